Background: an optimization exercise with open tools, aiming at small area. Do not read the settings as production practice. In this exercise RTL edits were held to simulation tests only and were not proved equivalent to the original. Order is by start time. A run may have started before the one above it ended, and the first run may already hold edits. The series may have gaps, and a smaller design here may also do less where the tests do not look. Power and IR drop assume default switching activity.

**config.mk**
```make
export PLATFORM = sky130hd
export DESIGN_NAME = exec_unit
export DESIGN_NICKNAME = exec_unit
export VERILOG_FILES = /design/flow/design.v
export SDC_FILE = /design/flow/constraint.sdc
export NUM_CORES = 4
export LEC_CHECK = 0
export CAP_MARGIN = 20
export CORE_MARGIN = 2
export CORE_UTILIZATION = 40
export PLACE_DENSITY = 0.6
export SLEW_MARGIN = 20
```
**constraint.sdc**
```tcl
create_clock -name core_clock -period 8.0 [get_ports {clock_i}]
set_input_delay 1.6000 -clock core_clock [delete_from_list [all_inputs] [get_ports {clock_i}]]
set_output_delay 1.6000 -clock core_clock [all_outputs]
set_load 0.01 [all_outputs]
```
**design.v**
```verilog
`timescale 1ns / 1ps
`timescale 1ns / 1ps
 `timescale 1ns / 1ps
package cpu_core_pkg;
localparam int RSIZE  = 32 ;   
localparam int ISIZE  = 32 ;   
localparam [6:0] OP_LUI     = 7'b011_0111 ;   
localparam [6:0] OP_AUIPC   = 7'b001_0111 ;   
localparam [6:0] OP_JAL     = 7'b110_1111 ;   
localparam [6:0] OP_JALR    = 7'b110_0111 ;   
localparam [6:0] OP_BRANCH  = 7'b110_0011 ;   
localparam [6:0] OP_LOAD    = 7'b000_0011 ;   
localparam [6:0] OP_STORE   = 7'b010_0011 ;   
localparam [6:0] OP_ALU     = 7'b011_0011 ;   
localparam [6:0] OP_ALUI    = 7'b001_0011 ;   
localparam [2:0] F3_ADDX  = 3'b000 ;
localparam [2:0] F3_SUB   = 3'b000 ;
localparam [2:0] F3_SLTX  = 3'b010 ;
localparam [2:0] F3_SLTUX = 3'b011 ;
localparam [2:0] F3_XORX  = 3'b100 ;
localparam [2:0] F3_ORX   = 3'b110 ;
localparam [2:0] F3_ANDX  = 3'b111 ;
localparam [2:0] F3_SLLX  = 3'b001 ;
localparam [2:0] F3_SRXX  = 3'b101 ;
localparam [2:0] F3_JALR = 3'b000 ;
localparam [2:0] F3_BEQ  = 3'b000 ;
localparam [2:0] F3_BNE  = 3'b001 ;
localparam [2:0] F3_BLT  = 3'b100 ;
localparam [2:0] F3_BGE  = 3'b101 ;  
localparam [2:0] F3_BLTU = 3'b110 ;
localparam [2:0] F3_BGEU = 3'b111 ;
localparam [2:0] F3_LB   = 3'b000 ;
localparam [2:0] F3_LH   = 3'b001 ;
localparam [2:0] F3_LW   = 3'b010 ;
localparam [2:0] F3_LBU  = 3'b100 ;
localparam [2:0] F3_LHU  = 3'b101 ;
localparam [2:0] F3_SB   = 3'b000 ;
localparam [2:0] F3_SH   = 3'b001 ;
localparam [2:0] F3_SW   = 3'b010 ;
localparam [1:0] BYTE    = 2'b00 ;
localparam [1:0] HWORD   = 2'b01 ;
localparam [1:0] WORD    = 2'b10 ;
localparam [3:0] ALU_ADD  = 4'b0000 ;
localparam [3:0] ALU_SUB  = 4'b0001 ;
localparam [3:0] ALU_SLT  = 4'b0100 ;
localparam [3:0] ALU_SLTU = 4'b0110 ;
localparam [3:0] ALU_XOR  = 4'b1000 ;
localparam [3:0] ALU_OR   = 4'b1100 ;
localparam [3:0] ALU_AND  = 4'b1110 ;
localparam [3:0] ALU_SLL  = 4'b0010 ;
localparam [3:0] ALU_SRL  = 4'b1010 ;
localparam [3:0] ALU_SRA  = 4'b1011 ;
localparam [3:0] ALU_ILLG = 4'b1111 ;   
endpackage
`timescale 1ns / 1ps
 import cpu_core_pkg :: *;
 `timescale 1ns / 1ps
module alu(
    input   logic [3:0]             alu_opcode_i,
    input   logic [32-1:0]       rs0_data_i,
    input   logic [32-1:0]       rs1_data_i,
    input   logic                   du_bubble_i,
    input   logic                   stall_i,
    output  logic [32-1:0]       alu_result_o,
    output  logic                   alu_bubble_o,
    input   logic                   clock_i,
    input   logic                   nreset_i
    );
logic [32-1:0]       alu_result,      alu_result_reg;
logic                    alu_bubble,      alu_bubble_reg;
always_comb  begin
alu_bubble = du_bubble_i;
case (alu_opcode_i) 
ALU_ADD  : alu_result = rs0_data_i + rs1_data_i; 
ALU_SUB  : alu_result = rs0_data_i - rs1_data_i; 
ALU_SLT  : alu_result = {{32-1{1'b0}} ,(signed'(rs0_data_i) < signed'(rs1_data_i))} ;
ALU_SLTU : alu_result = {{32-1{1'b0}} ,(rs0_data_i < rs1_data_i)} ;
ALU_XOR  : alu_result =  rs0_data_i ^ rs1_data_i;
ALU_OR   : alu_result =  rs0_data_i | rs1_data_i;
ALU_AND  : alu_result =  rs0_data_i & rs1_data_i;
ALU_SLL  : alu_result =  rs0_data_i << (rs1_data_i[4:0]);
ALU_SRL  : alu_result =  rs0_data_i >> (rs1_data_i[4:0]);
ALU_SRA  : alu_result =  signed'(rs0_data_i) >>> (rs1_data_i[4:0]);
default: begin alu_result = 32'h0; alu_bubble = 1'b1;  end 
endcase
end  
assign alu_result_o =  alu_result_reg; 
assign alu_bubble_o =  alu_bubble_reg;    
always_ff @(posedge clock_i or negedge nreset_i)  begin
if        (!nreset_i)  begin   alu_result_reg <= 32'h0;      alu_bubble_reg <= 1'b1;          end
else if   (!stall_i)   begin   alu_result_reg <=   alu_result ;  alu_bubble_reg <= alu_bubble ;  end 
end  
endmodule
 import cpu_core_pkg :: *;
 `timescale 1ns / 1ps
module load_store_unit #(parameter PC_INIT = 32'h0000_0000)
    (
    input logic               clock_i,
    input logic               nreset_i,
    input logic [6:0]          opcode_i,
    input logic [2:0]        func3_i,
    input logic [32-1:0]  reg_file_rs0_i,
    input logic [32-1:0]  reg_file_rs1_i,
    input logic              is_S_type_i,
    input logic [11:0]       immI_i,
    input logic [11:0]       immS_i,
    output  logic                 bubble_o,
    input   logic                 bubble_i,
    input   logic                 stall_i,
    output logic [32-1:0]      mem_addr_o,
    output logic                  mem_cmd_o,
    output logic [32-1:0]      mem_data_o,
    output logic [1:0]            mem_size_o
    );
    localparam LOAD = 1'b0;
    localparam STORE = 1'b1;
logic                  bubble, bubble_rg;
logic [32-1:0]      mem_addr_rg;
logic                  mem_cmd_rg;
logic [32-1:0]      mem_data_rg; 
logic [1:0]            mem_size_rg;
logic [32-1:0]      immI, immS;
logic                  is_op_store, is_op_load;
logic [32-1:0]      load_addr, store_addr;
logic [32-1:0]      store_data;
always_ff @(posedge clock_i or negedge nreset_i) begin
    if (!nreset_i) begin
        bubble_rg <= 1'b1;
        mem_addr_rg <= '0;
        mem_cmd_rg <= LOAD;
        mem_data_rg <= '0;
        mem_size_rg <= BYTE;
    end else if(! stall_i )begin
        bubble_rg <= bubble;
        mem_addr_rg <= is_op_store ? store_addr: load_addr;
        mem_cmd_rg <= is_op_store ;
        mem_data_rg <= is_op_store ? store_data : '0 ;
        mem_size_rg <=  func3_i[1:0] ;
    end
end
 always_comb  begin
    case(func3_i[1:0])
    BYTE    : store_data = reg_file_rs1_i[7:0]   <<  (8 * store_addr[1:0]);  
    HWORD   : store_data = reg_file_rs1_i[15:0]  <<  (8 * store_addr[1:0]);
    WORD    : store_data = reg_file_rs1_i;
    default : store_data = reg_file_rs1_i;
    endcase
 end
assign immS = {{ (32-12){immS_i[11]  }}, immS_i };
assign immI = {{(32-12) {immI_i[11]  }}, immI_i };
assign is_op_store = is_S_type_i;
assign is_op_load   = (opcode_i == OP_LOAD);
assign bubble  = (is_op_load || is_op_store) ? bubble_i : 1'b1;
assign load_addr   = reg_file_rs0_i + immI;
assign store_addr  = reg_file_rs0_i + immS;
assign mem_addr_o = mem_addr_rg;
assign mem_cmd_o  = mem_cmd_rg;
assign mem_data_o = mem_data_rg;
assign mem_size_o = mem_size_rg;
assign bubble_o   = bubble_rg;
endmodule
     import cpu_core_pkg :: *;
     `timescale 1ns / 1ps
module exec_unit #(parameter  PC_INIT = 32'h0000_0000 )(
    input  logic              clock_i,
    input  logic              nreset_i,
    input  logic [32-1:0]  reg_file_rs0_i,
    input  logic [32-1:0]  reg_file_rs1_i,
    output logic              du_stall_o,
    input  logic              du_bubble_i,
    input  logic [32-1:0]  du_pc_i,
    input  logic [4:0]        du_rs0_i,
    input  logic [4:0]        du_rs1_i,
    input  logic [4:0]        du_rdt_i,
    input  logic [6:0]        du_opcode_i,
    input  logic [3:0]        du_alu_opcode_i,
    input  logic [2:0]        du_func3_i,
    input  logic              du_is_R_type_i,
    input  logic              du_is_I_type_i,
    input  logic              du_is_S_type_i,
    input  logic              du_is_B_type_i,
    input  logic              du_is_U_type_i,
    input  logic [11:0]       du_immI_i,
    input  logic [11:0]       du_immS_i,
    input  logic [19:0]       du_immU_i,
    input  logic              mem_stall_i,
    output logic [32-1:0]  xu_alu_result_o,
    output logic              xu_alu_bubble_o,
    output logic [4:0]        xu_rdt_addr_o,
    output logic              xu_is_mem_op_o,
    output logic              xu_bubble_o,
    output logic [32-1:0]  mem_addr_o,
    output logic              mem_cmd_o,
    output logic [32-1:0]  mem_data_o,
    output logic [1:0]        mem_size_o
);
logic                 lsu_bubble ;
logic [32-1:0]     lsu_mem_addr ;
logic                 lsu_mem_cmd ;
logic [32-1:0]     lsu_mem_data ;
logic [1:0]           lsu_mem_size ;
logic [3:0]             alu_opcode;
logic [32-1:0]       alu_rs0;
logic [32-1:0]       alu_rs1;
logic [32-1:0]       immI, immU;
logic [32-1:0]       alu_result;
logic                   alu_bubble;
logic                   is_LUI_op;
logic                   stall, xu_stall;
logic [4:0]                    xu_rdt_rg;
logic                          is_xu_MEM;
logic                          xu_bubble;
logic                          is_xu_instuct_load;
logic                          is_xu_instuct_valid;
logic                          is_src_eq_dst; 
logic                          is_du_rs0_eq_xu_rdt;
logic                          is_du_rs1_eq_xu_rdt;
logic                          is_xu_rdt_not_x0;
logic [3:0]                    is_du_instuct_risb;
logic                          is_pipe_inlock;
load_store_unit #(.PC_INIT(32'h0000_0000)) lsu_inst (
    .clock_i(clock_i),
    .nreset_i(nreset_i),
    .opcode_i(du_opcode_i),
    .func3_i(du_func3_i),
    .reg_file_rs0_i(reg_file_rs0_i),
    .reg_file_rs1_i(reg_file_rs1_i),
    .is_S_type_i(du_is_S_type_i),
    .immI_i(du_immI_i),
    .immS_i(du_immS_i),
    .bubble_i(du_bubble_i | is_pipe_inlock),
    .stall_i(stall),
    .bubble_o(lsu_bubble),
    .mem_addr_o(lsu_mem_addr),
    .mem_cmd_o(lsu_mem_cmd),
    .mem_data_o(lsu_mem_data),
    .mem_size_o(lsu_mem_size)
);
alu alu_inst (
    .alu_opcode_i(alu_opcode),
    .rs0_data_i(alu_rs0),
    .rs1_data_i(alu_rs1),
    .du_bubble_i(du_bubble_i | is_pipe_inlock),
    .stall_i(stall),
    .alu_result_o(alu_result),
    .alu_bubble_o(alu_bubble),
    .clock_i(clock_i),
    .nreset_i(nreset_i)
);
always_comb begin
    case({du_is_I_type_i, du_is_R_type_i, du_is_U_type_i})
        3'b010: begin
                alu_rs0 = reg_file_rs0_i;
                alu_rs1 = reg_file_rs1_i;
        end
        3'b100: begin
                alu_rs0 = reg_file_rs0_i;
                alu_rs1 = immI;
        end
        3'b001: begin
                alu_rs0 = is_LUI_op ? '0 : du_pc_i;  
                alu_rs1 = immU;
        end
        default : begin
                alu_rs0 = '0;
                alu_rs1 = '0;
        end
    endcase
end 
assign is_LUI_op = (du_opcode_i == OP_LUI) ;
assign alu_opcode = du_alu_opcode_i;
assign immU = {du_immU_i[19:0], {(32-20){1'b0}}};
assign immI = {{(32-12){du_immI_i[11]}}, du_immI_i};
always_ff @(posedge clock_i or negedge nreset_i) begin
    if (!nreset_i) begin
        xu_rdt_rg <= 5'b0;
    end else if (!stall) begin
        xu_rdt_rg <= du_rdt_i;
    end
end
assign is_xu_MEM = ~lsu_bubble;
assign xu_bubble = alu_bubble & lsu_bubble;
always_comb begin
case (is_du_instuct_risb)
    4'b0001: begin is_src_eq_dst =(is_du_rs0_eq_xu_rdt || is_du_rs1_eq_xu_rdt)&& is_xu_rdt_not_x0 ; end
    4'b0010: begin is_src_eq_dst =(is_du_rs0_eq_xu_rdt || is_du_rs1_eq_xu_rdt)&& is_xu_rdt_not_x0 ; end
    4'b0100: begin is_src_eq_dst =(is_du_rs0_eq_xu_rdt                     )&& is_xu_rdt_not_x0 ; end
    4'b1000: begin is_src_eq_dst =(is_du_rs0_eq_xu_rdt || is_du_rs1_eq_xu_rdt)&& is_xu_rdt_not_x0 ; end
    default: begin is_src_eq_dst = 1'b0; end
endcase
end  
assign is_du_instuct_risb = {du_is_R_type_i, du_is_I_type_i, du_is_S_type_i, du_is_B_type_i};
assign is_du_rs0_eq_xu_rdt = (du_rs0_i == xu_rdt_rg);
assign is_du_rs1_eq_xu_rdt = (du_rs1_i == xu_rdt_rg);
assign is_xu_rdt_not_x0 = (|xu_rdt_rg);   
assign is_xu_instuct_valid =  ~xu_bubble;
assign is_xu_instuct_load  =  ~lsu_mem_cmd;
assign is_pipe_inlock = is_xu_MEM && is_src_eq_dst && is_xu_instuct_valid && is_xu_instuct_load ;    
assign stall  = mem_stall_i;
assign xu_stall =  ( stall & ~du_bubble_i) | is_pipe_inlock;
assign du_stall_o = xu_stall;
assign mem_addr_o = lsu_mem_addr;
assign mem_cmd_o  = lsu_mem_cmd;
assign mem_data_o = lsu_mem_data;
assign mem_size_o = lsu_mem_size;
assign xu_alu_result_o = alu_result;
assign xu_alu_bubble_o = alu_bubble;
assign xu_rdt_addr_o   = xu_rdt_rg;
assign xu_is_mem_op_o  = is_xu_MEM;
assign xu_bubble_o = xu_bubble | mem_stall_i;
endmodule
```
**run.sh**
```bash
#!/bin/bash
# synth_recipe.tcl (not shown) runs the flow's synth.tcl, then flattens the netlist and writes it again
# the make line also repeats each setting of config.mk as NAME=value (left out here)
make -C /OpenROAD-flow-scripts/flow DESIGN_CONFIG=/design/flow/config.mk WORK_HOME=/design/flow/orfs CLKGATE_MAP_FILE= SYNTH_SCRIPT=/design/flow/synth_recipe.tcl finish
```
==> results of run 1 <==
## power breakdown
part	switching (mW)	internal (mW)
clock	0.311	0.230
sequential	0.0452	0.601
combinational	0.988	0.633
## cell type report
class                      count  share of cell area
tap                          592              0.0347
clock buffer                   9              0.0106
multi-input combinational   2046               0.651
antenna                        6            0.000704
clock inverter                 7             0.00452
timing repair buffer         342               0.153
inverter                     120              0.0211
sequential                   106               0.124
## synth_stat cells, drive strengths merged (42+ instances only)
master	instances	area share
o21ai	160	0.045
nand2	311	0.066
a211oi	67	0.029
a22o	43	0.023
nor2	205	0.044
nor3	42	0.012
inv	118	0.025
clkbuf	99	0.021
a21o	48	0.020
mux2i	72	0.041
ha	161	0.11
buf	66	0.020
xnor2	52	0.026
dfrtp	104	0.15
a21oi	277	0.080
## cells by family (layout without fill, tap and decap cells)
logic type | after synthesis | count (layout)
flip-flops | 106 | 106
AO/OA/AOI/OAI | 955 | 955
multiplexers | 109 | 109
other | 0 | 6
AND/OR/NAND/NOR | 731 | 731
adder cells (fa/ha/maj) | 165 | 165
buffers and inverters | 285 | 478
XOR/XNOR | 86 | 86
## path summary, 6_finish.rpt
check                                                        start                                      end  slack (ns)  depth (start not counted)
min in group asynchronous                                 nreset_i     lsu_inst.mem_addr_rg[27]$_DFFE_PN0N_        1.26                          1
max reg2reg                alu_inst.alu_result_reg[19]$_DFFE_PN0N_  alu_inst.alu_result_reg[19]$_DFFE_PN0N_        5.50                          4
max in group asynchronous                                 nreset_i     lsu_inst.mem_data_rg[10]$_DFFE_PN0N_        5.34                          2
max                                                 du_is_I_type_i  alu_inst.alu_result_reg[30]$_DFFE_PN0N_        0.92                         18
min reg2reg                   lsu_inst.mem_addr_rg[21]$_DFFE_PN0N_     lsu_inst.mem_addr_rg[21]$_DFFE_PN0N_        0.49                          1
min                           lsu_inst.mem_addr_rg[21]$_DFFE_PN0N_     lsu_inst.mem_addr_rg[21]$_DFFE_PN0N_        0.49                          1
## metal layers
layer | global-route usage | up-vias | part of all wire
met1 | 0.515 | 10300 | 0.40
met3 | 0.0952 | 268 | 0.096
met4 | 0.221 | 8 | 0.060
met2 | 0.635 | 1289 | 0.44
li1 | - | 9426 | -
met5 | 0 | - | 0.00055
## stage by stage
| step | cell area, sq um | util | worst slack [ns] |
|---|---|---|---|
| after detailed placement | 21000 | 0.478 | 0.798 |
| after global routing | 21300 | 0.485 | 0.738 |
| after floorplan | 17700 | - | 2.31 |
| final | 21300 | 0.486 | 0.919 |
| after CTS | 21300 | 0.485 | 1.23 |
| after global placement | 21000 | 0.478 | 0.934 |
==> run summary, run 1 <==
status - complete, no violations
clock tree buffer depth - 2
Worst Setup End Kind - register
placed insts - 3206
post-synthesis average cell area - 7.25 sq um
Least-Margin Pin Slew - 1.29 ns
Die W - 214 um
Final #Nets - 2968
CTS tree - done
Hold Buf Count CTS - 0
port bufs - 284
YS warnings - 3
worst path required time - 8.29 ns
CTS root buffer - clkbuf_16
Mapped Cells - 2437
CP max FO - 15
Setup crit start kind - primary input
total I/O pin count - 286
via count - 21300
fill count - 4558
unrepaired setup endpoints after global routing - false
highest clock rate - 0.141 GHz
layout cells sized above 1 - 0.0749
average wire per standard cell - 29.7 um
Worst EP arrival - 7.37 ns
most common cell after layout, fill and taps aside - nand2_1
Worst path most repeated cell - a21oi_1
Primary FF master, synth - dfrtp_1
core area - 43900 sq um
Peak VDD IR - 0.000115 V
Worst-path clk slew - 0.10 ns
mux share of post-synthesis cell area - 0.0716
vias in the first global route - 20500
multi-input logic area - 13900 sq um
Synth cell types - 99
Cell Rows - 77
Max-Cap Viols - 0
Residual DRC - 0
crit share post-route - 0.885
slowest stage delay, CP - 0.87 ns
fin crit period - 7.08 ns
largest family of logic cells by synthesized area - compound AO/OA/AOI/OAI gates
H-tree depth - 3
DP HPWL - 76000 um
postcts setup bufs - 0
first-pass GRT wire length - 139000 um
GR Overflow Total - 0
asr flop ratio synth - 1.00
Slew headroom - 0.119
Iter 0 DRT Violations - 2506
total negative slack - 0 ns
vias per inst - 6.61
Register Area - 2660 sq um
Synth Area in Compound Gates - 0.365
final WL - 95900 um
FF+latch count, synth - 106
area of the mapped netlist - 17700 sq um
Final Non-Filler Cells - 3228
Max stage delay cell, worst path - clkdlybuf4s50_1
Initial Util - 0.402
Synth Area in Adders - 0.119
worst-path cell chain - clkdlybuf4s50_1, xnor2_1, nor2_4, a22o_1, ha_1, inv_1, fa_1, nor2b_1, o311ai_0, a21oi_1, a21oi_1, buf_4, o21ai_1, a41oi_1, a2111oi_0, nor4_1, o22ai_1, a31oi_1
P&R area growth vs syn - 20.7%
Post-synth EDFFs - 0
delay-heaviest family, CP - compound AO/OA/AOI/OAI gates
GPL Wtd Cong - 1.11
most frequent cells in the layout - nand2_1, clkdlybuf4s50_1, a21oi_1
post-synthesis xor/xnor area fraction - 0.0426
Crit Path Class - in2reg
critical path buffer and inverter count - 3
Min Hold Slack - 0.488 ns
Synth Area in Simple Gates - 0.186
total global-route track usage - 0.405
Post-CTS Resized - 0
clock latency on the worst-skew pair - 0.43 ns
total CTS buffers - 9
die area - 45900 sq um
initial antenna violation count - 9
register area share after synthesis - 0.150
Worst Hold Class - reg2reg
TritonCTS Sinks - 106
Syn Nets - 2780
largest net degree at the start of global routing - 88
total leakage power - 8.96 nW
Hold Vio Cnt, Final - 0
total power draw - 2.81 mW
# setup viols final - 0
Slew Limit Fails - 0
Die Span Y - 214 um
P per Cell Area - 132 nW/um^2
Routed Antenna Nets - 0
drt pass-1 iters - 8
clk_skew - 0.0131 ns
==> run 2: changes to the inputs <==
==> design.v (replaced) <==
`timescale 1ns / 1ps
`timescale 1ns / 1ps
 `timescale 1ns / 1ps
package cpu_core_pkg;
localparam int RSIZE  = 32 ;   
localparam int ISIZE  = 32 ;   
localparam [6:0] OP_LUI     = 7'b011_0111 ;   
localparam [6:0] OP_AUIPC   = 7'b001_0111 ;   
localparam [6:0] OP_JAL     = 7'b110_1111 ;   
localparam [6:0] OP_JALR    = 7'b110_0111 ;   
localparam [6:0] OP_BRANCH  = 7'b110_0011 ;   
localparam [6:0] OP_LOAD    = 7'b000_0011 ;   
localparam [6:0] OP_STORE   = 7'b010_0011 ;   
localparam [6:0] OP_ALU     = 7'b011_0011 ;   
localparam [6:0] OP_ALUI    = 7'b001_0011 ;   
localparam [2:0] F3_ADDX  = 3'b000 ;
localparam [2:0] F3_SUB   = 3'b000 ;
localparam [2:0] F3_SLTX  = 3'b010 ;
localparam [2:0] F3_SLTUX = 3'b011 ;
localparam [2:0] F3_XORX  = 3'b100 ;
localparam [2:0] F3_ORX   = 3'b110 ;
localparam [2:0] F3_ANDX  = 3'b111 ;
localparam [2:0] F3_SLLX  = 3'b001 ;
localparam [2:0] F3_SRXX  = 3'b101 ;
localparam [2:0] F3_JALR = 3'b000 ;
localparam [2:0] F3_BEQ  = 3'b000 ;
localparam [2:0] F3_BNE  = 3'b001 ;
localparam [2:0] F3_BLT  = 3'b100 ;
localparam [2:0] F3_BGE  = 3'b101 ;  
localparam [2:0] F3_BLTU = 3'b110 ;
localparam [2:0] F3_BGEU = 3'b111 ;
localparam [2:0] F3_LB   = 3'b000 ;
localparam [2:0] F3_LH   = 3'b001 ;
localparam [2:0] F3_LW   = 3'b010 ;
localparam [2:0] F3_LBU  = 3'b100 ;
localparam [2:0] F3_LHU  = 3'b101 ;
localparam [2:0] F3_SB   = 3'b000 ;
localparam [2:0] F3_SH   = 3'b001 ;
localparam [2:0] F3_SW   = 3'b010 ;
localparam [1:0] BYTE    = 2'b00 ;
localparam [1:0] HWORD   = 2'b01 ;
localparam [1:0] WORD    = 2'b10 ;
localparam [3:0] ALU_ADD  = 4'b0000 ;
localparam [3:0] ALU_SUB  = 4'b0001 ;
localparam [3:0] ALU_SLT  = 4'b0100 ;
localparam [3:0] ALU_SLTU = 4'b0110 ;
localparam [3:0] ALU_XOR  = 4'b1000 ;
localparam [3:0] ALU_OR   = 4'b1100 ;
localparam [3:0] ALU_AND  = 4'b1110 ;
localparam [3:0] ALU_SLL  = 4'b0010 ;
localparam [3:0] ALU_SRL  = 4'b1010 ;
localparam [3:0] ALU_SRA  = 4'b1011 ;
localparam [3:0] ALU_ILLG = 4'b1111 ;   
endpackage
 `timescale 1ns / 1ps
module exec_unit #(parameter  PC_INIT = 32'h0000_0000 )(
    input  logic              clock_i,
    input  logic              nreset_i,
    input  logic [32-1:0]  reg_file_rs0_i,
    input  logic [32-1:0]  reg_file_rs1_i,
    output logic              du_stall_o,
    input  logic              du_bubble_i,
    input  logic [32-1:0]  du_pc_i,
    input  logic [4:0]        du_rs0_i,
    input  logic [4:0]        du_rs1_i,
    input  logic [4:0]        du_rdt_i,
    input  logic [6:0]        du_opcode_i,
    input  logic [3:0]        du_alu_opcode_i,
    input  logic [2:0]        du_func3_i,
    input  logic              du_is_R_type_i,
    input  logic              du_is_I_type_i,
    input  logic              du_is_S_type_i,
    input  logic              du_is_B_type_i,
    input  logic              du_is_U_type_i,
    input  logic [11:0]       du_immI_i,
    input  logic [11:0]       du_immS_i,
    input  logic [19:0]       du_immU_i,
    input  logic              mem_stall_i,
    output logic [32-1:0]  xu_alu_result_o,
    output logic              xu_alu_bubble_o,
    output logic [4:0]        xu_rdt_addr_o,
    output logic              xu_is_mem_op_o,
    output logic              xu_bubble_o,
    output logic [32-1:0]  mem_addr_o,
    output logic              mem_cmd_o,
    output logic [32-1:0]  mem_data_o,
    output logic [1:0]        mem_size_o
);
logic [31:0] alu_result_rg, mem_addr_rg, mem_data_rg;
logic        alu_bubble_rg, lsu_bubble_rg, mem_cmd_rg;
logic [1:0]  mem_size_rg;
logic [4:0]  rdt_rg;
logic rs0_hit, rs1_hit, src_eq, interlock, bub;
assign rs0_hit = (du_rs0_i == rdt_rg);
assign rs1_hit = (du_rs1_i == rdt_rg);
always_comb begin
    case ({du_is_R_type_i, du_is_I_type_i, du_is_S_type_i, du_is_B_type_i})
        4'b1000, 4'b0010, 4'b0001: src_eq = rs0_hit | rs1_hit;
        4'b0100:                   src_eq = rs0_hit;
        default:                   src_eq = 1'b0;
    endcase
end
assign interlock = ~lsu_bubble_rg & ~mem_cmd_rg & src_eq & (|rdt_rg);
assign bub       = du_bubble_i | interlock;
assign du_stall_o     = (mem_stall_i & ~du_bubble_i) | interlock;
assign xu_bubble_o    = (alu_bubble_rg & lsu_bubble_rg) | mem_stall_i;
assign xu_is_mem_op_o = ~lsu_bubble_rg;
logic [31:0] op1, op2;
always_comb begin
    case ({du_is_I_type_i, du_is_R_type_i, du_is_U_type_i})
        3'b010:  begin op1 = reg_file_rs0_i; op2 = reg_file_rs1_i; end
        3'b100:  begin op1 = reg_file_rs0_i; op2 = {{20{du_immI_i[11]}}, du_immI_i}; end
        3'b001:  begin op1 = (du_opcode_i == 7'h37) ? 32'h0 : du_pc_i; op2 = {du_immU_i, 12'h000}; end
        default: begin op1 = 32'h0; op2 = 32'h0; end
    endcase
end
logic [3:0]  aop;
logic        legal, inv, lt;
logic [31:0] op2x, sum, shin, shr, res;
logic [32:0] sum33;
assign aop   = du_alu_opcode_i;
assign legal = ~aop[0] | (~aop[2] & (aop[1] == aop[3]));
assign inv   = ~aop[3] & (aop[0] | aop[2]);
assign op2x  = op2 ^ {32{inv}};
assign sum33 = {1'b0, op1} + {1'b0, op2x} + {32'h0, inv};
assign sum   = sum33[31:0];
assign lt    = aop[1] ? ~sum33[32] : ((op1[31] ^ op2[31]) ? op1[31] : sum[31]);
always_comb begin
    for (int i = 0; i < 32; i++) shin[i] = aop[3] ? op1[i] : op1[31-i];
end
logic fill;
logic [31:0] s1, s2, s3, s4;
assign fill = aop[0] & op1[31];
assign s1  = op2[0] ? {fill, shin[31:1]} : shin;
assign s2  = op2[1] ? {{2{fill}}, s1[31:2]} : s1;
assign s3  = op2[2] ? {{4{fill}}, s2[31:4]} : s2;
assign s4  = op2[3] ? {{8{fill}}, s3[31:8]} : s3;
assign shr = op2[4] ? {{16{fill}}, s4[31:16]} : s4;
always_comb begin
    res = 32'h0;
    if (legal) begin
        case ({aop[3], aop[2], aop[1]})
            3'b000: res = sum;
            3'b010, 3'b011: res = {31'h0, lt};
            3'b001: for (int i = 0; i < 32; i++) res[i] = shr[31-i];
            3'b100: res = op1 ^ op2;
            3'b101: res = shr;
            3'b110: res = op1 | op2;
            3'b111: res = op1 & op2;
        endcase
    end
end
logic        store, load;
logic [11:0] imm;
logic [31:0] addr, sdata;
logic [1:0]  off;
assign store = du_is_S_type_i;
assign load  = (du_opcode_i == 7'h03);
assign imm   = store ? du_immS_i : du_immI_i;
assign addr  = reg_file_rs0_i + {{20{imm[11]}}, imm};
assign off   = addr[1:0];
always_comb begin
    case (du_func3_i[1:0])
        2'b00:   sdata = {24'h0, reg_file_rs1_i[7:0]}  << {off, 3'b000};
        2'b01:   sdata = {16'h0, reg_file_rs1_i[15:0]} << {off, 3'b000};
        default: sdata = reg_file_rs1_i;
    endcase
end
always_ff @(posedge clock_i or negedge nreset_i) begin
    if (!nreset_i) begin
        alu_result_rg <= 32'h0;
        alu_bubble_rg <= 1'b1;
        lsu_bubble_rg <= 1'b1;
        mem_addr_rg   <= 32'h0;
        mem_cmd_rg    <= 1'b0;
        mem_data_rg   <= 32'h0;
        mem_size_rg   <= 2'b00;
        rdt_rg        <= 5'h0;
    end else if (!mem_stall_i) begin
        alu_result_rg <= res;
        alu_bubble_rg <= ~legal | bub;
        lsu_bubble_rg <= (load | store) ? bub : 1'b1;
        mem_addr_rg   <= addr;
        mem_cmd_rg    <= store;
        mem_data_rg   <= store ? sdata : 32'h0;
        mem_size_rg   <= du_func3_i[1:0];
        rdt_rg        <= du_rdt_i;
    end
end
assign xu_alu_result_o = alu_result_rg;
assign xu_alu_bubble_o = alu_bubble_rg;
assign xu_rdt_addr_o   = rdt_rg;
assign mem_addr_o      = mem_addr_rg;
assign mem_cmd_o       = mem_cmd_rg;
assign mem_data_o      = mem_data_rg;
assign mem_size_o      = mem_size_rg;
endmodule
==> run summary, run 2 <==
top post-synthesis cells by area - dfrtp_1, ha_1, a21oi_1, nand2_1, o21ai_0
GR Overflow Total - 0
GPL Wtd Cong - 1.00
die area - 37500 sq um
area of the mapped netlist - 14400 sq um
clk_skew - 0.0211 ns
Setup crit start - du_is_U_type_i
via count - 16500
top cell type's share of synthesized area - 0.181
Routed Antenna Nets - 0
sw frac - 0.446
Setup crit start kind - primary input
Worst path most repeated cell - buf_4
final WL - 69600 um
critical path buffer and inverter count - 4
most frequent cells in the layout - clkdlybuf4s50_1, nand2_1, a21oi_1
Post-CTS Resized - 0
CTS tree - done
Max-Cap Viols - 0
sequential share of power - 0.253
DP Area - 17500 sq um
Synth Area in Simple Gates - 0.182
total leakage power - 7.52 nW
Die W - 194 um
initial antenna violation count - 5
worst path required time - 8.29 ns
DRT met1 WL - 28400 um
Detail Route met3 WL - 5940 um
Min Hold Slack - 0.490 ns
P&R area growth vs syn - 23.6%
# setup viols final - 0
TritonCTS Sinks - 106
total global-route track usage - 0.361
first-pass GRT wire length - 102000 um
Residual DRC - 0
Hold Vio Cnt, Final - 0
setup ws final - 1.40 ns
Synth Area in Adders - 0.112
largest net degree at the start of global routing - 71
port bufs - 284
Worst EP arrival - 6.89 ns
Post-synth EDFFs - 0
Least-Margin Pin Slew - 1.17 ns
drt pass-1 iters - 8
register area share after synthesis - 0.184
clock tree buffer depth - 2
Worst Setup End Kind - register
mux share of post-synthesis cell area - 0.0387
DP HPWL - 54200 um
layout cells sized above 1 - 0.0699
total I/O pin count - 286
Synth cell types - 96
vias in the first global route - 15900
Critical R2R Launch - rdt_rg[3]$_DFFE_PN0N_
Initial Util - 0.406
fin crit period - 6.60 ns
Final Util - 0.502
Syn Nets - 2253
Clk pwr share - 0.207
YS warnings - 1
RR Endpoint - lsu_bubble_rg$_DFFE_PN1N_
status - complete, no violations
total power draw - 2.57 mW
total CTS buffers - 9
worst-path cell chain - clkdlybuf4s50_1, nor2b_2, buf_4, o211a_1, buf_4, a22o_2, ha_1, a21oi_1, o21ai_0, a211oi_1, a2111oi_2, nor4b_2, o31ai_1, buf_4, a31oi_1, xor2_1, nand2_1, a32o_1
top cells by count, synth - nand2_1, a21oi_1, o21ai_0
vias per inst - 6.34
Die Span Y - 194 um
highest routed layer - met5
Worst Hold Class - reg2reg
fill count - 3499
Logic pwr share - 0.539
crit share post-route - 0.825
average wire per standard cell - 26.7 um
Cell Rows - 69
postcts setup bufs - 0
CP max FO - 36
H-tree depth - 3
Final #Nets - 2447
delay-heaviest family, CP - compound AO/OA/AOI/OAI gates
Slew headroom - 0.208
Synth Area in Compound Gates - 0.360
Max stage delay cell, worst path - clkdlybuf4s50_1
worst hold stages - 2
cell accounting for the most synthesized area - dfrtp_1
highest clock rate - 0.152 GHz
P per Cell Area - 145 nW/um^2
Slew Limit Fails - 0
Iter 0 DRT Violations - 1908
core area - 35500 sq um
P_int - 1.43 mW
Final Non-Filler Cells - 2610
Sw Pwr - 1.15 mW
Mapped Cells - 1947
Crit Path Class - in2reg
reg2reg path depth - 10
Peak VDD IR - 0.000122 V
largest family of logic cells by synthesized area - compound AO/OA/AOI/OAI gates
Primary FF master, synth - dfrtp_1
post-synthesis average cell area - 7.40 sq um
Reg2Reg Setup Slack - 6.12 ns
most common cell after layout, fill and taps aside - clkdlybuf4s50_1
Worst-path clk slew - 0.08 ns
Met2 Wirelength - 32200 um
asr flop ratio synth - 1.00
placed insts - 2591
slowest stage delay, CP - 0.84 ns
CTS root buffer - clkbuf_16
HP Start - mem_data_rg[23]$_DFFE_PN0N_
count leader, synth - nand2_1
unrepaired setup endpoints after global routing - false
total negative slack - 0 ns
final design area excluding fillers - 17800 sq um
FF+latch count, synth - 106
Hold Buf Count CTS - 0
post-synthesis xor/xnor area fraction - 0.0582
worst hold endpoint - mem_data_rg[23]$_DFFE_PN0N_
clock latency on the worst-skew pair - 0.41 ns
pre-CTS setup slack - 1.09 ns
[run 2: changes by cell type after synthesis, moves of 13 or more]
cell / before / now
a21oi_1: 273 / 196
nor2_1: 204 / 129
mux2i_1: 71 / 13
nand2_1: 309 / 256
o21ai_0: 145 / 184
a211oi_1: 64 / 29
ha_1: 161 / 126
inv_1: 97 / 68
clkbuf_1: 99 / 83
o21bai_1: 24 / 9
a22o_1: 31 / 17
a31oi_1: 36 / 23
nor2b_1: 23 / 10
[run 2: logic make-up after synthesis]
group,after synthesis
xor gates and xnor gates,94
DFF,106
buffers and inverters,222
and+or+nand+nor,578
muxes,43
AOI/OAI and AO/OA,776
adders and majority gates,128
[run 2: tightest hold or removal path: stages (launching register included)]
cell and delay, ns:
dfrtp_1 0.35, nand2_1 0.05, o21ai_0 0.06
[run 2: power groups by stage]
stage	combinational [mW]	sequential, mW	clock [mW]
2_1_floorplan	0.739	0.691	0
3_3_place_gp	1.35	0.661	0
3_5_place_dp	1.35	0.662	0
4_1_cts	1.36	0.653	0.541
5_1_grt	1.48	0.662	0.559
6_report	1.39	0.652	0.534
[run 2: layout make-up]
cell class,instances,area (sq um),share of cell area
multi-input combinational,1619,10800,0.609
inverter,89,334,0.0188
sequential,106,2660,0.149
tap,461,577,0.0324
clock inverter,7,92.6,0.00520
clock buffer,9,225,0.0127
antenna,3,7.51,0.000422
timing repair buffer,316,3070,0.172
[run 2: worst max path at each step]
| stage | to | slack, ns | cells after the start |
|---|---|---|---|
| after detailed placement | alu_result_rg[31]$_DFFE_PN0N_ | 1.09 | 18 |
| after global placement | alu_result_rg[31]$_DFFE_PN0N_ | 1.16 | 18 |
| after CTS | alu_result_rg[31]$_DFFE_PN0N_ | 1.49 | 18 |
| after global routing | alu_result_rg[31]$_DFFE_PN0N_ | 1.01 | 18 |
| final | alu_result_rg[31]$_DFFE_PN0N_ | 1.40 | 18 |
| after floorplan | alu_result_rg[31]$_DFFE_PN0N_ | 2.38 | 21 |
[run 2: layer usage]
layer / GRT usage / vias up
met5: 0 / -
met4: 0.151 / 4
met3: 0.0774 / 157
met2: 0.591 / 831
met1: 0.460 / 7928
li1: - / 7626
==> run 3: changes to the inputs <==
==> flow/run.sh (new file) <==
#!/bin/bash
# Own layout flow:
#  1. the standard synthesis (synth_recipe.tcl) run through flow/synth.tcl,
#     which only swaps ORFS's delay-oriented ABC script for the area-oriented
#     flow/abc_area.script; adders use Yosys's default Brent-Kung carry
#     lookahead (no Kogge-Stone extra map) and no full/half-adder cells.
#  2. the standard layout (standard.sh) for every later step, with the
#     port buffers made of buf_1 cells (later repair may resize them).
set -euo pipefail
W=$(pwd)
export FLOW_WORK=$W
make -C "$FLOW_HOME" DESIGN_CONFIG="$W/config.mk" WORK_HOME="$W/orfs" CLKGATE_MAP_FILE= \
  SYNTH_SCRIPT="$W/flow/synth.tcl" SYNTH_OPERATIONS_ARGS=-booth ADDER_MAP_FILE= \
  synth > "$W/synth.log" 2>&1
bash standard.sh "BUFFER_PORTS_ARGS=-buffer_cell sky130_fd_sc_hd__buf_1" finish > "$W/layout.log" 2>&1
==> flow/abc_area.script (new file) <==
strash
&get -n
&fraig -x
&put
dc2
strash
&get -n
&dch -f
&nf -R 10
&put
==> flow/synth.tcl (new file) <==
# The standard synthesis (synth_recipe.tcl, unchanged), with one difference:
# ABC maps the logic with flow/abc_area.script, an area-oriented script, in
# place of ORFS's delay-oriented one. Registers, their names and cell types
# are made by the same steps as in the standard synthesis.
set own_abc_script [file join [file dirname [file normalize [info script]]] abc_area.script]
proc abc {args} {
  set i [lsearch -exact $args -script]
  if {$i >= 0} { lset args [expr {$i + 1}] $::own_abc_script }
  yosys abc {*}$args
}
source [file join $::env(FLOW_WORK) synth_recipe.tcl]
==> standard.sh (new file) <==
#!/bin/bash
# synth_recipe.tcl (not shown) runs the flow's synth.tcl, then flattens the netlist and writes it again
# the make line also repeats each setting of config.mk as NAME=value (left out here)
make -C /OpenROAD-flow-scripts/flow DESIGN_CONFIG=/design/flow/config.mk WORK_HOME=/design/flow/orfs CLKGATE_MAP_FILE= SYNTH_SCRIPT=/design/flow/synth_recipe.tcl "${@:-finish}"
--- a/config.mk
+++ b/config.mk
@@ -7,6 +7,6 @@
 export LEC_CHECK = 0
 export CAP_MARGIN = 20
 export CORE_MARGIN = 2
-export CORE_UTILIZATION = 40
-export PLACE_DENSITY = 0.6
+export CORE_UTILIZATION = 55
+export PLACE_DENSITY = 0.65
 export SLEW_MARGIN = 20
removed: run.sh
==> run summary, run 3 <==
initial antenna violation count - 3
clk_skew - 0.00587 ns
GR Overflow Total - 0
Worst Setup End Kind - register
vias per inst - 6.70
Die W - 142 um
# setup viols final - 0
final WL - 46100 um
TritonCTS Sinks - 106
CTS root buffer - clkbuf_16
register area share after synthesis - 0.254
worst hold stages - 2
Sw Pwr - 0.907 mW
placed insts - 2024
Routed Antenna Nets - 0
Die Span Y - 142 um
top cells by count, synth - nand2_1, o21ai_0, a21oi_1, nor2_1, dfrtp_1
Least-Margin Pin Slew - 1.21 ns
crit share post-route - 0.960
die area - 20100 sq um
Post-synth EDFFs - 0
Initial Util - 0.559
Max-Cap Viols - 0
Syn Nets - 1559
reg2reg path depth - 7
total power draw - 2.10 mW
CP max FO - 4
FF+latch count, synth - 106
Hold Vio Cnt, Final - 0
GPL Wtd Cong - 1.02
total CTS buffers - 9
Setup crit start kind - primary input
via count - 13700
P_int - 1.20 mW
average wire per standard cell - 22.5 um
Worst EP arrival - 7.89 ns
P per Cell Area - 158 nW/um^2
vias in the first global route - 12900
clock latency on the worst-skew pair - 0.37 ns
Final #Nets - 1984
worst path required time - 8.22 ns
status - complete, no violations
highest clock rate - 0.130 GHz
Mapped Cells - 1381
count leader, synth - nand2_1
largest net degree at the start of global routing - 69
total I/O pin count - 286
most common cell after layout, fill and taps aside - buf_1
Cell Rows - 50
Synth cell types - 60
Residual DRC - 0
CTS tree - done
Slew Limit Fails - 0
Logic pwr share - 0.454
Primary FF master, synth - dfrtp_1
Final Non-Filler Cells - 2048
Max stage delay cell, worst path - maj3_1
top cell type's share of synthesized area - 0.249
Min Hold Slack - 0.486 ns
clock tree buffer depth - 2
first-pass GRT wire length - 69900 um
most frequent cells in the layout - buf_1, nand2_1, o21ai_0
layout cells sized above 1 - 0.100
Worst Hold Class - reg2reg
Worst path most repeated cell - maj3_1
Critical Path Stages - 32
Slew headroom - 0.194
port bufs - 284
Peak VDD IR - 0.000116 V
sequential share of power - 0.311
cell accounting for the most synthesized area - dfrtp_1
total leakage power - 5.17 nW
delay-heaviest family, CP - adder cells
Iter 0 DRT Violations - 1849
core area - 18700 sq um
Clk pwr share - 0.235
fin crit period - 7.68 ns
total global-route track usage - 0.449
DP HPWL - 34900 um
asr flop ratio synth - 1.00
Worst-path clk slew - 0.09 ns
area of the mapped netlist - 10500 sq um
critical path buffer and inverter count - 3
slowest stage delay, CP - 0.40 ns
YS warnings - 1
P&R area growth vs syn - 27.4%
sw frac - 0.431
Final Util - 0.713
Crit Path Class - in2reg
Hold Buf Count CTS - 0
top post-synthesis cells by area - dfrtp_1, o21ai_0, xnor2_1, nand2_1, a21oi_1
H-tree depth - 3
drt pass-1 iters - 9
total negative slack - 0 ns
post-synthesis average cell area - 7.58 sq um
==> run 3: per-stage QoR <==
| step | setup slack (ns) | area [sq um] |
|---|---|---|
| final | 0.324 | 13300 |
| after detailed placement | -0.286 | 12900 |
| after CTS | 0.0295 | 13200 |
| after global placement | -0.154 | 12900 |
| after floorplan | -0.309 | 10500 |
| after global routing | -0.0404 | 13300 |
==> run 3: layer usage <==
layer	track usage	wire (um)	vias up
li1	-	-	6129
met1	0.558	17200	6382
met2	0.712	20200	981
met3	0.125	5730	230
met4	0.238	3040	0
met5	0	0	-
==> run 3: logic make-up (layout without fill, tap and decap cells) <==
logic type                 count (synthesis)  after routing  share of synthesized area
muxes                                     62             62                     0.0610
other                                      0              3                          0
and+or+nand+nor                          489            489                      0.206
buffers and inverters                     16            446                    0.00574
xor gates and xnor gates                 123            123                      0.107
AOI/OAI and AO/OA                        572            572                      0.354
DFF                                      106            106                      0.254
adders and majority gates                 13             13                     0.0124
==> run 3: area by class of cell <==
class / instances / area (sq um)
clock inverters: 7 / 93.8
inverters: 16 / 60.1
flip-flops and latches: 106 / 2660
well taps: 234 / 293
repair buffers: 414 / 2070
clock buffers: 9 / 225
fillers: 1561 / 5370
multi-input cells: 1259 / 7930
diodes: 3 / 7.51
==> run 3: power groups by stage <==
| stage | combinational [mW] | clock, mW | sequential (mW) |
|---|---|---|---|
| finish | 0.955 | 0.495 | 0.655 |
| global route | 1.03 | 0.515 | 0.662 |
| CTS | 0.914 | 0.497 | 0.653 |
| detailed placement | 0.905 | 0 | 0.663 |
| global placement | 0.888 | 0 | 0.660 |
| floorplan | 0.501 | 0 | 0.693 |
==> run 3: final timing paths <==
check | start | endpoint | slack (ns)
min in group asynchronous | nreset_i | mem_addr_rg[13]$_DFFE_PN0N_ | 1.28
worst min-delay path | alu_result_rg[18]$_DFFE_PN0N_ | alu_result_rg[18]$_DFFE_PN0N_ | 0.49
worst min register to register | alu_result_rg[18]$_DFFE_PN0N_ | alu_result_rg[18]$_DFFE_PN0N_ | 0.49
max in group asynchronous | nreset_i | mem_cmd_rg$_DFFE_PN0N_ | 5.34
worst max register to register | rdt_rg[1]$_DFFE_PN0N_ | lsu_bubble_rg$_DFFE_PN1N_ | 6.26
worst max-delay path | du_is_S_type_i | mem_addr_rg[31]$_DFFE_PN0N_ | 0.32
==> run 3: tightest hold or removal path, delay by kind of cell (launching register included) <==
family / cells / cell delay, ns
AND/OR/NAND/NOR: 2 / 0.10
flip-flops: 1 / 0.36
==> run 3: what timing repair did <==
item,in CTS,in global routing
setup endpoints to repair,1,7
gates resized for setup,1,15
setup buffers,0,4
pin swaps,0,6
hold endpoints to repair,0,0
==> run 4: changes to the inputs <==
--- a/design.v
+++ b/design.v
@@ -122,7 +122,25 @@
 assign legal = ~aop[0] | (~aop[2] & (aop[1] == aop[3]));
 assign inv   = ~aop[3] & (aop[0] | aop[2]);
 assign op2x  = op2 ^ {32{inv}};
-assign sum33 = {1'b0, op1} + {1'b0, op2x} + {32'h0, inv};
+logic [31:0] ap, ag, pp, gg;
+assign ap = op1 ^ op2x;
+assign ag = op1 & op2x;
+always_comb begin
+    pp = ap;
+    gg = ag;
+    gg[0] = ag[0] | (ap[0] & inv);
+    for (int l = 1; l <= 5; l++)
+        for (int j = (1 << l) - 1; j < 32; j += (1 << l)) begin
+            gg[j] = gg[j] | (pp[j] & gg[j - (1 << (l-1))]);
+            pp[j] = pp[j] & pp[j - (1 << (l-1))];
+        end
+    for (int l = 5; l > 0; l--)
+        for (int j = (1 << l) + (1 << (l-1)) - 1; j < 32; j += (1 << l)) begin
+            gg[j] = gg[j] | (pp[j] & gg[j - (1 << (l-1))]);
+            pp[j] = pp[j] & pp[j - (1 << (l-1))];
+        end
+end
+assign sum33 = {gg[31], ap ^ {gg[30:0], inv}};
 assign sum   = sum33[31:0];
 assign lt    = aop[1] ? ~sum33[32] : ((op1[31] ^ op2[31]) ? op1[31] : sum[31]);
 always_comb begin
@@ -136,20 +154,21 @@
 assign s3  = op2[2] ? {{4{fill}}, s2[31:4]} : s2;
 assign s4  = op2[3] ? {{8{fill}}, s3[31:8]} : s3;
 assign shr = op2[4] ? {{16{fill}}, s4[31:16]} : s4;
-always_comb begin
-    res = 32'h0;
-    if (legal) begin
-        case ({aop[3], aop[2], aop[1]})
-            3'b000: res = sum;
-            3'b010, 3'b011: res = {31'h0, lt};
-            3'b001: for (int i = 0; i < 32; i++) res[i] = shr[31-i];
-            3'b100: res = op1 ^ op2;
-            3'b101: res = shr;
-            3'b110: res = op1 | op2;
-            3'b111: res = op1 & op2;
-        endcase
-    end
-end
+logic en_sum, en_lt, en_sll, en_sr, en_x, en_o, en_a;
+logic [31:0] lp, lg, shl;
+assign en_sum = legal & ~aop[3] & ~aop[2] & ~aop[1];
+assign en_lt  = legal & ~aop[3] &  aop[2];
+assign en_sll = legal & ~aop[3] & ~aop[2] &  aop[1];
+assign en_sr  = legal &  aop[3] & ~aop[2] &  aop[1];
+assign en_x   = legal &  aop[3] & ~aop[2] & ~aop[1];
+assign en_o   = legal &  aop[3] &  aop[2] & ~aop[1];
+assign en_a   = legal &  aop[3] &  aop[2] &  aop[1];
+assign lp = ap;
+assign lg = ag;
+always_comb for (int i = 0; i < 32; i++) shl[i] = shr[31-i];
+assign res = ({32{en_x | en_o}} & lp) | ({32{en_a | en_o}} & lg)
+           | ({32{en_sum}} & sum) | ({32{en_sr}} & shr) | ({32{en_sll}} & shl)
+           | {31'h0, en_lt & lt};
 logic        store, load;
 logic [11:0] imm;
 logic [31:0] addr, sdata;
@@ -157,14 +176,32 @@
 assign store = du_is_S_type_i;
 assign load  = (du_opcode_i == 7'h03);
 assign imm   = store ? du_immS_i : du_immI_i;
-assign addr  = reg_file_rs0_i + {{20{imm[11]}}, imm};
+logic [12:0] alo;
+logic [19:0] ahi_q, ahi_run;
+logic        ahi_t;
+assign alo     = {1'b0, reg_file_rs0_i[11:0]} + {1'b0, imm};
+assign ahi_t   = alo[12] ^ imm[11];
+assign ahi_q   = reg_file_rs0_i[31:12] ^ {20{imm[11]}};
+always_comb begin
+    ahi_run[0] = 1'b1;
+    for (int i = 1; i < 20; i++) ahi_run[i] = ahi_run[i-1] & ahi_q[i-1];
+end
+assign addr = {reg_file_rs0_i[31:12] ^ ({20{ahi_t}} & ahi_run), alo[11:0]};
 assign off   = addr[1:0];
-always_comb begin
-    case (du_func3_i[1:0])
-        2'b00:   sdata = {24'h0, reg_file_rs1_i[7:0]}  << {off, 3'b000};
-        2'b01:   sdata = {16'h0, reg_file_rs1_i[15:0]} << {off, 3'b000};
-        default: sdata = reg_file_rs1_i;
-    endcase
+logic       sel_w;
+logic [3:0] sel_b, sel_h;
+assign sel_w = store & du_func3_i[1];
+always_comb begin
+    for (int k = 0; k < 4; k++) begin
+        sel_b[k] = store & ~du_func3_i[1] & (off == k[1:0]);
+        sel_h[k] = store & ~du_func3_i[1] & du_func3_i[0] & (k != 0) & (off == k[1:0] - 2'd1);
+    end
+end
+always_comb begin
+    for (int k = 0; k < 4; k++)
+        sdata[8*k +: 8] = ({8{sel_w}} & reg_file_rs1_i[8*k +: 8])
+                        | ({8{sel_b[k]}} & reg_file_rs1_i[7:0])
+                        | ({8{sel_h[k]}} & reg_file_rs1_i[15:8]);
 end
 always_ff @(posedge clock_i or negedge nreset_i) begin
     if (!nreset_i) begin
@@ -182,7 +219,7 @@
         lsu_bubble_rg <= (load | store) ? bub : 1'b1;
         mem_addr_rg   <= addr;
         mem_cmd_rg    <= store;
-        mem_data_rg   <= store ? sdata : 32'h0;
+        mem_data_rg   <= sdata;
         mem_size_rg   <= du_func3_i[1:0];
         rdt_rg        <= du_rdt_i;
     end
--- a/config.mk
+++ b/config.mk
@@ -7,6 +7,8 @@
 export LEC_CHECK = 0
 export CAP_MARGIN = 20
 export CORE_MARGIN = 2
-export CORE_UTILIZATION = 55
+export CORE_UTILIZATION = 40
+export GPL_TIMING_DRIVEN = 0
 export PLACE_DENSITY = 0.65
+export SETUP_SLACK_MARGIN = 0.2
 export SLEW_MARGIN = 20
==> run summary, run 4 <==
via count - 11600
final WL - 41000 um
crit share post-route - 0.953
slowest stage delay, CP - 0.41 ns
TritonCTS Sinks - 106
total negative slack - 0 ns
GR Overflow Total - 0
worst hold stages - 2
total CTS buffers - 9
# setup viols final - 0
Residual DRC - 0
unrepaired setup endpoints after global routing - true
Post-synth EDFFs - 0
Crit Path Class - in2reg
Die Span Y - 159 um
post-synthesis average cell area - 8.04 sq um
core area - 23500 sq um
Mapped Cells - 1200
Max-Cap Viols - 0
Die W - 159 um
area of the mapped netlist - 9640 sq um
CP max FO - 8
drt pass-1 iters - 6
most frequent cells in the layout - buf_1, nand2_1, o21ai_0
first-pass GRT wire length - 62200 um
top post-synthesis cells by area - dfrtp_1, xnor2_1, o21ai_0, nand2_1, mux2i_1
Max stage delay cell, worst path - a311oi_2
Cell Rows - 56
worst path required time - 8.31 ns
H-tree depth - 3
setup ws final - 0.379 ns
reg2reg path depth - 5
placed insts - 1825
Final #Nets - 1743
layout cells sized above 1 - 0.0975
Slew headroom - 0.296
Synth cell types - 58
highest clock rate - 0.131 GHz
Worst Setup End Kind - register
Least-Margin Pin Slew - 1.06 ns
top cells by count, synth - nand2_1, o21ai_0, dfrtp_1
P&R area growth vs syn - 29.9%
Worst Hold Class - reg2reg
CTS root buffer - clkbuf_16
Setup crit start kind - primary input
most common cell after layout, fill and taps aside - buf_1
Syn Nets - 1378
largest net degree at the start of global routing - 86
Primary FF master, synth - dfrtp_1
total I/O pin count - 286
DP HPWL - 30600 um
FF+latch count, synth - 106
sequential share of power - 0.327
Initial Util - 0.410
Logic pwr share - 0.421
Worst path most repeated cell - a21oi_2
vias per inst - 6.15
Routed Antenna Nets - 0
cell accounting for the most synthesized area - dfrtp_1
clk_skew - 0.0104 ns
Worst-path clk slew - 0.08 ns
average wire per standard cell - 21.7 um
Worst EP arrival - 7.93 ns
Min Hold Slack - 0.483 ns
pre-CTS setup slack - -1.73 ns
register area share after synthesis - 0.275
top cell type's share of synthesized area - 0.270
count leader, synth - nand2_1
Hold Vio Cnt, Final - 0
YS warnings - 1
fill count - 2332
Sw Pwr - 0.823 mW
port bufs - 284
Final Non-Filler Cells - 1890
CTS tree - done
vias in the first global route - 11000
clock tree buffer depth - 2
GPL Wtd Cong - 0.975
initial antenna violation count - 1
sw frac - 0.419
Peak VDD IR - 0.000106 V
clock latency on the worst-skew pair - 0.38 ns
total leakage power - 4.69 nW
P_int - 1.14 mW
Clk pwr share - 0.253
total global-route track usage - 0.312
Iter 0 DRT Violations - 1363
Slew Limit Fails - 0
die area - 25400 sq um
asr flop ratio synth - 1.00
P per Cell Area - 157 nW/um^2
status - complete, no violations
fin crit period - 7.62 ns
[run 4: cell count changes after synthesis, sizes merged, moves of 10 or more]
cell,before,now
o32a,0,12
nor2,147,92
clkinv,16,35
nand2b,24,13
xnor2,99,89
a21oi,147,100
mux2i,48,62
a22o,18,5
a2bb2oi,1,16
o221ai,6,21
o21ai,185,140
nand2,209,166
a221oi,22,37
a32o,43,18
[run 4: stage by stage]
step           instance area, sq um  utilization  total power [mW]
4_1_cts                       12200        0.520              1.93
6_report                      12500        0.532              1.96
3_3_place_gp                  11200        0.477              1.39
3_5_place_dp                  11600        0.494              1.41
5_1_grt                       12500        0.532              2.07
2_1_floorplan                  9760            -              1.12
[run 4: routing by layer]
layer,part of all wire,GRT usage
met3,0.092,0.0654
met2,0.45,0.491
met4,0.043,0.134
met5,0,0
met1,0.42,0.415
[run 4: critical path, delay by kind of cell]
kind / cells / cell delay [ns]
buf+inv: 4 / 0.61
compound gates: 28 / 5.14
fa+ha+maj: 1 / 0.28
simple gates: 2 / 0.30
[run 4: power by group through the flow]
stage / logic (mW) / clock network (mW) / registers, mW
floorplan: 0.441 / 0 / 0.678
global placement: 0.743 / 0 / 0.650
detailed placement: 0.762 / 0 / 0.651
CTS: 0.788 / 0.502 / 0.641
global route: 0.893 / 0.524 / 0.650
finish: 0.827 / 0.496 / 0.642
[run 4: final cells by class]
class / count / area, sq um / share of cell area
diodes: 1 / 2.50 / 0.000200
clock buffers: 9 / 225 / 0.0180
clock inverters: 7 / 88.8 / 0.00709
inverters: 35 / 136 / 0.0109
multi-input cells: 1062 / 7230 / 0.577
flip-flops and latches: 106 / 2660 / 0.212
well taps: 319 / 399 / 0.0319
repair buffers: 351 / 1790 / 0.143
[run 4: worst paths after layout]
kind | endpoint | start | slack [ns]
worst max-delay path | alu_result_rg[0]$_DFFE_PN0N_ | du_is_R_type_i | 0.38
worst min-delay path | mem_addr_rg[23]$_DFFE_PN0N_ | mem_addr_rg[23]$_DFFE_PN0N_ | 0.48
worst max register to register | lsu_bubble_rg$_DFFE_PN1N_ | rdt_rg[1]$_DFFE_PN0N_ | 6.20
worst min register to register | mem_addr_rg[23]$_DFFE_PN0N_ | mem_addr_rg[23]$_DFFE_PN0N_ | 0.48
max in group asynchronous | mem_addr_rg[22]$_DFFE_PN0N_ | nreset_i | 5.89
min in group asynchronous | mem_data_rg[4]$_DFFE_PN0N_ | nreset_i | 1.25
[run 4: cells by family (layout without fill, tap and decap cells)]
group	Yosys count	in the layout	share of synthesized area
and+or+nand+nor	374	376	0.175
DFF	106	106	0.275
AOI/OAI and AO/OA	482	483	0.335
other	0	1	0
adders and majority gates	5	5	0.00519
xor gates and xnor gates	122	122	0.115
buffers and inverters	35	402	0.0136
muxes	76	76	0.0807
[run 4: repair_timing]
item,4_1_cts,5_1_grt
hold buffers,0,0
setup buffers,21,24
gates resized for setup,30,23
endpoints found under the setup margin,21,11
endpoints found under the hold margin,0,0
gates cloned,3,0
pin swaps,11,34
==> run 5: changes to the inputs <==
==> flow/abc_area.script (replaced) <==
strash
&get -n
&nf
&put
--- a/config.mk
+++ b/config.mk
@@ -10,5 +10,4 @@
 export CORE_UTILIZATION = 40
 export GPL_TIMING_DRIVEN = 0
 export PLACE_DENSITY = 0.65
-export SETUP_SLACK_MARGIN = 0.2
 export SLEW_MARGIN = 20
==> run summary, run 5 <==
status - complete, no violations
Post-synth EDFFs - 0
# setup viols final - 0
GPL Wtd Cong - 0.957
sw frac - 0.419
clk_skew - 0.00383 ns
register area share after synthesis - 0.266
Synth cell types - 44
Peak VDD IR - 0.000118 V
most common cell after layout, fill and taps aside - buf_1
Post-CTS Resized - 0
clock latency on the worst-skew pair - 0.37 ns
Final #Nets - 1717
top cell type's share of synthesized area - 0.260
mux share of post-synthesis cell area - 0.149
Synth Area in Compound Gates - 0.278
Hold Vio Cnt, Final - 0
Max-Cap Viols - 0
Primary FF master, synth - dfrtp_1
Synth Area in Adders - 0.00501
Crit Path Class - in2reg
CTS tree - done
fin crit period - 7.48 ns
final design area excluding fillers - 12300 sq um
worst path required time - 8.28 ns
Hold Buf Count CTS - 0
most frequent cells in the layout - buf_1, nand2_1, o21ai_0
top cells by count, synth - nand2_1, o21ai_0, mux2i_1
Initial Util - 0.410
Syn Nets - 1388
pre-CTS setup slack - 0.370 ns
Slew headroom - 0.238
crit share post-route - 0.935
CP max FO - 20
port bufs - 284
Worst Setup End Kind - register
GR Overflow Total - 0
unrepaired setup endpoints after global routing - false
Final Non-Filler Cells - 1869
Synth Area in Simple Gates - 0.142
largest net degree at the start of global routing - 53
post-synthesis average cell area - 8.26 sq um
layout cells sized above 1 - 0.0492
total I/O pin count - 286
Cell Rows - 57
P per Cell Area - 158 nW/um^2
Mapped Cells - 1210
FF+latch count, synth - 106
Slew Limit Fails - 0
Logic pwr share - 0.427
post-synthesis xor/xnor area fraction - 0.150
total leakage power - 4.83 nW
sequential share of power - 0.330
DP Area - 12000 sq um
initial antenna violation count - 1
total negative slack - 0 ns
Least-Margin Pin Slew - 1.13 ns
worst hold stages - 2
cell accounting for the most synthesized area - dfrtp_1
Sw Pwr - 0.815 mW
Worst Hold Class - reg2reg
Setup crit start kind - primary input
Residual DRC - 0
total power draw - 1.95 mW
total CTS buffers - 9
asr flop ratio synth - 1.00
Routed Antenna Nets - 0
die area - 26300 sq um
area of the mapped netlist - 9990 sq um
CTS root buffer - clkbuf_16
reg2reg path depth - 8
core area - 24400 sq um
average wire per standard cell - 20.8 um
Worst-path clk slew - 0.09 ns
largest family of logic cells by synthesized area - compound AO/OA/AOI/OAI gates
P&R area growth vs syn - 23.1%
first-pass GRT wire length - 58600 um
count leader, synth - nand2_1
postcts setup bufs - 0
highest clock rate - 0.134 GHz
Die W - 162 um
setup ws final - 0.517 ns
DP HPWL - 30700 um
via count - 11100
Die Span Y - 162 um
Worst EP arrival - 7.76 ns
H-tree depth - 3
vias per inst - 5.95
P_int - 1.13 mW
Clk pwr share - 0.243
total global-route track usage - 0.287
TritonCTS Sinks - 106
vias in the first global route - 10400
placed insts - 1850
top post-synthesis cells by area - dfrtp_1, mux2i_1, xnor2_1, nand2_1, o21ai_0
YS warnings - 1
Iter 0 DRT Violations - 1178
clock tree buffer depth - 2
final WL - 38800 um
drt pass-1 iters - 10
-- run 5: changes by cell type after synthesis, moves of 16 or more --
cell	change
a222oi_1	+32
a221o_1	+21
mux2i_1	+73
a221oi_1	-26
xnor2_1	+22
o21ai_0	+26
nand2_1	+57
nor2_1	-42
a2bb2oi_1	-16
xor2_1	+30
a32oi_1	-18
a21oi_1	-28
-- run 5: metrics by stage --
step,utilization,hold slack (ns)
after floorplan,-,0.510
after global placement,0.471,0.463
after detailed placement,0.492,0.471
after CTS,0.504,0.491
after global routing,0.504,0.509
final,0.505,0.487
-- run 5: final timing paths --
kind	from	end	slack, ns
setup reg to reg	rdt_rg[2]$_DFFE_PN0N_	alu_bubble_rg$_DFFE_PN1N_	6.19
max in group asynchronous	nreset_i	mem_data_rg[31]$_DFFE_PN0N_	5.90
hold reg to reg	mem_addr_rg[14]$_DFFE_PN0N_	mem_addr_rg[14]$_DFFE_PN0N_	0.49
setup / recovery	du_is_R_type_i	alu_result_rg[0]$_DFFE_PN0N_	0.52
min in group asynchronous	nreset_i	rdt_rg[2]$_DFFE_PN0N_	1.25
hold / removal	mem_addr_rg[14]$_DFFE_PN0N_	mem_addr_rg[14]$_DFFE_PN0N_	0.49
-- run 5: per-layer routing --
layer / track usage / wire [um] / vias up
met4: 0.0929 / 1130 / 0
met1: 0.378 / 16400 / 5274
li1: - / - / 5266
met5: 0 / 0 / -
met3: 0.0559 / 3240 / 75
met2: 0.476 / 18000 / 508
-- run 5: cells by family after synthesis --
family,count (synthesis)
AND/OR/NAND/NOR,337
multiplexers,147
buffers and inverters,27
adder cells (fa/ha/maj),5
AO/OA/AOI/OAI,417
XOR/XNOR,171
flip-flops,106
-- run 5: cell type report --
class	count	area [sq um]
Antenna cell	1	2.50
Clock buffer	9	225
Clock inverter	7	61.3
Fill cell	2519	12100
Inverter	27	101
Multi-Input combinational cell	1077	7350
Sequential cell	106	2660
Tap cell	324	405
Timing Repair Buffer	318	1510
-- run 5: power groups by stage --
stage | combinational, mW | sequential, mW | clock (mW)
final | 0.831 | 0.642 | 0.472
after global routing | 0.908 | 0.651 | 0.496
after CTS | 0.823 | 0.642 | 0.483
after detailed placement | 0.819 | 0.652 | 0
after global placement | 0.791 | 0.652 | 0
after floorplan | 0.476 | 0.683 | 0
-- run 5: critical path, stage by stage --
cell	delay [ns]
buf_1	0.33
nor3b_4	0.79
buf_6	0.30
a22o_1	0.83
xnor2_1	0.23
xnor2_1	0.22
o21ai_0	0.41
a31o_1	0.36
a31oi_1	0.18
o221a_1	0.40
o21ba_1	0.28
o21ai_0	0.47
a21oi_1	0.18
o21ai_0	0.24
xnor2_1	0.13
maj3_1	0.36
o211ai_1	0.16
a31oi_1	0.11
a21o_1	0.16
==> run 6: changes to the inputs <==
==> flow/abc_area.script (replaced) <==
strash
&get -n
&fraig -x
&put
dc2
strash
&get -n
&dch -f
&nf -R 10
&put
==> run summary, run 6 <==
YS warnings - 1
initial antenna violation count - 0
most common cell after layout, fill and taps aside - buf_1
CTS root buffer - clkbuf_16
via count - 11400
Cell Rows - 56
Hold Vio Cnt, Final - 0
area of the mapped netlist - 9640 sq um
Worst-path clk slew - 0.10 ns
core area - 23500 sq um
Synth cell types - 58
CTS tree - done
asr flop ratio synth - 1.00
Residual DRC - 0
FF+latch count, synth - 106
top post-synthesis cells by area - dfrtp_1, xnor2_1, o21ai_0, nand2_1, mux2i_1
Setup crit start kind - primary input
Die W - 159 um
Slew headroom - 0.265
Hold Buf Count CTS - 0
die area - 25400 sq um
DP HPWL - 30700 um
Iter 0 DRT Violations - 1119
Final #Nets - 1722
Worst EP arrival - 8.09 ns
Worst Hold Class - reg2reg
Routed Antenna Nets - 0
drt pass-1 iters - 6
Antenna Cells - 0
post-synthesis average cell area - 8.04 sq um
H-tree depth - 3
Initial Util - 0.410
register area share after synthesis - 0.275
Crit Path Class - in2reg
fill count - 2315
DP Area - 11600 sq um
clk_skew - 0.0131 ns
# setup viols final - 0
most frequent cells in the layout - buf_1, nand2_1, o21ai_0
Die Span Y - 159 um
clock latency on the worst-skew pair - 0.39 ns
highest clock rate - 0.129 GHz
Register Area - 2660 sq um
setup ws final - 0.243 ns
final WL - 40500 um
Critical R2R Launch - rdt_rg[3]$_DFFE_PN0N_
top cell type's share of synthesized area - 0.270
count leader, synth - nand2_1
reg2reg path depth - 6
status - complete, no violations
Mapped Cells - 1200
average wire per standard cell - 21.7 um
Slew Limit Fails - 0
Peak VDD IR - 0.000100 V
total leakage power - 4.59 nW
P&R area growth vs syn - 28.0%
Syn Nets - 1378
port bufs - 284
first-pass GRT wire length - 61100 um
Least-Margin Pin Slew - 1.10 ns
GR Overflow Total - 0
layout cells sized above 1 - 0.0833
Max-Cap Viols - 0
RR Endpoint - alu_bubble_rg$_DFFE_PN1N_
P per Cell Area - 158 nW/um^2
pre-CTS setup slack - -1.82 ns
Reg2Reg Setup Slack - 6.05 ns
Worst path most repeated cell - a21oi_2
worst hold endpoint - alu_result_rg[27]$_DFFE_PN0N_
total negative slack - 0 ns
cell accounting for the most synthesized area - dfrtp_1
fin crit period - 7.76 ns
slowest stage delay, CP - 0.43 ns
total power draw - 1.95 mW
clock tree buffer depth - 2
crit share post-route - 0.970
Max stage delay cell, worst path - a311oi_2
vias per inst - 6.12
worst hold stages - 1
Min Hold Slack - 0.488 ns
unrepaired setup endpoints after global routing - true
total I/O pin count - 286
GPL Wtd Cong - 0.926
multi-input logic area - 7190 sq um
HP Start - alu_result_rg[27]$_DFFE_PN0N_
Worst Setup End Kind - register
total global-route track usage - 0.308
Primary FF master, synth - dfrtp_1
worst path required time - 8.33 ns
total CTS buffers - 9
vias in the first global route - 10600
TritonCTS Sinks - 106
top cells by count, synth - nand2_1, o21ai_0, dfrtp_1
Post-synth EDFFs - 0
largest net degree at the start of global routing - 86
CP max FO - 7
final design area excluding fillers - 12300 sq um
[run 6: cell count changes in the layout (fill, tap and decap cells not counted), moves of 18 or more]
cell and change:
buf_4 +18, nand2_1 -57, xor2_1 -30, nor2_1 +40, a221o_1 -21, o21ai_0 -37
a221oi_1 +26, a222oi_1 -32, xnor2_1 -23, mux2i_1 -74, a32oi_1 +18, a21oi_1 +18
[run 6: layout make-up]
class	instances	share of cell area
multi-input combinational	1062	0.583
tap	319	0.0323
clock inverter	7	0.00720
sequential	106	0.215
timing repair buffer	330	0.134
clock buffer	9	0.0182
inverter	35	0.0110
[run 6: cells by family after synthesis]
kind of cell    count (synthesis)  synth area share
mux                            76            0.0807
simple gates                  374             0.175
buf+inv                        35            0.0136
xor+xnor                      122             0.115
compound gates                482             0.335
flops                         106             0.275
fa+ha+maj                       5           0.00519
[run 6: worst max-delay path: cells and delay by family]
family                     cells  cell delay [ns]
AOI/OAI and AO/OA             28             5.39
adders and majority gates      1             0.26
buffers and inverters          3             0.51
and+or+nand+nor                2             0.35
[run 6: worst max-delay path by stage]
stage / startpoint / endpoint / slack [ns] / depth (start not counted)
after floorplan: du_is_I_type_i / alu_result_rg[0]$_DFFE_PN0N_ / -0.13 / 31
after global placement: mem_stall_i / du_stall_o / -4.12 / 4
after detailed placement: du_is_S_type_i / mem_addr_rg[30]$_DFFE_PN0N_ / -1.82 / 29
after CTS: du_is_I_type_i / alu_result_rg[0]$_DFFE_PN0N_ / 0.01 / 34
after global routing: du_is_I_type_i / alu_result_rg[0]$_DFFE_PN0N_ / -0.06 / 34
final: du_is_I_type_i / alu_result_rg[0]$_DFFE_PN0N_ / 0.24 / 34
[run 6: where the power goes]
| part | internal (mW) | total [mW] | switching [mW] |
|---|---|---|---|
| sequential | 0.600 | 0.641 | 0.0402 |
| combinational | 0.302 | 0.807 | 0.505 |
| clock | 0.227 | 0.499 | 0.272 |
| total | 1.13 | 1.95 | 0.817 |
[run 6: routing by layer]
metal / track usage / part of all wire / routed length (um) / up-vias
met2: 0.467 / 0.44 / 17700 / 607
met5: 0 / 0 / 0 / -
li1: - / - / - / 5304
met3: 0.0597 / 0.086 / 3490 / 116
met4: 0.148 / 0.049 / 2000 / 0
met1: 0.422 / 0.43 / 17300 / 5404
[run 6: stage by stage]
stage / cells / util
CTS: 1858 / 0.516
floorplan: 1200 / -
global route: 1868 / 0.524
detailed placement: 1824 / 0.495
global placement: 1803 / 0.477
finish: 1868 / 0.524
[run 6: repair_timing]
item                                    4_1_cts  5_1_grt
cloned                                        3        1
hold endpoints to repair                      0        0
setup buffers                                15        9
resized for setup                            21       22
endpoints found under the setup margin       18       12
pin swaps                                    10       14
==> run 7: changes to the inputs <==
--- a/design.v
+++ b/design.v
@@ -87,6 +87,8 @@
     output logic [1:0]        mem_size_o
 );
 logic [31:0] alu_result_rg, mem_addr_rg, mem_data_rg;
+logic        run;
+assign run = ~mem_stall_i;
 logic        alu_bubble_rg, lsu_bubble_rg, mem_cmd_rg;
 logic [1:0]  mem_size_rg;
 logic [4:0]  rdt_rg;
@@ -169,6 +171,10 @@
 assign res = ({32{en_x | en_o}} & lp) | ({32{en_a | en_o}} & lg)
            | ({32{en_sum}} & sum) | ({32{en_sr}} & shr) | ({32{en_sll}} & shl)
            | {31'h0, en_lt & lt};
+logic [31:0] res_next;
+assign res_next = ({32{run & (en_x | en_o)}} & lp) | ({32{run & (en_a | en_o)}} & lg)
+                | ({32{run & en_sum}} & sum) | ({32{run & en_sr}} & shr) | ({32{run & en_sll}} & shl)
+                | {31'h0, run & en_lt & lt} | ({32{mem_stall_i}} & alu_result_rg);
 logic        store, load;
 logic [11:0] imm;
 logic [31:0] addr, sdata;
@@ -199,27 +205,33 @@
 end
 always_comb begin
     for (int k = 0; k < 4; k++)
-        sdata[8*k +: 8] = ({8{sel_w}} & reg_file_rs1_i[8*k +: 8])
-                        | ({8{sel_b[k]}} & reg_file_rs1_i[7:0])
-                        | ({8{sel_h[k]}} & reg_file_rs1_i[15:8]);
+        sdata[8*k +: 8] = ({8{run & sel_w}} & reg_file_rs1_i[8*k +: 8])
+                        | ({8{run & sel_b[k]}} & reg_file_rs1_i[7:0])
+                        | ({8{run & sel_h[k]}} & reg_file_rs1_i[15:8])
+                        | ({8{mem_stall_i}} & mem_data_rg[8*k +: 8]);
 end
 always_ff @(posedge clock_i or negedge nreset_i) begin
     if (!nreset_i) begin
         alu_result_rg <= 32'h0;
+        mem_data_rg   <= 32'h0;
+    end else begin
+        alu_result_rg <= res_next;
+        mem_data_rg   <= sdata;
+    end
+end
+always_ff @(posedge clock_i or negedge nreset_i) begin
+    if (!nreset_i) begin
         alu_bubble_rg <= 1'b1;
         lsu_bubble_rg <= 1'b1;
         mem_addr_rg   <= 32'h0;
         mem_cmd_rg    <= 1'b0;
-        mem_data_rg   <= 32'h0;
         mem_size_rg   <= 2'b00;
         rdt_rg        <= 5'h0;
     end else if (!mem_stall_i) begin
-        alu_result_rg <= res;
         alu_bubble_rg <= ~legal | bub;
         lsu_bubble_rg <= (load | store) ? bub : 1'b1;
         mem_addr_rg   <= addr;
         mem_cmd_rg    <= store;
-        mem_data_rg   <= sdata;
         mem_size_rg   <= du_func3_i[1:0];
         rdt_rg        <= du_rdt_i;
     end
==> flow/abc_area.script (replaced) <==
strash
&get -n
&nf -F 8 -A 4 -C 32 -p
&put
--- a/config.mk
+++ b/config.mk
@@ -7,7 +7,7 @@
 export LEC_CHECK = 0
 export CAP_MARGIN = 20
 export CORE_MARGIN = 2
-export CORE_UTILIZATION = 40
+export CORE_UTILIZATION = 50
 export GPL_TIMING_DRIVEN = 0
-export PLACE_DENSITY = 0.65
+export PLACE_DENSITY = 0.75
 export SLEW_MARGIN = 20
==> run summary, run 7 <==
Setup crit start - du_is_R_type_i
Critical Path Stages - 19
Hold Buf Count CTS - 0
port bufs - 284
fin crit period - 7.30 ns
Slew Limit Fails - 0
clock tree buffer depth - 2
setup ws final - 0.696 ns
Worst Setup End Kind - register
CTS tree - done
P&R area growth vs syn - 23.6%
Iter 0 DRT Violations - 1332
Setup crit start kind - primary input
Peak VDD IR - 0.000113 V
FF+latch count, synth - 106
crit share post-route - 0.913
Final Non-Filler Cells - 1763
average wire per standard cell - 21.7 um
total leakage power - 5.04 nW
Final #Nets - 1671
vias per inst - 6.42
Routed Antenna Nets - 0
largest net degree at the start of global routing - 46
initial antenna violation count - 0
placed insts - 1747
critical path buffer and inverter count - 3
vias in the first global route - 10500
Cell Rows - 51
fill count - 1763
final WL - 38300 um
Reg2Reg Setup Slack - 6.09 ns
status - complete, no violations
top post-synthesis cells by area - dfrtp_1, mux2i_1, xnor2_1, nand2_1, o21ai_0
Mapped Cells - 1162
Post-synth EDFFs - 0
worst path required time - 8.24 ns
Least-Margin Pin Slew - 1.11 ns
delay-heaviest family, CP - compound AO/OA/AOI/OAI gates
total I/O pin count - 286
TritonCTS Sinks - 106
most frequent cells in the layout - buf_1, nand2_1, mux2i_1
Max stage delay cell, worst path - o21ai_0
Crit Path Class - in2reg
Primary FF master, synth - dfrtp_1
multi-input logic area - 7340 sq um
DP HPWL - 30600 um
pre-CTS setup slack - 0.321 ns
Worst path most repeated cell - o21ai_0
first-pass GRT wire length - 57700 um
Worst setup endpoint - alu_result_rg[31]$_DFF_PN0_
core area - 19500 sq um
count leader, synth - nand2_1
Syn Nets - 1340
post-synthesis average cell area - 8.52 sq um
GR Overflow Total - 0
Worst-path clk slew - 0.07 ns
RR Endpoint - alu_bubble_rg$_DFFE_PN1N_
via count - 11300
highest clock rate - 0.137 GHz
Post-CTS Resized - 0
P per Cell Area - 159 nW/um^2
area of the mapped netlist - 9900 sq um
Max-Cap Viols - 0
YS warnings - 1
Antenna Cells - 0
top cell type's share of synthesized area - 0.263
die area - 20900 sq um
total negative slack - 0 ns
Register Area - 2660 sq um
Worst Hold Class - reg2reg
worst-path cell chain - buf_1, nor3b_4, buf_8, buf_8, or2_1, a32o_1, o21ai_0, o21ai_0, a31o_1, a31o_1, a41oi_1, o31a_1, o21ai_0, a21oi_1, o21bai_1, xor2_1, a222oi_1, o21ai_0, a221o_1
clk_skew - 0.00175 ns
Die W - 145 um
layout cells sized above 1 - 0.0547
slowest stage delay, CP - 0.53 ns
Critical R2R Launch - rdt_rg[1]$_DFFE_PN0N_
total global-route track usage - 0.360
Min Hold Slack - 0.475 ns
clock latency on the worst-skew pair - 0.37 ns
reg2reg path depth - 8
Worst EP arrival - 7.54 ns
drt pass-1 iters - 12
CTS root buffer - clkbuf_16
Slew headroom - 0.248
CP max FO - 18
cell accounting for the most synthesized area - dfrtp_1
Residual DRC - 0
H-tree depth - 3
asr flop ratio synth - 1.00
postcts setup bufs - 0
most common cell after layout, fill and taps aside - buf_1
top cells by count, synth - nand2_1, mux2i_1, xnor2_1
# setup viols final - 0
Hold Vio Cnt, Final - 0
total CTS buffers - 9
Initial Util - 0.509
GPL Wtd Cong - 1.01
Die Span Y - 145 um
unrepaired setup endpoints after global routing - false
register area share after synthesis - 0.268
Synth cell types - 47
## run 7: cell type report
| type | count | share of cell area |
|---|---|---|
| sequential | 106 | 0.217 |
| timing repair buffer | 320 | 0.126 |
| tap | 265 | 0.0271 |
| multi-input combinational | 1042 | 0.600 |
| clock inverter | 6 | 0.00593 |
| clock buffer | 10 | 0.0195 |
| inverter | 14 | 0.00429 |
## run 7: cells by family after synthesis
| family | count (synthesis) | synth area share |
|---|---|---|
| AO/OA/AOI/OAI | 352 | 0.259 |
| XOR/XNOR | 170 | 0.150 |
| adder cells (fa/ha/maj) | 3 | 0.00303 |
| buffers and inverters | 14 | 0.00531 |
| flip-flops | 106 | 0.268 |
| multiplexers | 135 | 0.138 |
| AND/OR/NAND/NOR | 382 | 0.176 |
## run 7: per-stage QoR
step                      cell area [sq um]  power, mW  utilization
after detailed placement              11900       1.45        0.613
after floorplan                        9920       1.15            -
after global placement                11300       1.42        0.581
final                                 12200       1.94        0.629
after CTS                             12200       1.93        0.629
after global routing                  12200       2.04        0.629
## run 7: how the worst min path moves through the flow
stage,from,endpoint,slack [ns],cells past startpoint
final,mem_data_rg[25]$_DFF_PN0_,mem_data_rg[25]$_DFF_PN0_,0.47,2
after detailed placement,mem_data_rg[7]$_DFF_PN0_,mem_data_rg[7]$_DFF_PN0_,0.46,2
after global placement,mem_data_rg[29]$_DFF_PN0_,mem_data_rg[29]$_DFF_PN0_,0.45,2
after floorplan,mem_data_rg[0]$_DFF_PN0_,mem_data_rg[0]$_DFF_PN0_,0.50,2
after global routing,mem_data_rg[18]$_DFF_PN0_,mem_data_rg[18]$_DFF_PN0_,0.49,2
after CTS,mem_data_rg[31]$_DFF_PN0_,mem_data_rg[31]$_DFF_PN0_,0.48,2
## run 7: worst reg2reg max path, cell delays in order, from the launching register on
cell and delay [ns]:
dfrtp_1 0.45, xnor2_1 0.22, nand4_1 0.15, o22ai_1 0.20, a22oi_1 0.09, nor4_1 0.35
nor2_1 0.11, a21oi_1 0.19, a21o_1 0.11
## run 7: per-layer routing
layer,up-vias,part of all wire,GRT usage
li1,5146,-,-
met1,5423,0.40,0.467
met2,627,0.46,0.587
met3,128,0.086,0.0566
met4,0,0.052,0.175
met5,-,0,0
## run 7: power by group
part | internal [mW] | switching [mW]
logic | 0.308 | 0.505
registers | 0.605 | 0.0432
clock network | 0.256 | 0.224
total | 1.17 | 0.772
==> run 8: changes to the inputs <==
--- a/config.mk
+++ b/config.mk
@@ -7,7 +7,7 @@
 export LEC_CHECK = 0
 export CAP_MARGIN = 20
 export CORE_MARGIN = 2
-export CORE_UTILIZATION = 50
+export CORE_UTILIZATION = 40
 export GPL_TIMING_DRIVEN = 0
-export PLACE_DENSITY = 0.75
+export PLACE_DENSITY = 0.65
 export SLEW_MARGIN = 20
==> run summary, run 8 <==
GPL Wtd Cong - 0.951
slowest stage delay, CP - 0.78 ns
Post-CTS Resized - 0
Min Hold Slack - 0.476 ns
vias per inst - 6.07
setup ws final - 0.709 ns
top cells by count, synth - nand2_1, mux2i_1, xnor2_1
# setup viols final - 0
FF+latch count, synth - 106
total I/O pin count - 286
average wire per standard cell - 21.6 um
via count - 11100
Final #Nets - 1670
Least-Margin Pin Slew - 1.15 ns
most frequent cells in the layout - buf_1, nand2_1, mux2i_1
Hold Vio Cnt, Final - 0
H-tree depth - 3
unrepaired setup endpoints after global routing - false
delay-heaviest family, CP - compound AO/OA/AOI/OAI gates
largest net degree at the start of global routing - 44
core area - 24300 sq um
Crit Path Class - in2reg
Worst Hold Class - reg2reg
highest clock rate - 0.137 GHz
clock latency on the worst-skew pair - 0.36 ns
crit share post-route - 0.911
status - complete, no violations
Syn Nets - 1340
fin crit period - 7.29 ns
Worst-path clk slew - 0.09 ns
Die W - 161 um
CTS tree - done
TritonCTS Sinks - 106
Slew headroom - 0.230
DP Area - 12000 sq um
placed insts - 1805
CTS root buffer - clkbuf_16
register area share after synthesis - 0.268
cell accounting for the most synthesized area - dfrtp_1
Worst path most repeated cell - o21ai_0
Hold Buf Count CTS - 0
Post-synth EDFFs - 0
total CTS buffers - 9
drt pass-1 iters - 6
count leader, synth - nand2_1
total global-route track usage - 0.295
Max-Cap Viols - 0
final design area excluding fillers - 12300 sq um
clk_skew - 0.00156 ns
Worst Setup End Kind - register
vias in the first global route - 10500
Setup crit start kind - primary input
top cell type's share of synthesized area - 0.263
worst-path cell chain - buf_1, nor3b_4, buf_6, or2_1, a32o_1, o21ai_0, o21ai_0, a31o_1, a31o_1, a41oi_1, o31a_1, o21ai_0, a21oi_1, o21bai_1, xor2_1, maj3_1, o211ai_1, o2111ai_1
Primary FF master, synth - dfrtp_1
Peak VDD IR - 0.0000915 V
CP max FO - 19
HP Start - mem_data_rg[4]$_DFF_PN0_
area of the mapped netlist - 9900 sq um
layout cells sized above 1 - 0.0534
Antenna Cells - 0
first-pass GRT wire length - 59800 um
Residual DRC - 0
die area - 26000 sq um
total leakage power - 5.03 nW
Slew Limit Fails - 0
pre-CTS setup slack - 0.548 ns
worst path required time - 8.23 ns
Max stage delay cell, worst path - nor3b_4
Synth cell types - 47
Cell Rows - 57
DP HPWL - 31200 um
Routed Antenna Nets - 0
Critical R2R Launch - rdt_rg[3]$_DFFE_PN0N_
final WL - 39300 um
Final Non-Filler Cells - 1821
Worst EP arrival - 7.52 ns
asr flop ratio synth - 1.00
YS warnings - 1
P per Cell Area - 159 nW/um^2
top post-synthesis cells by area - dfrtp_1, mux2i_1, xnor2_1, nand2_1, o21ai_0
Mapped Cells - 1162
Initial Util - 0.407
port bufs - 284
Die Span Y - 161 um
Setup crit start - du_is_I_type_i
critical path buffer and inverter count - 2
GR Overflow Total - 0
initial antenna violation count - 0
clock tree buffer depth - 2
Iter 0 DRT Violations - 1205
P&R area growth vs syn - 24.1%
postcts setup bufs - 0
post-synthesis average cell area - 8.52 sq um
most common cell after layout, fill and taps aside - buf_1
==> run 8: power breakdown <==
part | leakage [nW] | switching [mW] | internal [mW]
registers | 1.36 | 0.0419 | 0.605
clock network | 0.154 | 0.242 | 0.250
logic | 3.53 | 0.508 | 0.309
==> run 8: logic make-up (layout without fill, tap and decap cells) <==
logic type,count (synthesis),after routing,synth area share
XOR/XNOR,170,170,0.150
AO/OA/AOI/OAI,352,352,0.259
flip-flops,106,106,0.268
multiplexers,135,135,0.138
AND/OR/NAND/NOR,382,382,0.176
adder cells (fa/ha/maj),3,3,0.00303
buffers and inverters,14,349,0.00531
==> run 8: final cells by class <==
cell class	count	area (sq um)
fill	2434	12000
multi-input combinational	1042	7340
sequential	106	2660
timing repair buffer	319	1520
tap	324	405
clock buffer	9	225
clock inverter	7	86.3
inverter	14	52.6
==> run 8: metrics by stage <==
step | util | total power, mW | TNS [ns]
finish | 0.505 | 1.96 | 0
global route | 0.505 | 2.06 | 0
CTS | 0.505 | 1.95 | 0
detailed placement | 0.492 | 1.46 | 0
global placement | 0.468 | 1.43 | -182.30
floorplan | - | 1.15 | 0
==> run 8: worst paths after layout <==
kind / end / slack [ns] / cells past startpoint
min in group asynchronous: rdt_rg[2]$_DFFE_PN0N_ / 1.23 / 1
max in group asynchronous: mem_data_rg[31]$_DFF_PN0_ / 5.98 / 3
setup / recovery: alu_result_rg[0]$_DFF_PN0_ / 0.71 / 18
hold / removal: mem_data_rg[4]$_DFF_PN0_ / 0.48 / 2
hold reg to reg: mem_data_rg[4]$_DFF_PN0_ / 0.48 / 2
setup reg to reg: alu_bubble_rg$_DFFE_PN1N_ / 6.15 / 8
==> run 8: layer usage <==
layer  share of wire  up-vias  track usage
met1            0.42     5283        0.388
li1                -     5133            -
met3           0.083      115       0.0614
met2            0.45      528        0.464
met4           0.048        0        0.136
met5               0        -            0
==> run 8: worst min-delay path, delay by kind of cell (launching register included) <==
kind | cells | cell delay, ns
flops | 1 | 0.34
simple gates | 2 | 0.10
==> run 9: changes to the inputs <==
--- a/design.v
+++ b/design.v
@@ -118,7 +118,7 @@
 end
 logic [3:0]  aop;
 logic        legal, inv, lt;
-logic [31:0] op2x, sum, shin, shr, res;
+logic [31:0] op2x, sum, shin;
 logic [32:0] sum33;
 assign aop   = du_alu_opcode_i;
 assign legal = ~aop[0] | (~aop[2] & (aop[1] == aop[3]));
@@ -155,9 +155,8 @@
 assign s2  = op2[1] ? {{2{fill}}, s1[31:2]} : s1;
 assign s3  = op2[2] ? {{4{fill}}, s2[31:4]} : s2;
 assign s4  = op2[3] ? {{8{fill}}, s3[31:8]} : s3;
-assign shr = op2[4] ? {{16{fill}}, s4[31:16]} : s4;
 logic en_sum, en_lt, en_sll, en_sr, en_x, en_o, en_a;
-logic [31:0] lp, lg, shl;
+logic [31:0] lp, lg;
 assign en_sum = legal & ~aop[3] & ~aop[2] & ~aop[1];
 assign en_lt  = legal & ~aop[3] &  aop[2];
 assign en_sll = legal & ~aop[3] & ~aop[2] &  aop[1];
@@ -167,13 +166,22 @@
 assign en_a   = legal &  aop[3] &  aop[2] &  aop[1];
 assign lp = ap;
 assign lg = ag;
-always_comb for (int i = 0; i < 32; i++) shl[i] = shr[31-i];
-assign res = ({32{en_x | en_o}} & lp) | ({32{en_a | en_o}} & lg)
-           | ({32{en_sum}} & sum) | ({32{en_sr}} & shr) | ({32{en_sll}} & shl)
-           | {31'h0, en_lt & lt};
+logic        e_sr_hi, e_sr_lo, e_sll_hi, e_sll_lo;
+logic [31:0] shift_term;
+assign e_sr_hi  = run & en_sr  &  op2[4];
+assign e_sr_lo  = run & en_sr  & ~op2[4];
+assign e_sll_hi = run & en_sll &  op2[4];
+assign e_sll_lo = run & en_sll & ~op2[4];
+always_comb begin
+    for (int i = 0; i < 32; i++) begin
+        shift_term[i] = (e_sr_lo & s4[i]) | (e_sll_lo & s4[31-i])
+                      | (e_sr_hi & ((i < 16) ? s4[(i+16) % 32] : fill))
+                      | (e_sll_hi & ((i >= 16) ? s4[(47-i) % 32] : 1'b0));
+    end
+end
 logic [31:0] res_next;
 assign res_next = ({32{run & (en_x | en_o)}} & lp) | ({32{run & (en_a | en_o)}} & lg)
-                | ({32{run & en_sum}} & sum) | ({32{run & en_sr}} & shr) | ({32{run & en_sll}} & shl)
+                | ({32{run & en_sum}} & sum) | shift_term
                 | {31'h0, run & en_lt & lt} | ({32{mem_stall_i}} & alu_result_rg);
 logic        store, load;
 logic [11:0] imm;
--- a/flow/run.sh
+++ b/flow/run.sh
@@ -1,11 +1,13 @@
 #!/bin/bash
 # Own layout flow:
 #  1. the standard synthesis (synth_recipe.tcl) run through flow/synth.tcl,
-#     which only swaps ORFS's delay-oriented ABC script for the area-oriented
+#     which only swaps ORFS's delay-oriented ABC script for
 #     flow/abc_area.script; adders use Yosys's default Brent-Kung carry
 #     lookahead (no Kogge-Stone extra map) and no full/half-adder cells.
 #  2. the standard layout (standard.sh) for every later step, with the
 #     port buffers made of buf_1 cells (later repair may resize them).
+# Each tool's output goes to its own log in the work folder (synth.log,
+# layout.log); ORFS's per-step logs are under orfs/logs/.
 set -euo pipefail
 W=$(pwd)
 export FLOW_WORK=$W
==> flow/synth.tcl (replaced) <==
# The standard synthesis (synth_recipe.tcl, unchanged), with one difference:
# ABC maps the logic with flow/abc_area.script in place of ORFS's
# delay-oriented script. That script maps the AIG as the RTL structures it
# (no rewriting), with extra area-recovery rounds, so the RTL's Brent-Kung
# carry trees survive while the rest is mapped for area. Registers, their
# names and cell types are made by the same steps as in the standard synthesis.
set own_abc_script [file join [file dirname [file normalize [info script]]] abc_area.script]
proc abc {args} {
  set i [lsearch -exact $args -script]
  if {$i >= 0} { lset args [expr {$i + 1}] $::own_abc_script }
  yosys abc {*}$args
}
source [file join $::env(FLOW_WORK) synth_recipe.tcl]
==> run summary, run 9 <==
status - complete, no violations
Syn Nets - 1323
total I/O pin count - 286
Clk pwr share - 0.247
via count - 10900
crit share post-route - 0.926
Mapped Cells - 1145
worst path required time - 8.21 ns
Setup crit start kind - primary input
fin crit period - 7.41 ns
register area share after synthesis - 0.269
P&R area growth vs syn - 24.5%
top post-synthesis cells by area - dfrtp_1, mux2i_1, xnor2_1, nand2_1, o21ai_0
YS warnings - 1
Die Span Y - 161 um
GPL Wtd Cong - 0.925
Slew Limit Fails - 0
count leader, synth - nand2_1
layout cells sized above 1 - 0.0521
top cells by count, synth - nand2_1, mux2i_1, xnor2_1
total negative slack - 0 ns
sequential share of power - 0.340
Max-Cap Viols - 0
core area - 24300 sq um
postcts setup bufs - 0
fill count - 2406
unrepaired setup endpoints after global routing - false
Worst Setup End Kind - register
top cell type's share of synthesized area - 0.263
Final #Nets - 1652
Min Hold Slack - 0.479 ns
clock tree buffer depth - 2
Least-Margin Pin Slew - 1.11 ns
Routed Antenna Nets - 0
Peak VDD IR - 0.000136 V
CTS tree - done
asr flop ratio synth - 1.00
TritonCTS Sinks - 106
placed insts - 1787
# setup viols final - 0
first-pass GRT wire length - 59600 um
FF+latch count, synth - 106
area of the mapped netlist - 9880 sq um
P per Cell Area - 155 nW/um^2
most frequent cells in the layout - buf_1, nand2_1, mux2i_1
Slew headroom - 0.254
total leakage power - 4.91 nW
Post-CTS Resized - 0
Crit Path Class - in2reg
DP HPWL - 30900 um
drt pass-1 iters - 10
Synth cell types - 49
H-tree depth - 3
Die W - 161 um
post-synthesis average cell area - 8.63 sq um
clock latency on the worst-skew pair - 0.37 ns
initial antenna violation count - 0
Antenna Cells - 0
Post-synth EDFFs - 0
DP Area - 12000 sq um
Iter 0 DRT Violations - 1314
Residual DRC - 0
Worst Hold Class - reg2reg
sw frac - 0.409
Worst EP arrival - 7.62 ns
CTS root buffer - clkbuf_16
total power draw - 1.90 mW
most common cell after layout, fill and taps aside - buf_1
vias in the first global route - 10300
total CTS buffers - 9
Logic pwr share - 0.413
Sw Pwr - 0.779 mW
Hold Buf Count CTS - 0
vias per inst - 6.07
clk_skew - 0.00421 ns
Final Non-Filler Cells - 1803
Initial Util - 0.406
Hold Vio Cnt, Final - 0
final WL - 38900 um
cell accounting for the most synthesized area - dfrtp_1
P_int - 1.12 mW
final design area excluding fillers - 12300 sq um
port bufs - 284
average wire per standard cell - 21.6 um
Primary FF master, synth - dfrtp_1
GR Overflow Total - 0
largest net degree at the start of global routing - 40
total global-route track usage - 0.295
Cell Rows - 57
Worst-path clk slew - 0.09 ns
die area - 26000 sq um
Reg2Reg Setup Slack - 6.16 ns
highest clock rate - 0.135 GHz
CP max FO - 15
-- run 9: changes by cell type after synthesis, moves of 7 or more --
cell / delta
a21oi_1: -20
a221o_1: -26
clkinv_1: +10
mux2_1: +8
nand2_1: -33
nand4_1: -7
o2111ai_1: +26
o22a_1: +10
o22ai_1: +21
-- run 9: cell type report --
| type | instances | area, sq um | share of cell area |
|---|---|---|---|
| multi-input combinational | 1015 | 7270 | 0.591 |
| clock inverter | 7 | 71.3 | 0.00580 |
| inverter | 24 | 90.1 | 0.00733 |
| tap | 324 | 405 | 0.0330 |
| timing repair buffer | 318 | 1580 | 0.128 |
| sequential | 106 | 2660 | 0.216 |
| clock buffer | 9 | 225 | 0.0183 |
-- run 9: stage by stage --
step,util,setup slack [ns]
6_report,0.506,0.591
5_1_grt,0.506,0.261
4_1_cts,0.505,0.755
3_5_place_dp,0.493,0.383
3_3_place_gp,0.467,-4.18
2_1_floorplan,-,0.218
-- run 9: cell families after synthesis --
| family | count (synthesis) | share of synthesized area |
|---|---|---|
| compound gates | 347 | 0.257 |
| xor+xnor | 170 | 0.151 |
| fa+ha+maj | 5 | 0.00507 |
| buf+inv | 24 | 0.00912 |
| flops | 106 | 0.269 |
| mux | 142 | 0.146 |
| simple gates | 351 | 0.163 |
-- run 9: path summary, 6_finish.rpt --
| kind | from | to | cells past startpoint |
|---|---|---|---|
| max | du_is_I_type_i | alu_result_rg[0]$_DFF_PN0_ | 17 |
| min | mem_data_rg[0]$_DFF_PN0_ | mem_data_rg[0]$_DFF_PN0_ | 2 |
| max reg2reg | rdt_rg[3]$_DFFE_PN0N_ | lsu_bubble_rg$_DFFE_PN1N_ | 8 |
| min reg2reg | mem_data_rg[0]$_DFF_PN0_ | mem_data_rg[0]$_DFF_PN0_ | 2 |
| max in group asynchronous | nreset_i | alu_result_rg[20]$_DFF_PN0_ | 3 |
| min in group asynchronous | nreset_i | rdt_rg[4]$_DFFE_PN0N_ | 1 |
-- run 9: critical path: stages --
cell	delay, ns
buf_1	0.34
nor3b_4	0.71
or2_1	0.65
a32o_1	0.37
xnor2_1	0.23
o21ai_0	0.27
a221o_1	0.48
a41o_1	0.35
a311oi_1	0.88
o31a_1	0.30
o21ai_0	0.18
a21oi_1	0.28
o21bai_1	0.12
xor2_1	0.18
maj3_1	0.36
o211ai_1	0.17
nand3_1	0.10
-- run 9: routing by layer --
| layer | track usage | part of all wire |
|---|---|---|
| met4 | 0.110 | 0.034 |
| met5 | 0 | 0 |
| met2 | 0.470 | 0.45 |
| met3 | 0.0586 | 0.089 |
| met1 | 0.397 | 0.42 |
-- run 9: power by group through the flow --
stage,clock (mW),combinational (mW),sequential (mW)
2_1_floorplan,0,0.440,0.685
3_3_place_gp,0,0.734,0.657
3_5_place_dp,0,0.769,0.658
4_1_cts,0.477,0.774,0.647
5_1_grt,0.500,0.853,0.655
6_report,0.470,0.787,0.647
==> run 10: changes to the inputs <==
--- a/config.mk
+++ b/config.mk
@@ -8,6 +8,7 @@
 export CAP_MARGIN = 20
 export CORE_MARGIN = 2
 export CORE_UTILIZATION = 40
+export CTS_CLUSTER_SIZE = 20
 export GPL_TIMING_DRIVEN = 0
 export PLACE_DENSITY = 0.65
 export SLEW_MARGIN = 20
==> run summary, run 10 <==
top cell type's share of synthesized area - 0.263
highest clock rate - 0.135 GHz
Routed Antenna Nets - 0
clock latency on the worst-skew pair - 0.37 ns
Post-CTS Resized - 0
Worst Setup End Kind - register
core area - 24300 sq um
CP max FO - 15
total global-route track usage - 0.295
Setup crit start kind - primary input
fin crit period - 7.41 ns
via count - 10900
post-synthesis average cell area - 8.63 sq um
port bufs - 284
Post-synth EDFFs - 0
Hold Vio Cnt, Final - 0
Synth Area in Adders - 0.00507
top post-synthesis cells by area - dfrtp_1, mux2i_1, xnor2_1, nand2_1, o21ai_0
Antenna Cells - 0
H-tree depth - 3
P per Cell Area - 155 nW/um^2
Final #Nets - 1652
Synth cell types - 49
clock tree buffer depth - 2
RR Endpoint - lsu_bubble_rg$_DFFE_PN1N_
reg2reg path depth - 8
Synth Area in Compound Gates - 0.257
total leakage power - 4.91 nW
P&R area growth vs syn - 24.5%
top cells by count, synth - nand2_1, mux2i_1, xnor2_1
Peak VDD IR - 0.000136 V
total CTS buffers - 9
initial antenna violation count - 0
mux share of post-synthesis cell area - 0.146
Syn Nets - 1323
most frequent cells in the layout - buf_1, nand2_1, mux2i_1
CTS tree - done
most common cell after layout, fill and taps aside - buf_1
Slew headroom - 0.254
worst path required time - 8.21 ns
Critical R2R Launch - rdt_rg[3]$_DFFE_PN0N_
setup ws final - 0.591 ns
Initial Util - 0.406
DP HPWL - 30900 um
drt pass-1 iters - 10
Hold Buf Count CTS - 0
register area share after synthesis - 0.269
total negative slack - 0 ns
Worst-path clk slew - 0.09 ns
Mapped Cells - 1145
vias per inst - 6.07
Setup crit start - du_is_I_type_i
GR Overflow Total - 0
Max-Cap Viols - 0
Least-Margin Pin Slew - 1.11 ns
Primary FF master, synth - dfrtp_1
largest net degree at the start of global routing - 40
Synth Area in Simple Gates - 0.163
Worst Hold Class - reg2reg
Worst setup endpoint - alu_result_rg[0]$_DFF_PN0_
postcts setup bufs - 0
cell accounting for the most synthesized area - dfrtp_1
total I/O pin count - 286
first-pass GRT wire length - 59600 um
crit share post-route - 0.926
largest family of logic cells by synthesized area - compound AO/OA/AOI/OAI gates
layout cells sized above 1 - 0.0521
asr flop ratio synth - 1.00
FF+latch count, synth - 106
Die Span Y - 161 um
die area - 26000 sq um
count leader, synth - nand2_1
status - complete, no violations
average wire per standard cell - 21.6 um
final WL - 38900 um
TritonCTS Sinks - 106
fill count - 2406
post-synthesis xor/xnor area fraction - 0.151
Die W - 161 um
Slew Limit Fails - 0
clk_skew - 0.00421 ns
Residual DRC - 0
Worst EP arrival - 7.62 ns
YS warnings - 1
# setup viols final - 0
Reg2Reg Setup Slack - 6.16 ns
area of the mapped netlist - 9880 sq um
Cell Rows - 57
GPL Wtd Cong - 0.925
Crit Path Class - in2reg
vias in the first global route - 10300
pre-CTS setup slack - 0.383 ns
unrepaired setup endpoints after global routing - false
CTS root buffer - clkbuf_16
Iter 0 DRT Violations - 1314
## run 10: critical path, stage by stage
cell	delay [ns]
buf_1	0.34
nor3b_4	0.71
or2_1	0.65
a32o_1	0.37
xnor2_1	0.23
o21ai_0	0.27
a221o_1	0.48
a41o_1	0.35
a311oi_1	0.88
o31a_1	0.30
o21ai_0	0.18
a21oi_1	0.28
o21bai_1	0.12
xor2_1	0.18
maj3_1	0.36
o211ai_1	0.17
nand3_1	0.10
## run 10: cells by family (layout without fill, tap and decap cells)
| family | after synthesis | after routing |
|---|---|---|
| AO/OA/AOI/OAI | 347 | 347 |
| XOR/XNOR | 170 | 170 |
| adder cells (fa/ha/maj) | 5 | 5 |
| buffers and inverters | 24 | 358 |
| flip-flops | 106 | 106 |
| multiplexers | 142 | 142 |
| AND/OR/NAND/NOR | 351 | 351 |
## run 10: layer usage
layer / GRT usage / up-vias / wire [um]
met5: 0 / - / 0
met3: 0.0586 / 75 / 3450
met1: 0.397 / 5246 / 16500
met4: 0.110 / 0 / 1310
met2: 0.470 / 549 / 17700
li1: - / 5075 / -
## run 10: metrics by stage
| stage | power [mW] | utilization | cells | cell area (sq um) | hold WS (ns) |
|---|---|---|---|---|---|
| 3_3_place_gp | 1.39 | 0.467 | 1753 | 11400 | 0.454 |
| 4_1_cts | 1.90 | 0.505 | 1803 | 12300 | 0.478 |
| 3_5_place_dp | 1.43 | 0.493 | 1787 | 12000 | 0.459 |
| 6_report | 1.90 | 0.506 | 1803 | 12300 | 0.479 |
| 2_1_floorplan | 1.12 | - | 1145 | 9900 | 0.504 |
| 5_1_grt | 2.01 | 0.506 | 1803 | 12300 | 0.500 |
## run 10: final cells by class
type                    instances  area [sq um]  area share
multi-input cells            1015          7270       0.591
well taps                     324           405      0.0330
clock buffers                   9           225      0.0183
clock inverters                 7          71.3     0.00580
flip-flops and latches        106          2660       0.216
inverters                      24          90.1     0.00733
repair buffers                318          1580       0.128
## run 10: worst min path at each step
stage / startpoint / to / slack, ns / depth (start not counted)
6_report: mem_data_rg[0]$_DFF_PN0_ / mem_data_rg[0]$_DFF_PN0_ / 0.48 / 2
5_1_grt: mem_data_rg[18]$_DFF_PN0_ / mem_data_rg[18]$_DFF_PN0_ / 0.50 / 2
2_1_floorplan: alu_result_rg[11]$_DFF_PN0_ / alu_result_rg[11]$_DFF_PN0_ / 0.50 / 2
4_1_cts: mem_data_rg[1]$_DFF_PN0_ / mem_data_rg[1]$_DFF_PN0_ / 0.48 / 2
3_5_place_dp: mem_data_rg[1]$_DFF_PN0_ / mem_data_rg[1]$_DFF_PN0_ / 0.46 / 2
3_3_place_gp: mem_data_rg[5]$_DFF_PN0_ / mem_data_rg[5]$_DFF_PN0_ / 0.45 / 2
## run 10: power breakdown
part           switching [mW]  internal [mW]  leakage [nW]
Clock                   0.248          0.222         0.139
Sequential             0.0426          0.605          1.36
Combinational           0.488          0.298          3.41
==> run 11: changes to the inputs <==
==> flow/abc_area.script (replaced) <==
strash
&get -n
&fraig -x
&put
dc2
strash
&get -n
&dch -f
&nf -p -R 10
&put
--- a/config.mk
+++ b/config.mk
@@ -8,7 +8,6 @@
 export CAP_MARGIN = 20
 export CORE_MARGIN = 2
 export CORE_UTILIZATION = 40
-export CTS_CLUSTER_SIZE = 20
 export GPL_TIMING_DRIVEN = 0
 export PLACE_DENSITY = 0.65
 export SLEW_MARGIN = 20
==> run summary, run 11 <==
Residual DRC - 0
Worst EP arrival - 8.07 ns
total power draw - 1.90 mW
Primary FF master, synth - dfrtp_1
initial antenna violation count - 0
count leader, synth - nand2_1
vias per inst - 6.16
Die Span Y - 158 um
CTS tree - done
Slew headroom - 0.254
# setup viols final - 0
most frequent cells in the layout - buf_1, nand2_1, o21ai_0
drt pass-1 iters - 8
Setup crit start kind - primary input
top cell type's share of synthesized area - 0.276
DP HPWL - 30600 um
Cell Rows - 56
register area share after synthesis - 0.281
Slew Limit Fails - 0
asr flop ratio synth - 1.00
Peak VDD IR - 0.0000977 V
total CTS buffers - 9
Worst Hold Class - reg2reg
P per Cell Area - 158 nW/um^2
setup ws final - 0.261 ns
Hold Vio Cnt, Final - 0
core area - 23300 sq um
highest clock rate - 0.129 GHz
Hold Buf Count CTS - 0
CTS root buffer - clkbuf_16
Antenna Cells - 0
H-tree depth - 3
Final Non-Filler Cells - 1871
Iter 0 DRT Violations - 1343
average wire per standard cell - 21.5 um
port bufs - 284
Final #Nets - 1725
post-synthesis average cell area - 7.83 sq um
Syn Nets - 1385
clock tree buffer depth - 2
top cells by count, synth - nand2_1, o21ai_0, nor2_1
Max-Cap Viols - 0
final WL - 40300 um
Worst-path clk slew - 0.10 ns
die area - 24900 sq um
Max stage delay cell, worst path - or2_1
Worst path most repeated cell - a21oi_2
area of the mapped netlist - 9450 sq um
Worst Setup End Kind - register
total negative slack - 0 ns
Initial Util - 0.405
vias in the first global route - 10300
critical path buffer and inverter count - 2
layout cells sized above 1 - 0.0741
Min Hold Slack - 0.484 ns
pre-CTS setup slack - -1.91 ns
YS warnings - 1
worst path required time - 8.33 ns
cell accounting for the most synthesized area - dfrtp_1
Mapped Cells - 1207
TritonCTS Sinks - 106
placed insts - 1833
largest net degree at the start of global routing - 51
FF+latch count, synth - 106
GPL Wtd Cong - 0.916
total leakage power - 4.70 nW
P&R area growth vs syn - 27.7%
total global-route track usage - 0.312
delay-heaviest family, CP - compound AO/OA/AOI/OAI gates
total I/O pin count - 286
CP max FO - 11
Synth cell types - 56
Crit Path Class - in2reg
fin crit period - 7.74 ns
clock latency on the worst-skew pair - 0.38 ns
first-pass GRT wire length - 59100 um
Routed Antenna Nets - 0
GR Overflow Total - 0
slowest stage delay, CP - 0.49 ns
status - complete, no violations
most common cell after layout, fill and taps aside - buf_1
via count - 11500
Post-synth EDFFs - 0
Least-Margin Pin Slew - 1.12 ns
crit share post-route - 0.967
clk_skew - 0.0114 ns
Die W - 158 um
top post-synthesis cells by area - dfrtp_1, o21ai_0, nand2_1, xnor2_1, a21oi_1
[run 11: cell types whose count changed after synthesis, moves of 27 or more]
cell / before / now
o2111ai_1: 28 / 0
nor2_1: 61 / 116
xnor2_1: 117 / 74
o21ai_0: 93 / 145
mux2i_1: 122 / 35
a221oi_1: 15 / 42
a21oi_1: 39 / 100
[run 11: timing repair]
| action | in CTS | in global routing |
|---|---|---|
| setup endpoints to repair | 19 | 8 |
| pin swaps | 3 | 11 |
| cloned | 0 | 1 |
| setup buffers | 13 | 8 |
| resized for setup | 18 | 27 |
[run 11: layout make-up]
cell class                      count  area (sq um)
Clock buffer                        9           225
Clock inverter                      7          93.8
Multi-Input combinational cell   1068          6990
Fill cell                        2342         11300
Timing Repair Buffer              328          1570
Sequential cell                   106          2660
Tap cell                          319           399
Inverter                           34           128
[run 11: cell families after synthesis]
family | share of synthesized area
multiplexers | 0.0550
AO/OA/AOI/OAI | 0.337
XOR/XNOR | 0.106
AND/OR/NAND/NOR | 0.203
buffers and inverters | 0.0135
adder cells (fa/ha/maj) | 0.00424
flip-flops | 0.281
[run 11: layer usage]
layer / up-vias / global-route usage / share of wire
met5: - / 0 / 0
met4: 0 / 0.129 / 0.040
met2: 703 / 0.492 / 0.45
met1: 5447 / 0.415 / 0.41
li1: 5292 / - / -
met3: 90 / 0.0638 / 0.10
[run 11: path summary, 6_finish.rpt]
check                                             from  cells after the start                     endpoint  slack (ns)
max                                     du_opcode_i[6]                     30   alu_result_rg[0]$_DFF_PN0_        0.26
min                        mem_addr_rg[21]$_DFFE_PN0N_                      2  mem_addr_rg[21]$_DFFE_PN0N_        0.48
max reg2reg                      rdt_rg[3]$_DFFE_PN0N_                      8    alu_bubble_rg$_DFFE_PN1N_        6.03
min reg2reg                mem_addr_rg[21]$_DFFE_PN0N_                      2  mem_addr_rg[21]$_DFFE_PN0N_        0.48
max in group asynchronous                     nreset_i                      3    lsu_bubble_rg$_DFFE_PN1N_        5.86
min in group asynchronous                     nreset_i                      1    mem_data_rg[14]$_DFF_PN0_        1.23
[run 11: power breakdown]
part	switching, mW	total [mW]	internal [mW]
sequential	0.0442	0.646	0.601
combinational	0.487	0.762	0.275
clock	0.267	0.493	0.226
[run 11: metrics by stage]
| stage | instance area [sq um] | utilization |
|---|---|---|
| 3_5_place_dp | 11400 | 0.487 |
| 2_1_floorplan | 9510 | - |
| 4_1_cts | 11800 | 0.507 |
| 6_report | 12100 | 0.517 |
| 3_3_place_gp | 11000 | 0.470 |
| 5_1_grt | 12100 | 0.517 |
[run 11: worst register-to-register path: cells and delay by family (launching register included)]
kind | cells | cell delay (ns)
AOI/OAI and AO/OA | 5 | 1.05
xor gates and xnor gates | 1 | 0.16
DFF | 1 | 0.44
and+or+nand+nor | 2 | 0.25
==> run 12: changes to the inputs <==
==> flow/abc_area.script (replaced) <==
strash
&get -n
&fraig -x
&put
dc2
strash
&get -n
&dch -f
&nf -p
&put
==> run summary, run 12 <==
clock tree buffer depth - 2
top cell type's share of synthesized area - 0.276
Worst EP arrival - 7.99 ns
Primary FF master, synth - dfrtp_1
clock latency on the worst-skew pair - 0.38 ns
layout cells sized above 1 - 0.0741
Slew headroom - 0.307
Max-Cap Viols - 0
Min Hold Slack - 0.483 ns
Worst Hold Class - reg2reg
DP HPWL - 30800 um
clk_skew - 0.00268 ns
via count - 11400
Slew Limit Fails - 0
Residual DRC - 0
vias per inst - 6.17
Setup crit start kind - primary input
Worst-path clk slew - 0.09 ns
asr flop ratio synth - 1.00
worst path required time - 8.25 ns
fill count - 2357
YS warnings - 1
CP max FO - 26
most common cell after layout, fill and taps aside - buf_1
Crit Path Class - in2reg
top cells by count, synth - nand2_1, o21ai_0, nor2_1
Syn Nets - 1373
die area - 24800 sq um
Routed Antenna Nets - 0
vias in the first global route - 10400
Post-synth EDFFs - 0
Peak VDD IR - 0.0000950 V
post-synthesis average cell area - 7.88 sq um
port bufs - 284
CTS tree - done
placed insts - 1822
total leakage power - 4.66 nW
H-tree depth - 3
Die W - 157 um
Initial Util - 0.405
total negative slack - 0 ns
Final #Nets - 1711
cell accounting for the most synthesized area - dfrtp_1
Synth cell types - 56
Die Span Y - 157 um
Iter 0 DRT Violations - 1501
FF+latch count, synth - 106
register area share after synthesis - 0.282
CTS root buffer - clkbuf_16
total CTS buffers - 9
Hold Buf Count CTS - 0
total I/O pin count - 286
highest clock rate - 0.129 GHz
Mapped Cells - 1195
fin crit period - 7.74 ns
Antenna Cells - 0
slowest stage delay, CP - 0.42 ns
Worst Setup End Kind - register
multi-input logic area - 6950 sq um
most frequent cells in the layout - buf_1, nand2_1, nor2_1, o21ai_0, dfrtp_1
Final Util - 0.518
final WL - 41600 um
drt pass-1 iters - 9
area of the mapped netlist - 9420 sq um
Least-Margin Pin Slew - 1.04 ns
# setup viols final - 0
status - complete, no violations
core area - 23300 sq um
GR Overflow Total - 0
average wire per standard cell - 22.4 um
Final Non-Filler Cells - 1857
total global-route track usage - 0.321
first-pass GRT wire length - 60500 um
count leader, synth - nand2_1
Max stage delay cell, worst path - a311oi_2
TritonCTS Sinks - 106
Reg2Reg Setup Slack - 5.95 ns
initial antenna violation count - 0
P per Cell Area - 160 nW/um^2
Cell Rows - 56
P&R area growth vs syn - 27.9%
Hold Vio Cnt, Final - 0
Register Area - 2660 sq um
largest net degree at the start of global routing - 52
GPL Wtd Cong - 0.970
top post-synthesis cells by area - dfrtp_1, xnor2_1, o21ai_0, nand2_1, nor2_1
crit share post-route - 0.968
==> run 12: changes by cell type after synthesis, sizes merged, moves of 4 or more <==
cell,before,now
o21ai,145,134
nor2,116,133
nand2b,28,19
nand2,186,174
a31oi,4,9
and2,15,11
o21bai,3,7
nand3,23,16
xnor2,74,80
==> run 12: critical path, delay by kind of cell <==
| kind | cells | cell delay [ns] |
|---|---|---|
| fa+ha+maj | 1 | 0.36 |
| buf+inv | 2 | 0.46 |
| xor+xnor | 1 | 0.13 |
| compound gates | 24 | 5.39 |
==> run 12: metrics by stage <==
stage | power [mW] | worst slack [ns] | cell area (sq um)
finish | 1.92 | 0.259 | 12000
global route | 2.01 | -0.0143 | 12000
CTS | 1.89 | -0.0173 | 11800
detailed placement | 1.38 | -1.80 | 11400
global placement | 1.36 | -2.88 | 11000
floorplan | 1.08 | -0.215 | 9490
==> run 12: kinds of logic (layout without fill, tap and decap cells) <==
| logic type | after synthesis | in the layout | share of synthesized area |
|---|---|---|---|
| muxes | 49 | 49 | 0.0542 |
| buffers and inverters | 31 | 372 | 0.0124 |
| AOI/OAI and AO/OA | 471 | 473 | 0.338 |
| adders and majority gates | 7 | 7 | 0.00744 |
| DFF | 106 | 106 | 0.282 |
| xor gates and xnor gates | 115 | 115 | 0.111 |
| and+or+nand+nor | 416 | 416 | 0.194 |
==> run 12: final timing paths <==
path                                        startpoint                          end  cells after the start
setup / recovery                    du_alu_opcode_i[3]   alu_result_rg[0]$_DFF_PN0_                     28
hold / removal             mem_addr_rg[25]$_DFFE_PN0N_  mem_addr_rg[25]$_DFFE_PN0N_                      2
setup reg to reg                 rdt_rg[3]$_DFFE_PN0N_    alu_bubble_rg$_DFFE_PN1N_                      8
hold reg to reg            mem_addr_rg[25]$_DFFE_PN0N_  mem_addr_rg[25]$_DFFE_PN0N_                      2
max in group asynchronous                     nreset_i    lsu_bubble_rg$_DFFE_PN1N_                      4
min in group asynchronous                     nreset_i    mem_data_rg[14]$_DFF_PN0_                      1
==> run 12: timing repair <==
action,in CTS,in global routing
gates cloned,1,2
resized for setup,24,26
pin swaps,3,10
hold endpoints to repair,0,0
setup endpoints to repair,19,8
setup buffers,9,6
==> run 12: area by class of cell <==
class | instances | share of cell area
Multi-Input combinational cell | 1060 | 0.578
Timing Repair Buffer | 325 | 0.134
Clock buffer | 11 | 0.0210
Tap cell | 319 | 0.0331
Inverter | 31 | 0.00966
Clock inverter | 5 | 0.00426
Sequential cell | 106 | 0.221
==> run 12: power by group <==
part           total [mW]  switching (mW)  leakage, nW  internal [mW]
registers           0.645          0.0437         1.36          0.602
logic               0.779           0.496         3.15          0.283
clock network       0.498           0.259        0.153          0.239
total                1.92           0.799         4.66           1.12
==> run 12: layer usage <==
metal | track usage | wire length (um)
met5 | 0 | 0
met2 | 0.493 | 18400
met1 | 0.444 | 17300
met3 | 0.0520 | 4020
met4 | 0.142 | 1770
==> run 13: changes to the inputs <==
--- a/design.v
+++ b/design.v
@@ -52,6 +52,34 @@
 localparam [3:0] ALU_SRA  = 4'b1011 ;
 localparam [3:0] ALU_ILLG = 4'b1111 ;   
 endpackage
+module xu_adder (
+    input  logic [31:0] op1_i,
+    input  logic [31:0] op2x_i,
+    input  logic        cin_i,
+    output logic [31:0] p_o,
+    output logic [31:0] g_o,
+    output logic [32:0] sum_o
+);
+logic [31:0] pp, gg;
+assign p_o = op1_i ^ op2x_i;
+assign g_o = op1_i & op2x_i;
+always_comb begin
+    pp = p_o;
+    gg = g_o;
+    gg[0] = g_o[0] | (p_o[0] & cin_i);
+    for (int l = 1; l <= 5; l++)
+        for (int j = (1 << l) - 1; j < 32; j += (1 << l)) begin
+            gg[j] = gg[j] | (pp[j] & gg[j - (1 << (l-1))]);
+            pp[j] = pp[j] & pp[j - (1 << (l-1))];
+        end
+    for (int l = 5; l > 0; l--)
+        for (int j = (1 << l) + (1 << (l-1)) - 1; j < 32; j += (1 << l)) begin
+            gg[j] = gg[j] | (pp[j] & gg[j - (1 << (l-1))]);
+            pp[j] = pp[j] & pp[j - (1 << (l-1))];
+        end
+end
+assign sum_o = {gg[31], p_o ^ {gg[30:0], cin_i}};
+endmodule
  `timescale 1ns / 1ps
 module exec_unit #(parameter  PC_INIT = 32'h0000_0000 )(
     input  logic              clock_i,
@@ -124,25 +152,8 @@
 assign legal = ~aop[0] | (~aop[2] & (aop[1] == aop[3]));
 assign inv   = ~aop[3] & (aop[0] | aop[2]);
 assign op2x  = op2 ^ {32{inv}};
-logic [31:0] ap, ag, pp, gg;
-assign ap = op1 ^ op2x;
-assign ag = op1 & op2x;
-always_comb begin
-    pp = ap;
-    gg = ag;
-    gg[0] = ag[0] | (ap[0] & inv);
-    for (int l = 1; l <= 5; l++)
-        for (int j = (1 << l) - 1; j < 32; j += (1 << l)) begin
-            gg[j] = gg[j] | (pp[j] & gg[j - (1 << (l-1))]);
-            pp[j] = pp[j] & pp[j - (1 << (l-1))];
-        end
-    for (int l = 5; l > 0; l--)
-        for (int j = (1 << l) + (1 << (l-1)) - 1; j < 32; j += (1 << l)) begin
-            gg[j] = gg[j] | (pp[j] & gg[j - (1 << (l-1))]);
-            pp[j] = pp[j] & pp[j - (1 << (l-1))];
-        end
-end
-assign sum33 = {gg[31], ap ^ {gg[30:0], inv}};
+logic [31:0] ap, ag;
+xu_adder adder_inst (.op1_i(op1), .op2x_i(op2x), .cin_i(inv), .p_o(ap), .g_o(ag), .sum_o(sum33));
 assign sum   = sum33[31:0];
 assign lt    = aop[1] ? ~sum33[32] : ((op1[31] ^ op2[31]) ? op1[31] : sum[31]);
 always_comb begin
--- a/flow/run.sh
+++ b/flow/run.sh
@@ -1,6 +1,6 @@
 #!/bin/bash
 # Own layout flow:
-#  1. the standard synthesis (synth_recipe.tcl) run through flow/synth.tcl,
+#  1. the standard synthesis (synth_recipe.tcl), hierarchical, run through flow/synth.tcl,
 #     which only swaps ORFS's delay-oriented ABC script for
 #     flow/abc_area.script; adders use Yosys's default Brent-Kung carry
 #     lookahead (no Kogge-Stone extra map) and no full/half-adder cells.
@@ -12,6 +12,6 @@
 W=$(pwd)
 export FLOW_WORK=$W
 make -C "$FLOW_HOME" DESIGN_CONFIG="$W/config.mk" WORK_HOME="$W/orfs" CLKGATE_MAP_FILE= \
-  SYNTH_SCRIPT="$W/flow/synth.tcl" SYNTH_OPERATIONS_ARGS=-booth ADDER_MAP_FILE= \
+  SYNTH_SCRIPT="$W/flow/synth.tcl" SYNTH_OPERATIONS_ARGS=-booth ADDER_MAP_FILE= SYNTH_HIERARCHICAL=1 \
   synth > "$W/synth.log" 2>&1
 bash standard.sh "BUFFER_PORTS_ARGS=-buffer_cell sky130_fd_sc_hd__buf_1" finish > "$W/layout.log" 2>&1
==> flow/abc_tree.script (new file) <==
strash
&get -n
&nf -F 8 -A 4 -C 32 -p
&put
==> flow/synth.tcl (replaced) <==
# The standard synthesis (synth_recipe.tcl, unchanged), with one difference:
# ABC maps the logic with this folder's scripts in place of ORFS's
# delay-oriented one. The design keeps its modules through synthesis
# (SYNTH_HIERARCHICAL=1 from run.sh; synth_recipe.tcl flattens at the end):
#  - the ALU adder module (xu_adder) with abc_tree.script, which maps the AIG
#    as the RTL structures it, so its Brent-Kung carry tree survives;
#  - every other module with abc_area.script, which rewrites the logic for
#    area before mapping.
# Registers, their names and cell types are made by the same steps as in the
# standard synthesis.
set own_flow_dir [file dirname [file normalize [info script]]]
proc abc {args} {
  set i [lsearch -exact $args -script]
  set tree $args
  set area $args
  if {$i >= 0} {
    lset tree [expr {$i + 1}] [file join $::own_flow_dir abc_tree.script]
    lset area [expr {$i + 1}] [file join $::own_flow_dir abc_area.script]
  }
  set mods [yosys tee -q -s result.string select -list-mod *]
  foreach m [split [string trim $mods] "\n"] {
    set m [string trim $m]
    if {$m eq ""} continue
    if {[string match *xu_adder* $m]} {
      yosys abc {*}$tree $m
    } else {
      yosys abc {*}$area $m
    }
  }
}
source [file join $::env(FLOW_WORK) synth_recipe.tcl]
==> run summary, run 13 <==
top cells by count, synth - nand2_1, o21ai_0, nor2_1
top cell type's share of synthesized area - 0.269
worst path required time - 8.27 ns
Slew headroom - 0.287
Hold Buf Count CTS - 0
setup ws final - 0.314 ns
Syn Nets - 1415
drt pass-1 iters - 9
FF+latch count, synth - 106
Worst Setup End Kind - register
layout cells sized above 1 - 0.0441
sw frac - 0.426
slowest stage delay, CP - 0.67 ns
Iter 0 DRT Violations - 1725
total I/O pin count - 286
final design area excluding fillers - 11900 sq um
Final Util - 0.504
Least-Margin Pin Slew - 1.07 ns
GPL Wtd Cong - 0.980
RR Endpoint - lsu_bubble_rg$_DFFE_PN1N_
die area - 25400 sq um
Post-CTS Resized - 0
Slew Limit Fails - 0
Final #Nets - 1739
Max stage delay cell, worst path - nor2_4
CTS root buffer - clkbuf_16
P per Cell Area - 163 nW/um^2
Cell Rows - 56
sequential share of power - 0.333
status - complete, no violations
CP max FO - 37
postcts setup bufs - 0
Synth cell types - 53
Crit Path Class - in2reg
register area share after synthesis - 0.274
Logic pwr share - 0.406
Reg2Reg Setup Slack - 6.03 ns
via count - 11600
total global-route track usage - 0.305
Primary FF master, synth - dfrtp_1
Residual DRC - 0
Die W - 160 um
most common cell after layout, fill and taps aside - buf_1
Max-Cap Viols - 0
Register Area - 2660 sq um
clk_skew - 0.00615 ns
Final Non-Filler Cells - 1885
top post-synthesis cells by area - dfrtp_1, xnor2_1, nand2_1, a222oi_1, o21ai_0
highest clock rate - 0.130 GHz
HP Start - mem_addr_rg[24]$_DFFE_PN0N_
cell accounting for the most synthesized area - dfrtp_1
H-tree depth - 3
P_int - 1.12 mW
unrepaired setup endpoints after global routing - false
# setup viols final - 0
port bufs - 284
post-synthesis average cell area - 7.82 sq um
core area - 23600 sq um
placed insts - 1869
DP HPWL - 31800 um
Min Hold Slack - 0.485 ns
initial antenna violation count - 1
YS warnings - 8
Sw Pwr - 0.827 mW
fill count - 2434
asr flop ratio synth - 1.00
TritonCTS Sinks - 106
area of the mapped netlist - 9670 sq um
total leakage power - 4.58 nW
Peak VDD IR - 0.000112 V
Hold Vio Cnt, Final - 0
Die Span Y - 160 um
GR Overflow Total - 0
first-pass GRT wire length - 61200 um
critical path buffer and inverter count - 1
CTS tree - done
Critical R2R Launch - rdt_rg[1]$_DFFE_PN0N_
Mapped Cells - 1237
Worst Hold Class - reg2reg
Setup crit start kind - primary input
Setup crit start - du_is_R_type_i
average wire per standard cell - 21.5 um
final WL - 40500 um
Routed Antenna Nets - 0
total CTS buffers - 9
count leader, synth - nand2_1
delay-heaviest family, CP - compound AO/OA/AOI/OAI gates
multi-input logic area - 6850 sq um
Clk pwr share - 0.260
Worst EP arrival - 7.96 ns
pre-CTS setup slack - 0.108 ns
largest net degree at the start of global routing - 48
worst hold stages - 2
vias per inst - 6.16
most frequent cells in the layout - buf_1, nand2_1, o21ai_0
clock tree buffer depth - 2
worst hold endpoint - mem_addr_rg[24]$_DFFE_PN0N_
reg2reg path depth - 9
Post-synth EDFFs - 0
clock latency on the worst-skew pair - 0.38 ns
vias in the first global route - 10600
Antenna Cells - 0
Worst path most repeated cell - o21ai_0
fin crit period - 7.69 ns
P&R area growth vs syn - 23.1%
Worst-path clk slew - 0.09 ns
crit share post-route - 0.961
Initial Util - 0.410
DP Area - 11600 sq um
worst-path cell chain - buf_1, nand2b_1, nor2_4, a22oi_2, xnor2_1, maj3_1, a21o_1, a221oi_1, o2111ai_1, a31o_1, a21oi_1, o21ai_0, a21oi_1, o21ai_0, xor2_1, maj3_1, o21ai_0, nand4b_1, nand3_1, a211o_1
-- run 13: cell count changes after synthesis, sizes merged, moves of 7 or more --
cell / previous run / this run
nor2: 133 / 110
xor2: 32 / 40
a211oi: 12 / 5
a222oi: 32 / 63
nand2: 174 / 203
nand4: 1 / 11
o211ai: 12 / 5
o21ai: 134 / 112
o22ai: 15 / 6
nand2b: 19 / 10
and2: 11 / 38
nor2b: 25 / 16
xnor2: 80 / 93
clkinv: 31 / 65
-- run 13: worst register-to-register path, stage by stage (launching register included) --
cell and delay [ns]:
dfrtp_1 0.44, clkinv_1 0.14, a222oi_1 0.30, o21ai_0 0.14, nor3_1 0.20, a21oi_1 0.06, a211o_1 0.25, a21oi_1 0.23
nor2_1 0.07, o21ai_0 0.07
-- run 13: layer usage --
metal,track usage,vias to the layer above,wire length [um],part of all wire
li1,-,5356,-,-
met1,0.421,5539,17100,0.42
met2,0.481,632,17800,0.44
met3,0.0430,89,3800,0.094
met4,0.122,0,1770,0.044
met5,0,-,0,0
-- run 13: how the worst max path moves through the flow --
stage	end	depth (start not counted)
after floorplan	alu_result_rg[0]$_DFF_PN0_	19
after global placement	alu_result_rg[12]$_DFF_PN0_	6
after detailed placement	alu_result_rg[0]$_DFF_PN0_	20
after CTS	alu_result_rg[0]$_DFF_PN0_	20
after global routing	alu_result_rg[0]$_DFF_PN0_	20
final	alu_result_rg[0]$_DFF_PN0_	20
-- run 13: stage by stage --
stage	total power [mW]	setup TNS (ns)
finish	1.94	0
global route	2.04	0
CTS	1.93	0
detailed placement	1.43	0
global placement	1.40	-187.59
floorplan	1.12	0
-- run 13: logic make-up after synthesis --
logic type	Yosys count	synth area share
compound gates	433	0.315
xor+xnor	133	0.120
fa+ha+maj	6	0.00621
buf+inv	66	0.0260
flops	106	0.274
mux	52	0.0557
simple gates	441	0.203
-- run 13: cell type report --
type                            instances  share of cell area
Buffer                                  1            0.000630
Clock buffer                            9              0.0189
Clock inverter                          7             0.00725
Inverter                               65              0.0206
Multi-Input combinational cell       1065               0.575
Sequential cell                       106               0.223
Tap cell                              319              0.0335
Timing Repair Buffer                  313               0.121
-- run 13: Yosys stat by module (local to each module, per instance) --
module	cell area, sq um	copies in the design
xu_adder	1300	1
exec_unit	8380	1
-- run 13: power by group through the flow --
| stage | Sequential (mW) | Clock (mW) | Combinational [mW] |
|---|---|---|---|
| 5_1_grt | 0.654 | 0.527 | 0.855 |
| 2_1_floorplan | 0.681 | 0 | 0.443 |
| 3_5_place_dp | 0.657 | 0 | 0.769 |
| 4_1_cts | 0.647 | 0.510 | 0.774 |
| 3_3_place_gp | 0.657 | 0 | 0.746 |
| 6_report | 0.648 | 0.506 | 0.790 |
==> run 14: changes to the inputs <==
--- a/design.v
+++ b/design.v
@@ -52,34 +52,6 @@
 localparam [3:0] ALU_SRA  = 4'b1011 ;
 localparam [3:0] ALU_ILLG = 4'b1111 ;   
 endpackage
-module xu_adder (
-    input  logic [31:0] op1_i,
-    input  logic [31:0] op2x_i,
-    input  logic        cin_i,
-    output logic [31:0] p_o,
-    output logic [31:0] g_o,
-    output logic [32:0] sum_o
-);
-logic [31:0] pp, gg;
-assign p_o = op1_i ^ op2x_i;
-assign g_o = op1_i & op2x_i;
-always_comb begin
-    pp = p_o;
-    gg = g_o;
-    gg[0] = g_o[0] | (p_o[0] & cin_i);
-    for (int l = 1; l <= 5; l++)
-        for (int j = (1 << l) - 1; j < 32; j += (1 << l)) begin
-            gg[j] = gg[j] | (pp[j] & gg[j - (1 << (l-1))]);
-            pp[j] = pp[j] & pp[j - (1 << (l-1))];
-        end
-    for (int l = 5; l > 0; l--)
-        for (int j = (1 << l) + (1 << (l-1)) - 1; j < 32; j += (1 << l)) begin
-            gg[j] = gg[j] | (pp[j] & gg[j - (1 << (l-1))]);
-            pp[j] = pp[j] & pp[j - (1 << (l-1))];
-        end
-end
-assign sum_o = {gg[31], p_o ^ {gg[30:0], cin_i}};
-endmodule
  `timescale 1ns / 1ps
 module exec_unit #(parameter  PC_INIT = 32'h0000_0000 )(
     input  logic              clock_i,
@@ -152,8 +124,25 @@
 assign legal = ~aop[0] | (~aop[2] & (aop[1] == aop[3]));
 assign inv   = ~aop[3] & (aop[0] | aop[2]);
 assign op2x  = op2 ^ {32{inv}};
-logic [31:0] ap, ag;
-xu_adder adder_inst (.op1_i(op1), .op2x_i(op2x), .cin_i(inv), .p_o(ap), .g_o(ag), .sum_o(sum33));
+logic [31:0] ap, ag, pp, gg;
+assign ap = op1 ^ op2x;
+assign ag = op1 & op2x;
+always_comb begin
+    pp = ap;
+    gg = ag;
+    gg[0] = ag[0] | (ap[0] & inv);
+    for (int l = 1; l <= 5; l++)
+        for (int j = (1 << l) - 1; j < 32; j += (1 << l)) begin
+            gg[j] = gg[j] | (pp[j] & gg[j - (1 << (l-1))]);
+            pp[j] = pp[j] & pp[j - (1 << (l-1))];
+        end
+    for (int l = 5; l > 0; l--)
+        for (int j = (1 << l) + (1 << (l-1)) - 1; j < 32; j += (1 << l)) begin
+            gg[j] = gg[j] | (pp[j] & gg[j - (1 << (l-1))]);
+            pp[j] = pp[j] & pp[j - (1 << (l-1))];
+        end
+end
+assign sum33 = {gg[31], ap ^ {gg[30:0], inv}};
 assign sum   = sum33[31:0];
 assign lt    = aop[1] ? ~sum33[32] : ((op1[31] ^ op2[31]) ? op1[31] : sum[31]);
 always_comb begin
--- a/flow/run.sh
+++ b/flow/run.sh
@@ -1,6 +1,6 @@
 #!/bin/bash
 # Own layout flow:
-#  1. the standard synthesis (synth_recipe.tcl), hierarchical, run through flow/synth.tcl,
+#  1. the standard synthesis (synth_recipe.tcl) run through flow/synth.tcl,
 #     which only swaps ORFS's delay-oriented ABC script for
 #     flow/abc_area.script; adders use Yosys's default Brent-Kung carry
 #     lookahead (no Kogge-Stone extra map) and no full/half-adder cells.
@@ -12,6 +12,6 @@
 W=$(pwd)
 export FLOW_WORK=$W
 make -C "$FLOW_HOME" DESIGN_CONFIG="$W/config.mk" WORK_HOME="$W/orfs" CLKGATE_MAP_FILE= \
-  SYNTH_SCRIPT="$W/flow/synth.tcl" SYNTH_OPERATIONS_ARGS=-booth ADDER_MAP_FILE= SYNTH_HIERARCHICAL=1 \
+  SYNTH_SCRIPT="$W/flow/synth.tcl" SYNTH_OPERATIONS_ARGS=-booth ADDER_MAP_FILE= \
   synth > "$W/synth.log" 2>&1
 bash standard.sh "BUFFER_PORTS_ARGS=-buffer_cell sky130_fd_sc_hd__buf_1" finish > "$W/layout.log" 2>&1
==> flow/synth.tcl (replaced) <==
# The standard synthesis (synth_recipe.tcl, unchanged), with one difference:
# ABC maps the logic with flow/abc_area.script in place of ORFS's
# delay-oriented script: it rewrites the logic for area (dc2) and maps it with
# area recovery. Registers, their names and cell types are made by the same
# steps as in the standard synthesis.
set own_abc_script [file join [file dirname [file normalize [info script]]] abc_area.script]
proc abc {args} {
  set i [lsearch -exact $args -script]
  if {$i >= 0} { lset args [expr {$i + 1}] $::own_abc_script }
  yosys abc {*}$args
}
source [file join $::env(FLOW_WORK) synth_recipe.tcl]
removed: flow/abc_tree.script
==> run summary, run 14 <==
first-pass GRT wire length - 60500 um
met1 Track Usage GR - 0.444
Post-synth EDFFs - 0
status - complete, no violations
asr flop ratio synth - 1.00
vias per inst - 6.17
worst path required time - 8.25 ns
layout cells sized above 1 - 0.0741
fin crit period - 7.74 ns
TritonCTS Sinks - 106
Hold Vio Cnt, Final - 0
Die Span Y - 157 um
Worst-path clk slew - 0.09 ns
HP Start - mem_addr_rg[25]$_DFFE_PN0N_
met3 Track Usage GR - 0.0520
Reg2Reg Setup Slack - 5.95 ns
die area - 24800 sq um
post-synthesis average cell area - 7.88 sq um
Register Area - 2660 sq um
layer with the highest usage - met2
Cell Rows - 56
area of the mapped netlist - 9420 sq um
Critical R2R Launch - rdt_rg[3]$_DFFE_PN0N_
Routed Antenna Nets - 0
Worst EP arrival - 7.99 ns
P per Cell Area - 160 nW/um^2
multi-input logic area - 6950 sq um
core area - 23300 sq um
most common cell after layout, fill and taps aside - buf_1
sequential share of power - 0.336
initial antenna violation count - 0
Iter 0 DRT Violations - 1501
GRT met2 Usage - 0.493
H-tree depth - 3
Syn Nets - 1373
DP HPWL - 30800 um
# setup viols final - 0
P&R area growth vs syn - 27.9%
Hold Buf Count CTS - 0
Max-Cap Viols - 0
fill count - 2357
top cell type's share of synthesized area - 0.276
Initial Util - 0.405
Slew Limit Fails - 0
Residual DRC - 0
CTS tree - done
highest clock rate - 0.129 GHz
Clk pwr share - 0.259
clk_skew - 0.00268 ns
Worst Setup End Kind - register
count leader, synth - nand2_1
crit share post-route - 0.968
critical path buffer and inverter count - 2
average wire per standard cell - 22.4 um
Setup crit start - du_alu_opcode_i[3]
total leakage power - 4.66 nW
CP max FO - 26
vias in the first global route - 10400
sw frac - 0.416
via count - 11400
total global-route track usage - 0.321
Die W - 157 um
Synth cell types - 56
GPL Wtd Cong - 0.970
total power draw - 1.92 mW
Min Hold Slack - 0.483 ns
slowest stage delay, CP - 0.42 ns
total CTS buffers - 9
clock latency on the worst-skew pair - 0.38 ns
top post-synthesis cells by area - dfrtp_1, xnor2_1, o21ai_0, nand2_1, nor2_1
YS warnings - 1
total I/O pin count - 286
P_int - 1.12 mW
port bufs - 284
Final #Nets - 1711
Primary FF master, synth - dfrtp_1
Crit Path Class - in2reg
Least-Margin Pin Slew - 1.04 ns
Logic pwr share - 0.405
Sw Pwr - 0.799 mW
top cells by count, synth - nand2_1, o21ai_0, nor2_1
worst hold endpoint - mem_addr_rg[25]$_DFFE_PN0N_
clock tree buffer depth - 2
Antenna Cells - 0
reg2reg path depth - 8
most frequent cells in the layout - buf_1, nand2_1, nor2_1, o21ai_0, dfrtp_1
GR Overflow Total - 0
drt pass-1 iters - 9
register area share after synthesis - 0.282
final WL - 41600 um
largest net degree at the start of global routing - 52
Peak VDD IR - 0.0000950 V
Worst Hold Class - reg2reg
CTS root buffer - clkbuf_16
Slew headroom - 0.307
worst hold stages - 2
delay-heaviest family, CP - compound AO/OA/AOI/OAI gates
cell accounting for the most synthesized area - dfrtp_1
Setup crit start kind - primary input
RR Endpoint - alu_bubble_rg$_DFFE_PN1N_
FF+latch count, synth - 106
Mapped Cells - 1195
Max stage delay cell, worst path - a311oi_2
## run 14: how the worst max path moves through the flow
| stage | slack, ns | cells after the start | endpoint |
|---|---|---|---|
| global route | -0.01 | 27 | mem_addr_rg[31]$_DFFE_PN0N_ |
| finish | 0.26 | 28 | alu_result_rg[0]$_DFF_PN0_ |
| CTS | -0.02 | 27 | mem_addr_rg[31]$_DFFE_PN0N_ |
| detailed placement | -1.80 | 27 | mem_addr_rg[31]$_DFFE_PN0N_ |
| global placement | -2.88 | 10 | alu_result_rg[19]$_DFF_PN0_ |
| floorplan | -0.22 | 25 | alu_result_rg[0]$_DFF_PN0_ |
## run 14: power groups by stage
stage	clock (mW)	combinational [mW]	sequential, mW
global route	0.522	0.838	0.653
finish	0.498	0.779	0.645
detailed placement	0	0.728	0.655
floorplan	0	0.404	0.678
global placement	0	0.705	0.655
CTS	0.500	0.744	0.645
## run 14: cell type report
cell class / count / area share
timing repair buffer: 325 / 0.134
multi-input combinational: 1060 / 0.578
clock buffer: 11 / 0.0210
sequential: 106 / 0.221
clock inverter: 5 / 0.00426
tap: 319 / 0.0331
inverter: 31 / 0.00966
## run 14: through the flow
step | std cells | area [sq um] | TNS [ns] | setup slack (ns) | utilization
3_5_place_dp | 1822 | 11400 | -22.32 | -1.80 | 0.489
3_3_place_gp | 1798 | 11000 | -177.54 | -2.88 | 0.471
6_report | 1857 | 12000 | 0 | 0.259 | 0.518
4_1_cts | 1848 | 11800 | -0.0173 | -0.0173 | 0.509
2_1_floorplan | 1195 | 9490 | -0.348 | -0.215 | -
5_1_grt | 1857 | 12000 | -0.0143 | -0.0143 | 0.518
## run 14: worst min-delay path, delay by kind of cell, from the launching register on
kind,cells,cell delay (ns)
and+or+nand+nor,1,0.05
DFF,1,0.35
AOI/OAI and AO/OA,1,0.05
## run 14: layer usage
metal  wire length [um]  up-vias
met5                  0        -
met3               4020       96
met1              17300     5445
met4               1770        0
met2              18400      643
li1                   -     5265
## run 14: timing repair
| item | CTS | global route |
|---|---|---|
| cloned | 1 | 2 |
| endpoints found under the setup margin | 19 | 8 |
| setup buffers | 9 | 6 |
| hold endpoints to repair | 0 | 0 |
| pin swaps | 3 | 10 |
| resized for setup | 24 | 26 |
## run 14: logic make-up (layout without fill, tap and decap cells)
family | after synthesis | after routing | synth area share
DFF | 106 | 106 | 0.282
and+or+nand+nor | 416 | 416 | 0.194
adders and majority gates | 7 | 7 | 0.00744
buffers and inverters | 31 | 372 | 0.0124
AOI/OAI and AO/OA | 471 | 473 | 0.338
muxes | 49 | 49 | 0.0542
xor gates and xnor gates | 115 | 115 | 0.111
==> run 15: changes to the inputs <==
--- a/design.v
+++ b/design.v
@@ -52,6 +52,34 @@
 localparam [3:0] ALU_SRA  = 4'b1011 ;
 localparam [3:0] ALU_ILLG = 4'b1111 ;   
 endpackage
+module xu_adder (
+    input  logic [31:0] op1_i,
+    input  logic [31:0] op2x_i,
+    input  logic        cin_i,
+    output logic [31:0] p_o,
+    output logic [31:0] g_o,
+    output logic [32:0] sum_o
+);
+logic [31:0] pp, gg;
+assign p_o = op1_i ^ op2x_i;
+assign g_o = op1_i & op2x_i;
+always_comb begin
+    pp = p_o;
+    gg = g_o;
+    gg[0] = g_o[0] | (p_o[0] & cin_i);
+    for (int l = 1; l <= 5; l++)
+        for (int j = (1 << l) - 1; j < 32; j += (1 << l)) begin
+            gg[j] = gg[j] | (pp[j] & gg[j - (1 << (l-1))]);
+            pp[j] = pp[j] & pp[j - (1 << (l-1))];
+        end
+    for (int l = 5; l > 0; l--)
+        for (int j = (1 << l) + (1 << (l-1)) - 1; j < 32; j += (1 << l)) begin
+            gg[j] = gg[j] | (pp[j] & gg[j - (1 << (l-1))]);
+            pp[j] = pp[j] & pp[j - (1 << (l-1))];
+        end
+end
+assign sum_o = {gg[31], p_o ^ {gg[30:0], cin_i}};
+endmodule
  `timescale 1ns / 1ps
 module exec_unit #(parameter  PC_INIT = 32'h0000_0000 )(
     input  logic              clock_i,
@@ -124,25 +152,8 @@
 assign legal = ~aop[0] | (~aop[2] & (aop[1] == aop[3]));
 assign inv   = ~aop[3] & (aop[0] | aop[2]);
 assign op2x  = op2 ^ {32{inv}};
-logic [31:0] ap, ag, pp, gg;
-assign ap = op1 ^ op2x;
-assign ag = op1 & op2x;
-always_comb begin
-    pp = ap;
-    gg = ag;
-    gg[0] = ag[0] | (ap[0] & inv);
-    for (int l = 1; l <= 5; l++)
-        for (int j = (1 << l) - 1; j < 32; j += (1 << l)) begin
-            gg[j] = gg[j] | (pp[j] & gg[j - (1 << (l-1))]);
-            pp[j] = pp[j] & pp[j - (1 << (l-1))];
-        end
-    for (int l = 5; l > 0; l--)
-        for (int j = (1 << l) + (1 << (l-1)) - 1; j < 32; j += (1 << l)) begin
-            gg[j] = gg[j] | (pp[j] & gg[j - (1 << (l-1))]);
-            pp[j] = pp[j] & pp[j - (1 << (l-1))];
-        end
-end
-assign sum33 = {gg[31], ap ^ {gg[30:0], inv}};
+logic [31:0] ap, ag;
+xu_adder adder_inst (.op1_i(op1), .op2x_i(op2x), .cin_i(inv), .p_o(ap), .g_o(ag), .sum_o(sum33));
 assign sum   = sum33[31:0];
 assign lt    = aop[1] ? ~sum33[32] : ((op1[31] ^ op2[31]) ? op1[31] : sum[31]);
 always_comb begin
==> flow/run.sh (replaced) <==
#!/bin/bash
# Own layout flow:
#  1. the standard synthesis (synth_recipe.tcl) run hierarchically
#     (SYNTH_HIERARCHICAL=1; synth_recipe.tcl flattens at the end) through
#     flow/synth.tcl, which only swaps ORFS's delay-oriented ABC script for
#     this folder's area-oriented ones (see synth.tcl); adders use Yosys's
#     default Brent-Kung carry lookahead (no Kogge-Stone extra map) and no
#     full/half-adder cells.
#  2. the standard layout (standard.sh) for every later step, with the
#     port buffers made of buf_1 cells (later repair may resize them).
# Each tool's output goes to its own log in the work folder (synth.log,
# layout.log); ORFS's per-step logs are under orfs/logs/.
set -euo pipefail
W=$(pwd)
export FLOW_WORK=$W
make -C "$FLOW_HOME" DESIGN_CONFIG="$W/config.mk" WORK_HOME="$W/orfs" CLKGATE_MAP_FILE= \
  SYNTH_SCRIPT="$W/flow/synth.tcl" SYNTH_OPERATIONS_ARGS=-booth ADDER_MAP_FILE= SYNTH_HIERARCHICAL=1 \
  synth > "$W/synth.log" 2>&1
bash standard.sh "BUFFER_PORTS_ARGS=-buffer_cell sky130_fd_sc_hd__buf_1" finish > "$W/layout.log" 2>&1
==> flow/abc_tree.script (new file) <==
strash
&get -n
&nf -F 8 -A 4 -C 32 -p
&put
==> flow/synth.tcl (replaced) <==
# The standard synthesis (synth_recipe.tcl, unchanged), with one difference:
# ABC maps the logic with this folder's scripts in place of ORFS's
# delay-oriented one. The design keeps its modules through synthesis
# (SYNTH_HIERARCHICAL=1 from run.sh; synth_recipe.tcl flattens at the end):
#  - the ALU adder module (xu_adder) with abc_tree.script, which maps the AIG
#    as the RTL structures it, so its Brent-Kung carry tree survives;
#  - every other module with abc_area.script, which rewrites the logic for
#    area before mapping.
# Registers, their names and cell types are made by the same steps as in the
# standard synthesis.
set own_flow_dir [file dirname [file normalize [info script]]]
proc abc {args} {
  set i [lsearch -exact $args -script]
  set tree $args
  set area $args
  if {$i >= 0} {
    lset tree [expr {$i + 1}] [file join $::own_flow_dir abc_tree.script]
    lset area [expr {$i + 1}] [file join $::own_flow_dir abc_area.script]
  }
  set mods [yosys tee -q -s result.string select -list-mod *]
  foreach m [split [string trim $mods] "\n"] {
    set m [string trim $m]
    if {$m eq ""} continue
    if {[string match *xu_adder* $m]} {
      yosys abc {*}$tree $m
    } else {
      yosys abc {*}$area $m
    }
  }
}
source [file join $::env(FLOW_WORK) synth_recipe.tcl]
==> run summary, run 15 <==
status - complete, no violations
P per Cell Area - 163 nW/um^2
most frequent cells in the layout - buf_1, nand2_1, o21ai_0
Antenna Cells - 0
# setup viols final - 0
Iter 0 DRT Violations - 1725
first-pass GRT wire length - 61200 um
slowest stage delay, CP - 0.67 ns
Max stage delay cell, worst path - nor2_4
Die W - 160 um
area of the mapped netlist - 9670 sq um
Cell Rows - 56
P&R area growth vs syn - 23.1%
cell accounting for the most synthesized area - dfrtp_1
final design area excluding fillers - 11900 sq um
final WL - 40500 um
Worst Setup End Kind - register
DP HPWL - 31800 um
clk_skew - 0.00615 ns
Worst Hold Class - reg2reg
FF+latch count, synth - 106
worst-path cell chain - buf_1, nand2b_1, nor2_4, a22oi_2, xnor2_1, maj3_1, a21o_1, a221oi_1, o2111ai_1, a31o_1, a21oi_1, o21ai_0, a21oi_1, o21ai_0, xor2_1, maj3_1, o21ai_0, nand4b_1, nand3_1, a211o_1
clock latency on the worst-skew pair - 0.38 ns
vias per inst - 6.16
total leakage power - 4.58 nW
Synth cell types - 53
layout cells sized above 1 - 0.0441
top cell type's share of synthesized area - 0.269
Routed Antenna Nets - 0
Worst-path clk slew - 0.09 ns
Final Util - 0.504
CTS root buffer - clkbuf_16
CP max FO - 37
DP Area - 11600 sq um
port bufs - 284
Least-Margin Pin Slew - 1.07 ns
CTS tree - done
Mapped Cells - 1237
Die Span Y - 160 um
Slew Limit Fails - 0
Slew headroom - 0.287
register area share after synthesis - 0.274
Hold Buf Count CTS - 0
total I/O pin count - 286
core area - 23600 sq um
Worst path most repeated cell - o21ai_0
Final #Nets - 1739
top post-synthesis cells by area - dfrtp_1, xnor2_1, nand2_1, a222oi_1, o21ai_0
average wire per standard cell - 21.5 um
total negative slack - 0 ns
most common cell after layout, fill and taps aside - buf_1
Setup crit start kind - primary input
initial antenna violation count - 1
H-tree depth - 3
post-synthesis average cell area - 7.82 sq um
via count - 11600
GPL Wtd Cong - 0.980
clock tree buffer depth - 2
fin crit period - 7.69 ns
total CTS buffers - 9
Peak VDD IR - 0.000112 V
crit share post-route - 0.961
top cells by count, synth - nand2_1, o21ai_0, nor2_1
asr flop ratio synth - 1.00
drt pass-1 iters - 9
Post-synth EDFFs - 0
Worst EP arrival - 7.96 ns
worst path required time - 8.27 ns
vias in the first global route - 10600
total global-route track usage - 0.305
Max-Cap Viols - 0
unrepaired setup endpoints after global routing - false
largest net degree at the start of global routing - 48
Primary FF master, synth - dfrtp_1
count leader, synth - nand2_1
Hold Vio Cnt, Final - 0
highest clock rate - 0.130 GHz
Crit Path Class - in2reg
TritonCTS Sinks - 106
Post-CTS Resized - 0
GR Overflow Total - 0
Syn Nets - 1415
YS warnings - 8
Residual DRC - 0
die area - 25400 sq um
Initial Util - 0.410
postcts setup bufs - 0
-- run 15: worst paths after layout --
| path | from | endpoint | slack (ns) | depth (start not counted) |
|---|---|---|---|---|
| max | du_is_R_type_i | alu_result_rg[0]$_DFF_PN0_ | 0.31 | 20 |
| min | mem_addr_rg[24]$_DFFE_PN0N_ | mem_addr_rg[24]$_DFFE_PN0N_ | 0.48 | 2 |
| max reg2reg | rdt_rg[1]$_DFFE_PN0N_ | lsu_bubble_rg$_DFFE_PN1N_ | 6.03 | 9 |
| min reg2reg | mem_addr_rg[24]$_DFFE_PN0N_ | mem_addr_rg[24]$_DFFE_PN0N_ | 0.48 | 2 |
| max in group asynchronous | nreset_i | alu_result_rg[26]$_DFF_PN0_ | 6.00 | 3 |
| min in group asynchronous | nreset_i | rdt_rg[2]$_DFFE_PN0N_ | 1.26 | 1 |
-- run 15: worst max-delay path, delay by kind of cell --
family | cells | cell delay [ns]
fa+ha+maj | 2 | 0.79
buf+inv | 1 | 0.22
xor+xnor | 2 | 0.46
compound gates | 11 | 3.78
simple gates | 4 | 1.08
-- run 15: stage by stage --
stage | setup slack [ns] | cells | total power, mW | hold slack (ns)
floorplan | 0.0432 | 1237 | 1.12 | 0.504
global placement | -3.62 | 1840 | 1.40 | 0.461
detailed placement | 0.108 | 1869 | 1.43 | 0.468
CTS | 0.497 | 1885 | 1.93 | 0.489
global route | 0.0108 | 1885 | 2.04 | 0.505
finish | 0.314 | 1885 | 1.94 | 0.485
-- run 15: cells by family (layout without fill, tap and decap cells) --
family	Yosys count	in the layout	share of synthesized area
flip-flops	106	106	0.274
XOR/XNOR	133	133	0.120
AO/OA/AOI/OAI	433	433	0.315
buffers and inverters	66	395	0.0260
multiplexers	52	52	0.0557
AND/OR/NAND/NOR	441	441	0.203
adder cells (fa/ha/maj)	6	6	0.00621
-- run 15: modules after synthesis (local to each module, per instance) --
| module | area (sq um) | copies in the design |
|---|---|---|
| exec_unit | 8380 | 1 |
| xu_adder | 1300 | 1 |
-- run 15: final cells by class --
| type | count | area (sq um) |
|---|---|---|
| clock inverters | 7 | 86.3 |
| repair buffers | 313 | 1450 |
| plain buffers | 1 | 7.51 |
| clock buffers | 9 | 225 |
| multi-input cells | 1065 | 6850 |
| inverters | 65 | 245 |
| flip-flops and latches | 106 | 2660 |
| fillers | 2434 | 11700 |
| well taps | 319 | 399 |
-- run 15: layer usage --
metal	global-route usage	share of wire	wire length (um)	vias to the layer above
met2	0.481	0.44	17800	632
met4	0.122	0.044	1770	0
met5	0	0	0	-
li1	-	-	-	5356
met1	0.421	0.42	17100	5539
met3	0.0430	0.094	3800	89
-- run 15: power by group --
part           internal [mW]  total, mW  switching, mW
Clock                  0.229      0.506          0.276
Sequential             0.603      0.648         0.0452
Combinational          0.284      0.790          0.506

==> port drivers added, routing unchanged <==
The flow's constraints put no driver on any port. The routed layouts listed below were extracted and timed again, unchanged, in two steps.
Step 1 (the two cells are an assumption about what drives the block):
set clk [get_ports {clock_i}]
set_driving_cell -lib_cell sky130_fd_sc_hd__clkbuf_16 $clk
set_driving_cell -lib_cell sky130_fd_sc_hd__buf_2 [delete_from_list [all_inputs] $clk]
Step 2 also shifts input and output timing later by t, the mid clock arrival at the registers, as if the neighbouring blocks saw the same clock.
Slacks: no drivers / after step 1 / after step 2; pairs: no drivers / after step 1.
| run | t (ns) | setup WS [ns] | worst register clock-pin slew, ns |
|---|---|---|---|
| run 1 | 0.478 | 0.919 / 0.949 / 0.471 | 0.11 / 0.11 |
| run 2 | 0.456 | 1.400 / 1.398 / 0.942 | 0.11 / 0.11 |
| run 3 | 0.418 | 0.324 / 0.345 / -0.073 | 0.10 / 0.10 |
| run 4 | 0.421 | 0.379 / 0.408 / -0.014 | 0.10 / 0.10 |
| run 5 | 0.419 | 0.517 / 0.536 / 0.117 | 0.09 / 0.09 |
| run 6 | 0.430 | 0.243 / 0.269 / -0.161 | 0.10 / 0.10 |
| run 7 | 0.409 | 0.696 / 0.710 / 0.301 | 0.08 / 0.08 |
| run 8 | 0.417 | 0.709 / 0.711 / 0.294 | 0.09 / 0.09 |
| run 9 | 0.414 | 0.591 / 0.586 / 0.172 | 0.09 / 0.09 |
| run 10 | 0.414 | 0.591 / 0.586 / 0.172 | 0.09 / 0.09 |
| run 11 | 0.431 | 0.261 / 0.286 / -0.145 | 0.10 / 0.10 |
| run 12 | 0.423 | 0.259 / 0.273 / -0.150 | 0.09 / 0.09 |
| run 13 | 0.418 | 0.314 / 0.324 / -0.094 | 0.10 / 0.10 |
| run 14 | 0.423 | 0.259 / 0.273 / -0.150 | 0.09 / 0.09 |
| run 15 | 0.418 | 0.314 / 0.324 / -0.094 | 0.10 / 0.10 |
With both steps, setup timing fails in 8 of these runs, where it was met with ideal ports. The setup slack of run 2, which loses most, moves by -0.002 ns with the drivers and by -0.458 ns with both steps.
